Source: an optimization exercise on an open RTL-to-GDS flow (aim: small area and a short achievable clock period). Production flows keep margins and buffers that such runs may drop.
The RTL was checked by simulation tests, not by an equivalence proof against the original design.
Order is by start time. A run may have started before the one above it ended, and the first run may already hold edits.
Some runs may be left out. An edit can pass the tests and still lose a function that they never use.
Power and IR drop assume default switching activity.

<file path="design.v">
module ALU(
   input wire [31:0] operand_a,
	input wire [31:0] operand_b,
	input wire [2:0]  operation,
	input wire        logic_arithmetic,
	input wire        add_sub,
	output reg [31:0] alu_out
);
   always@* begin
	   case(operation)
		   'h0: begin
			   if(!add_sub) begin
				   alu_out = operand_a + operand_b; 
				end
			   else begin
				   alu_out = operand_a - operand_b; 
				end
			end
			'h1: begin
			   alu_out = operand_a << operand_b; 
			end	
			'h2: begin 
			   case({operand_a[31],operand_b[31]})
				   'h1: alu_out = 'h0;
				   'h2: alu_out = 'h1;
					default: alu_out = operand_a < operand_b ?'h1:'h0;
				endcase
			end
			'h3: begin
			   alu_out = (operand_a < operand_b)?'h1:'h0; 
			end
		   'h4: begin
			   alu_out = operand_a ^ operand_b; 
			end
		   'h5: begin
			   if(!logic_arithmetic) begin
				   alu_out = operand_a >> operand_b;
            end
	         else begin			
					case(operand_b)
				      'd0 : alu_out =      operand_a;
					   'd1 : alu_out = {    operand_a[31],operand_a[31:1]};
					   'd2 : alu_out = {{2 {operand_a[31]}},operand_a[31:2]};
					   'd3 : alu_out = {{3 {operand_a[31]}},operand_a[31:3]};
					   'd4 : alu_out = {{4 {operand_a[31]}},operand_a[31:4]};
					   'd5 : alu_out = {{5 {operand_a[31]}},operand_a[31:5]};
					   'd6 : alu_out = {{6 {operand_a[31]}},operand_a[31:6]};
					   'd7 : alu_out = {{7 {operand_a[31]}},operand_a[31:7]};
					   'd8 : alu_out = {{8 {operand_a[31]}},operand_a[31:8]};
					   'd9 : alu_out = {{9 {operand_a[31]}},operand_a[31:9]};
					   'd10: alu_out = {{10{operand_a[31]}},operand_a[31:10]};
					   'd11: alu_out = {{11{operand_a[31]}},operand_a[31:11]};
					   'd12: alu_out = {{12{operand_a[31]}},operand_a[31:12]};
					   'd13: alu_out = {{13{operand_a[31]}},operand_a[31:13]};
					   'd14: alu_out = {{14{operand_a[31]}},operand_a[31:14]};
					   'd15: alu_out = {{15{operand_a[31]}},operand_a[31:15]};
					   'd16: alu_out = {{16{operand_a[31]}},operand_a[31:16]};
					   'd17: alu_out = {{17{operand_a[31]}},operand_a[31:17]};
					   'd18: alu_out = {{18{operand_a[31]}},operand_a[31:18]};
					   'd19: alu_out = {{19{operand_a[31]}},operand_a[31:19]};
					   'd20: alu_out = {{20{operand_a[31]}},operand_a[31:20]};
					   'd21: alu_out = {{21{operand_a[31]}},operand_a[31:21]};
					   'd22: alu_out = {{22{operand_a[31]}},operand_a[31:22]};
					   'd23: alu_out = {{23{operand_a[31]}},operand_a[31:23]};
					   'd24: alu_out = {{24{operand_a[31]}},operand_a[31:24]};
					   'd25: alu_out = {{25{operand_a[31]}},operand_a[31:25]};
					   'd26: alu_out = {{26{operand_a[31]}},operand_a[31:26]};
					   'd27: alu_out = {{27{operand_a[31]}},operand_a[31:27]};
					   'd28: alu_out = {{28{operand_a[31]}},operand_a[31:28]};
					   'd29: alu_out = {{29{operand_a[31]}},operand_a[31:29]};
					   'd30: alu_out = {{30{operand_a[31]}},operand_a[31:30]};
					   'd31: alu_out = {{31{operand_a[31]}},operand_a[31]};
					   default: alu_out = 'hffff_ffff;
				   endcase
				end
		   end
			'h6: begin
			   alu_out = operand_a & operand_b; 
			end
			'h7: begin
			   alu_out = operand_a | operand_b; 
			end
		endcase
	end
endmodule 
module CPU(
   input wire        clk,
	input wire        rstn,
   input wire [31:0] operand_a,
	input wire [31:0] operand_b,
	input wire [2:0]  operation,
	input wire        logic_arithmetic, 
	input wire        add_sub,
	output reg [31:0] alu_out
);
   reg  [31:0] buf_operand_a;
	reg  [31:0] buf_operand_b;
	reg  [2:0]  buf_operation;
	reg         buf_logic_arithmetic;
	reg         buf_add_sub;
	wire [31:0] buf_alu_out;
	always@(posedge clk or negedge rstn) begin
	   if(!rstn) begin
		   buf_operand_a        <= 'h0;
			buf_operand_b        <= 'h0;
			buf_operation        <= 'h0;
			buf_logic_arithmetic <= 'h0;
			buf_add_sub          <= 'h0;
			alu_out              <= 'h0;
		end
		else begin
		   buf_operand_a 		   <= operand_a;
			buf_operand_b 		   <= operand_b;
			buf_operation 		   <= operation;
			buf_logic_arithmetic <= logic_arithmetic;
			buf_add_sub   		   <= add_sub;
			alu_out       		   <= buf_alu_out;		
		end
	end
	ALU u_ALU (
      .operand_a        (buf_operand_a),
	   .operand_b        (buf_operand_b),
	   .operation        (buf_operation),
		.logic_arithmetic (buf_logic_arithmetic), 
	   .add_sub          (buf_add_sub),
	   .alu_out          (buf_alu_out)	   
   );
endmodule 
</file>
<file path="constraint.sdc">
create_clock -name core_clock -period 5.0 [get_ports {clk}]
set_input_delay 1.0000 -clock core_clock [delete_from_list [all_inputs] [get_ports {clk}]]
set_output_delay 1.0000 -clock core_clock [all_outputs]
set_load 0.01 [all_outputs]
</file>
<file path="run.sh">
#!/bin/bash
# synth_recipe.tcl (not shown) runs the flow's synth.tcl, then flattens the netlist and writes it again
# the make line also repeats each setting of config.mk as NAME=value (left out here)
make -C /OpenROAD-flow-scripts/flow DESIGN_CONFIG=/design/flow/config.mk WORK_HOME=/design/flow/orfs CLKGATE_MAP_FILE= SYNTH_SCRIPT=/design/flow/synth_recipe.tcl finish
</file>
<file path="config.mk">
export PLATFORM = sky130hd
export DESIGN_NAME = CPU
export DESIGN_NICKNAME = CPU
export VERILOG_FILES = /design/flow/design.v
export SDC_FILE = /design/flow/constraint.sdc
export NUM_CORES = 8
export LEC_CHECK = 0
export CAP_MARGIN = 20
export CORE_MARGIN = 2
export CORE_UTILIZATION = 40
export SLEW_MARGIN = 20
</file>
==> flow_summary.yaml, run 1 <==
synth:
  ys_warn_count: 2
  synth.yosys.seq_area_share_pct: 16.9
  avgSynthCellArea_um2: 7.60
  synth.distinct_cells: 97
  ys.flop_type: "dfrtp_1"
  synth_edf_count: 0
  ys_ff_latch: 101
  synth_async_sr_flop_share_pct: 100
  synth_nets: 2133
  synth_area_um2: 14900
  syn-instance-count: 1964
place:
  dpl.hpwl_mm: 66.0
  dpl.cell_count: 2438
  gp_congestion: 1.07
  portBuffers: 102
power:
  power.leakage_nw: 6.63
  power_per_cell_area_nw_per_um2: 191
  pwr-share-clk_pct: 27.5
  p_sw_mw: 1.37
  sw_frac_of_total_pct: 42.3
  p_seq_share_pct: 30.0
  ir_worst_vdd_uv: 187
  p_int_mw: 1.87
  p_comb_share_pct: 42.5
sta:
  max_freq_ghz: 0.233
  rsz0062_at_grt: "no"
  setup_viol: 0
  period_needed_ns: 4.30
  fin_crit_sh_pct: 85.9
  hold_violations: 0
  setup_tns_ns: 0
  tightest_slew_ns: 1.25
  slew_violations: 0
  clock-skew-final_ns: 0.0117
  maxSlewHeadroom_pct: 16.2
clock_tree:
  cts_hold_buf: 0
  cts_sinks: 101
  cts_buffer_depth: 2
  clk_pin_slew_ns: 0.08
  cts-resized-gates: 0
  cts.htree.levels: 3
  cts_tree: "yes"
  numCtsBuffers: 9
  cts_root_buf: "clkbuf_16"
  post_cts_buffers: 0
  worstSkewPairLatency_ns: 0.40
floorplanning:
  initial_core_util_pct: 40.7
  core-area_um2: 36700
  std_cell_rows: 70
  die_w_um: 197
  die-area_um2: 38900
  chipHeight_um: 197
  io_pins: 103
detailed_routing:
  drt_iter0_drc: 3271
  firstDrtPassIters: 10
  drtAntennaViolNets: 0
  avgRoutedWirePerCell_um: 37.1
  drc: 0
  viasPerCell: 7.60
  vias: 18700
  wirelength_mm: 91.2
run_status:
  status: "no timing/DRC/antenna violations"
setup_path:
  cp.arrival_ns: 4.58
  path_class: "register to register"
  r2r-end: "alu_out[21]$_DFF_PN0_"
  reg2reg_from: "buf_operand_b[4]$_DFF_PN0_"
  endpoint_kind: "register"
  crit_required_ns: 5.29
  r2r_slack_ns: 0.70
  r2r_cells: 10
  cp_max_fo: 11
  worstSetupStartpointType: "register"
global_route:
  grt_busiest_layer: "met2"
  grt_overflow: 0
  grt_pass1_vias: 17400
  antenna_found_initial: 7
  grt_pass1_wl_mm: 129
  use_met3_pct: 20.0
  grt_usage_pct: 46.2
  grt_max_degree: 86
  use_met2_pct: 64.2
  grt_use_met1_pct: 59.9
cells_and_area:
  post-route-util_pct: 46.3
  final_common_cell: "nor2_1"
  fin_nets: 2151
  area_growth_pct: 13.7
  mostFrequentLayoutCells: "nor2_1, nand2_1, buf_4, a21oi_1, o21ai_0"
  final_cell_count_no_fill: 2460
  drive_above_1_share_pct: 12.1
hold_path:
  hold_path_class: "input port to async pin"
run:
  cap_violations: 0
-- power by group through the flow --
stage          registers (mW)  clock network [mW]  logic [mW]
2_1_floorplan           0.944                   0       0.771
3_3_place_gp            0.980                   0        1.30
3_5_place_dp            0.981                   0        1.30
4_1_cts                 0.965               0.895        1.31
5_1_grt                 0.972               0.936        1.43
6_report                0.970               0.890        1.37
-- registers in the layout, indices dropped and copies added, names as in the netlist --
name                  flops
alu_out                  32
buf_operand_a            32
buf_operand_b            32
buf_operation             3
buf_add_sub               1
buf_logic_arithmetic      1
-- metal layers --
| metal | vias up | wire, um |
|---|---|---|
| met4 | 10 | 5950 |
| li1 | 7563 | - |
| met2 | 1587 | 36200 |
| met3 | 382 | 13100 |
| met5 | - | 117 |
| met1 | 9154 | 35900 |
-- stage by stage --
step	setup WS, ns	total power, mW	cell area, um2	hold slack, ns
floorplan	1.38	1.71	14900	0.704
global placement	1.04	2.28	16600	0.922
detailed placement	0.917	2.28	16600	0.922
CTS	0.907	3.17	17000	0.637
global route	0.677	3.33	17000	0.647
finish	0.705	3.23	17000	0.607
-- cell type report --
type	count	area (um2)
inverters	96	360
clock buffers	10	239
well taps	468	586
repair buffers	228	1980
flip-flops and latches	101	2540
clock inverters	6	119
multi-input cells	1546	11100
fillers	3715	19700
diodes	5	12.5
-- worst max-delay path, cell delays in order, from the launching register on --
cell      delay [ns]
dfrtp_1         0.77
inv_1           0.31
ha_1            0.64
nor2_1          0.12
a221oi_2        0.47
a311o_1         0.37
o21ai_0         0.19
a311oi_1        0.58
mux2i_1         0.19
xnor2_1         0.19
a221o_1         0.36
-- cells by family (layout without fill, tap and decap cells) --
logic type | count (synthesis) | in the layout | synth area share, %
compound gates | 750 | 750 | 35.7
xor+xnor | 26 | 26 | 1.52
fa+ha+maj | 98 | 98 | 8.31
buf+inv | 317 | 340 | 8.77
flops | 101 | 101 | 16.9
mux | 117 | 117 | 10.3
other cells | 0 | 5 | 0
simple gates | 555 | 555 | 18.6
-- how the worst max path moves through the flow --
stage / start / end / cells past startpoint
floorplan: buf_operand_b[2]$_DFF_PN0_ / alu_out[27]$_DFF_PN0_ / 14
global placement: buf_operand_b[4]$_DFF_PN0_ / alu_out[21]$_DFF_PN0_ / 10
detailed placement: buf_operand_b[4]$_DFF_PN0_ / alu_out[21]$_DFF_PN0_ / 10
CTS: buf_operand_b[4]$_DFF_PN0_ / alu_out[21]$_DFF_PN0_ / 10
global route: buf_operand_b[4]$_DFF_PN0_ / alu_out[31]$_DFF_PN0_ / 11
finish: buf_operand_b[4]$_DFF_PN0_ / alu_out[21]$_DFF_PN0_ / 10
-- cell usage after synthesis, types with 7 or more instances --
cell type | count | area (um2)
o22ai_1 | 47 | 294
clkbuf_1 | 135 | 507
dfrtp_1 | 101 | 2530
mux2i_1 | 81 | 811
a31oi_1 | 30 | 188
a21o_1 | 24 | 180
ha_1 | 96 | 1200
nand4_1 | 40 | 250
inv_1 | 93 | 349
mux2_2 | 8 | 90.1
nor4_1 | 8 | 50.1
a21oi_1 | 123 | 616
a32oi_1 | 19 | 166
a211o_1 | 8 | 70.1
nor2b_1 | 14 | 87.6
o21ai_1 | 10 | 50.1
and3_1 | 13 | 81.3
buf_1 | 17 | 63.8
a22o_1 | 22 | 193
a311oi_1 | 8 | 70.1
and2_1 | 7 | 43.8
o21bai_1 | 10 | 75.1
o21ai_0 | 117 | 586
a211oi_1 | 33 | 248
nand3_1 | 35 | 175
nor2_1 | 168 | 631
buf_4 | 11 | 82.6
or3_1 | 13 | 81.3
xnor2_1 | 20 | 175
nor3_1 | 53 | 265
nand2b_1 | 16 | 100
o31ai_1 | 12 | 90.1
a222oi_1 | 32 | 320
a2111oi_0 | 8 | 70.1
buf_2 | 56 | 280
a22oi_1 | 91 | 683
nor4_2 | 11 | 138
a221oi_1 | 48 | 420
mux4_2 | 28 | 631
nor3_2 | 8 | 80.1
o211ai_1 | 16 | 120
nand2_1 | 136 | 510
a221o_1 | 11 | 110
o221ai_1 | 7 | 61.3
==> run 2, diff against run 1 <==
==> design.v (replaced) <==
module ALU(
   input wire [31:0] a,
   input wire [31:0] b,
   input wire        cin,
   input wire        m_c,
   input wire        m_p,
   input wire        m_g,
   input wire        sel_r,
   input wire        sel_l,
   input wire        fill,
   input wire        slt_s,
   input wire        slt_u,
   output reg [31:0] res
);
   wire [31:0] p = a ^ b;
   wire [31:0] g = a & b;
   wire [31:0] sum = a + b + {31'd0, cin};
   wire lt = p[31] ? sum[31] : (a[31] ^ slt_u);
   wire [31:0] s0 = b[0] ? {{1{fill}},  a[31:1]}  : a;
   wire [31:0] s1 = b[1] ? {{2{fill}},  s0[31:2]} : s0;
   wire [31:0] s2 = b[2] ? {{4{fill}},  s1[31:4]} : s1;
   wire [31:0] s3 = b[3] ? {{8{fill}},  s2[31:8]} : s2;
   wire [31:0] sh = b[4] ? {{16{fill}}, s3[31:16]} : s3;
   integer i;
   always @* begin
      for (i = 0; i < 32; i = i + 1)
         res[i] = (m_c ? sum[i] : ((p[i] & m_p) | (g[i] & m_g)))
                | (sh[i] & sel_r) | (sh[31-i] & sel_l);
      res[0] = res[0] | (lt & (slt_s | slt_u));
   end
endmodule
module CPU(
   input wire        clk,
   input wire        rstn,
   input wire [31:0] operand_a,
   input wire [31:0] operand_b,
   input wire [2:0]  operation,
   input wire        logic_arithmetic,
   input wire        add_sub,
   output reg [31:0] alu_out
);
   wire is_add  = (operation == 3'd0) & ~add_sub;
   wire is_sub  = (operation == 3'd0) &  add_sub;
   wire is_sll  = (operation == 3'd1);
   wire is_slt  = (operation == 3'd2);
   wire is_sltu = (operation == 3'd3);
   wire is_xor  = (operation == 3'd4);
   wire is_sr   = (operation == 3'd5);
   wire is_sra  = is_sr & logic_arithmetic;
   wire is_and  = (operation == 3'd6);
   wire is_or   = (operation == 3'd7);
   wire big     = |operand_b[31:5];
   wire sub     = is_sub | is_slt | is_sltu;
   reg  [31:0] a_rev;
   integer i;
   always @* for (i = 0; i < 32; i = i + 1) a_rev[i] = operand_a[31-i];
   reg [31:0] ra, rb;
   always @(posedge clk) begin
      ra <= ((is_sll | is_sr) & big) ? {32{is_sra}} : (is_sll ? a_rev : operand_a);
      rb <= operand_b ^ {32{sub}};
   end
   reg cin, m_c, m_p, m_g, sel_r, sel_l, fill, slt_s, slt_u;
   always @(posedge clk or negedge rstn) begin
      if (!rstn) begin
         {cin, m_c, m_p, m_g, sel_r, sel_l, fill, slt_s, slt_u} <= 9'd0;
      end else begin
         cin   <= sub;
         m_c   <= is_add | is_sub;
         m_p   <= is_xor | is_or;
         m_g   <= is_and | is_or;
         sel_r <= is_sr;
         sel_l <= is_sll;
         fill  <= is_sra & (operand_a[31] | big);
         slt_s <= is_slt;
         slt_u <= is_sltu;
      end
   end
   wire [31:0] alu_res;
   ALU u_ALU (
      .a(ra), .b(rb), .cin(cin), .m_c(m_c), .m_p(m_p), .m_g(m_g),
      .sel_r(sel_r), .sel_l(sel_l), .fill(fill), .slt_s(slt_s), .slt_u(slt_u),
      .res(alu_res)
   );
   always @(posedge clk or negedge rstn) begin
      if (!rstn) alu_out <= 32'd0;
      else       alu_out <= alu_res;
   end
endmodule
==> run 2 against run 1 <==
Effect of this change:
- core utilization grew 1.8 points
- register-to-register slack gained 1.1 ns
- routed wire length shrank 69%
- via count shrank 58%
- clock skew grew 0.0016 ns
- setup slack gained 1.1 ns
- sequential power grew 9%
- design area shrank 42%
- total power shrank 0.31%
- non-clock buffer count shrank 112
- critical endpoint is now alu_out[27]$_DFF_PN0_
- largest power group unchanged
==> flow_summary.yaml, run 2 <==
run_status:
  status: "no timing/DRC/antenna violations"
synth:
  yosysMostFrequentCell: "nand2_1"
  synth_nets: 1037
  synthAdderAreaFrac_pct: 5.30
  synth.yosys.seq_area_share_pct: 27.8
  ys_warn_count: 2
  synth_top_family_by_area: "compound AO/OA/AOI/OAI gates"
  syn-instance-count: 932
  ys.flop_type: "dfxtp_1"
  synth_edf_count: 0
  synth_commonest_cells: "nand2_1, o21ai_0, dfxtp_1, mux2i_1"
  synth.area.mux_share_pct: 18.7
  synth-simple-area-share_pct: 12.1
  synth_area_um2: 8300
  synth_top_area_cell: "dfxtp_1"
  synth_compound_area_share_pct: 26.0
  synth.distinct_cells: 70
  ys_ff_latch: 105
  synth_async_sr_flop_share_pct: 39.0
  synthTopCellsByArea: "dfxtp_1, dfrtp_1, mux2i_1, mux4_2, o21ai_0"
  synth_xor_area_share_pct: 5.48
  synth.top_cell.area_share_pct: 15.4
  avgSynthCellArea_um2: 8.91
clock_tree:
  worstSkewPairLatency_ns: 0.36
  cts_hold_buf: 0
  cts.htree.levels: 3
  cts-resized-gates: 0
  cts_root_buf: "clkbuf_16"
  cts_tree: "yes"
  post_cts_buffers: 0
  numCtsBuffers: 9
  clk_pin_slew_ns: 0.07
  cts_sinks: 105
  cts_buffer_depth: 2
place:
  dpl.hpwl_mm: 21.4
  place_area_um2: 9460
  portBuffers: 102
  gp_congestion: 0.958
run:
  cap_violations: 0
floorplanning:
  chipHeight_um: 148
  core-area_um2: 20300
  die_w_um: 148
  initial_core_util_pct: 40.9
  std_cell_rows: 52
  io_pins: 103
  die-area_um2: 21900
detailed_routing:
  vias: 7861
  wirelength_mm: 28.3
  route.met2.wl_mm: 11.9
  drtAntennaViolNets: 0
  avgRoutedWirePerCell_um: 22.5
  viasPerCell: 6.25
  wl_met3_mm: 2.63
  wl_met1_mm: 12.6
  firstDrtPassIters: 8
  drc: 0
  top_layer: "met4"
  drt_iter0_drc: 1215
global_route:
  grt_overflow: 0
  antenna_found_initial: 0
  grt_pass1_vias: 7306
  grt_max_degree: 58
  grt_pass1_wl_mm: 44.1
  grt_usage_pct: 26.1
power:
  p_int_mw: 1.96
  sw_frac_of_total_pct: 39.2
  ir_worst_vdd_uv: 159
  p_comb_share_pct: 44.4
  p_sw_mw: 1.26
  power_per_cell_area_nw_per_um2: 330
  pwr-share-clk_pct: 22.6
  p_seq_share_pct: 33.0
  power.leakage_nw: 3.83
setup_path:
  crit_slowest_cell: "dfxtp_2"
  slowest_delay_ns: 0.62
  worstSetupStartpointType: "register"
  cp.arrival_ns: 3.47
  crit_required_ns: 5.24
  cp_max_fo: 17
  endpoint_kind: "register"
  path_class: "register to register"
  crit_chain: "ha_1 -> a211oi_1 -> o21ai_1 -> nand4_1 -> nand3_1 -> a21oi_1 -> xnor2_1 -> a221o_1"
  r2r_cells: 8
sta:
  rsz0062_at_grt: "no"
  period_needed_ns: 3.23
  setup_viol: 0
  maxSlewHeadroom_pct: 50.3
  setup_tns_ns: 0
  slew_violations: 0
  tightest_slew_ns: 0.745
  clock-skew-final_ns: 0.0133
  fin_crit_sh_pct: 64.6
  hold_violations: 0
  hold_ws_ns: 0.536
  max_freq_ghz: 0.310
cells_and_area:
  final_area_um2: 9760
  top_regs: "alu_out: 32 flops, ra: 32 flops, rb: 32 flops"
  area_growth_pct: 17.6
  post-route-util_pct: 48.1
  fillCellCount: 1964
  drive_above_1_share_pct: 7.70
  fin_nets: 1087
  final_common_cell: "clkdlybuf4s50_1"
  n_antenna_cell: 0
  mostFrequentLayoutCells: "clkdlybuf4s50_1, nand2_1, o21ai_0, mux2i_1, dfxtp_1"
hold_path:
  hold_path_class: "register to register"
  holdPathStages: 2
run 2: cell count changes after synthesis, sizes merged, moves of 45 or more:
cell and change:
a21oi -64, dfrtp -60, nor2 -117, a22oi -77, o22ai -45, clkbuf -77
inv -82, buf -67, nor3 -51, ha -64, dfxtp +64
run 2: stage by stage:
step	total power, mW	setup WS [ns]	instances
finish	3.22	1.77	1257
global route	3.39	1.59	1257
CTS	3.20	1.88	1257
detailed placement	2.48	1.89	1241
global placement	2.48	1.78	1240
floorplan	1.97	2.23	932
run 2: final timing paths:
| check | startpoint | slack (ns) | endpoint |
|---|---|---|---|
| min | slt_s$_DFF_PN0_ | 0.54 | alu_out[0]$_DFF_PN0_ |
| min reg2reg | slt_s$_DFF_PN0_ | 0.54 | alu_out[0]$_DFF_PN0_ |
| min in group asynchronous | rstn | 0.63 | alu_out[19]$_DFF_PN0_ |
| max reg2reg | rb[1]$_DFF_P_ | 1.77 | alu_out[27]$_DFF_PN0_ |
| max in group asynchronous | rstn | 3.97 | cin$_DFF_PN0_ |
| max | rb[1]$_DFF_P_ | 1.77 | alu_out[27]$_DFF_PN0_ |
run 2: layout make-up:
type	instances	area [um2]	area share, %
clock inverters	4	32.5	0.333
well taps	270	338	3.46
repair buffers	116	1140	11.6
clock buffers	12	268	2.74
multi-input cells	736	5630	57.6
flip-flops and latches	105	2310	23.7
inverters	14	52.6	0.538
run 2: cells by family after synthesis:
kind of cell | after synthesis
AO/OA/AOI/OAI | 320
AND/OR/NAND/NOR | 223
flip-flops | 105
XOR/XNOR | 52
multiplexers | 107
adder cells (fa/ha/maj) | 34
buffers and inverters | 91
run 2: power groups by stage:
stage	logic, mW	clock network, mW	registers, mW
after global routing	1.55	0.767	1.07
after detailed placement	1.40	0	1.08
after floorplan	0.924	0	1.05
after CTS	1.40	0.738	1.06
final	1.43	0.730	1.06
after global placement	1.40	0	1.08
run 2: layer usage:
layer	vias up	GRT usage, %
met4	0	10.5
li1	3674	-
met2	468	37.9
met3	58	5.43
met5	-	0
met1	3661	37.8
run 2: worst max-delay path, delay by kind of cell, from the launching register on:
kind,cells,cell delay (ns)
flip-flops,1,0.62
AO/OA/AOI/OAI,4,1.43
adder cells (fa/ha/maj),1,0.35
AND/OR/NAND/NOR,2,0.47
XOR/XNOR,1,0.24
==> run 3, diff against run 2 <==
==> design.v (replaced) <==
module ALU(
   input wire [31:0] a,       
   input wire [31:0] b,       
   input wire        cin,     
   input wire        m_c,     
   input wire        m_p,     
   input wire        m_g,     
   input wire        sel_r,   
   input wire        sel_l,   
   input wire        fill,    
   input wire        slt_s,   
   input wire        slt_u,   
   output wire [31:0] res
);
   wire [31:0] p = a ^ b;
   wire [31:0] g = a & b;
   wire g0c = g[0] | (p[0] & cin);
   wire G_1_0 = g[1] | (p[1] & g0c);
   wire G_3_2 = g[3] | (p[3] & g[2]);
   wire P_3_2 = p[3] & p[2];
   wire G_5_4 = g[5] | (p[5] & g[4]);
   wire P_5_4 = p[5] & p[4];
   wire G_7_6 = g[7] | (p[7] & g[6]);
   wire P_7_6 = p[7] & p[6];
   wire G_9_8 = g[9] | (p[9] & g[8]);
   wire P_9_8 = p[9] & p[8];
   wire G_11_10 = g[11] | (p[11] & g[10]);
   wire P_11_10 = p[11] & p[10];
   wire G_13_12 = g[13] | (p[13] & g[12]);
   wire P_13_12 = p[13] & p[12];
   wire G_15_14 = g[15] | (p[15] & g[14]);
   wire P_15_14 = p[15] & p[14];
   wire G_17_16 = g[17] | (p[17] & g[16]);
   wire P_17_16 = p[17] & p[16];
   wire G_19_18 = g[19] | (p[19] & g[18]);
   wire P_19_18 = p[19] & p[18];
   wire G_21_20 = g[21] | (p[21] & g[20]);
   wire P_21_20 = p[21] & p[20];
   wire G_23_22 = g[23] | (p[23] & g[22]);
   wire P_23_22 = p[23] & p[22];
   wire G_25_24 = g[25] | (p[25] & g[24]);
   wire P_25_24 = p[25] & p[24];
   wire G_27_26 = g[27] | (p[27] & g[26]);
   wire P_27_26 = p[27] & p[26];
   wire G_29_28 = g[29] | (p[29] & g[28]);
   wire P_29_28 = p[29] & p[28];
   wire G_31_30 = g[31] | (p[31] & g[30]);
   wire P_31_30 = p[31] & p[30];
   wire G_2_0 = g[2] | (p[2] & G_1_0);
   wire G_3_0 = G_3_2 | (P_3_2 & G_1_0);
   wire G_6_4 = g[6] | (p[6] & G_5_4);
   wire P_6_4 = p[6] & P_5_4;
   wire G_7_4 = G_7_6 | (P_7_6 & G_5_4);
   wire P_7_4 = P_7_6 & P_5_4;
   wire G_10_8 = g[10] | (p[10] & G_9_8);
   wire P_10_8 = p[10] & P_9_8;
   wire G_11_8 = G_11_10 | (P_11_10 & G_9_8);
   wire P_11_8 = P_11_10 & P_9_8;
   wire G_14_12 = g[14] | (p[14] & G_13_12);
   wire P_14_12 = p[14] & P_13_12;
   wire G_15_12 = G_15_14 | (P_15_14 & G_13_12);
   wire P_15_12 = P_15_14 & P_13_12;
   wire G_18_16 = g[18] | (p[18] & G_17_16);
   wire P_18_16 = p[18] & P_17_16;
   wire G_19_16 = G_19_18 | (P_19_18 & G_17_16);
   wire P_19_16 = P_19_18 & P_17_16;
   wire G_22_20 = g[22] | (p[22] & G_21_20);
   wire P_22_20 = p[22] & P_21_20;
   wire G_23_20 = G_23_22 | (P_23_22 & G_21_20);
   wire P_23_20 = P_23_22 & P_21_20;
   wire G_26_24 = g[26] | (p[26] & G_25_24);
   wire P_26_24 = p[26] & P_25_24;
   wire G_27_24 = G_27_26 | (P_27_26 & G_25_24);
   wire P_27_24 = P_27_26 & P_25_24;
   wire G_30_28 = g[30] | (p[30] & G_29_28);
   wire P_30_28 = p[30] & P_29_28;
   wire G_31_28 = G_31_30 | (P_31_30 & G_29_28);
   wire P_31_28 = P_31_30 & P_29_28;
   wire G_4_0 = g[4] | (p[4] & G_3_0);
   wire G_5_0 = G_5_4 | (P_5_4 & G_3_0);
   wire G_6_0 = G_6_4 | (P_6_4 & G_3_0);
   wire G_7_0 = G_7_4 | (P_7_4 & G_3_0);
   wire G_12_8 = g[12] | (p[12] & G_11_8);
   wire P_12_8 = p[12] & P_11_8;
   wire G_13_8 = G_13_12 | (P_13_12 & G_11_8);
   wire P_13_8 = P_13_12 & P_11_8;
   wire G_14_8 = G_14_12 | (P_14_12 & G_11_8);
   wire P_14_8 = P_14_12 & P_11_8;
   wire G_15_8 = G_15_12 | (P_15_12 & G_11_8);
   wire P_15_8 = P_15_12 & P_11_8;
   wire G_20_16 = g[20] | (p[20] & G_19_16);
   wire P_20_16 = p[20] & P_19_16;
   wire G_21_16 = G_21_20 | (P_21_20 & G_19_16);
   wire P_21_16 = P_21_20 & P_19_16;
   wire G_22_16 = G_22_20 | (P_22_20 & G_19_16);
   wire P_22_16 = P_22_20 & P_19_16;
   wire G_23_16 = G_23_20 | (P_23_20 & G_19_16);
   wire P_23_16 = P_23_20 & P_19_16;
   wire G_28_24 = g[28] | (p[28] & G_27_24);
   wire P_28_24 = p[28] & P_27_24;
   wire G_29_24 = G_29_28 | (P_29_28 & G_27_24);
   wire P_29_24 = P_29_28 & P_27_24;
   wire G_30_24 = G_30_28 | (P_30_28 & G_27_24);
   wire P_30_24 = P_30_28 & P_27_24;
   wire G_31_24 = G_31_28 | (P_31_28 & G_27_24);
   wire P_31_24 = P_31_28 & P_27_24;
   wire G_8_0 = g[8] | (p[8] & G_7_0);
   wire G_9_0 = G_9_8 | (P_9_8 & G_7_0);
   wire G_10_0 = G_10_8 | (P_10_8 & G_7_0);
   wire G_11_0 = G_11_8 | (P_11_8 & G_7_0);
   wire G_12_0 = G_12_8 | (P_12_8 & G_7_0);
   wire G_13_0 = G_13_8 | (P_13_8 & G_7_0);
   wire G_14_0 = G_14_8 | (P_14_8 & G_7_0);
   wire G_15_0 = G_15_8 | (P_15_8 & G_7_0);
   wire G_24_16 = g[24] | (p[24] & G_23_16);
   wire P_24_16 = p[24] & P_23_16;
   wire G_25_16 = G_25_24 | (P_25_24 & G_23_16);
   wire P_25_16 = P_25_24 & P_23_16;
   wire G_26_16 = G_26_24 | (P_26_24 & G_23_16);
   wire P_26_16 = P_26_24 & P_23_16;
   wire G_27_16 = G_27_24 | (P_27_24 & G_23_16);
   wire P_27_16 = P_27_24 & P_23_16;
   wire G_28_16 = G_28_24 | (P_28_24 & G_23_16);
   wire P_28_16 = P_28_24 & P_23_16;
   wire G_29_16 = G_29_24 | (P_29_24 & G_23_16);
   wire P_29_16 = P_29_24 & P_23_16;
   wire G_30_16 = G_30_24 | (P_30_24 & G_23_16);
   wire P_30_16 = P_30_24 & P_23_16;
   wire G_31_16 = G_31_24 | (P_31_24 & G_23_16);
   wire P_31_16 = P_31_24 & P_23_16;
   wire G_16_0 = g[16] | (p[16] & G_15_0);
   wire G_17_0 = G_17_16 | (P_17_16 & G_15_0);
   wire G_18_0 = G_18_16 | (P_18_16 & G_15_0);
   wire G_19_0 = G_19_16 | (P_19_16 & G_15_0);
   wire G_20_0 = G_20_16 | (P_20_16 & G_15_0);
   wire G_21_0 = G_21_16 | (P_21_16 & G_15_0);
   wire G_22_0 = G_22_16 | (P_22_16 & G_15_0);
   wire G_23_0 = G_23_16 | (P_23_16 & G_15_0);
   wire G_24_0 = G_24_16 | (P_24_16 & G_15_0);
   wire G_25_0 = G_25_16 | (P_25_16 & G_15_0);
   wire G_26_0 = G_26_16 | (P_26_16 & G_15_0);
   wire G_27_0 = G_27_16 | (P_27_16 & G_15_0);
   wire G_28_0 = G_28_16 | (P_28_16 & G_15_0);
   wire G_29_0 = G_29_16 | (P_29_16 & G_15_0);
   wire G_30_0 = G_30_16 | (P_30_16 & G_15_0);
   wire G_31_0 = G_31_16 | (P_31_16 & G_15_0);
   wire [31:0] c;    
   assign c[0] = cin;
   assign c[1] = g0c;
   assign c[2] = G_1_0;
   assign c[3] = G_2_0;
   assign c[4] = G_3_0;
   assign c[5] = G_4_0;
   assign c[6] = G_5_0;
   assign c[7] = G_6_0;
   assign c[8] = G_7_0;
   assign c[9] = G_8_0;
   assign c[10] = G_9_0;
   assign c[11] = G_10_0;
   assign c[12] = G_11_0;
   assign c[13] = G_12_0;
   assign c[14] = G_13_0;
   assign c[15] = G_14_0;
   assign c[16] = G_15_0;
   assign c[17] = G_16_0;
   assign c[18] = G_17_0;
   assign c[19] = G_18_0;
   assign c[20] = G_19_0;
   assign c[21] = G_20_0;
   assign c[22] = G_21_0;
   assign c[23] = G_22_0;
   assign c[24] = G_23_0;
   assign c[25] = G_24_0;
   assign c[26] = G_25_0;
   assign c[27] = G_26_0;
   assign c[28] = G_27_0;
   assign c[29] = G_28_0;
   assign c[30] = G_29_0;
   assign c[31] = G_30_0;
   wire [31:0] s0 = b[0] ? {{1{fill}}, a[31:1]}  : a;
   wire [31:0] s1 = b[1] ? {{2{fill}}, s0[31:2]} : s0;
   wire [31:0] sh = b[2] ? {{4{fill}}, s1[31:4]} : s1;
   wire [31:0] sh_rev;
   genvar k;
   generate for (k = 0; k < 32; k = k + 1) begin : rv
      assign sh_rev[k] = sh[31-k];
   end endgenerate
   wire [31:0] other = ({32{m_p}} & p) | ({32{m_g}} & g)
                     | ({32{sel_r}} & sh) | ({32{sel_l}} & sh_rev);
   wire [31:0] x0 = ({32{m_c}} &  p) | other;
   wire [31:0] x1 = ({32{m_c}} & ~p) | other;
   wire [31:0] r = (c & x1) | (~c & x0);
   wire lt = p[31] ? ~c[31] : (a[31] ^ slt_u);
   assign res = {r[31:1], r[0] | ((slt_s | slt_u) & lt)};
endmodule
module CPU(
   input wire        clk,
   input wire        rstn,
   input wire [31:0] operand_a,
   input wire [31:0] operand_b,
   input wire [2:0]  operation,
   input wire        logic_arithmetic,
   input wire        add_sub,
   output reg [31:0] alu_out
);
   wire is_add  = (operation == 3'd0) & ~add_sub;
   wire is_sub  = (operation == 3'd0) &  add_sub;
   wire is_sll  = (operation == 3'd1);
   wire is_slt  = (operation == 3'd2);
   wire is_sltu = (operation == 3'd3);
   wire is_xor  = (operation == 3'd4);
   wire is_sr   = (operation == 3'd5);
   wire is_sra  = is_sr & logic_arithmetic;
   wire is_and  = (operation == 3'd6);
   wire is_or   = (operation == 3'd7);
   wire big     = |operand_b[31:5];
   wire sub     = is_sub | is_slt | is_sltu;
   wire shift   = is_sll | is_sr;
   wire fill_in = is_sra & (operand_a[31] | big);
   reg  [31:0] a_rev;
   integer i;
   always @* for (i = 0; i < 32; i = i + 1) a_rev[i] = operand_a[31-i];
   wire [31:0] t0 = big ? {32{fill_in}} : (is_sll ? a_rev : operand_a);
   wire [31:0] t1 = operand_b[4] ? {{16{fill_in}}, t0[31:16]} : t0;
   wire [31:0] t2 = operand_b[3] ? {{8{fill_in}},  t1[31:8]}  : t1;
   reg [31:0] ra, rb;
   always @(posedge clk) begin
      ra <= shift ? t2 : operand_a;
      rb <= operand_b ^ {32{sub}};
   end
   reg cin, m_c, m_p, m_g, sel_r, sel_l, fill, slt_s, slt_u;
   always @(posedge clk or negedge rstn) begin
      if (!rstn) begin
         {cin, m_c, m_p, m_g, sel_r, sel_l, fill, slt_s, slt_u} <= 9'd0;
      end else begin
         cin   <= sub;
         m_c   <= is_add | is_sub;
         m_p   <= is_xor | is_or;
         m_g   <= is_and | is_or;
         sel_r <= is_sr;
         sel_l <= is_sll;
         fill  <= fill_in;
         slt_s <= is_slt;
         slt_u <= is_sltu;
      end
   end
   wire [31:0] alu_res;
   ALU u_ALU (
      .a(ra), .b(rb), .cin(cin), .m_c(m_c), .m_p(m_p), .m_g(m_g),
      .sel_r(sel_r), .sel_l(sel_l), .fill(fill), .slt_s(slt_s), .slt_u(slt_u),
      .res(alu_res)
   );
   always @(posedge clk or negedge rstn) begin
      if (!rstn) alu_out <= 32'd0;
      else       alu_out <= alu_res;
   end
endmodule
--- a/config.mk
+++ b/config.mk
@@ -8,4 +8,5 @@
 export CAP_MARGIN = 20
 export CORE_MARGIN = 2
 export CORE_UTILIZATION = 40
+export SETUP_SLACK_MARGIN = 3.0
 export SLEW_MARGIN = 20
==> run 3 against run 2 <==
Effect of this change:
- via count down 0.31%
- critical endpoint is now ra[21]$_DFF_P_
- register-to-register slack better by 0.65 ns
- clock power down 6.4%
- final cell count up 0.64%
- largest cell class unchanged
- critical path type is now input port to register
==> flow_summary.yaml, run 3 <==
global_route:
  grt_overflow: 0
  grt_usage_pct: 27.1
  grt_pass1_wl_mm: 42.2
  antenna_found_initial: 0
  grt_max_degree: 72
  grt_pass1_vias: 7386
synth:
  ys.flop_type: "dfxtp_1"
  synth.top_cell.area_share_pct: 16.9
  synth_top_area_cell: "dfxtp_1"
  synth.yosys.seq_area_share_pct: 30.4
  synth_edf_count: 0
  avgSynthCellArea_um2: 8.72
  synth.distinct_cells: 72
  synth_commonest_cells: "nand2_1, a21oi_1, dfxtp_1, o21ai_0, mux2i_1"
  synthTopCellsByArea: "dfxtp_1, dfrtp_1, nand2_1, mux2i_1, ha_1"
  syn-instance-count: 870
  yosysMostFrequentCell: "nand2_1"
  synth_area_um2: 7590
  synth_nets: 973
  synth_async_sr_flop_share_pct: 39.0
  ys_ff_latch: 105
  ys_warn_count: 1
place:
  portBuffers: 102
  place_area_um2: 9050
  dpl.hpwl_mm: 18.4
  gp_congestion: 0.916
power:
  p_int_mw: 1.96
  ir_worst_vdd_uv: 171
  sw_frac_of_total_pct: 36.5
  pwr-share-clk_pct: 22.1
  p_seq_share_pct: 33.5
  p_sw_mw: 1.13
  power_per_cell_area_nw_per_um2: 276
  p_comb_share_pct: 44.4
  power.leakage_nw: 4.52
sta:
  max_freq_ghz: 0.387
  maxSlewHeadroom_pct: 31.4
  hold_ws_ns: 0.608
  clock-skew-final_ns: 0.0122
  setup_viol: 0
  period_needed_ns: 2.58
  slew_violations: 0
  hold_violations: 0
  setup_tns_ns: 0
  rsz0062_at_grt: "yes"
  fin_crit_sh_pct: 51.7
  tightest_slew_ns: 1.03
clock_tree:
  cts.htree.levels: 3
  worstSkewPairLatency_ns: 0.37
  clk_pin_slew_ns: 0.07
  cts_hold_buf: 0
  cts_sinks: 105
  cts_buffer_depth: 2
  cts_root_buf: "clkbuf_16"
  cts_tree: "yes"
  numCtsBuffers: 9
run:
  cap_violations: 0
detailed_routing:
  avgRoutedWirePerCell_um: 22.0
  vias: 7837
  drc: 0
  drtAntennaViolNets: 0
  firstDrtPassIters: 5
  wirelength_mm: 27.8
  viasPerCell: 6.20
  drt_iter0_drc: 832
setup_path:
  worstSetupStartpointType: "input port"
  crit_required_ns: 5.28
  reg2reg_from: "ra[12]$_DFF_P_"
  cp.arrival_ns: 2.87
  r2r-end: "alu_out[25]$_DFF_PN0_"
  r2r_cells: 10
  path_class: "input port to register"
  cp_max_fo: 8
  r2r_slack_ns: 2.42
  endpoint_kind: "register"
floorplanning:
  core-area_um2: 18600
  initial_core_util_pct: 40.7
  std_cell_rows: 50
  io_pins: 103
  chipHeight_um: 142
  die_w_um: 142
  die-area_um2: 20100
hold_path:
  hold_path_class: "input port to async pin"
cells_and_area:
  area_growth_pct: 47.8
  fin_nets: 1129
  fillCellCount: 1570
  mostFrequentLayoutCells: "nand2_1, buf_4, dfxtp_1, a21oi_1, dfrtp_1"
  n_antenna_cell: 0
  final_common_cell: "nand2_1"
  drive_above_1_share_pct: 33.8
  final_area_um2: 11200
  top_regs: "alu_out: 32 flops, ra: 32 flops, rb: 32 flops"
run_status:
  status: "no timing/DRC/antenna violations"
==> run 3: how the worst max path moves through the flow <==
stage	start	end
after global routing	ra[6]$_DFF_P_	alu_out[30]$_DFF_PN0_
after global placement	operand_b[29]	ra[12]$_DFF_P_
after detailed placement	operand_b[29]	ra[20]$_DFF_P_
after CTS	rb[0]$_DFF_P_	alu_out[29]$_DFF_PN0_
after floorplan	operation[1]	ra[13]$_DFF_P_
final	operand_b[10]	ra[21]$_DFF_P_
==> run 3: timing repair <==
item	4_1_cts	5_1_grt
resized for setup	329	92
gates cloned	8	0
pin swaps	86	48
setup endpoints to repair	130	87
setup buffers	50	28
==> run 3: area by class of cell <==
class                   instances  area (um2)  share of cell area, %
multi-input cells             689        6110                   54.5
clock inverters                 5        40.0                  0.357
inverters                      18        78.8                  0.703
well taps                     234         293                   2.61
flip-flops and latches        105        2340                   20.8
repair inverters                1        7.51                 0.0669
repair buffers                202        2110                   18.8
clock buffers                  11         233                   2.08
==> run 3: power by group through the flow <==
stage	Sequential (mW)	Clock [mW]	Combinational (mW)
floorplan	1.05	0	0.728
global placement	1.05	0	1.12
detailed placement	1.05	0	1.12
CTS	1.03	0.693	1.24
global route	1.04	0.729	1.48
finish	1.04	0.683	1.37
==> run 3: logic make-up (layout without fill, tap and decap cells) <==
logic type,count (synthesis),after routing,share of synthesized area [%]
compound gates,290,290,26.8
xor+xnor,43,43,4.96
fa+ha+maj,32,32,5.28
buf+inv,76,237,4.17
flops,105,105,30.4
mux,90,90,14.3
simple gates,234,234,14.1
==> run 3: routing by layer <==
| layer | GRT usage (%) | part of all wire [%] |
|---|---|---|
| met5 | 0 | 0 |
| met4 | 8.84 | 2.2 |
| met3 | 3.91 | 6.8 |
| met2 | 43.7 | 47 |
| met1 | 37.5 | 44 |
==> run 3: critical path, stage by stage <==
cell     delay, ns
buf_2         0.12
nor4_4        0.31
nand4_1       0.22
buf_4         0.20
nor3_4        0.22
buf_6         0.14
buf_12        0.15
a21oi_4       0.08
mux2_4        0.28
o21ai_2       0.12
==> run 3: per-stage QoR <==
| step | cells | power (mW) | util [%] | worst slack (ns) |
|---|---|---|---|---|
| CTS | 1237 | 2.97 | 57.2 | 2.43 |
| global route | 1265 | 3.25 | 60.2 | 2.35 |
| finish | 1265 | 3.09 | 60.2 | 2.42 |
| global placement | 1163 | 2.17 | 48.6 | 1.17 |
| floorplan | 870 | 1.78 | - | 2.33 |
| detailed placement | 1163 | 2.17 | 48.6 | 1.20 |
==> run 4, diff against run 3 <==
--- a/design.v
+++ b/design.v
@@ -1,19 +1,18 @@
 module ALU(
-   input wire [31:0] a,       
-   input wire [31:0] b,       
+   input wire [31:0] p,       
+   input wire [31:0] g,       
    input wire        cin,     
    input wire        m_c,     
    input wire        m_p,     
    input wire        m_g,     
    input wire        sel_r,   
    input wire        sel_l,   
+   input wire        ones,    
    input wire        fill,    
    input wire        slt_s,   
    input wire        slt_u,   
    output wire [31:0] res
 );
-   wire [31:0] p = a ^ b;
-   wire [31:0] g = a & b;
    wire g0c = g[0] | (p[0] & cin);
    wire G_1_0 = g[1] | (p[1] & g0c);
    wire G_3_2 = g[3] | (p[3] & g[2]);
@@ -177,20 +176,20 @@
    assign c[29] = G_28_0;
    assign c[30] = G_29_0;
    assign c[31] = G_30_0;
-   wire [31:0] s0 = b[0] ? {{1{fill}}, a[31:1]}  : a;
-   wire [31:0] s1 = b[1] ? {{2{fill}}, s0[31:2]} : s0;
-   wire [31:0] sh = b[2] ? {{4{fill}}, s1[31:4]} : s1;
+   wire [31:0] s0 = g[0] ? {{1{fill}}, p[31:1]}  : p;
+   wire [31:0] s1 = g[1] ? {{2{fill}}, s0[31:2]} : s0;
+   wire [31:0] sh = g[2] ? {{4{fill}}, s1[31:4]} : s1;
    wire [31:0] sh_rev;
    genvar k;
    generate for (k = 0; k < 32; k = k + 1) begin : rv
       assign sh_rev[k] = sh[31-k];
    end endgenerate
    wire [31:0] other = ({32{m_p}} & p) | ({32{m_g}} & g)
-                     | ({32{sel_r}} & sh) | ({32{sel_l}} & sh_rev);
+                     | ({32{sel_r}} & sh) | ({32{sel_l}} & sh_rev) | {32{ones}};
    wire [31:0] x0 = ({32{m_c}} &  p) | other;
    wire [31:0] x1 = ({32{m_c}} & ~p) | other;
    wire [31:0] r = (c & x1) | (~c & x0);
-   wire lt = p[31] ? ~c[31] : (a[31] ^ slt_u);
+   wire lt = p[31] ? ~c[31] : (g[31] ^ slt_u);
    assign res = {r[31:1], r[0] | ((slt_s | slt_u) & lt)};
 endmodule
 module CPU(
@@ -216,29 +215,31 @@
    wire big     = |operand_b[31:5];
    wire sub     = is_sub | is_slt | is_sltu;
    wire shift   = is_sll | is_sr;
-   wire fill_in = is_sra & (operand_a[31] | big);
+   wire fill_in = is_sra & operand_a[31];
    reg  [31:0] a_rev;
    integer i;
    always @* for (i = 0; i < 32; i = i + 1) a_rev[i] = operand_a[31-i];
-   wire [31:0] t0 = big ? {32{fill_in}} : (is_sll ? a_rev : operand_a);
+   wire [31:0] t0 = is_sll ? a_rev : operand_a;
    wire [31:0] t1 = operand_b[4] ? {{16{fill_in}}, t0[31:16]} : t0;
    wire [31:0] t2 = operand_b[3] ? {{8{fill_in}},  t1[31:8]}  : t1;
-   reg [31:0] ra, rb;
+   wire [31:0] bx = operand_b ^ {32{sub}};
+   reg [31:0] rp, rg;
    always @(posedge clk) begin
-      ra <= shift ? t2 : operand_a;
-      rb <= operand_b ^ {32{sub}};
+      rp <= shift ? t2 : (operand_a ^ bx);
+      rg <= shift ? {29'd0, operand_b[2:0]} : (operand_a & bx);
    end
-   reg cin, m_c, m_p, m_g, sel_r, sel_l, fill, slt_s, slt_u;
+   reg cin, m_c, m_p, m_g, sel_r, sel_l, ones, fill, slt_s, slt_u;
    always @(posedge clk or negedge rstn) begin
       if (!rstn) begin
-         {cin, m_c, m_p, m_g, sel_r, sel_l, fill, slt_s, slt_u} <= 9'd0;
+         {cin, m_c, m_p, m_g, sel_r, sel_l, ones, fill, slt_s, slt_u} <= 10'd0;
       end else begin
          cin   <= sub;
          m_c   <= is_add | is_sub;
          m_p   <= is_xor | is_or;
          m_g   <= is_and | is_or;
-         sel_r <= is_sr;
-         sel_l <= is_sll;
+         sel_r <= is_sr & ~big;
+         sel_l <= is_sll & ~big;
+         ones  <= is_sra & big;
          fill  <= fill_in;
          slt_s <= is_slt;
          slt_u <= is_sltu;
@@ -246,8 +247,8 @@
    end
    wire [31:0] alu_res;
    ALU u_ALU (
-      .a(ra), .b(rb), .cin(cin), .m_c(m_c), .m_p(m_p), .m_g(m_g),
-      .sel_r(sel_r), .sel_l(sel_l), .fill(fill), .slt_s(slt_s), .slt_u(slt_u),
+      .p(rp), .g(rg), .cin(cin), .m_c(m_c), .m_p(m_p), .m_g(m_g),
+      .sel_r(sel_r), .sel_l(sel_l), .ones(ones), .fill(fill), .slt_s(slt_s), .slt_u(slt_u),
       .res(alu_res)
    );
    always @(posedge clk or negedge rstn) begin
==> flow/run.sh (new file) <==
#!/bin/bash
set -euo pipefail
W=$(pwd)
sed 's|log_cmd abc {\*}$abc_args|log_cmd abc -script '"$W"'/flow/speed.abc {*}[lrange $abc_args 2 end]|' \
  "$FLOW_HOME/scripts/synth.tcl" > "$W/synth_mod.tcl"
grep -q "flow/speed.abc" "$W/synth_mod.tcl"
sed "s|\$::env(SCRIPTS_DIR)/synth.tcl|$W/synth_mod.tcl|" synth_recipe.tcl > "$W/synth_top.tcl"
grep -q "synth_mod.tcl" "$W/synth_top.tcl"
bash standard.sh SYNTH_SCRIPT="$W/synth_top.tcl" ABC_CLOCK_PERIOD_IN_PS=1200 \
  BUFFER_PORTS_ARGS="-buffer_cell sky130_fd_sc_hd__buf_1" finish > "$W/flow_make.log" 2>&1
==> flow/speed.abc (new file) <==
strash
dch -f
map {D}
topo
buffer -p
upsize {D}
dnsize {D}
stime -p
==> standard.sh (new file) <==
#!/bin/bash
# synth_recipe.tcl (not shown) runs the flow's synth.tcl, then flattens the netlist and writes it again
# the make line also repeats each setting of config.mk as NAME=value (left out here)
make -C /OpenROAD-flow-scripts/flow DESIGN_CONFIG=/design/flow/config.mk WORK_HOME=/design/flow/orfs CLKGATE_MAP_FILE= SYNTH_SCRIPT=/design/flow/synth_recipe.tcl "${@:-finish}"
removed: run.sh
==> run 4 against run 3 <==
Effect of this change:
- routed wire length is 18% higher
- largest power group unchanged
- critical endpoint is now rp[9]$_DFF_P_
- synthesized cell count is 32% higher
- global-route usage is 3.7 points higher
- first-iteration DRC count is 45% higher
- still clean
- non-clock buffer count is 29 lower
==> flow_summary.yaml, run 4 <==
sta:
  slew_violations: 0
  period_needed_ns: 2.12
  rsz0062_at_grt: "yes"
  setup_viol: 0
  fin_crit_sh_pct: 42.4
  max_freq_ghz: 0.472
  clock-skew-final_ns: 0.0115
  setup_tns_ns: 0
  maxSlewHeadroom_pct: 37.4
  tightest_slew_ns: 0.939
  hold_violations: 0
setup_path:
  crit_required_ns: 5.26
  cp_max_fo: 7
  cp.depth: 12
  worstSetupStartpointType: "input port"
  critical-path-top-delay-family: "buffers and inverters"
  cp.arrival_ns: 2.38
  startpoint: "operation[0]"
  path_class: "input port to register"
  slowest_delay_ns: 0.21
  crit_slowest_cell: "nor2_4"
  r2r_slack_ns: 2.93
  endpoint_kind: "register"
  reg2reg_from: "rg[1]$_DFF_P_"
  path_buf_inv: 4
  r2r_cells: 10
  crit_chain: "buf_12 -> buf_12 -> nand2_8 -> nor2_4 -> buf_6 -> buf_12 -> nor2_4 -> a21oi_2 -> nand2_1 -> o21ai_2 -> a21oi_2 -> a22o_1"
  r2r-end: "alu_out[16]$_DFF_PN0_"
  cpMostUsedCell: "buf_12"
place:
  dpl.cell_count: 1452
  portBuffers: 102
  place_area_um2: 8410
  gp_congestion: 1.01
  dpl.hpwl_mm: 21.4
global_route:
  grt_pass1_wl_mm: 47.9
  grt_max_degree: 43
  grt_pass1_vias: 8268
  grt_usage_pct: 30.8
  grt_overflow: 0
  antenna_found_initial: 0
synth:
  synthTopCellsByArea: "dfxtp_1, dfrtp_1, nand2_1, o21ai_0, a21oi_1"
  synth.distinct_cells: 58
  synth_nets: 1249
  ys_ff_latch: 106
  yosysMostFrequentCell: "nand2_1"
  ys_warn_count: 1
  synth.yosys.seq_area_share_pct: 29.6
  syn-instance-count: 1146
  synth_async_sr_flop_share_pct: 39.6
  synth.top_cell.area_share_pct: 16.3
  synth_area_um2: 7880
  avgSynthCellArea_um2: 6.88
  synth_edf_count: 0
  synth_top_area_cell: "dfxtp_1"
  synth_commonest_cells: "nand2_1, o21ai_0, nor2_1, a21oi_1, inv_1"
  ys.flop_type: "dfxtp_1"
floorplanning:
  chipHeight_um: 144
  initial_core_util_pct: 40.6
  die-area_um2: 20800
  std_cell_rows: 51
  core-area_um2: 19400
  io_pins: 103
  die_w_um: 144
detailed_routing:
  drtAntennaViolNets: 0
  vias: 9136
  drc: 0
  firstDrtPassIters: 8
  viasPerCell: 5.94
  avgRoutedWirePerCell_um: 21.3
  wirelength_mm: 32.8
  drt_iter0_drc: 1206
hold_path:
  holdPathStages: 2
  hold_path_class: "register to register"
  min-delay-start: "slt_s$_DFF_PN0_"
  min_to: "alu_out[0]$_DFF_PN0_"
clock_tree:
  cts_tree: "yes"
  cts_buffer_depth: 2
  cts_hold_buf: 0
  worstSkewPairLatency_ns: 0.37
  clk_pin_slew_ns: 0.08
  numCtsBuffers: 9
  cts.htree.levels: 3
  cts_sinks: 106
  cts_root_buf: "clkbuf_16"
cells_and_area:
  area_growth_pct: 30.3
  multi_input_area_um2: 5430
  final_cell_count_no_fill: 1539
  n_antenna_cell: 0
  drive_above_1_share_pct: 18.8
  fin_nets: 1372
  fillCellCount: 1921
  final_common_cell: "nand2_1"
  mostFrequentLayoutCells: "nand2_1, nor2_1, buf_1, inv_1, a21oi_1"
  top_regs: "alu_out: 32 flops, rg: 32 flops, rp: 32 flops"
  final_area_um2: 10300
  post-route-util_pct: 53.0
  layout.area.seq_um2: 2370
run:
  cap_violations: 0
power:
  power_per_cell_area_nw_per_um2: 292
  power.leakage_nw: 4.31
  ir_worst_vdd_uv: 145
run_status:
  status: "no timing/DRC/antenna violations"
[run 4: worst max path at each step]
stage                endpoint
2_1_floorplan   rp[4]$_DFF_P_
3_3_place_gp   rp[22]$_DFF_P_
3_5_place_dp   rp[10]$_DFF_P_
4_1_cts         rp[9]$_DFF_P_
5_1_grt         rp[9]$_DFF_P_
6_report        rp[9]$_DFF_P_
[run 4: report_power, final]
group | switching (mW) | total (mW) | internal, mW
Sequential | 0.144 | 1.11 | 0.967
Clock | 0.357 | 0.731 | 0.374
Combinational | 0.707 | 1.16 | 0.449
Total | 1.21 | 3.00 | 1.79
[run 4: area by class of cell]
class	instances	share of cell area (%)
clock buffers	11	2.46
repair buffers	173	13.2
multi-input cells	864	52.8
clock inverters	5	0.402
well taps	265	3.23
flip-flops and latches	106	23.0
inverters	108	4.37
repair inverters	7	0.511
[run 4: cell families after synthesis]
group | after synthesis | share of synthesized area, %
adders and majority gates | 32 | 5.08
buffers and inverters | 181 | 9.25
DFF | 106 | 29.6
xor gates and xnor gates | 34 | 3.78
and+or+nand+nor | 384 | 20.4
muxes | 2 | 0.254
AOI/OAI and AO/OA | 407 | 31.7
[run 4: stage by stage]
| step | hold WS, ns | total power, mW | setup slack, ns |
|---|---|---|---|
| 5_1_grt | 0.624 | 3.15 | 2.81 |
| 3_3_place_gp | 0.573 | 1.99 | 1.46 |
| 4_1_cts | 0.568 | 2.87 | 2.87 |
| 3_5_place_dp | 0.556 | 1.99 | 1.48 |
| 2_1_floorplan | 0.471 | 1.68 | 2.78 |
| 6_report | 0.606 | 3.00 | 2.88 |
[run 4: layer usage]
layer	vias to the layer above	wire [um]	track usage, %	share of wire (%)
li1	4223	-	-	-
met1	4191	12800	39.8	39
met2	596	14800	49.1	45
met3	126	3230	4.90	9.9
met4	0	1890	17.1	5.8
met5	-	0	0	0
[run 4: repair_timing]
item	in CTS	in global routing
pin swaps	19	29
setup buffers	32	19
resized for setup	116	130
setup endpoints to repair	99	61
cloned	17	3
[run 4: tightest hold or removal path: cells and delay by family, from the launching register on]
family         cells  cell delay (ns)
AO/OA/AOI/OAI      2             0.26
flip-flops         1             0.32
==> run 5, diff against run 4 <==
==> flow/speed.abc (replaced) <==
strash
dch -f
map {D}
topo
stime -p
==> run 5 against run 4 <==
Effect of this change:
- critical path depth fell by 3
- setup slack worse by 0.016 ns
- worst hold slack worse by 0.054 ns
- core utilization grew 2.2 points
- highest routed layer is now met5
==> flow_summary.yaml, run 5 <==
run_status:
  status: "no timing/DRC/antenna violations"
setup_path:
  r2r_slack_ns: 3.03
  crit_slowest_cell: "a22o_2"
  crit_required_ns: 5.26
  startpoint: "operation[0]"
  reg2reg_from: "rg[0]$_DFF_P_"
  cp_max_fo: 8
  path_class: "input port to register"
  cpMostUsedCell: "buf_16"
  slowest_delay_ns: 0.27
  endpoint_kind: "register"
  r2r_cells: 9
  crit_chain: "buf_16 -> clkinv_16 -> nand2_8 -> a21oi_4 -> buf_12 -> buf_16 -> xor2_2 -> ha_1 -> a22o_2"
  worstSetupStartpointType: "input port"
  r2r-end: "alu_out[27]$_DFF_PN0_"
  cp.arrival_ns: 2.39
hold_path:
  hold_path_class: "register to register"
  holdPathStages: 2
  min_to: "alu_out[0]$_DFF_PN0_"
  min-delay-start: "slt_s$_DFF_PN0_"
sta:
  clock-skew-final_ns: 0.0102
  fin_crit_sh_pct: 42.7
  tightest_slew_ns: 0.563
  setup_tns_ns: 0
  period_needed_ns: 2.14
  maxSlewHeadroom_pct: 62.4
  hold_violations: 0
  slew_violations: 0
  hold_ws_ns: 0.552
  setup_viol: 0
  final.setup.worst_slack_ns: 2.86
  max_freq_ghz: 0.468
  rsz0062_at_grt: "yes"
global_route:
  grt_pass1_wl_mm: 45.4
  grt_max_degree: 49
  grt_pass1_vias: 7957
  grt_overflow: 0
  antenna_found_initial: 1
  grt_usage_pct: 29.7
synth:
  yosysMostFrequentCell: "nand2_1"
  avgSynthCellArea_um2: 6.99
  synth_async_sr_flop_share_pct: 39.6
  synth_edf_count: 0
  ys_ff_latch: 106
  synth_area_um2: 7500
  synth_nets: 1176
  synth_commonest_cells: "nand2_1, o21ai_0, clkinv_1, nor2_1, a21oi_1"
  synth_top_area_cell: "dfxtp_1"
  ys_warn_count: 1
  ys.flop_type: "dfxtp_1"
  synthTopCellsByArea: "dfxtp_1, dfrtp_1, nand2_1, o21ai_0, a21oi_1"
  synth.yosys.seq_area_share_pct: 31.1
  synth.distinct_cells: 35
  syn-instance-count: 1073
  synth.top_cell.area_share_pct: 17.1
power:
  power_per_cell_area_nw_per_um2: 288
  ir_worst_vdd_uv: 159
  finalPower_mw: 2.95
  power.leakage_nw: 4.02
floorplanning:
  chipHeight_um: 141
  initial_core_util_pct: 40.5
  core-area_um2: 18500
  die-area_um2: 19900
  io_pins: 103
  std_cell_rows: 50
  die_w_um: 141
clock_tree:
  cts_sinks: 106
  cts_root_buf: "clkbuf_16"
  cts_tree: "yes"
  clk_pin_slew_ns: 0.08
  worstSkewPairLatency_ns: 0.37
  cts_buffer_depth: 2
  cts.htree.levels: 3
  cts_hold_buf: 0
  numCtsBuffers: 9
detailed_routing:
  drtAntennaViolNets: 0
  drc: 0
  drt_iter0_drc: 1018
  wirelength_mm: 31.0
  avgRoutedWirePerCell_um: 20.8
  firstDrtPassIters: 5
  viasPerCell: 5.93
  vias: 8835
place:
  portBuffers: 102
  dpl.hpwl_mm: 20.0
  dpl_worst_slack_ns: 1.01
  dpl.cell_count: 1421
  place_area_um2: 8440
  gp_congestion: 0.990
cells_and_area:
  final_area_um2: 10200
  post-route-util_pct: 55.2
  final_common_cell: "nand2_1"
  top_regs: "alu_out: 32 flops, rg: 32 flops, rp: 32 flops"
  mostFrequentLayoutCells: "nand2_1, buf_1, clkinv_1, nor2_1, o21ai_0"
  final_cell_count_no_fill: 1490
  fin_nets: 1354
  fillCellCount: 1813
  area_growth_pct: 36.3
  n_antenna_cell: 0
  drive_above_1_share_pct: 20.9
run:
  cap_violations: 0
==> run 5: worst max-delay path by stage <==
stage	slack, ns	cells after the start	to
after global placement	1.11	8	rp[23]$_DFF_P_
after detailed placement	1.01	9	rp[21]$_DFF_P_
after CTS	2.89	8	rp[15]$_DFF_P_
final	2.86	9	rp[3]$_DFF_P_
after global routing	2.83	8	rp[15]$_DFF_P_
after floorplan	2.28	9	rp[10]$_DFF_P_
==> run 5: what timing repair did <==
action / 4_1_cts / 5_1_grt
cloned: 8 / 5
resized for setup: 98 / 151
endpoints found under the setup margin: 101 / 67
buffers inserted: 24 / 16
pin swaps: 24 / 43
==> run 5: kinds of logic after synthesis <==
family,share of synthesized area [%]
XOR/XNOR,3.97
AO/OA/AOI/OAI,33.1
flip-flops,31.1
adder cells (fa/ha/maj),5.34
multiplexers,0.267
AND/OR/NAND/NOR,20.8
buffers and inverters,5.41
==> run 5: per-layer routing <==
metal	vias to the layer above	part of all wire (%)	GRT usage (%)
met5	-	0.026	0
met4	2	5.4	13.6
met3	102	8.3	4.28
met2	484	45	46.9
met1	4048	41	40.3
li1	4199	-	-
==> run 5: cell type report <==
type,count,area [um2],area share [%]
Clock inverter,6,67.6,0.661
Clock buffer,10,229,2.24
Inverter,108,527,5.15
Timing Repair Buffer,162,1250,12.3
Tap cell,234,293,2.86
Multi-Input combinational cell,862,5460,53.5
Timing Repair inverter,2,22.5,0.220
Sequential cell,106,2370,23.2
==> run 5: critical path: cells and delay by family <==
| kind | cells | cell delay (ns) |
|---|---|---|
| simple gates | 1 | 0.04 |
| xor+xnor | 1 | 0.13 |
| fa+ha+maj | 1 | 0.24 |
| buf+inv | 4 | 0.50 |
| compound gates | 2 | 0.45 |
==> run 5: where the power goes <==
part,total (mW),leakage [nW],switching (mW),internal [mW]
registers,1.10,1.08,0.137,0.967
logic,1.11,2.80,0.680,0.434
clock network,0.728,0.144,0.374,0.354
==> run 6, diff against run 5 <==
--- a/design.v
+++ b/design.v
@@ -176,16 +176,17 @@
    assign c[29] = G_28_0;
    assign c[30] = G_29_0;
    assign c[31] = G_30_0;
-   wire [31:0] s0 = g[0] ? {{1{fill}}, p[31:1]}  : p;
-   wire [31:0] s1 = g[1] ? {{2{fill}}, s0[31:2]} : s0;
-   wire [31:0] sh = g[2] ? {{4{fill}}, s1[31:4]} : s1;
-   wire [31:0] sh_rev;
-   genvar k;
-   generate for (k = 0; k < 32; k = k + 1) begin : rv
-      assign sh_rev[k] = sh[31-k];
-   end endgenerate
+   wire        l0 = g[0] & sel_l, r0 = g[0] & ~sel_l;
+   wire [31:0] s0 = ({32{l0}} & {p[30:0], 1'b0}) | ({32{r0}} & {fill, p[31:1]})
+                  | ({32{~g[0]}} & p);
+   wire        l1 = g[1] & sel_l, r1 = g[1] & ~sel_l;
+   wire [31:0] s1 = ({32{l1}} & {s0[29:0], 2'b0}) | ({32{r1}} & {{2{fill}}, s0[31:2]})
+                  | ({32{~g[1]}} & s0);
+   wire        l2 = g[2] & sel_l, r2 = g[2] & sel_r, n2 = ~g[2] & (sel_l | sel_r);
+   wire [31:0] sh = ({32{l2}} & {s1[27:0], 4'b0}) | ({32{r2}} & {{4{fill}}, s1[31:4]})
+                  | ({32{n2}} & s1);
    wire [31:0] other = ({32{m_p}} & p) | ({32{m_g}} & g)
-                     | ({32{sel_r}} & sh) | ({32{sel_l}} & sh_rev) | {32{ones}};
+                     | sh | {32{ones}};
    wire [31:0] x0 = ({32{m_c}} &  p) | other;
    wire [31:0] x1 = ({32{m_c}} & ~p) | other;
    wire [31:0] r = (c & x1) | (~c & x0);
@@ -216,17 +217,21 @@
    wire sub     = is_sub | is_slt | is_sltu;
    wire shift   = is_sll | is_sr;
    wire fill_in = is_sra & operand_a[31];
-   reg  [31:0] a_rev;
-   integer i;
-   always @* for (i = 0; i < 32; i = i + 1) a_rev[i] = operand_a[31-i];
-   wire [31:0] t0 = is_sll ? a_rev : operand_a;
-   wire [31:0] t1 = operand_b[4] ? {{16{fill_in}}, t0[31:16]} : t0;
-   wire [31:0] t2 = operand_b[3] ? {{8{fill_in}},  t1[31:8]}  : t1;
-   wire [31:0] bx = operand_b ^ {32{sub}};
+   wire        l4 = operand_b[4] & is_sll, r4 = operand_b[4] & is_sr;
+   wire        n4 = ~(operand_b[4] & shift);
+   wire [31:0] t1 = ({32{l4}} & {operand_a[15:0], 16'd0})
+                  | ({32{r4}} & {{16{fill_in}}, operand_a[31:16]})
+                  | ({32{n4}} & operand_a);
+   wire        l3 = operand_b[3] & is_sll, r3 = operand_b[3] & is_sr;
+   wire        n3 = ~(operand_b[3] & shift);
+   wire [31:0] t2 = ({32{l3}} & {t1[23:0], 8'd0})
+                  | ({32{r3}} & {{8{fill_in}}, t1[31:8]})
+                  | ({32{n3}} & t1);
+   wire [31:0] bx = (operand_b ^ {32{sub}}) & {32{~shift}};
    reg [31:0] rp, rg;
    always @(posedge clk) begin
-      rp <= shift ? t2 : (operand_a ^ bx);
-      rg <= shift ? {29'd0, operand_b[2:0]} : (operand_a & bx);
+      rp <= t2 ^ bx;
+      rg <= (operand_a & bx) | {29'd0, operand_b[2:0] & {3{shift}}};
    end
    reg cin, m_c, m_p, m_g, sel_r, sel_l, ones, fill, slt_s, slt_u;
    always @(posedge clk or negedge rstn) begin
==> flow/speed.abc (replaced) <==
strash
dch -f
map {D}
topo
buffer -p
stime -p
--- a/config.mk
+++ b/config.mk
@@ -8,5 +8,5 @@
 export CAP_MARGIN = 20
 export CORE_MARGIN = 2
 export CORE_UTILIZATION = 40
-export SETUP_SLACK_MARGIN = 3.0
+export SETUP_SLACK_MARGIN = 2.9
 export SLEW_MARGIN = 20
==> run 6 against run 5 <==
Effect of this change:
- sequential power hardly changed
- maximum frequency decreased by 0.88%
- non-clock buffer count shrank 5
- worst hold slack worse by 0.012 ns
- die area grew 9.2%
- sequential share of layout area grew 0.41 points
==> flow_summary.yaml, run 6 <==
run_status:
  status: "no timing/DRC/antenna violations"
detailed_routing:
  vias: 9673
  drtAntennaViolNets: 0
  drc: 0
  drt_iter0_drc: 1569
  firstDrtPassIters: 8
  viasPerCell: 6.31
  avgRoutedWirePerCell_um: 22.2
  wirelength_mm: 34.0
synth:
  ys_warn_count: 1
  synth.top_cell.area_share_pct: 15.6
  ys_ff_latch: 106
  synth_nets: 1219
  synth_commonest_cells: "nand2_1, nor2_1, inv_1, dfxtp_1, clkbuf_8"
  syn-instance-count: 1148
  synth_async_sr_flop_share_pct: 39.6
  synth.distinct_cells: 37
  synthTopCellsByArea: "dfxtp_1, dfrtp_1, nand2_1, clkbuf_8, nor2_1"
  ys.flop_type: "dfxtp_1"
  avgSynthCellArea_um2: 7.15
  synth_top_area_cell: "dfxtp_1"
  synth_area_um2: 8210
  synth_edf_count: 0
  synth.yosys.seq_area_share_pct: 28.4
  yosysMostFrequentCell: "nand2_1"
place:
  portBuffers: 102
  dpl.hpwl_mm: 22.6
  dpl_worst_slack_ns: 1.50
  gp_congestion: 0.969
  place_area_um2: 8310
cells_and_area:
  n_antenna_cell: 0
  final_area_um2: 9950
  top_regs: "alu_out: 32 flops, rg: 32 flops, rp: 32 flops"
  post-route-util_pct: 49.3
  area_growth_pct: 21.2
  fin_nets: 1328
  drive_above_1_share_pct: 19.4
  mostFrequentLayoutCells: "nand2_1, nor2_1, inv_1, buf_1, dfxtp_1"
  final_common_cell: "nand2_1"
sta:
  setup_viol: 0
  hold_violations: 0
  slew_violations: 0
  rsz0062_at_grt: "yes"
  fin_crit_sh_pct: 43.1
  maxSlewHeadroom_pct: 29.9
  final.setup.worst_slack_ns: 2.85
  max_freq_ghz: 0.464
  period_needed_ns: 2.15
  tightest_slew_ns: 1.05
  clock-skew-final_ns: 0.00862
  setup_tns_ns: 0
power:
  ir_worst_vdd_uv: 191
  power.leakage_nw: 4.11
  finalPower_mw: 2.79
  power_per_cell_area_nw_per_um2: 281
clock_tree:
  cts_hold_buf: 0
  worstSkewPairLatency_ns: 0.37
  cts_root_buf: "clkbuf_16"
  cts_sinks: 106
  clk_pin_slew_ns: 0.08
  cts_tree: "yes"
  cts.htree.levels: 3
  cts_buffer_depth: 2
  numCtsBuffers: 9
floorplanning:
  initial_core_util_pct: 40.7
  die-area_um2: 21700
  io_pins: 103
  std_cell_rows: 52
  chipHeight_um: 147
  core-area_um2: 20200
  die_w_um: 147
global_route:
  grt_max_degree: 47
  grt_usage_pct: 29.3
  antenna_found_initial: 0
  grt_overflow: 0
  grt_pass1_vias: 8653
  grt_pass1_wl_mm: 49.6
hold_path:
  hold_path_class: "register to register"
setup_path:
  crit_required_ns: 5.25
  cp_max_fo: 29
  endpoint_kind: "register"
  worstSetupStartpointType: "input port"
  path_class: "input port to register"
  cp.arrival_ns: 2.41
run:
  cap_violations: 0
[run 6: cell count changes after synthesis, moves of 32 or more]
cell      before  now
clkbuf_8       0   62
nand2_1      206  264
ha_1          32    0
xor2_1        34    1
o21ai_0      154   46
clkinv_1     108    3
a22oi_1        6   55
a21oi_1      104   55
nor2_1       108  147
inv_1          0  118
[run 6: cell type report]
class	instances	area, um2
clock buffer	10	229
fill	2042	10200
timing repair inverter	1	7.51
tap	270	338
multi-input combinational	861	5470
sequential	106	2340
inverter	121	508
clock inverter	6	57.6
timing repair buffer	157	998
[run 6: cell families after synthesis]
group                  count (synthesis)  synth area share [%]
AND/OR/NAND/NOR                      533                  27.1
flip-flops                           106                  28.4
buffers and inverters                185                  16.2
XOR/XNOR                               1                 0.107
AO/OA/AOI/OAI                        323                  28.3
[run 6: report_power, final]
part           switching, mW  internal (mW)  total, mW
sequential             0.115          0.952       1.07
clock                  0.378          0.352      0.730
combinational          0.639          0.354      0.993
total                   1.13           1.66       2.79
[run 6: through the flow]
stage          hold slack [ns]  std cells
5_1_grt                  0.580       1532
4_1_cts                  0.554       1507
3_3_place_gp             0.535       1470
2_1_floorplan            0.481       1148
3_5_place_dp             0.540       1470
6_report                 0.540       1532
[run 6: final timing paths]
check,from,to,slack [ns],depth (start not counted)
worst max-delay path,operation[0],rp[19]$_DFF_P_,2.85,10
worst min-delay path,rg[3]$_DFF_P_,alu_out[3]$_DFF_PN0_,0.54,2
worst max register to register,sel_l$_DFF_PN0_,alu_out[9]$_DFF_PN0_,2.90,7
worst min register to register,rg[3]$_DFF_P_,alu_out[3]$_DFF_PN0_,0.54,2
max in group asynchronous,rstn,sel_l$_DFF_PN0_,3.87,2
min in group asynchronous,rstn,alu_out[10]$_DFF_PN0_,0.72,2
[run 6: worst max-delay path, stage by stage]
cell and delay (ns):
buf_12 0.11, inv_12 0.03, nor2_4 0.11, buf_12 0.15, nand2_8 0.08, inv_8 0.22
o22ai_4 0.13, a22oi_1 0.27, o311a_4 0.25, nor2_4 0.04
[run 6: repair_timing]
action	4_1_cts	5_1_grt
cloned	2	7
setup buffers	19	18
resized for setup	79	126
endpoints found under the setup margin	98	69
pin swaps	12	34
[run 6: metal layers]
metal / track usage, % / share of wire [%]
met5: 0 / 0
met4: 12.4 / 4.6
met3: 5.59 / 12
met2: 44.6 / 44
met1: 40.7 / 40
==> run 7, diff against run 6 <==
==> flow/speed.abc (replaced) <==
strash
dch -f
map
topo
buffer -p
upsize -D 1300
dnsize -D 1300
stime -p
--- a/config.mk
+++ b/config.mk
@@ -8,5 +8,6 @@
 export CAP_MARGIN = 20
 export CORE_MARGIN = 2
 export CORE_UTILIZATION = 40
-export SETUP_SLACK_MARGIN = 2.9
+export SETUP_SLACK_MARGIN = 3.0
 export SLEW_MARGIN = 20
+export TNS_END_PERCENT = 0
==> run 7 against run 6 <==
Effect of this change:
- still clean on timing, DRC and antenna
- register-to-register slack about the same
- synthesized cell count stayed put
- non-clock buffer count shrank 17
- critical path depth decreased by 4
- worst hold slack improved by 0.041 ns
- synthesized area shrank 6.6%
- first-iteration DRC count down 20%
- sequential power about the same
- total power down 1.5%
- flip-flop and latch count stayed put
- via count shrank 3.5%
- clock skew down 0.00065 ns
- critical path type unchanged
- critical endpoint is now sel_r$_DFF_PN0_
- highest routed layer unchanged
==> flow_summary.yaml, run 7 <==
run_status:
  status: "no timing/DRC/antenna violations"
cells_and_area:
  area_growth_pct: 22.0
  final_area_um2: 9350
  drive_above_1_share_pct: 14.0
  fin_nets: 1309
  layout.area.seq_um2: 2340
  final_common_cell: "nand2_1"
  mostFrequentLayoutCells: "nand2_1, nor2_1, inv_1, buf_1, dfxtp_1"
  final_cell_count_no_fill: 1477
  multi_input_area_um2: 5120
  fillCellCount: 1944
  top_regs: "alu_out: 32 flops, rg: 32 flops, rp: 32 flops"
  post-route-util_pct: 49.8
  n_antenna_cell: 0
synth:
  synth_compound_area_share_pct: 30.5
  ys_ff_latch: 106
  synth_edf_count: 0
  synth.yosys.seq_area_share_pct: 30.4
  ys_warn_count: 1
  synth_commonest_cells: "nand2_1, nor2_1, inv_1, dfxtp_1, a22oi_1"
  yosysMostFrequentCell: "nand2_1"
  synth_xor_area_share_pct: 0.114
  synth_area_um2: 7660
  synth-simple-area-share_pct: 29.2
  synth_top_area_cell: "dfxtp_1"
  synth_top_family_by_area: "compound AO/OA/AOI/OAI gates"
  synth_async_sr_flop_share_pct: 39.6
  synth.distinct_cells: 48
  synth.area.mux_share_pct: 0
  ys.flop_type: "dfxtp_1"
  synth_nets: 1219
  synth.top_cell.area_share_pct: 16.7
  synthTopCellsByArea: "dfxtp_1, dfrtp_1, nand2_1, nor2_1, a22oi_1"
  avgSynthCellArea_um2: 6.68
  syn-instance-count: 1148
  synthAdderAreaFrac_pct: 0
power:
  ir_worst_vdd_uv: 162
  finalPower_mw: 2.75
  power_per_cell_area_nw_per_um2: 294
  power.leakage_nw: 3.99
setup_path:
  crit_required_ns: 5.25
  cp.arrival_ns: 2.40
  cp_max_fo: 3
  worstSetupStartpointType: "input port"
  crit_slowest_cell: "nor4_1"
  path_buf_inv: 2
  path_class: "input port to register"
  critical-path-top-delay-family: "simple AND/OR/NAND/NOR gates"
  endpoint_kind: "register"
  crit_chain: "buf_1 -> nor4_1 -> nand3_1 -> nor3_2 -> inv_1 -> nor3_1"
  slowest_delay_ns: 0.39
clock_tree:
  worstSkewPairLatency_ns: 0.37
  clk_pin_slew_ns: 0.08
  cts_tree: "yes"
  cts_sinks: 106
  cts_root_buf: "clkbuf_16"
  cts_buffer_depth: 2
  cts.htree.levels: 3
  cts_hold_buf: 0
  numCtsBuffers: 9
place:
  dpl.cell_count: 1432
  place_area_um2: 8270
  dpl.hpwl_mm: 22.3
  dpl_worst_slack_ns: 1.45
  gp_congestion: 0.965
  portBuffers: 102
sta:
  fin_crit_sh_pct: 43.0
  period_needed_ns: 2.15
  final.setup.worst_slack_ns: 2.85
  max_freq_ghz: 0.465
  slew_violations: 0
  clock-skew-final_ns: 0.00796
  rsz0062_at_grt: "yes"
  setup_viol: 0
  setup_tns_ns: 0
  tightest_slew_ns: 0.559
  hold_violations: 0
  hold_ws_ns: 0.581
  maxSlewHeadroom_pct: 62.7
global_route:
  grt_max_degree: 59
  grt_pass1_wl_mm: 49.1
  grt_usage_pct: 31.4
  antenna_found_initial: 0
  grt_overflow: 0
  grt_pass1_vias: 8584
detailed_routing:
  firstDrtPassIters: 7
  wirelength_mm: 32.0
  vias: 9334
  drt_iter0_drc: 1263
  drc: 0
  viasPerCell: 6.32
  avgRoutedWirePerCell_um: 21.7
  drtAntennaViolNets: 0
floorplanning:
  initial_core_util_pct: 40.8
  std_cell_rows: 50
  chipHeight_um: 142
  io_pins: 103
  die_w_um: 142
  core-area_um2: 18800
  die-area_um2: 20300
hold_path:
  hold_path_class: "register to register"
run:
  cap_violations: 0
-- run 7: kinds of logic (layout without fill, tap and decap cells) --
group / count (synthesis) / count (layout)
compound gates: 323 / 323
xor+xnor: 1 / 1
flops: 106 / 106
buf+inv: 185 / 277
simple gates: 533 / 536
-- run 7: report_power, final --
part | total [mW] | internal (mW) | leakage (nW) | switching (mW)
clock network | 0.770 | 0.371 | 0.152 | 0.399
logic | 0.916 | 0.314 | 2.76 | 0.602
registers | 1.06 | 0.951 | 1.07 | 0.111
total | 2.75 | 1.64 | 3.99 | 1.11
-- run 7: worst paths after layout --
check / start / endpoint / slack (ns) / depth (start not counted)
setup / recovery: operand_b[10] / sel_r$_DFF_PN0_ / 2.85 / 6
hold / removal: rg[3]$_DFF_P_ / alu_out[3]$_DFF_PN0_ / 0.58 / 2
setup reg to reg: rp[18]$_DFF_P_ / alu_out[31]$_DFF_PN0_ / 2.91 / 6
hold reg to reg: rg[3]$_DFF_P_ / alu_out[3]$_DFF_PN0_ / 0.58 / 2
max in group asynchronous: rstn / m_c$_DFF_PN0_ / 3.90 / 2
min in group asynchronous: rstn / alu_out[2]$_DFF_PN0_ / 0.70 / 2
-- run 7: final cells by class --
class | count | area share (%)
inverter | 121 | 5.41
sequential | 106 | 25.0
clock buffer | 10 | 2.56
tap | 234 | 3.13
multi-input combinational | 860 | 54.8
timing repair buffer | 140 | 8.36
clock inverter | 6 | 0.723
-- run 7: metal layers --
layer	routed length, um	track usage [%]	vias to the layer above
li1	-	-	4273
met1	12900	43.1	4277
met2	14100	48.5	659
met3	3640	5.65	125
met4	1380	13.6	0
met5	0	0	-
-- run 7: worst min-delay path, stage by stage, from the launching register on --
cell	delay, ns
dfxtp_1	0.30
inv_1	0.10
o2111ai_1	0.13
-- run 7: repair_timing --
| action | CTS | global route |
|---|---|---|
| setup endpoints to repair | 99 | 92 |
| cloned | 3 | 2 |
| pin swaps | 13 | 13 |
| endpoints found under the hold margin | 0 | 0 |
| resized for setup | 84 | 37 |
| setup buffers | 12 | 12 |
==> run 8, diff against run 7 <==
--- a/design.v
+++ b/design.v
@@ -5,8 +5,9 @@
    input wire        m_c,     
    input wire        m_p,     
    input wire        m_g,     
-   input wire        sel_r,   
-   input wire        sel_l,   
+   input wire        l2,      
+   input wire        r2,      
+   input wire        n2,      
    input wire        ones,    
    input wire        fill,    
    input wire        slt_s,   
@@ -176,13 +177,10 @@
    assign c[29] = G_28_0;
    assign c[30] = G_29_0;
    assign c[31] = G_30_0;
-   wire        l0 = g[0] & sel_l, r0 = g[0] & ~sel_l;
-   wire [31:0] s0 = ({32{l0}} & {p[30:0], 1'b0}) | ({32{r0}} & {fill, p[31:1]})
-                  | ({32{~g[0]}} & p);
-   wire        l1 = g[1] & sel_l, r1 = g[1] & ~sel_l;
-   wire [31:0] s1 = ({32{l1}} & {s0[29:0], 2'b0}) | ({32{r1}} & {{2{fill}}, s0[31:2]})
-                  | ({32{~g[1]}} & s0);
-   wire        l2 = g[2] & sel_l, r2 = g[2] & sel_r, n2 = ~g[2] & (sel_l | sel_r);
+   wire [31:0] s0 = ({32{g[3]}} & {p[30:0], 1'b0}) | ({32{g[4]}} & {fill, p[31:1]})
+                  | ({32{g[5]}} & p);
+   wire [31:0] s1 = ({32{g[6]}} & {s0[29:0], 2'b0}) | ({32{g[7]}} & {{2{fill}}, s0[31:2]})
+                  | ({32{g[8]}} & s0);
    wire [31:0] sh = ({32{l2}} & {s1[27:0], 4'b0}) | ({32{r2}} & {{4{fill}}, s1[31:4]})
                   | ({32{n2}} & s1);
    wire [31:0] other = ({32{m_p}} & p) | ({32{m_g}} & g)
@@ -228,22 +226,26 @@
                   | ({32{r3}} & {{8{fill_in}}, t1[31:8]})
                   | ({32{n3}} & t1);
    wire [31:0] bx = (operand_b ^ {32{sub}}) & {32{~shift}};
+   wire [8:0] sh_ctl = {~operand_b[1], operand_b[1] & ~is_sll, operand_b[1] & is_sll,
+                        ~operand_b[0], operand_b[0] & ~is_sll, operand_b[0] & is_sll,
+                        operand_b[2:0]};
    reg [31:0] rp, rg;
    always @(posedge clk) begin
       rp <= t2 ^ bx;
-      rg <= (operand_a & bx) | {29'd0, operand_b[2:0] & {3{shift}}};
+      rg <= (operand_a & bx) | ({23'd0, sh_ctl} & {32{shift}});
    end
-   reg cin, m_c, m_p, m_g, sel_r, sel_l, ones, fill, slt_s, slt_u;
+   reg cin, m_c, m_p, m_g, l2, r2, n2, ones, fill, slt_s, slt_u;
    always @(posedge clk or negedge rstn) begin
       if (!rstn) begin
-         {cin, m_c, m_p, m_g, sel_r, sel_l, ones, fill, slt_s, slt_u} <= 10'd0;
+         {cin, m_c, m_p, m_g, l2, r2, n2, ones, fill, slt_s, slt_u} <= 11'd0;
       end else begin
          cin   <= sub;
          m_c   <= is_add | is_sub;
          m_p   <= is_xor | is_or;
          m_g   <= is_and | is_or;
-         sel_r <= is_sr & ~big;
-         sel_l <= is_sll & ~big;
+         l2    <= is_sll & operand_b[2] & ~big;
+         r2    <= is_sr & operand_b[2] & ~big;
+         n2    <= shift & ~operand_b[2] & ~big;
          ones  <= is_sra & big;
          fill  <= fill_in;
          slt_s <= is_slt;
@@ -253,7 +255,7 @@
    wire [31:0] alu_res;
    ALU u_ALU (
       .p(rp), .g(rg), .cin(cin), .m_c(m_c), .m_p(m_p), .m_g(m_g),
-      .sel_r(sel_r), .sel_l(sel_l), .ones(ones), .fill(fill), .slt_s(slt_s), .slt_u(slt_u),
+      .l2(l2), .r2(r2), .n2(n2), .ones(ones), .fill(fill), .slt_s(slt_s), .slt_u(slt_u),
       .res(alu_res)
    );
    always @(posedge clk or negedge rstn) begin
==> flow/run.sh (replaced) <==
#!/bin/bash
# Layout flow: the standard ORFS flow (standard.sh) with these changes:
#  - synthesis keeps the shift-select and decode wires listed in KEEP as
#    nets of their own, so ABC maps each of them as its own gate (the
#    registers, and all else in synthesis, are the standard synthesis's);
#  - ABC maps the logic with flow/speed.abc (delay-driven map with area
#    recovery, buffering and gate sizing) instead of ORFS's abc_speed script;
#  - the port buffers are buf_1 cells instead of buffer_ports' default pick;
set -euo pipefail
W=$(pwd)
KEEP="l4 r4 n4 l3 r3 n3 sub shift is_sll is_sr"
sed -e 's|log_cmd abc {\*}$abc_args|log_cmd abc -script '"$W"'/flow/speed.abc {*}[lrange $abc_args 2 end]|' \
    -e 's|^hierarchy -check -top $::env(DESIGN_NAME)$|&\nforeach w {'"$KEEP"'} { setattr -set keep 1 $::env(DESIGN_NAME)/w:$w }|' \
  "$FLOW_HOME/scripts/synth.tcl" > "$W/synth_mod.tcl"
grep -q "flow/speed.abc" "$W/synth_mod.tcl"
grep -q "setattr -set keep 1" "$W/synth_mod.tcl"
sed "s|\$::env(SCRIPTS_DIR)/synth.tcl|$W/synth_mod.tcl|" synth_recipe.tcl > "$W/synth_top.tcl"
grep -q "synth_mod.tcl" "$W/synth_top.tcl"
bash standard.sh SYNTH_SCRIPT="$W/synth_top.tcl" ABC_CLOCK_PERIOD_IN_PS=1200 \
  BUFFER_PORTS_ARGS="-buffer_cell sky130_fd_sc_hd__buf_1" finish > "$W/flow_make.log" 2>&1
==> run 8 against run 7 <==
Effect of this change:
- count of clock-buffer cells in the layout unchanged
- maximum frequency up 1.3%
- die area rose by 0.22%
- synthesized area is 0.23% higher
- sequential power hardly changed
- sequential share of layout area rose by 0.45 points
- still clean on timing, DRC and antenna
- design area down 0.62%
- highest routed layer unchanged
- clock skew is 0.0021 ns higher
- final cell count decreased by 1.4%
==> flow_summary.yaml, run 8 <==
setup_path:
  cpMostUsedCell: "a21oi_1"
  cp.arrival_ns: 2.37
  cp_max_fo: 11
  r2r-end: "alu_out[22]$_DFF_PN0_"
  crit_chain: "buf_6 -> inv_8 -> o21ai_4 -> buf_12 -> nor2_2 -> a21oi_1 -> a221oi_1 -> a21oi_1"
  worstSetupStartpointType: "input port"
  slowest_delay_ns: 0.29
  reg2reg_from: "m_p$_DFF_PN0_"
  r2r_slack_ns: 2.95
  path_class: "input port to register"
  r2r_cells: 6
  endpoint_kind: "register"
  crit_slowest_cell: "nor2_2"
  crit_required_ns: 5.24
synth:
  ys.flop_type: "dfxtp_1"
  ys_warn_count: 1
  syn-instance-count: 1111
  avgSynthCellArea_um2: 6.91
  synth_edf_count: 0
  synth.top_cell.area_share_pct: 16.7
  synth_area_um2: 7680
  synth.distinct_cells: 59
  yosysMostFrequentCell: "nand2_1"
  synthTopCellsByArea: "dfxtp_1, dfrtp_1, nand2_1, a22oi_1, a21oi_1"
  synth_nets: 1182
  ys_ff_latch: 107
  synth.yosys.seq_area_share_pct: 30.7
  synth_commonest_cells: "nand2_1, inv_1, nor2_1, a22oi_1, a21oi_1"
  synth_top_area_cell: "dfxtp_1"
  synth_async_sr_flop_share_pct: 40.2
sta:
  tightest_slew_ns: 0.611
  slew_violations: 0
  maxSlewHeadroom_pct: 59.3
  max_freq_ghz: 0.471
  setup_tns_ns: 0
  setup_viol: 0
  fin_crit_sh_pct: 42.4
  final.setup.worst_slack_ns: 2.88
  period_needed_ns: 2.12
  hold_ws_ns: 0.599
  clock-skew-final_ns: 0.0100
  hold_violations: 0
  rsz0062_at_grt: "yes"
floorplanning:
  die-area_um2: 20300
  core-area_um2: 18800
  chipHeight_um: 143
  std_cell_rows: 50
  die_w_um: 143
  initial_core_util_pct: 40.9
  io_pins: 103
run:
  cap_violations: 0
global_route:
  grt_overflow: 0
  grt_max_degree: 44
  grt_usage_pct: 30.9
  grt_pass1_vias: 8211
  grt_pass1_wl_mm: 48.3
  antenna_found_initial: 0
detailed_routing:
  top_layer: "met4"
  wirelength_mm: 30.9
  viasPerCell: 6.18
  drtAntennaViolNets: 0
  drt_iter0_drc: 1277
  wl_met1_mm: 13.4
  wl_met3_mm: 3.12
  firstDrtPassIters: 6
  route.met2.wl_mm: 13.2
  drc: 0
  avgRoutedWirePerCell_um: 21.2
  vias: 9002
place:
  dpl_worst_slack_ns: 1.27
  dpl.cell_count: 1391
  dpl.hpwl_mm: 21.5
  portBuffers: 102
  gp_congestion: 0.938
cells_and_area:
  final_cell_count_no_fill: 1457
  top_regs: "alu_out: 32 flops, rg: 32 flops, rp: 32 flops"
  layout.area.seq_um2: 2370
  area_growth_pct: 21.0
  drive_above_1_share_pct: 14.6
  final_common_cell: "nand2_1"
  mostFrequentLayoutCells: "nand2_1, buf_1, inv_1, nor2_1, a22oi_1"
  multi_input_area_um2: 4970
  fin_nets: 1289
  fillCellCount: 1953
  n_antenna_cell: 0
power:
  p_int_mw: 1.66
  power.leakage_nw: 3.93
  power_per_cell_area_nw_per_um2: 297
  ir_worst_vdd_uv: 156
  sw_frac_of_total_pct: 40.0
  p_seq_share_pct: 39.5
  pwr-share-clk_pct: 26.8
  p_sw_mw: 1.10
  p_comb_share_pct: 33.7
  finalPower_mw: 2.76
hold_path:
  hold_path_class: "register to register"
  min_to: "alu_out[1]$_DFF_PN0_"
  min-delay-start: "rg[1]$_DFF_P_"
  holdPathStages: 2
clock_tree:
  clk_pin_slew_ns: 0.08
  worstSkewPairLatency_ns: 0.36
  cts_tree: "yes"
  cts_hold_buf: 0
  cts_buffer_depth: 2
  cts_sinks: 107
  numCtsBuffers: 9
  cts_root_buf: "clkbuf_16"
  cts.htree.levels: 3
run_status:
  status: "no timing/DRC/antenna violations"
[run 8: cell count changes in the layout (fill, tap and decap cells not counted), moves of 12 or more]
cell | before | now
nor3_1 | 23 | 10
o21ai_1 | 23 | 50
o221ai_1 | 32 | 1
nor2_2 | 20 | 6
a22oi_1 | 53 | 81
nand2_1 | 258 | 230
a21oi_2 | 4 | 16
inv_1 | 110 | 88
o21ai_0 | 22 | 57
o311a_1 | 16 | 0
nor2_1 | 120 | 82
nor4_2 | 24 | 2
[run 8: timing repair]
item	CTS	global route
gates resized for setup	72	36
gates cloned	14	0
setup endpoints to repair	90	73
pin swaps	23	14
buffers inserted	30	6
[run 8: cell type report]
class / instances / share of cell area [%]
clock buffers: 10 / 2.57
clock inverters: 6 / 0.700
inverters: 102 / 4.74
multi-input cells: 846 / 53.4
flip-flops and latches: 107 / 25.5
well taps: 234 / 3.15
repair buffers: 152 / 9.90
[run 8: worst max-delay path: cells and delay by family]
| kind | cells | cell delay, ns |
|---|---|---|
| AO/OA/AOI/OAI | 4 | 0.62 |
| AND/OR/NAND/NOR | 1 | 0.29 |
| buffers and inverters | 3 | 0.44 |
[run 8: worst max path at each step]
stage | startpoint | endpoint | cells past startpoint
after floorplan | operation[2] | rp[16]$_DFF_P_ | 11
after global placement | operation[0] | rp[16]$_DFF_P_ | 8
after detailed placement | operation[0] | rp[20]$_DFF_P_ | 8
after CTS | operation[1] | rp[19]$_DFF_P_ | 11
after global routing | operation[1] | rp[17]$_DFF_P_ | 11
final | operation[2] | rp[2]$_DFF_P_ | 8
[run 8: cells by family (layout without fill, tap and decap cells)]
family,Yosys count,in the layout,synth area share (%)
simple gates,421,433,24.1
xor+xnor,9,9,1.03
compound gates,403,404,35.0
buf+inv,171,270,9.15
flops,107,107,30.7
[run 8: power groups by stage]
stage               Sequential, mW  Clock, mW  Combinational, mW
floorplan                     1.07          0              0.574
CTS                           1.08      0.756              0.894
global placement              1.10          0              0.819
global route                  1.10      0.795               1.02
detailed placement            1.10          0              0.821
finish                        1.09      0.738              0.929
[run 8: layer usage]
| metal | global-route usage [%] | up-vias |
|---|---|---|
| met5 | 0 | - |
| met4 | 12.3 | 0 |
| met3 | 4.81 | 78 |
| met2 | 45.9 | 588 |
| met1 | 44.8 | 4140 |
| li1 | - | 4196 |
[run 8: per-stage QoR]
step / utilization [%] / area (um2)
after floorplan: - / 7740
after global placement: 43.6 / 8170
after detailed placement: 43.6 / 8170
after CTS: 48.5 / 9100
after global routing: 49.5 / 9290
final: 49.5 / 9290
==> run 9, diff against run 8 <==
--- a/design.v
+++ b/design.v
@@ -215,13 +215,16 @@
    wire sub     = is_sub | is_slt | is_sltu;
    wire shift   = is_sll | is_sr;
    wire fill_in = is_sra & operand_a[31];
-   wire        l4 = operand_b[4] & is_sll, r4 = operand_b[4] & is_sr;
-   wire        n4 = ~(operand_b[4] & shift);
+   wire        l4, r4, n4, l3, r3, n3;
+   AND4BB u_l4 (.A_N(operation[2]), .B_N(operation[1]), .C(operation[0]), .D(operand_b[4]), .X(l4));
+   AND4B  u_r4 (.A_N(operation[1]), .B(operation[2]), .C(operation[0]), .D(operand_b[4]), .X(r4));
+   NAND3B u_n4 (.A_N(operation[1]), .B(operation[0]), .C(operand_b[4]), .Y(n4));
+   AND4BB u_l3 (.A_N(operation[2]), .B_N(operation[1]), .C(operation[0]), .D(operand_b[3]), .X(l3));
+   AND4B  u_r3 (.A_N(operation[1]), .B(operation[2]), .C(operation[0]), .D(operand_b[3]), .X(r3));
+   NAND3B u_n3 (.A_N(operation[1]), .B(operation[0]), .C(operand_b[3]), .Y(n3));
    wire [31:0] t1 = ({32{l4}} & {operand_a[15:0], 16'd0})
                   | ({32{r4}} & {{16{fill_in}}, operand_a[31:16]})
                   | ({32{n4}} & operand_a);
-   wire        l3 = operand_b[3] & is_sll, r3 = operand_b[3] & is_sr;
-   wire        n3 = ~(operand_b[3] & shift);
    wire [31:0] t2 = ({32{l3}} & {t1[23:0], 8'd0})
                   | ({32{r3}} & {{8{fill_in}}, t1[31:8]})
                   | ({32{n3}} & t1);
@@ -263,3 +266,12 @@
       else       alu_out <= alu_res;
    end
 endmodule
+module AND4BB(input wire A_N, input wire B_N, input wire C, input wire D, output wire X);
+   assign X = ~A_N & ~B_N & C & D;
+endmodule
+module AND4B(input wire A_N, input wire B, input wire C, input wire D, output wire X);
+   assign X = ~A_N & B & C & D;
+endmodule
+module NAND3B(input wire A_N, input wire B, input wire C, output wire Y);
+   assign Y = ~(~A_N & B & C);
+endmodule
==> flow/run.sh (replaced) <==
#!/bin/bash
# Layout flow: the standard ORFS flow (standard.sh) with these changes:
#  - synthesis maps the RTL's decode gate modules (AND4BB, AND4B, NAND3B)
#    to single library cells with flow/cells_map.v before flattening (the
#    registers, and all else in synthesis, are the standard synthesis's);
#  - ABC maps the logic with flow/speed.abc (delay-driven map with area
#    recovery, buffering and gate sizing) instead of ORFS's abc_speed script;
#  - the port buffers are buf_1 cells instead of buffer_ports' default pick;
set -euo pipefail
W=$(pwd)
sed -e 's|log_cmd abc {\*}$abc_args|log_cmd abc -script '"$W"'/flow/speed.abc {*}[lrange $abc_args 2 end]|' \
    -e 's|^hierarchy -check -top $::env(DESIGN_NAME)$|&\ntechmap -map '"$W"'/flow/cells_map.v\nhierarchy -check -top $::env(DESIGN_NAME)|' \
  "$FLOW_HOME/scripts/synth.tcl" > "$W/synth_mod.tcl"
grep -q "flow/speed.abc" "$W/synth_mod.tcl"
grep -q "flow/cells_map.v" "$W/synth_mod.tcl"
sed "s|\$::env(SCRIPTS_DIR)/synth.tcl|$W/synth_mod.tcl|" synth_recipe.tcl > "$W/synth_top.tcl"
grep -q "synth_mod.tcl" "$W/synth_top.tcl"
bash standard.sh SYNTH_SCRIPT="$W/synth_top.tcl" ABC_CLOCK_PERIOD_IN_PS=1200 \
  BUFFER_PORTS_ARGS="-buffer_cell sky130_fd_sc_hd__buf_1" finish > "$W/flow_make.log" 2>&1
==> flow/cells_map.v (new file) <==
// Maps the RTL's decode gates to single library cells.
module AND4BB(input A_N, input B_N, input C, input D, output X);
  sky130_fd_sc_hd__and4bb_1 _TECHMAP_REPLACE_ (.A_N(A_N), .B_N(B_N), .C(C), .D(D), .X(X));
endmodule
module AND4B(input A_N, input B, input C, input D, output X);
  sky130_fd_sc_hd__and4b_1 _TECHMAP_REPLACE_ (.A_N(A_N), .B(B), .C(C), .D(D), .X(X));
endmodule
module NAND3B(input A_N, input B, input C, output Y);
  sky130_fd_sc_hd__nand3b_1 _TECHMAP_REPLACE_ (.A_N(A_N), .B(B), .C(C), .Y(Y));
endmodule
==> run 9 against run 8 <==
Effect of this change:
- routed wire length down 2.9%
- setup slack better by 0.045 ns
- first-iteration DRC count up 7.3%
==> flow_summary.yaml, run 9 <==
run_status:
  status: "no timing/DRC/antenna violations"
setup_path:
  crit_required_ns: 5.25
  path_class: "input port to register"
  cp.arrival_ns: 2.33
  crit_chain: "buf_12 -> nand3b_1 -> buf_4 -> a22oi_2 -> nand2_2 -> a22oi_2 -> nand2_1 -> xor2_1"
  crit_slowest_cell: "nand3b_1"
  slowest_delay_ns: 0.28
  cp_max_fo: 5
  cpMostUsedCell: "a22oi_2"
  endpoint_kind: "register"
  worstSetupStartpointType: "input port"
sta:
  rsz0062_at_grt: "yes"
  clock-skew-final_ns: 0.00880
  setup_tns_ns: 0
  final.setup.worst_slack_ns: 2.92
  slew_violations: 0
  max_freq_ghz: 0.481
  hold_violations: 0
  period_needed_ns: 2.08
  fin_crit_sh_pct: 41.5
  maxSlewHeadroom_pct: 31.9
  tightest_slew_ns: 1.02
  setup_viol: 0
clock_tree:
  cts_buffer_depth: 2
  numCtsBuffers: 9
  cts_root_buf: "clkbuf_16"
  worstSkewPairLatency_ns: 0.37
  clk_pin_slew_ns: 0.08
  cts_tree: "yes"
  cts_hold_buf: 0
  cts_sinks: 107
  cts.htree.levels: 3
place:
  dpl.hpwl_mm: 20.8
  portBuffers: 102
  dpl.cell_count: 1423
  dpl_worst_slack_ns: 1.67
  gp_congestion: 0.967
synth:
  ys_ff_latch: 107
  synth.distinct_cells: 58
  syn-instance-count: 1116
  synth_edf_count: 0
  yosysMostFrequentCell: "nand2_1"
  synth_area_um2: 7720
  synth_nets: 1187
  ys_warn_count: 1
  synth.top_cell.area_share_pct: 16.6
  synth.yosys.seq_area_share_pct: 30.5
  synth_async_sr_flop_share_pct: 40.2
  ys.flop_type: "dfxtp_1"
  synth_top_area_cell: "dfxtp_1"
  avgSynthCellArea_um2: 6.92
  synthTopCellsByArea: "dfxtp_1, dfrtp_1, a22oi_1, nand2_1, inv_1"
  synth_commonest_cells: "nand2_1, a22oi_1, inv_1, nor2_1, o21ai_0"
detailed_routing:
  viasPerCell: 5.98
  drc: 0
  drtAntennaViolNets: 0
  avgRoutedWirePerCell_um: 20.3
  wirelength_mm: 30.0
  vias: 8813
  drt_iter0_drc: 1370
  firstDrtPassIters: 7
cells_and_area:
  fin_nets: 1280
  area_growth_pct: 20.7
  top_regs: "alu_out: 32 flops, rg: 32 flops, rp: 32 flops"
  n_antenna_cell: 0
  final_cell_count_no_fill: 1474
  mostFrequentLayoutCells: "nand2_1, inv_1, a22oi_1, buf_1, nor2_1"
  final_common_cell: "nand2_1"
  drive_above_1_share_pct: 14.4
global_route:
  grt_pass1_wl_mm: 45.7
  grt_overflow: 0
  grt_pass1_vias: 8060
  antenna_found_initial: 0
  grt_usage_pct: 29.0
  grt_max_degree: 44
hold_path:
  hold_path_class: "register to register"
floorplanning:
  core-area_um2: 18800
  chipHeight_um: 143
  die_w_um: 143
  die-area_um2: 20400
  initial_core_util_pct: 41.0
  io_pins: 103
  std_cell_rows: 50
power:
  ir_worst_vdd_uv: 170
  power.leakage_nw: 4.02
  finalPower_mw: 2.89
  power_per_cell_area_nw_per_um2: 311
run:
  cap_violations: 0
run 9: power breakdown:
group | total, mW | internal, mW | leakage (nW) | switching, mW
logic | 1.02 | 0.359 | 2.78 | 0.663
clock network | 0.726 | 0.352 | 0.144 | 0.374
registers | 1.15 | 0.986 | 1.09 | 0.160
run 9: final cells by class:
type / count / area, um2
flip-flops and latches: 107 / 2370
fillers: 1977 / 9510
repair buffers: 144 / 840
clock buffers: 9 / 225
repair inverters: 1 / 6.26
multi-input cells: 831 / 5020
well taps: 260 / 325
clock inverters: 7 / 68.8
inverters: 115 / 462
run 9: timing repair:
action | in CTS | in global routing
gates resized for setup | 67 | 65
setup buffers | 21 | 6
endpoints found under the setup margin | 95 | 89
pin swaps | 17 | 29
gates cloned | 6 | 2
run 9: worst paths after layout:
path / startpoint / slack [ns] / end / cells after the start
hold / removal: slt_s$_DFF_PN0_ / 0.58 / alu_out[0]$_DFF_PN0_ / 2
setup / recovery: operation[1] / 2.92 / rp[18]$_DFF_P_ / 8
min in group asynchronous: rstn / 0.71 / alu_out[5]$_DFF_PN0_ / 2
hold reg to reg: slt_s$_DFF_PN0_ / 0.58 / alu_out[0]$_DFF_PN0_ / 2
max in group asynchronous: rstn / 3.88 / n2$_DFF_PN0_ / 2
setup reg to reg: rg[5]$_DFF_P_ / 3.00 / alu_out[23]$_DFF_PN0_ / 11
run 9: cell families (layout without fill, tap and decap cells):
family	count (synthesis)	in the layout	share of synthesized area, %
simple gates	396	401	22.3
compound gates	392	392	33.4
buf+inv	183	276	9.49
flops	107	107	30.5
xor+xnor	38	38	4.31
run 9: metrics by stage:
stage / hold slack [ns] / cell area, um2 / util, %
final: 0.578 / 9320 / 49.5
after floorplan: 0.509 / 7770 / -
after detailed placement: 0.560 / 8250 / 43.8
after CTS: 0.577 / 9010 / 47.8
after global placement: 0.552 / 8250 / 43.8
after global routing: 0.618 / 9320 / 49.5
run 9: worst max-delay path: cells and delay by family:
| kind | cells | cell delay, ns |
|---|---|---|
| xor+xnor | 1 | 0.14 |
| compound gates | 2 | 0.36 |
| buf+inv | 2 | 0.33 |
| simple gates | 3 | 0.50 |
run 9: per-layer routing:
metal  share of wire, %  vias to the layer above  track usage (%)
met4                4.0                        0             12.6
met5                  0                        -                0
met3                 10                       87             4.93
li1                   -                     4130                -
met1                 43                     3994             42.2
met2                 43                      602             41.9
==> run 10, diff against run 9 <==
--- a/design.v
+++ b/design.v
@@ -177,19 +177,53 @@
    assign c[29] = G_28_0;
    assign c[30] = G_29_0;
    assign c[31] = G_30_0;
-   wire [31:0] s0 = ({32{g[3]}} & {p[30:0], 1'b0}) | ({32{g[4]}} & {fill, p[31:1]})
-                  | ({32{g[5]}} & p);
-   wire [31:0] s1 = ({32{g[6]}} & {s0[29:0], 2'b0}) | ({32{g[7]}} & {{2{fill}}, s0[31:2]})
-                  | ({32{g[8]}} & s0);
-   wire [31:0] sh = ({32{l2}} & {s1[27:0], 4'b0}) | ({32{r2}} & {{4{fill}}, s1[31:4]})
-                  | ({32{n2}} & s1);
-   wire [31:0] other = ({32{m_p}} & p) | ({32{m_g}} & g)
-                     | sh | {32{ones}};
+   wire [31:0] s0n, s1, shn;
+   wire        nfill = ~fill;
+   genvar k;
+   generate for (k = 0; k < 32; k = k + 1) begin : sv
+      if (k == 0)
+         A22OI  m0 (.A1(g[4]), .A2(p[1]), .B1(g[5]), .B2(p[0]), .Y(s0n[k]));
+      else if (k == 31)
+         A222OI m0 (.A1(g[3]), .A2(p[30]), .B1(g[4]), .B2(fill), .C1(g[5]), .C2(p[31]), .Y(s0n[k]));
+      else
+         A222OI m0 (.A1(g[3]), .A2(p[k-1]), .B1(g[4]), .B2(p[k+1]), .C1(g[5]), .C2(p[k]), .Y(s0n[k]));
+      if (k < 2)
+         A221OI m1 (.A1(g[7]), .A2(s0n[k+2]), .B1(g[8]), .B2(s0n[k]), .C1(g[6]), .Y(s1[k]));
+      else if (k >= 30)
+         A222OI m1 (.A1(g[6]), .A2(s0n[k-2]), .B1(g[7]), .B2(nfill), .C1(g[8]), .C2(s0n[k]), .Y(s1[k]));
+      else
+         A222OI m1 (.A1(g[6]), .A2(s0n[k-2]), .B1(g[7]), .B2(s0n[k+2]), .C1(g[8]), .C2(s0n[k]), .Y(s1[k]));
+      if (k < 4)
+         A22OI  m2 (.A1(r2), .A2(s1[k+4]), .B1(n2), .B2(s1[k]), .Y(shn[k]));
+      else if (k >= 28)
+         A222OI m2 (.A1(l2), .A2(s1[k-4]), .B1(r2), .B2(fill), .C1(n2), .C2(s1[k]), .Y(shn[k]));
+      else
+         A222OI m2 (.A1(l2), .A2(s1[k-4]), .B1(r2), .B2(s1[k+4]), .C1(n2), .C2(s1[k]), .Y(shn[k]));
+   end endgenerate
+   wire [31:0] other = ({32{m_p}} & p) | ({32{m_g}} & g);
    wire [31:0] x0 = ({32{m_c}} &  p) | other;
    wire [31:0] x1 = ({32{m_c}} & ~p) | other;
-   wire [31:0] r = (c & x1) | (~c & x0);
+   wire [31:0] r = (c & x1) | (~c & x0) | {32{ones}};
    wire lt = p[31] ? ~c[31] : (g[31] ^ slt_u);
-   assign res = {r[31:1], r[0] | ((slt_s | slt_u) & lt)};
+   wire [31:0] m = {r[31:1], r[0] | ((slt_s | slt_u) & lt)};
+   genvar q;
+   generate for (q = 0; q < 32; q = q + 1) begin : fin
+      NAND2 u_f (.A(shn[q]), .B(~m[q]), .Y(res[q]));
+   end endgenerate
+endmodule
+module A222OI(input wire A1, input wire A2, input wire B1, input wire B2,
+              input wire C1, input wire C2, output wire Y);
+   assign Y = ~((A1 & A2) | (B1 & B2) | (C1 & C2));
+endmodule
+module A221OI(input wire A1, input wire A2, input wire B1, input wire B2,
+              input wire C1, output wire Y);
+   assign Y = ~((A1 & A2) | (B1 & B2) | C1);
+endmodule
+module A22OI(input wire A1, input wire A2, input wire B1, input wire B2, output wire Y);
+   assign Y = ~((A1 & A2) | (B1 & B2));
+endmodule
+module NAND2(input wire A, input wire B, output wire Y);
+   assign Y = ~(A & B);
 endmodule
 module CPU(
    input wire        clk,
@@ -222,11 +256,15 @@
    AND4BB u_l3 (.A_N(operation[2]), .B_N(operation[1]), .C(operation[0]), .D(operand_b[3]), .X(l3));
    AND4B  u_r3 (.A_N(operation[1]), .B(operation[2]), .C(operation[0]), .D(operand_b[3]), .X(r3));
    NAND3B u_n3 (.A_N(operation[1]), .B(operation[0]), .C(operand_b[3]), .Y(n3));
+   wire        sra_d, f4, f3;
+   AND4B  u_sra (.A_N(operation[1]), .B(operation[2]), .C(operation[0]), .D(logic_arithmetic), .X(sra_d));
+   AND3   u_f4  (.A(sra_d), .B(operand_b[4]), .C(operand_a[31]), .X(f4));
+   AND3   u_f3  (.A(sra_d), .B(operand_b[3]), .C(operand_a[31]), .X(f3));
    wire [31:0] t1 = ({32{l4}} & {operand_a[15:0], 16'd0})
-                  | ({32{r4}} & {{16{fill_in}}, operand_a[31:16]})
+                  | {{16{f4}}, {16{r4}} & operand_a[31:16]}
                   | ({32{n4}} & operand_a);
    wire [31:0] t2 = ({32{l3}} & {t1[23:0], 8'd0})
-                  | ({32{r3}} & {{8{fill_in}}, t1[31:8]})
+                  | {{8{f3}}, {24{r3}} & t1[31:8]}
                   | ({32{n3}} & t1);
    wire [31:0] bx = (operand_b ^ {32{sub}}) & {32{~shift}};
    wire [8:0] sh_ctl = {~operand_b[1], operand_b[1] & ~is_sll, operand_b[1] & is_sll,
@@ -269,6 +307,9 @@
 module AND4BB(input wire A_N, input wire B_N, input wire C, input wire D, output wire X);
    assign X = ~A_N & ~B_N & C & D;
 endmodule
+module AND3(input wire A, input wire B, input wire C, output wire X);
+   assign X = A & B & C;
+endmodule
 module AND4B(input wire A_N, input wire B, input wire C, input wire D, output wire X);
    assign X = ~A_N & B & C & D;
 endmodule
--- a/flow/run.sh
+++ b/flow/run.sh
@@ -1,6 +1,7 @@
 #!/bin/bash
 # Layout flow: the standard ORFS flow (standard.sh) with these changes:
-#  - synthesis maps the RTL's decode gate modules (AND4BB, AND4B, NAND3B)
+#  - synthesis maps the RTL's gate modules (AND3, AND4B, AND4BB, NAND3B,
+#    A22OI, A221OI, A222OI, NAND2)
 #    to single library cells with flow/cells_map.v before flattening (the
 #    registers, and all else in synthesis, are the standard synthesis's);
 #  - ABC maps the logic with flow/speed.abc (delay-driven map with area
--- a/flow/cells_map.v
+++ b/flow/cells_map.v
@@ -8,3 +8,18 @@
 module NAND3B(input A_N, input B, input C, output Y);
   sky130_fd_sc_hd__nand3b_1 _TECHMAP_REPLACE_ (.A_N(A_N), .B(B), .C(C), .Y(Y));
 endmodule
+module A222OI(input A1, input A2, input B1, input B2, input C1, input C2, output Y);
+  sky130_fd_sc_hd__a222oi_1 _TECHMAP_REPLACE_ (.A1(A1), .A2(A2), .B1(B1), .B2(B2), .C1(C1), .C2(C2), .Y(Y));
+endmodule
+module A221OI(input A1, input A2, input B1, input B2, input C1, output Y);
+  sky130_fd_sc_hd__a221oi_1 _TECHMAP_REPLACE_ (.A1(A1), .A2(A2), .B1(B1), .B2(B2), .C1(C1), .Y(Y));
+endmodule
+module A22OI(input A1, input A2, input B1, input B2, output Y);
+  sky130_fd_sc_hd__a22oi_1 _TECHMAP_REPLACE_ (.A1(A1), .A2(A2), .B1(B1), .B2(B2), .Y(Y));
+endmodule
+module NAND2(input A, input B, output Y);
+  sky130_fd_sc_hd__nand2_1 _TECHMAP_REPLACE_ (.A(A), .B(B), .Y(Y));
+endmodule
+module AND3(input A, input B, input C, output X);
+  sky130_fd_sc_hd__and3_1 _TECHMAP_REPLACE_ (.A(A), .B(B), .C(C), .X(X));
+endmodule
==> run 10 against run 9 <==
Effect of this change:
- synthesized cell count down 12%
- flip-flop and latch count unchanged
- largest cell class unchanged
- count of clock-buffer cells in the layout rose by 1
- critical path depth is the same
- register-to-register slack worse by 0.05 ns
==> flow_summary.yaml, run 10 <==
run_status:
  status: "no timing/DRC/antenna violations"
place:
  gp_congestion: 0.910
  dpl.hpwl_mm: 19.5
  portBuffers: 102
  dpl_worst_slack_ns: 1.97
  dpl.cell_count: 1282
synth:
  synth.top_cell.area_share_pct: 17.5
  ys_warn_count: 1
  avgSynthCellArea_um2: 7.47
  synth.distinct_cells: 46
  synth_edf_count: 0
  synthTopCellsByArea: "dfxtp_1, dfrtp_1, a222oi_1, a21oi_1, inv_1"
  synth_area_um2: 7320
  yosysMostFrequentCell: "inv_1"
  ys_ff_latch: 107
  synth_commonest_cells: "inv_1, nand2_1, a21oi_1, a222oi_1, o21ai_0"
  ys.flop_type: "dfxtp_1"
  syn-instance-count: 981
  synth_nets: 1052
  synth_async_sr_flop_share_pct: 40.2
  synth_top_area_cell: "dfxtp_1"
  synth.yosys.seq_area_share_pct: 32.2
clock_tree:
  cts_sinks: 107
  cts_tree: "yes"
  cts_hold_buf: 0
  cts.htree.levels: 3
  cts_buffer_depth: 2
  clk_pin_slew_ns: 0.08
  cts_root_buf: "clkbuf_16"
  numCtsBuffers: 9
  worstSkewPairLatency_ns: 0.37
setup_path:
  cp_max_fo: 8
  endpoint_kind: "register"
  crit_required_ns: 5.28
  crit_chain: "buf_12 -> and4b_2 -> and3_4 -> a21oi_2 -> o21ai_2 -> a22oi_1 -> nand2_1 -> xnor2_1"
  path_buf_inv: 1
  cp.arrival_ns: 2.36
  crit_slowest_cell: "and4b_2"
  slowest_delay_ns: 0.27
  critical-path-top-delay-family: "simple AND/OR/NAND/NOR gates"
  worstSetupStartpointType: "input port"
  path_class: "input port to register"
hold_path:
  hold_path_class: "register to register"
cells_and_area:
  fin_nets: 1186
  mostFrequentLayoutCells: "nand2_1, inv_1, a21oi_1, buf_1, a222oi_1"
  post-route-util_pct: 51.0
  n_antenna_cell: 0
  final_common_cell: "nand2_1"
  top_regs: "alu_out: 32 flops, rg: 32 flops, rp: 32 flops"
  area_growth_pct: 25.1
  final_cell_count_no_fill: 1349
  drive_above_1_share_pct: 16.9
sta:
  slew_violations: 0
  hold_violations: 0
  setup_tns_ns: 0
  period_needed_ns: 2.08
  clock-skew-final_ns: 0.0106
  fin_crit_sh_pct: 41.7
  tightest_slew_ns: 1.04
  final.setup.worst_slack_ns: 2.92
  maxSlewHeadroom_pct: 30.8
  setup_viol: 0
  max_freq_ghz: 0.480
  rsz0062_at_grt: "yes"
power:
  ir_worst_vdd_uv: 179
  p_int_mw: 1.76
  p_comb_share_pct: 35.3
  power_per_cell_area_nw_per_um2: 320
  sw_frac_of_total_pct: 40.1
  p_seq_share_pct: 40.0
  p_sw_mw: 1.18
  finalPower_mw: 2.93
  pwr-share-clk_pct: 24.7
  power.leakage_nw: 3.83
floorplanning:
  io_pins: 103
  core-area_um2: 18000
  chipHeight_um: 139
  die-area_um2: 19400
  std_cell_rows: 49
  die_w_um: 139
  initial_core_util_pct: 40.8
detailed_routing:
  drt_iter0_drc: 1778
  viasPerCell: 6.53
  firstDrtPassIters: 12
  vias: 8812
  wirelength_mm: 29.3
  avgRoutedWirePerCell_um: 21.7
  drc: 0
  drtAntennaViolNets: 0
global_route:
  grt_usage_pct: 28.5
  grt_max_degree: 44
  grt_overflow: 0
  grt_pass1_vias: 7666
  antenna_found_initial: 0
  grt_pass1_wl_mm: 43.7
run:
  cap_violations: 0
## run 10: changes by cell type after synthesis, sizes merged, moves of 14 or more
| cell | delta |
|---|---|
| nand3 | -43 |
| clkbuf | -21 |
| a21oi | +40 |
| a222oi | +89 |
| o21ai | -20 |
| a221oi | -15 |
| o22ai | +24 |
| nand2 | -101 |
| xor2 | -21 |
| o211a | +14 |
| a22oi | -93 |
| xnor2 | +15 |
## run 10: cell families (layout without fill, tap and decap cells)
group / count (synthesis) / after routing / synth area share, %
buffers and inverters: 165 / 301 / 8.75
AND/OR/NAND/NOR: 239 / 240 / 13.7
flip-flops: 107 / 107 / 32.2
XOR/XNOR: 32 / 32 / 3.83
AO/OA/AOI/OAI: 438 / 440 / 41.5
## run 10: path summary, 6_finish.rpt
check,startpoint,depth (start not counted),end,slack [ns]
max in group asynchronous,rstn,1,n2$_DFF_PN0_,3.65
max,operation[2],8,rp[13]$_DFF_P_,2.92
min reg2reg,rg[1]$_DFF_P_,2,alu_out[1]$_DFF_PN0_,0.57
min in group asynchronous,rstn,1,alu_out[30]$_DFF_PN0_,0.77
max reg2reg,rg[4]$_DFF_P_,5,alu_out[31]$_DFF_PN0_,2.95
min,rg[1]$_DFF_P_,2,alu_out[1]$_DFF_PN0_,0.57
## run 10: timing repair
item                       CTS  global route
gates resized for setup     76            90
buffers inserted            11            34
pin swaps                    6            42
cloned                       5             1
setup endpoints to repair  100            79
## run 10: stage by stage
stage | cell area, um2 | hold slack (ns)
5_1_grt | 9160 | 0.621
2_1_floorplan | 7340 | 0.460
3_5_place_dp | 7910 | 0.534
6_report | 9160 | 0.575
3_3_place_gp | 7910 | 0.522
4_1_cts | 8560 | 0.562
## run 10: per-layer routing
metal | track usage (%) | share of wire [%]
met4 | 9.52 | 3.8
met3 | 5.88 | 13
met5 | 0 | 0
met1 | 40.9 | 40
met2 | 42.7 | 43
## run 10: worst register-to-register path, stage by stage, from the launching register on
cell	delay (ns)
dfxtp_4	0.39
buf_6	0.17
a222oi_1	0.53
a222oi_1	0.26
a222oi_1	0.45
nand2_1	0.10
## run 10: area by class of cell
| type | count | area [um2] |
|---|---|---|
| inverter | 128 | 499 |
| tap | 229 | 287 |
| clock inverter | 6 | 53.8 |
| clock buffer | 10 | 239 |
| timing repair buffer | 155 | 922 |
| sequential | 107 | 2410 |
| fill | 1746 | 8800 |
| timing repair inverter | 2 | 15.0 |
| multi-input combinational | 712 | 4740 |
## run 10: power by group through the flow
stage | Clock [mW] | Sequential [mW] | Combinational (mW)
2_1_floorplan | 0 | 1.14 | 0.560
3_3_place_gp | 0 | 1.19 | 0.810
3_5_place_dp | 0 | 1.18 | 0.817
4_1_cts | 0.731 | 1.17 | 0.876
5_1_grt | 0.773 | 1.19 | 1.12
6_report | 0.723 | 1.17 | 1.04
==> run 11, diff against run 10 <==
--- a/design.v
+++ b/design.v
@@ -256,16 +256,24 @@
    AND4BB u_l3 (.A_N(operation[2]), .B_N(operation[1]), .C(operation[0]), .D(operand_b[3]), .X(l3));
    AND4B  u_r3 (.A_N(operation[1]), .B(operation[2]), .C(operation[0]), .D(operand_b[3]), .X(r3));
    NAND3B u_n3 (.A_N(operation[1]), .B(operation[0]), .C(operand_b[3]), .Y(n3));
-   wire        sra_d, f4, f3;
+   wire        sra_d, f4;
    AND4B  u_sra (.A_N(operation[1]), .B(operation[2]), .C(operation[0]), .D(logic_arithmetic), .X(sra_d));
    AND3   u_f4  (.A(sra_d), .B(operand_b[4]), .C(operand_a[31]), .X(f4));
-   AND3   u_f3  (.A(sra_d), .B(operand_b[3]), .C(operand_a[31]), .X(f3));
-   wire [31:0] t1 = ({32{l4}} & {operand_a[15:0], 16'd0})
-                  | {{16{f4}}, {16{r4}} & operand_a[31:16]}
-                  | ({32{n4}} & operand_a);
-   wire [31:0] t2 = ({32{l3}} & {t1[23:0], 8'd0})
-                  | {{8{f3}}, {24{r3}} & t1[31:8]}
-                  | ({32{n3}} & t1);
+   wire [31:0] t1n, t2;
+   wire        rnf3 = r3 & ~fill_in;
+   genvar k;
+   generate for (k = 0; k < 32; k = k + 1) begin : sv
+      if (k < 16)
+         A22OI  m1 (.A1(r4), .A2(operand_a[k+16]), .B1(n4), .B2(operand_a[k]), .Y(t1n[k]));
+      else
+         A221OI m1 (.A1(l4), .A2(operand_a[k-16]), .B1(n4), .B2(operand_a[k]), .C1(f4), .Y(t1n[k]));
+      if (k < 8)
+         A221OI m2 (.A1(r3), .A2(t1n[k+8]), .B1(n3), .B2(t1n[k]), .C1(l3), .Y(t2[k]));
+      else if (k >= 24)
+         A221OI m2 (.A1(l3), .A2(t1n[k-8]), .B1(n3), .B2(t1n[k]), .C1(rnf3), .Y(t2[k]));
+      else
+         A222OI m2 (.A1(l3), .A2(t1n[k-8]), .B1(r3), .B2(t1n[k+8]), .C1(n3), .C2(t1n[k]), .Y(t2[k]));
+   end endgenerate
    wire [31:0] bx = (operand_b ^ {32{sub}}) & {32{~shift}};
    wire [8:0] sh_ctl = {~operand_b[1], operand_b[1] & ~is_sll, operand_b[1] & is_sll,
                         ~operand_b[0], operand_b[0] & ~is_sll, operand_b[0] & is_sll,
==> run 11 against run 10 <==
Effect of this change:
- largest power group unchanged
- total power fell by 5.0%
- routed wire length fell by 6.7%
- clock power fell by 7.5%
- sequential share of layout area rose by 1.4 points
==> flow_summary.yaml, run 11 <==
synth:
  synth_async_sr_flop_share_pct: 40.2
  synth-simple-area-share_pct: 12.5
  ys_ff_latch: 107
  synth_edf_count: 0
  synthTopCellsByArea: "dfxtp_1, dfrtp_1, a222oi_1, inv_1, a21oi_1"
  synth.top_cell.area_share_pct: 17.8
  synth.yosys.seq_area_share_pct: 32.7
  synth_top_area_cell: "dfxtp_1"
  ys.flop_type: "dfxtp_1"
  synth_compound_area_share_pct: 42.6
  avgSynthCellArea_um2: 7.80
  synth_top_family_by_area: "compound AO/OA/AOI/OAI gates"
  synth_xor_area_share_pct: 4.01
  synth_area_um2: 7200
  synth.area.mux_share_pct: 0
  synthAdderAreaFrac_pct: 0
  ys_warn_count: 1
  syn-instance-count: 923
  synth.distinct_cells: 46
  synth_nets: 994
  yosysMostFrequentCell: "inv_1"
  synth_commonest_cells: "inv_1, a222oi_1, nand2_1, a21oi_1, nor2_1"
sta:
  hold_violations: 0
  setup_tns_ns: 0
  tightest_slew_ns: 1.11
  slew_violations: 0
  clock-skew-final_ns: 0.00927
  final.setup.worst_slack_ns: 2.77
  period_needed_ns: 2.23
  rsz0062_at_grt: "yes"
  fin_crit_sh_pct: 44.6
  max_freq_ghz: 0.448
  maxSlewHeadroom_pct: 25.9
  setup_viol: 0
power:
  finalPower_mw: 2.79
  p_int_mw: 1.68
  p_sw_mw: 1.11
  sw_frac_of_total_pct: 39.7
  power_per_cell_area_nw_per_um2: 325
  ir_worst_vdd_uv: 172
  p_seq_share_pct: 42.1
  pwr-share-clk_pct: 24.0
  power.leakage_nw: 3.56
  p_comb_share_pct: 33.9
place:
  gp_congestion: 0.919
  dpl.hpwl_mm: 19.1
  portBuffers: 102
  dpl_worst_slack_ns: 1.53
  place_area_um2: 7820
floorplanning:
  die-area_um2: 19100
  chipHeight_um: 138
  io_pins: 103
  std_cell_rows: 49
  die_w_um: 138
  initial_core_util_pct: 40.4
  core-area_um2: 17800
cells_and_area:
  final_area_um2: 8580
  drive_above_1_share_pct: 9.67
  final_common_cell: "inv_1"
  fillCellCount: 1762
  post-route-util_pct: 48.1
  mostFrequentLayoutCells: "inv_1, a222oi_1, buf_1, nand2_1, a21oi_1"
  top_regs: "alu_out: 32 flops, rg: 32 flops, rp: 32 flops"
  area_growth_pct: 19.2
  n_antenna_cell: 0
  fin_nets: 1110
global_route:
  grt_pass1_vias: 7449
  grt_max_degree: 45
  use_met3_pct: 4.71
  grt_use_met1_pct: 41.4
  use_met2_pct: 41.4
  antenna_found_initial: 0
  grt_busiest_layer: "met2"
  grt_overflow: 0
  grt_pass1_wl_mm: 42.7
  grt_usage_pct: 27.9
setup_path:
  worstSetupStartpointType: "input port"
  cp_max_fo: 8
  crit_required_ns: 5.29
  cp.arrival_ns: 2.52
  endpoint_kind: "register"
  path_class: "input port to register"
detailed_routing:
  firstDrtPassIters: 13
  vias: 8422
  drtAntennaViolNets: 0
  drc: 0
  avgRoutedWirePerCell_um: 21.5
  wirelength_mm: 27.4
  viasPerCell: 6.62
  drt_iter0_drc: 1576
clock_tree:
  cts_sinks: 107
  cts_tree: "yes"
  numCtsBuffers: 9
  cts_buffer_depth: 2
  worstSkewPairLatency_ns: 0.36
  cts.htree.levels: 3
  cts_hold_buf: 0
  clk_pin_slew_ns: 0.07
  cts_root_buf: "clkbuf_16"
hold_path:
  hold_path_class: "register to register"
run_status:
  status: "no timing/DRC/antenna violations"
run:
  cap_violations: 0
run 11: critical path, stage by stage:
cell and delay (ns):
buf_12 0.11, and4b_1 0.32, and3_4 0.30, a221oi_2 0.07, a222oi_1 0.55, xnor2_1 0.18
run 11: routing by layer:
layer / vias to the layer above / wire length, um
met5: - / 0
met3: 57 / 3320
met1: 3850 / 11600
li1: 3857 / -
met2: 658 / 11700
met4: 0 / 783
run 11: worst paths after layout:
kind                                from               endpoint  slack [ns]  cells past startpoint
max in group asynchronous           rstn  alu_out[20]$_DFF_PN0_        3.89                      2
min in group asynchronous           rstn          cin$_DFF_PN0_        0.70                      2
min reg2reg                rg[1]$_DFF_P_   alu_out[1]$_DFF_PN0_        0.63                      2
max                         operation[1]         rp[23]$_DFF_P_        2.77                      6
min                        rg[1]$_DFF_P_   alu_out[1]$_DFF_PN0_        0.63                      2
max reg2reg                m_p$_DFF_PN0_  alu_out[14]$_DFF_PN0_        2.84                      6
run 11: power groups by stage:
stage	logic, mW	clock network (mW)	registers [mW]
floorplan	0.574	0	1.14
global placement	0.851	0	1.18
detailed placement	0.853	0	1.18
CTS	0.910	0.683	1.16
global route	1.03	0.712	1.19
finish	0.944	0.669	1.17
run 11: what timing repair did:
action                                  CTS  global route
resized for setup                        71            15
endpoints found under the setup margin   98            96
buffers inserted                         13             0
pin swaps                                 9             3
gates cloned                              6             0
run 11: logic make-up (layout without fill, tap and decap cells):
| logic type | after synthesis | after routing |
|---|---|---|
| AO/OA/AOI/OAI | 419 | 419 |
| AND/OR/NAND/NOR | 214 | 217 |
| flip-flops | 107 | 107 |
| buffers and inverters | 150 | 268 |
| XOR/XNOR | 33 | 33 |
run 11: per-stage QoR:
stage | cells | hold slack, ns
2_1_floorplan | 923 | 0.460
3_3_place_gp | 1238 | 0.588
3_5_place_dp | 1238 | 0.583
4_1_cts | 1273 | 0.610
5_1_grt | 1273 | 0.674
6_report | 1273 | 0.627
run 11: layout make-up:
cell class | count | area (um2) | area share (%)
Multi-Input combinational cell | 669 | 4490 | 52.4
Sequential cell | 107 | 2380 | 27.7
Timing Repair Buffer | 125 | 659 | 7.68
Inverter | 125 | 480 | 5.60
Tap cell | 229 | 287 | 3.34
Clock buffer | 11 | 233 | 2.71
Clock inverter | 5 | 37.5 | 0.437
Timing Repair inverter | 2 | 15.0 | 0.175
==> run 12, diff against run 11 <==
--- a/config.mk
+++ b/config.mk
@@ -7,7 +7,7 @@
 export LEC_CHECK = 0
 export CAP_MARGIN = 20
 export CORE_MARGIN = 2
-export CORE_UTILIZATION = 40
+export CORE_UTILIZATION = 38
 export SETUP_SLACK_MARGIN = 3.0
 export SLEW_MARGIN = 20
 export TNS_END_PERCENT = 0
==> run 12 against run 11 <==
Effect of this change:
- final cell count rose by 0.63%
- non-clock buffer count is 4 higher
- register-to-register slack improved by 0.12 ns
- clock skew rose by 0.0028 ns
- synthesized area unchanged
- worst hold slack worse by 0.027 ns
- first-iteration DRC count is 1.6% lower
- global-route usage down 0.083 points
- clock power grew 7.9%
- largest cell class unchanged
- largest power group unchanged
==> flow_summary.yaml, run 12 <==
power:
  power_per_cell_area_nw_per_um2: 328
  finalPower_mw: 2.88
  ir_worst_vdd_uv: 177
  power.leakage_nw: 3.61
global_route:
  grt_use_met1_pct: 40.5
  grt_usage_pct: 27.8
  grt_busiest_layer: "met2"
  use_met2_pct: 41.1
  grt_pass1_vias: 7517
  use_met3_pct: 5.70
  antenna_found_initial: 1
  grt_overflow: 0
  grt_max_degree: 64
  grt_pass1_wl_mm: 43.3
synth:
  ys_warn_count: 1
  synth.distinct_cells: 46
  yosysMostFrequentCell: "inv_1"
  synth.yosys.seq_area_share_pct: 32.7
  synth_area_um2: 7200
  synth.top_cell.area_share_pct: 17.8
  synthTopCellsByArea: "dfxtp_1, dfrtp_1, a222oi_1, inv_1, a21oi_1"
  synth_edf_count: 0
  synth_async_sr_flop_share_pct: 40.2
  synth_top_area_cell: "dfxtp_1"
  synth_nets: 994
  ys.flop_type: "dfxtp_1"
  syn-instance-count: 923
  avgSynthCellArea_um2: 7.80
  ys_ff_latch: 107
  synth_commonest_cells: "inv_1, a222oi_1, nand2_1, a21oi_1, nor2_1"
clock_tree:
  cts_hold_buf: 0
  numCtsBuffers: 9
  clk_pin_slew_ns: 0.08
  cts_sinks: 107
  cts_buffer_depth: 2
  worstSkewPairLatency_ns: 0.37
  cts_root_buf: "clkbuf_16"
  cts.htree.levels: 3
  cts_tree: "yes"
sta:
  max_freq_ghz: 0.463
  final.setup.worst_slack_ns: 2.84
  slew_violations: 0
  setup_viol: 0
  period_needed_ns: 2.16
  rsz0062_at_grt: "yes"
  maxSlewHeadroom_pct: 28.2
  hold_violations: 0
  clock-skew-final_ns: 0.0121
  setup_tns_ns: 0
  fin_crit_sh_pct: 43.2
  tightest_slew_ns: 1.08
cells_and_area:
  n_antenna_cell: 0
  fin_nets: 1113
  final_common_cell: "inv_1"
  drive_above_1_share_pct: 13.3
  area_growth_pct: 22.1
  final_area_um2: 8790
  mostFrequentLayoutCells: "inv_1, a222oi_1, buf_1, nand2_1, a21oi_1"
  top_regs: "alu_out: 32 flops, rg: 32 flops, rp: 32 flops"
  fillCellCount: 1857
detailed_routing:
  firstDrtPassIters: 11
  viasPerCell: 6.62
  avgRoutedWirePerCell_um: 22.1
  drtAntennaViolNets: 0
  vias: 8486
  wirelength_mm: 28.3
  drt_iter0_drc: 1551
  drc: 0
setup_path:
  startpoint: "operation[1]"
  endpoint_kind: "register"
  path_class: "input port to register"
  cp_max_fo: 8
  r2r_slack_ns: 2.96
  reg2reg_from: "cin$_DFF_PN0_"
  r2r-end: "alu_out[8]$_DFF_PN0_"
  r2r_cells: 9
  crit_required_ns: 5.24
  worstSetupStartpointType: "input port"
  crit_end: "rp[11]$_DFF_P_"
  cp.arrival_ns: 2.40
place:
  dpl_worst_slack_ns: 1.85
  place_area_um2: 7840
  portBuffers: 102
  gp_congestion: 0.955
  dpl.hpwl_mm: 19.7
hold_path:
  holdPathStages: 2
  hold_path_class: "register to register"
run:
  cap_violations: 0
floorplanning:
  die_w_um: 142
  core-area_um2: 18600
  std_cell_rows: 50
  io_pins: 103
  initial_core_util_pct: 38.6
  die-area_um2: 20100
  chipHeight_um: 142
run_status:
  status: "no timing/DRC/antenna violations"
## run 12: cell types whose count changed in the layout (fill, tap and decap cells not counted), moves of 4 or more
cell / delta
o21ai_0: -13
a221oi_2: +10
o21ai_1: +11
dfxtp_2: +16
buf_8: +4
dfxtp_1: -18
a221oi_1: -11
## run 12: metal layers
layer / share of wire [%] / up-vias
met2: 43 / 607
met3: 12 / 64
li1: - / 3853
met4: 2.9 / 0
met1: 43 / 3962
met5: 0 / -
## run 12: kinds of logic (layout without fill, tap and decap cells)
logic type / count (synthesis) / after routing / synth area share (%)
xor+xnor: 33 / 33 / 4.01
simple gates: 214 / 216 / 12.5
flops: 107 / 107 / 32.7
buf+inv: 150 / 272 / 8.12
compound gates: 419 / 419 / 42.6
## run 12: critical path, cell delays in order
cell      delay, ns
buf_12         0.11
and4b_2        0.32
and3_4         0.31
a221oi_2       0.09
a222oi_1       0.42
xnor2_1        0.14
## run 12: how the worst min path moves through the flow
stage / start / to
5_1_grt: rg[1]$_DFF_P_ / alu_out[1]$_DFF_PN0_
6_report: rg[1]$_DFF_P_ / alu_out[1]$_DFF_PN0_
2_1_floorplan: rg[1]$_DFF_P_ / alu_out[1]$_DFF_PN0_
3_5_place_dp: rg[1]$_DFF_P_ / alu_out[1]$_DFF_PN0_
3_3_place_gp: rg[1]$_DFF_P_ / alu_out[1]$_DFF_PN0_
4_1_cts: rg[1]$_DFF_P_ / alu_out[1]$_DFF_PN0_
## run 12: power breakdown
part	leakage, nW	internal, mW	switching, mW
sequential	1.09	0.993	0.203
combinational	2.37	0.363	0.604
clock	0.147	0.353	0.370
total	3.61	1.71	1.18
## run 12: what timing repair did
| action | CTS | global route |
|---|---|---|
| endpoints found under the hold margin | 0 | 0 |
| setup buffers | 12 | 5 |
| setup endpoints to repair | 98 | 90 |
| pin swaps | 19 | 12 |
| gates cloned | 4 | 1 |
| gates resized for setup | 97 | 42 |
## run 12: layout make-up
type                            count  area (um2)  area share [%]
Multi-Input combinational cell    668        4580            52.1
Inverter                          125         484            5.51
Timing Repair Buffer              129         717            8.15
Sequential cell                   107        2400            27.4
Clock buffer                        9         225            2.56
Tap cell                          234         293            3.33
Timing Repair inverter              2        15.0           0.171
Clock inverter                      7        70.1           0.797
## run 12: metrics by stage
step	std cells	util, %	hold slack [ns]
after detailed placement	1243	42.1	0.588
after CTS	1275	45.8	0.609
final	1281	47.2	0.599
after global placement	1241	41.9	0.566
after floorplan	923	-	0.460
after global routing	1281	47.2	0.655
==> run 13, diff against run 12 <==
--- a/design.v
+++ b/design.v
@@ -256,21 +256,20 @@
    AND4BB u_l3 (.A_N(operation[2]), .B_N(operation[1]), .C(operation[0]), .D(operand_b[3]), .X(l3));
    AND4B  u_r3 (.A_N(operation[1]), .B(operation[2]), .C(operation[0]), .D(operand_b[3]), .X(r3));
    NAND3B u_n3 (.A_N(operation[1]), .B(operation[0]), .C(operand_b[3]), .Y(n3));
-   wire        sra_d, f4;
-   AND4B  u_sra (.A_N(operation[1]), .B(operation[2]), .C(operation[0]), .D(logic_arithmetic), .X(sra_d));
-   AND3   u_f4  (.A(sra_d), .B(operand_b[4]), .C(operand_a[31]), .X(f4));
+   wire        lax, nlax;
+   AND2  u_lax  (.A(logic_arithmetic), .B(operand_a[31]), .X(lax));
+   NAND2 u_nlax (.A(logic_arithmetic), .B(operand_a[31]), .Y(nlax));
    wire [31:0] t1n, t2;
-   wire        rnf3 = r3 & ~fill_in;
    genvar k;
    generate for (k = 0; k < 32; k = k + 1) begin : sv
       if (k < 16)
          A22OI  m1 (.A1(r4), .A2(operand_a[k+16]), .B1(n4), .B2(operand_a[k]), .Y(t1n[k]));
       else
-         A221OI m1 (.A1(l4), .A2(operand_a[k-16]), .B1(n4), .B2(operand_a[k]), .C1(f4), .Y(t1n[k]));
+         A222OI m1 (.A1(l4), .A2(operand_a[k-16]), .B1(n4), .B2(operand_a[k]), .C1(r4), .C2(lax), .Y(t1n[k]));
       if (k < 8)
          A221OI m2 (.A1(r3), .A2(t1n[k+8]), .B1(n3), .B2(t1n[k]), .C1(l3), .Y(t2[k]));
       else if (k >= 24)
-         A221OI m2 (.A1(l3), .A2(t1n[k-8]), .B1(n3), .B2(t1n[k]), .C1(rnf3), .Y(t2[k]));
+         A222OI m2 (.A1(l3), .A2(t1n[k-8]), .B1(n3), .B2(t1n[k]), .C1(r3), .C2(nlax), .Y(t2[k]));
       else
          A222OI m2 (.A1(l3), .A2(t1n[k-8]), .B1(r3), .B2(t1n[k+8]), .C1(n3), .C2(t1n[k]), .Y(t2[k]));
    end endgenerate
@@ -315,8 +314,8 @@
 module AND4BB(input wire A_N, input wire B_N, input wire C, input wire D, output wire X);
    assign X = ~A_N & ~B_N & C & D;
 endmodule
-module AND3(input wire A, input wire B, input wire C, output wire X);
-   assign X = A & B & C;
+module AND2(input wire A, input wire B, output wire X);
+   assign X = A & B;
 endmodule
 module AND4B(input wire A_N, input wire B, input wire C, input wire D, output wire X);
    assign X = ~A_N & B & C & D;
--- a/flow/cells_map.v
+++ b/flow/cells_map.v
@@ -20,6 +20,6 @@
 module NAND2(input A, input B, output Y);
   sky130_fd_sc_hd__nand2_1 _TECHMAP_REPLACE_ (.A(A), .B(B), .Y(Y));
 endmodule
-module AND3(input A, input B, input C, output X);
-  sky130_fd_sc_hd__and3_1 _TECHMAP_REPLACE_ (.A(A), .B(B), .C(C), .X(X));
+module AND2(input A, input B, output X);
+  sky130_fd_sc_hd__and2_1 _TECHMAP_REPLACE_ (.A(A), .B(B), .X(X));
 endmodule
==> run 13 against run 12 <==
Effect of this change:
- sequential share of layout area grew 0.34 points
- clock skew shrank 0.0012 ns
- synthesized area up 0.14%
- die area grew 0.13%
- flip-flop and latch count unchanged
- total power grew 1.1%
- register-to-register slack worse by 0.04 ns
- non-clock buffer count is 9 higher
- core utilization fell by 0.87 points
- critical path type unchanged
- critical endpoint is now rp[15]$_DFF_P_
==> flow_summary.yaml, run 13 <==
run_status:
  status: "no timing/DRC/antenna violations"
place:
  gp_congestion: 0.953
  place_area_um2: 7840
  dpl.hpwl_mm: 19.6
  portBuffers: 102
setup_path:
  path_class: "input port to register"
  crit_required_ns: 5.25
  r2r_slack_ns: 2.92
  cp_max_fo: 14
  endpoint_kind: "register"
  reg2reg_from: "rp[1]$_DFF_P_"
  crit_end: "rp[15]$_DFF_P_"
  startpoint: "operation[1]"
  r2r_cells: 10
  worstSetupStartpointType: "input port"
  r2r-end: "alu_out[10]$_DFF_PN0_"
  cp.arrival_ns: 2.38
global_route:
  grt_usage_pct: 27.7
  grt_pass1_vias: 7455
  grt_overflow: 0
  grt_max_degree: 64
  grt_pass1_wl_mm: 43.0
  antenna_found_initial: 0
synth:
  synth_commonest_cells: "a222oi_1, inv_1, nand2_1, a21oi_1, nor2_1"
  synth_area_um2: 7210
  yosysMostFrequentCell: "a222oi_1"
  ys_warn_count: 1
  ys.flop_type: "dfxtp_1"
  synth_top_area_cell: "a222oi_1"
  synth.distinct_cells: 45
  avgSynthCellArea_um2: 7.84
  synth_async_sr_flop_share_pct: 40.2
  synth_edf_count: 0
  synthTopCellsByArea: "a222oi_1, dfxtp_1, dfrtp_1, a21oi_1, inv_1"
  syn-instance-count: 920
  synth.top_cell.area_share_pct: 17.9
  synth_nets: 991
  ys_ff_latch: 107
  synth.yosys.seq_area_share_pct: 32.7
run:
  cap_violations: 0
detailed_routing:
  vias: 8520
  top_layer: "met4"
  firstDrtPassIters: 14
  avgRoutedWirePerCell_um: 21.9
  viasPerCell: 6.61
  wl_met1_mm: 11.8
  wl_met3_mm: 4.07
  drc: 0
  drtAntennaViolNets: 0
  route.met2.wl_mm: 11.7
  wirelength_mm: 28.2
  drt_iter0_drc: 1993
sta:
  rsz0062_at_grt: "yes"
  fin_crit_sh_pct: 42.6
  slew_violations: 0
  clock-skew-final_ns: 0.0109
  period_needed_ns: 2.13
  setup_viol: 0
  setup_tns_ns: 0
  max_freq_ghz: 0.469
  maxSlewHeadroom_pct: 30.0
  tightest_slew_ns: 1.05
  hold_violations: 0
cells_and_area:
  multi_input_area_um2: 4420
  final_area_um2: 8630
  top_regs: "alu_out: 32 flops, rg: 32 flops, rp: 32 flops"
  drive_above_1_share_pct: 10.1
  final_common_cell: "a222oi_1"
  post-route-util_pct: 46.3
  fillCellCount: 1935
  area_growth_pct: 19.7
  mostFrequentLayoutCells: "a222oi_1, inv_1, nand2_1, buf_1, a21oi_1"
  fin_nets: 1121
  layout.area.seq_um2: 2390
  n_antenna_cell: 0
clock_tree:
  cts_root_buf: "clkbuf_16"
  cts_sinks: 107
  cts_hold_buf: 0
  worstSkewPairLatency_ns: 0.37
  numCtsBuffers: 9
  clk_pin_slew_ns: 0.08
  cts_buffer_depth: 2
  cts.htree.levels: 3
  cts_tree: "yes"
floorplanning:
  io_pins: 103
  die_w_um: 142
  core-area_um2: 18600
  initial_core_util_pct: 38.7
  chipHeight_um: 142
  std_cell_rows: 50
  die-area_um2: 20100
power:
  p_comb_share_pct: 32.7
  power_per_cell_area_nw_per_um2: 338
  p_sw_mw: 1.15
  power.leakage_nw: 3.61
  sw_frac_of_total_pct: 39.3
  finalPower_mw: 2.92
  p_int_mw: 1.77
  pwr-share-clk_pct: 26.7
  ir_worst_vdd_uv: 176
  p_seq_share_pct: 40.6
hold_path:
  hold_path_class: "register to register"
==> run 13: kinds of logic (layout without fill, tap and decap cells) <==
| group | count (synthesis) | in the layout | synth area share, % |
|---|---|---|---|
| buffers and inverters | 147 | 278 | 7.93 |
| XOR/XNOR | 33 | 33 | 4.01 |
| AND/OR/NAND/NOR | 214 | 218 | 12.4 |
| flip-flops | 107 | 107 | 32.7 |
| AO/OA/AOI/OAI | 419 | 419 | 43.0 |
==> run 13: worst min path at each step <==
stage / startpoint / end / cells after the start
4_1_cts: rg[1]$_DFF_P_ / alu_out[1]$_DFF_PN0_ / 2
6_report: rg[1]$_DFF_P_ / alu_out[1]$_DFF_PN0_ / 2
3_3_place_gp: rg[1]$_DFF_P_ / alu_out[1]$_DFF_PN0_ / 2
3_5_place_dp: rg[1]$_DFF_P_ / alu_out[1]$_DFF_PN0_ / 2
5_1_grt: rg[1]$_DFF_P_ / alu_out[1]$_DFF_PN0_ / 2
2_1_floorplan: rg[1]$_DFF_P_ / alu_out[1]$_DFF_PN0_ / 2
==> run 13: final cells by class <==
cell class	instances	area share, %
multi-input combinational	670	51.2
sequential	107	27.7
timing repair buffer	138	8.51
inverter	123	5.47
tap	234	3.39
clock buffer	11	2.94
clock inverter	5	0.739
timing repair inverter	1	0.0870
==> run 13: through the flow <==
stage	hold WS (ns)	worst slack, ns	std cells
final	0.590	2.87	1289
after CTS	0.579	2.93	1281
after detailed placement	0.561	1.51	1240
after global routing	0.613	2.82	1289
after floorplan	0.460	2.32	920
after global placement	0.543	1.59	1240
==> run 13: per-layer routing <==
layer  track usage (%)  vias up
li1                  -     3899
met5                 0        -
met2              40.9      703
met3              6.24       53
met1              40.7     3865
met4              7.26        0
==> run 13: critical path: stages <==
cell and delay [ns]:
buf_8 0.12, and4b_4 0.34, buf_4 0.16, a222oi_1 0.07, buf_4 0.16, a222oi_1 0.39
xnor2_1 0.12
==> run 13: repair_timing <==
item,in CTS,in global routing
cloned,5,0
hold endpoints to repair,0,0
resized for setup,75,19
pin swaps,14,13
setup buffers,20,8
endpoints found under the setup margin,101,93
==> run 13: power by group through the flow <==
stage | clock, mW | combinational [mW] | sequential (mW)
floorplan | 0 | 0.578 | 1.14
global placement | 0 | 0.860 | 1.18
detailed placement | 0 | 0.861 | 1.18
CTS | 0.783 | 0.915 | 1.17
global route | 0.816 | 1.05 | 1.20
finish | 0.779 | 0.955 | 1.18

what the ideal ports hide:
No port has a modelled driver above. Below, the same layouts with a new extraction and two added sets of constraints. Step 1 sets driving cells, clkbuf_16 on the clock port and buf_2 on the other inputs (assumed; they add their load-dependent delay and slew). Step 2 adds t to the input delays and takes it off the output delays; t is the mean of the earliest and latest rising clock arrival at the registers after step 1. Input paths then give back, and output paths get back, about the clock's delay inside the block. Three values: ideal, step 1, step 2; two values: the first two.
run | t, ns | slack for setup (ns) | worst setup path after step 2
run 1 | 0.452 | 0.705 / 0.705 / 0.705 | register to register
run 2 | 0.404 | 1.771 / 1.771 / 1.771 | register to register
run 3 | 0.404 | 2.416 / 2.424 / 2.031 | input to register
run 4 | 0.411 | 2.881 / 2.863 / 2.452 | input to register
run 5 | 0.406 | 2.865 / 2.845 / 2.438 | input to register
run 6 | 0.409 | 2.846 / 2.819 / 2.409 | input to register
run 7 | 0.412 | 2.851 / 2.848 / 2.435 | input to register
run 8 | 0.401 | 2.878 / 2.888 / 2.487 | input to register
run 9 | 0.408 | 2.923 / 2.895 / 2.487 | input to register
run 10 | 0.412 | 2.917 / 2.915 / 2.502 | input to register
run 11 | 0.399 | 2.769 / 2.737 / 2.338 | input to register
run 12 | 0.403 | 2.842 / 2.813 / 2.410 | input to register
run 13 | 0.403 | 2.868 / 2.866 / 2.463 | input to register
After both steps setup and hold are still met in every run listed. The setup slack of run 6, which loses most, moves by -0.027 ns with the drivers and by -0.437 ns with both steps.
